This design comes from an exercise in tuning for small area, a short achievable clock period and few clock cycles on the open sky130 flow, not from production work. The RTL was checked by simulation tests, not by an equivalence proof against the original design. The runs stand in the order in which they began. Some may have run side by side, so a run need not build on the results above it, and the first need not be the original design. Not every run is shown, and edits may drop behaviour that the tests do not exercise. Power is estimated from default activity; no workload was simulated.

### design.v
module priority_encoder #(parameter [31:0] W = 16)(
    input wire [W-1:0] input_vec,
    output reg output_valid,
    output reg [$clog2(W)-1:0] output_index
);
  integer i;
  always @(*) begin
    output_valid = 0;  
    output_index = 0;  
    for (i = W-1; i >= 0; i = i - 1) begin
      if (input_vec[i]) begin
        output_valid = 1;
        output_index = i[$clog2(W)-1:0];
      end
    end
  end
endmodule
module match_req_route_table (
    input wire [4*20-1:0] offset,
    output wire [4*(3 + 1)-1:0] route_map
);
    wire [20-1:0] channel_lower_bound [(3 + 1)-1:0];
    wire [20-1:0] channel_upper_bound [(3 + 1)-1:0];
    assign channel_lower_bound[0] = 0;
    assign channel_upper_bound[0] = 2 ** 12 - 768;
    assign channel_lower_bound[1] = 0;
    assign channel_upper_bound[1] = 2 ** 15 - 768;  
    assign channel_lower_bound[2] = 0;
    assign channel_upper_bound[2] = 2 ** 16 - 768;  
    assign channel_lower_bound[3] = 2 ** 16 - 768;
    assign channel_upper_bound[3] = 2 ** 20 - 1;  
    genvar i, j;
    generate
        for(i = 0; i < 4; i = i + 1) begin: ROUTE_MAP_GEN
            for(j = 0; j < (3 + 1); j = j + 1) begin: CHANNEL_GEN
                assign route_map[i*(3 + 1) + j] = 
                {offset[(i)*(20) +: (20)]} >= channel_lower_bound[j] && 
                {offset[(i)*(20) +: (20)]} < channel_upper_bound[j];
            end
        end
    endgenerate
endmodule
module lazy_summary_pipeline (
    input wire clk,
    input wire i_match_done,
    input wire [6-1:0] i_match_head_ptr,
    input wire [6-1:0] i_seq_head_ptr,
    input wire i_delim,
    input wire [4-1:0] i_match_valid,
    input wire [4*((5 + 6 - 1)+1)-1:0] i_match_len,
    input wire [4*20-1:0] i_offset,
    output wire o_summary_done,
    output wire [6-1:0] o_seq_head_ptr,
    output wire [17-1:0] o_summary_ll,
    output wire [(((5 + 6 - 1)+1))-1:0] o_summary_ml,
    output wire [20-1:0] o_summary_offset,
    output wire o_summary_delim,
    output wire o_summary_eoj,
    output wire [(((5 + 6 - 1)+1))-1:0] o_summary_overlap_len,
    output wire o_move_to_next_job,
    output wire [6-1:0] o_move_forward
);
    localparam GAIN_BITS = ((5 + 6 - 1)+1) + 2;
    reg s0_match_done_reg;
    reg [6-1:0] s0_seq_head_ptr_reg;
    reg s0_delim_reg;
    reg [4-1:0] s0_match_valid_reg;
    reg [4*(6+1)-1:0] s0_ll_reg;
    reg [4*((5 + 6 - 1)+1)-1:0] s0_match_len_reg;
    reg [4*20-1:0] s0_offset_reg;
    reg [4*$clog2(20)-1:0] s0_offset_bits_reg;
    reg [4*GAIN_BITS-1:0] s0_gain_reg;
    wire [4 * $clog2(20)-1:0] reversed_offset_bits;
    wire [4 * $clog2(20)-1:0] s0_offset_bits;
    function  automatic  [20-1:0] reverse_offset (
        input [20-1:0] offset
    );
        integer i;
        for(i = 0; i < 20; i = i + 1) begin
        reverse_offset[i] = offset[20-1-i];
        end
    endfunction
    genvar g_i;
    generate
        for(g_i = 0; g_i < 4; g_i = g_i + 1) begin: OFFSET_BITS_GEN
        /*verilator lint_off PINCONNECTEMPTY*/
        priority_encoder #(20) offset_bits_enc (
            .input_vec(reverse_offset({i_offset[(g_i)*(20) +: (20)]})),
            .output_valid(),
            .output_index({reversed_offset_bits[(g_i)*($clog2(20)) +: ($clog2(20))]})
        );
        assign {s0_offset_bits[(g_i)*($clog2(20)) +: ($clog2(20))]} = 20 - {reversed_offset_bits[(g_i)*($clog2(20)) +: ($clog2(20))]};
        end
    endgenerate
    always @(posedge clk) begin
        s0_match_done_reg <= i_match_done;
        s0_seq_head_ptr_reg <= i_seq_head_ptr;
        s0_delim_reg <= i_delim;
        s0_match_valid_reg <= i_match_valid;
        s0_match_len_reg <= i_match_len;
        s0_offset_bits_reg <= s0_offset_bits;
        s0_offset_reg <= i_offset;
        for(integer i = 0; i < 4; i = i + 1) begin
            {s0_ll_reg[(i)*(6+1) +: (6+1)]} <= {{(6+1)-$bits(i_match_head_ptr){1'b0}}, (i_match_head_ptr)} - {{(6+1)-$bits(i_seq_head_ptr){1'b0}}, (i_seq_head_ptr)} + i[6+1-1:0];
            {s0_gain_reg[(i)*(GAIN_BITS) +: (GAIN_BITS)]} <= {{(GAIN_BITS)-$bits({{i_match_len[(i)*(((5 + 6 - 1)+1)) +: (((5 + 6 - 1)+1))]}, 2'b0}){1'b0}}, ({{i_match_len[(i)*(((5 + 6 - 1)+1)) +: (((5 + 6 - 1)+1))]}, 2'b0})}
            + (GAIN_BITS)'(4 * (4 - i) + 20 + 1);  
        end
    end
    reg s1_match_done_reg;
    reg [6-1:0] s1_seq_head_ptr_reg;
    reg s1_delim_reg;
    reg [4-1:0] s1_match_valid_reg;
    reg [4*(6+1)-1:0] s1_ll_reg;
    reg [4*((5 + 6 - 1)+1)-1:0] s1_match_len_reg;
    reg [4*20-1:0] s1_offset_reg;
    reg [4*((5 + 6 - 1)+1)-1:0] s1_move_forward_reg; 
    reg [4*GAIN_BITS-1:0] s1_gain_reg;
    always @(posedge clk) begin
        s1_match_done_reg <= s0_match_done_reg;
        s1_seq_head_ptr_reg <= s0_seq_head_ptr_reg;
        s1_delim_reg <= s0_delim_reg;
        s1_match_valid_reg <= s0_match_valid_reg;
        s1_match_len_reg <= s0_match_len_reg;
        s1_offset_reg <= s0_offset_reg;
        s1_ll_reg <= s0_ll_reg;
        for(integer i = 0; i < 4; i = i + 1) begin
            {s1_gain_reg[(i)*(GAIN_BITS) +: (GAIN_BITS)]} <= s0_match_valid_reg[i] ? ({s0_gain_reg[(i)*(GAIN_BITS) +: (GAIN_BITS)]}
            - {{(GAIN_BITS)-$bits({s0_offset_bits_reg[(i)*($clog2(20)) +: ($clog2(20))]}){1'b0}}, ({s0_offset_bits_reg[(i)*($clog2(20)) +: ($clog2(20))]})}) : 0;
            {s1_move_forward_reg[(i)*(((5 + 6 - 1)+1)) +: (((5 + 6 - 1)+1))]} <= {s0_match_len_reg[(i)*(((5 + 6 - 1)+1)) +: (((5 + 6 - 1)+1))]} + 
            {{(((5 + 6 - 1)+1))-$bits({s0_ll_reg[(i)*(6+1) +: (6+1)]}){1'b0}}, ({s0_ll_reg[(i)*(6+1) +: (6+1)]})}; 
        end
    end
    localparam BEST_LAYER = $clog2(4);
    reg best_match_done_reg[BEST_LAYER-1:0];
    reg [6-1:0] best_seq_head_ptr_reg[BEST_LAYER-1:0];
    reg best_delim_reg[BEST_LAYER-1:0];
    wire [GAIN_BITS-1:0] cand_gain [4-1:0];
    genvar g_c;
    generate
        for(g_c = 0; g_c < 4; g_c = g_c + 1) begin: CAND_GEN
            assign cand_gain[g_c] = {s1_gain_reg[(g_c)*(GAIN_BITS) +: (GAIN_BITS)]};
        end
    endgenerate
    wire l0_sel_a = !(cand_gain[0] > cand_gain[1]);          
    wire l0_sel_b = !(cand_gain[2] > cand_gain[3]);          
    wire [1:0] l0_idx_a = {1'b0, l0_sel_a};
    wire [1:0] l0_idx_b = {1'b1, l0_sel_b};
    wire l1_sel = !(cand_gain[l0_idx_a] > cand_gain[l0_idx_b]);
    wire [1:0] best_idx = l1_sel ? l0_idx_b : l0_idx_a;
    reg [6+1-1:0] best_ll_q;
    reg [((5 + 6 - 1)+1)-1:0] best_match_len_q;
    reg [20-1:0] best_offset_q;
    reg [((5 + 6 - 1)+1)-1:0] best_move_forward_q;
    always @(posedge clk) begin
        best_match_done_reg[0] <= s1_match_done_reg;
        best_seq_head_ptr_reg[0] <= s1_seq_head_ptr_reg;
        best_delim_reg[0] <= s1_delim_reg;
        for(integer layer = 1; layer < BEST_LAYER; layer = layer + 1) begin
            best_match_done_reg[layer] <= best_match_done_reg[layer-1];
            best_seq_head_ptr_reg[layer] <= best_seq_head_ptr_reg[layer-1];
            best_delim_reg[layer] <= best_delim_reg[layer-1];
        end
        best_ll_q <= {s1_ll_reg[(best_idx)*(6+1) +: (6+1)]};
        best_match_len_q <= {s1_match_len_reg[(best_idx)*(((5 + 6 - 1)+1)) +: (((5 + 6 - 1)+1))]};
        best_offset_q <= {s1_offset_reg[(best_idx)*(20) +: (20)]};
        best_move_forward_q <= {s1_move_forward_reg[(best_idx)*(((5 + 6 - 1)+1)) +: (((5 + 6 - 1)+1))]};
    end
    reg s3_match_done_reg;
    reg [6-1:0] s3_seq_head_ptr_reg;
    reg [6+1-1:0] s3_ll_reg;
    reg [((5 + 6 - 1)+1)-1:0] s3_ml_reg;
    reg [20-1:0] s3_offset_reg;
    reg s3_eoj_reg;
    reg [(((5 + 6 - 1)+1))-1:0] s3_overlap_len_reg;
    reg s3_move_to_next_job_reg;
    reg [6-1:0] s3_move_forward_reg;
    reg s3_delim_reg;
    wire signed [((5 + 6 - 1)+1)+1-1:0] s3_overlap_len;
    assign s3_overlap_len = best_move_forward_q + {{(((5 + 6 - 1)+1))-$bits(best_seq_head_ptr_reg[BEST_LAYER-1]){1'b0}}, (best_seq_head_ptr_reg[BEST_LAYER-1])} - (2**6);
    always @(posedge clk) begin
        s3_match_done_reg <= best_match_done_reg[BEST_LAYER-1];
        s3_seq_head_ptr_reg <= best_seq_head_ptr_reg[BEST_LAYER-1];
        s3_delim_reg <= best_delim_reg[BEST_LAYER-1];
        if (s3_overlap_len >= 0) begin
            if(best_delim_reg[BEST_LAYER-1]) begin
                s3_ll_reg <= (2**6) - {{(6+1)-$bits(best_seq_head_ptr_reg[BEST_LAYER-1]){1'b0}}, (best_seq_head_ptr_reg[BEST_LAYER-1])};
                s3_ml_reg <= '0;
                s3_offset_reg <= '0;
                s3_eoj_reg <= 1'b1;
                s3_overlap_len_reg <= '0;
                s3_move_to_next_job_reg <= 1'b1;
                s3_move_forward_reg <= '0;
            end else begin
                s3_ll_reg <= best_ll_q;
                s3_ml_reg <= best_match_len_q;  
                s3_offset_reg <= best_offset_q;  
                s3_eoj_reg <= 1'b1;
                s3_overlap_len_reg <= s3_overlap_len[(((5 + 6 - 1)+1))-1:0];
                s3_move_to_next_job_reg <= 1'b1;
                s3_move_forward_reg <= '0;
            end
        end else begin
            s3_ll_reg <= best_ll_q;  
            s3_ml_reg <= best_match_len_q;  
            s3_offset_reg <= best_offset_q;  
            s3_eoj_reg <= 1'b0;
            s3_overlap_len_reg <= '0;
            s3_move_to_next_job_reg <= 1'b0;
            s3_move_forward_reg <= best_move_forward_q[6-1:0];  
        end
    end
    assign o_summary_done = s3_match_done_reg;
    assign o_seq_head_ptr = s3_seq_head_ptr_reg;
    assign o_summary_ll = {{(17)-$bits(s3_ll_reg){1'b0}}, (s3_ll_reg)};
    assign o_summary_ml = s3_ml_reg;
    assign o_summary_offset = s3_offset_reg;
    assign o_summary_delim = s3_delim_reg;
    assign o_summary_eoj = s3_eoj_reg;
    assign o_summary_overlap_len = s3_overlap_len_reg;
    assign o_move_to_next_job = s3_move_to_next_job_reg;
    assign o_move_forward = s3_move_forward_reg;
endmodule
module job_pe #(parameter JOB_PE_IDX = 0) (
    input wire clk,
    input wire rst_n,
    input wire hash_batch_valid,
    input wire [23-1:0] hash_batch_head_addr,
    input wire [(2**4)-1:0] hash_batch_history_valid,
    input wire [(2**4)*23-1:0] hash_batch_history_addr,
    input wire [(2**4)*($clog2(13)+1)-1:0] hash_batch_meta_match_len,
    input wire [(2**4)-1:0] hash_batch_meta_match_can_ext,
    input wire hash_batch_delim,
    output wire hash_batch_ready,
    output reg seq_valid,
    output reg [17-1:0] seq_ll,
    output reg [(((5 + 6 - 1)+1))-1:0] seq_ml,
    output reg [20-1:0] seq_offset,
    output reg seq_eoj,
    output reg [(((5 + 6 - 1)+1))-1:0] seq_overlap_len,
    output reg seq_delim,
    input wire seq_ready,
    output wire match_req_group_valid,
    output wire [4*23-1:0] match_req_group_head_addr,
    output reg [4*23-1:0] match_req_group_history_addr,
    output reg [4*(3 + 1)-1:0] match_req_group_router_map,
    output reg [4-1:0] match_req_group_strb,
    input wire match_req_group_ready,
    input wire match_resp_group_valid,
    output wire match_resp_group_ready,
    input wire [4*((5 + 6 - 1)+1)-1:0] match_resp_group_match_len
);
  localparam LAZY_GAIN_BITS = ((5 + 6 - 1)+1) + 3;
  reg [23-1:0] job_head_addr_reg;
  reg job_delim_reg;
  reg [(2**6)-1:0] job_tbl_history_valid_reg;
  reg [(2**6)*23-1:0] job_tbl_history_addr_reg;
  reg [(2**6)*($clog2(13)+1)-1:0] job_tbl_meta_match_len_reg;
  reg [(2**6)-1:0] job_tbl_meta_match_can_ext_reg;
  reg [(2**6)*20-1:0] job_tbl_offset_reg;  
  localparam S_LOAD = 3'b001;
  localparam S_SEEK_MATCH_HEAD = 3'b010;
  localparam S_LAZY_MATCH_REQ = 3'b011;
  localparam S_LAZY_MATCH_RESP = 3'b100;
  localparam S_LAZY_SUMMARY = 3'b101;
  localparam S_LIT_TAIL = 3'b110;
  reg [2:0] state_reg;
  localparam LOAD_COUNT_LOG2 = 6 - 4;
  localparam MAX_LOAD_COUNT = 2 ** LOAD_COUNT_LOG2;
  reg [LOAD_COUNT_LOG2+1-1:0] load_counter_reg;
  wire [(2**4)*20-1:0] hash_batch_offset;
  wire [(2**4)*23-1:0] hash_batch_history_addr_meta_bias;
  genvar g_i;
  generate
    for(g_i = 0; g_i < (2**4); g_i = g_i + 1) begin: HASH_BATCH_OFFSET_GEN
      assign {hash_batch_offset[(g_i)*(20) +: (20)]} = hash_batch_history_valid[g_i] ? 
      20'(hash_batch_head_addr + g_i[23-1:0] - {hash_batch_history_addr[(g_i)*(23) +: (23)]}) : '0;  
      assign {hash_batch_history_addr_meta_bias[(g_i)*(23) +: (23)]} = {hash_batch_history_addr[(g_i)*(23) +: (23)]} + 13;
    end
  endgenerate
  assign hash_batch_ready = (state_reg == S_LOAD);
  always @(posedge clk) begin
    if (!rst_n) begin
      load_counter_reg <= '0;
    end else begin
      if ((state_reg == S_LOAD)) begin
        if(hash_batch_valid) begin
          if (load_counter_reg == 0) begin
            job_head_addr_reg <= hash_batch_head_addr;
          end else if (load_counter_reg == (MAX_LOAD_COUNT[LOAD_COUNT_LOG2+1-1:0] - 1)) begin
            job_delim_reg <= hash_batch_delim;
          end
          for (integer i = 0; i < MAX_LOAD_COUNT; i = i + 1) begin
            if (i[LOAD_COUNT_LOG2+1-1:0] == load_counter_reg) begin
              job_tbl_history_valid_reg[i * (2**4) +: (2**4)] <= hash_batch_history_valid;
              job_tbl_history_addr_reg[i * 23 * (2**4) +: 23 * (2**4)] <= hash_batch_history_addr_meta_bias;
              job_tbl_meta_match_len_reg[i * ($clog2(13)+1) * (2**4) +: ($clog2(13)+1) * (2**4)] <= hash_batch_meta_match_len;
              job_tbl_meta_match_can_ext_reg[i * (2**4) +: (2**4)] <= hash_batch_meta_match_can_ext;
              job_tbl_offset_reg[i * 20 * (2**4) +: 20 * (2**4)] <= hash_batch_offset;
            end
          end
          load_counter_reg <= load_counter_reg + 1;
        end
      end else begin
        load_counter_reg <= '0;
      end
    end
  end
  reg [6-1:0] seq_head_ptr_reg;
  reg [6-1:0] match_head_ptr_reg;
  reg [6+1-1:0] match_head_ptr_plus_reg[4-1:0];
  wire [6-1:0] match_head_ptr_plus_idx[4-1:0];
  generate
    for(g_i = 0; g_i < 4; g_i = g_i + 1) begin: MATCH_HEAD_PTR_PLUS_IDX_GEN
      assign match_head_ptr_plus_idx[g_i] = (6)'(match_head_ptr_plus_reg[g_i]);
    end
  endgenerate
  wire lazy_summary_done, lazy_summary_seq_eoj, lazy_summary_overlap_len, lazy_summary_seq_delim, move_to_next_job;
  wire [6-1:0] move_forward;
  wire [17-1:0] lazy_summary_seq_ll;
  wire [(((5 + 6 - 1)+1))-1:0] lazy_summary_seq_ml;
  wire [20-1:0] lazy_summary_seq_offset;
  wire [(((5 + 6 - 1)+1))-1:0] lazy_summary_seq_overlap_len;
  wire [6-1:0] lazy_summary_seq_head_ptr;
  always @(posedge clk) begin
    if (state_reg == S_LOAD) begin
      seq_head_ptr_reg   <= 0;
      match_head_ptr_reg <= 0;
      for(integer i = 0; i < 4; i = i + 1) begin
        match_head_ptr_plus_reg[i] <= (6+1)'(i);
      end
    end else if (state_reg == S_SEEK_MATCH_HEAD) begin
      if((match_head_ptr_reg < (2**6) - 8) && (job_tbl_history_valid_reg[match_head_ptr_reg +: 8] == 8'h00)) begin
        match_head_ptr_reg <= match_head_ptr_reg + 8;
        for(integer i = 0; i < 4; i = i + 1) begin
          match_head_ptr_plus_reg[i] <= match_head_ptr_plus_reg[i] + 8;
        end
      end else if ((match_head_ptr_reg < (2**6) - 4) && (job_tbl_history_valid_reg[match_head_ptr_reg +: 4] == 4'h0)) begin
        match_head_ptr_reg <= match_head_ptr_reg + 4;
        for(integer i = 0; i < 4; i = i + 1) begin
          match_head_ptr_plus_reg[i] <= match_head_ptr_plus_reg[i] + 4;
        end
      end else if ((match_head_ptr_reg < (2**6) - 1) && (job_tbl_history_valid_reg[match_head_ptr_reg] == 1'b0)) begin
        match_head_ptr_reg <= match_head_ptr_reg + 1;
        for(integer i = 0; i < 4; i = i + 1) begin
          match_head_ptr_plus_reg[i] <= match_head_ptr_plus_reg[i] + 1;
        end
      end
    end else if (state_reg == S_LAZY_SUMMARY) begin
      if (seq_valid && seq_ready) begin
        seq_head_ptr_reg <= seq_head_ptr_reg + move_forward;
        match_head_ptr_reg <= seq_head_ptr_reg + move_forward;
        for(integer i = 0; i < 4; i = i + 1) begin
          match_head_ptr_plus_reg[i] <= seq_head_ptr_reg + (6+1)'(i) + move_forward;
        end
      end
    end
  end
  reg [17-1:0] lit_tail_seq_ll_reg;
  always @(posedge clk) begin
    lit_tail_seq_ll_reg <= {{(17)-$bits((match_head_ptr_reg - seq_head_ptr_reg)){1'b0}}, ((match_head_ptr_reg - seq_head_ptr_reg))} + 1;
  end
  reg [4-1:0] lazy_tbl_valid_reg;
  reg [4-1:0] lazy_tbl_pending_reg;
  reg [4*6-1:0] lazy_tbl_idx_reg;
  reg [4*23-1:0] lazy_tbl_head_addr_reg;
  reg [4*23-1:0] lazy_tbl_history_addr_reg;
  reg [4*((5 + 6 - 1)+1)-1:0] lazy_tbl_match_len_reg;
  reg [4*20-1:0] lazy_tbl_offset_reg;
  always @(posedge clk) begin
    if(state_reg == S_SEEK_MATCH_HEAD && job_tbl_history_valid_reg[match_head_ptr_reg]) begin
      for(integer i = 0; i < 4; i = i + 1) begin
        if(match_head_ptr_plus_reg[i] < (2**6)) begin
          lazy_tbl_valid_reg[i] <= job_tbl_history_valid_reg[match_head_ptr_plus_idx[i]];
          if(i == 0) begin
            lazy_tbl_pending_reg[i] <= job_tbl_history_valid_reg[match_head_ptr_plus_idx[i]] && job_tbl_meta_match_can_ext_reg[match_head_ptr_plus_idx[i]];
          end else begin
            lazy_tbl_pending_reg[i] <= job_tbl_history_valid_reg[match_head_ptr_plus_idx[i]] 
            && job_tbl_meta_match_can_ext_reg[match_head_ptr_plus_idx[i]]
            && ({job_tbl_offset_reg[(match_head_ptr_plus_idx[i])*(20) +: (20)]} != {job_tbl_offset_reg[(match_head_ptr_plus_idx[i-1])*(20) +: (20)]});
          end
          {lazy_tbl_idx_reg[(i)*(6) +: (6)]} <= match_head_ptr_plus_idx[i];
          {lazy_tbl_head_addr_reg[(i)*(23) +: (23)]} <= job_head_addr_reg + {{(23)-$bits(match_head_ptr_plus_idx[i]){1'b0}}, (match_head_ptr_plus_idx[i])} + 13;
          {lazy_tbl_history_addr_reg[(i)*(23) +: (23)]} <= {job_tbl_history_addr_reg[(match_head_ptr_plus_idx[i])*(23) +: (23)]};
          {lazy_tbl_offset_reg[(i)*(20) +: (20)]} <= {job_tbl_offset_reg[(match_head_ptr_plus_idx[i])*(20) +: (20)]};
          {lazy_tbl_match_len_reg[(i)*(((5 + 6 - 1)+1)) +: (((5 + 6 - 1)+1))]} <= {{(((5 + 6 - 1)+1))-$bits({job_tbl_meta_match_len_reg[(match_head_ptr_plus_idx[i])*(($clog2(13)+1)) +: (($clog2(13)+1))]}){1'b0}}, ({job_tbl_meta_match_len_reg[(match_head_ptr_plus_idx[i])*(($clog2(13)+1)) +: (($clog2(13)+1))]})};
        end else begin
          lazy_tbl_valid_reg[i] <= 1'b0;
          lazy_tbl_pending_reg[i] <= 1'b0;
          {lazy_tbl_match_len_reg[(i)*(((5 + 6 - 1)+1)) +: (((5 + 6 - 1)+1))]} <= '0;
        end
      end
    end else if (state_reg == S_LAZY_MATCH_RESP && match_resp_group_valid) begin
      for(integer i = 0; i < 4; i = i + 1) begin
        if(lazy_tbl_pending_reg[i]) begin
          {lazy_tbl_match_len_reg[(i)*(((5 + 6 - 1)+1)) +: (((5 + 6 - 1)+1))]} <= {lazy_tbl_match_len_reg[(i)*(((5 + 6 - 1)+1)) +: (((5 + 6 - 1)+1))]} + {match_resp_group_match_len[(i)*(((5 + 6 - 1)+1)) +: (((5 + 6 - 1)+1))]};
        end
      end
    end
  end
  assign match_req_group_valid = (state_reg == S_LAZY_MATCH_REQ) && (|lazy_tbl_pending_reg);
  assign match_req_group_head_addr = lazy_tbl_head_addr_reg;
  assign match_req_group_history_addr = lazy_tbl_history_addr_reg;
  assign match_req_group_strb = lazy_tbl_pending_reg;
  match_req_route_table mrrt(
    .offset(lazy_tbl_offset_reg),
    .route_map(match_req_group_router_map)
  );
  assign match_resp_group_ready = state_reg == S_LAZY_MATCH_RESP;
  lazy_summary_pipeline lsp_inst(
    .clk(clk),
    .i_match_done((state_reg == S_LAZY_MATCH_REQ & (&(~lazy_tbl_pending_reg))) | state_reg == S_LAZY_SUMMARY ),
    .i_match_head_ptr(match_head_ptr_reg),
    .i_seq_head_ptr(seq_head_ptr_reg),
    .i_delim(job_delim_reg),
    .i_match_valid(lazy_tbl_valid_reg),
    .i_match_len(lazy_tbl_match_len_reg),
    .i_offset(lazy_tbl_offset_reg),
    .o_summary_done(lazy_summary_done),
    .o_seq_head_ptr(lazy_summary_seq_head_ptr),
    .o_summary_ll(lazy_summary_seq_ll),
    .o_summary_ml(lazy_summary_seq_ml),
    .o_summary_offset(lazy_summary_seq_offset),
    .o_summary_eoj(lazy_summary_seq_eoj),
    .o_summary_overlap_len(lazy_summary_seq_overlap_len),
    .o_summary_delim(lazy_summary_seq_delim),
    .o_move_to_next_job(move_to_next_job),
    .o_move_forward(move_forward)
  );
  always @(*) begin
    case(state_reg)
      S_LAZY_SUMMARY: begin
        seq_valid = lazy_summary_done && (lazy_summary_seq_head_ptr == seq_head_ptr_reg);
        seq_ll = lazy_summary_seq_ll;
        seq_ml = lazy_summary_seq_ml;
        seq_offset = lazy_summary_seq_offset;
        seq_eoj = lazy_summary_seq_eoj;
        seq_overlap_len = lazy_summary_seq_overlap_len;
        seq_delim = lazy_summary_seq_delim;
      end
      S_LIT_TAIL: begin
        seq_valid = 1'b1;
        seq_ll = lit_tail_seq_ll_reg;
        seq_ml = '0;
        seq_offset = '0;
        seq_eoj = 1'b1;
        seq_overlap_len = '0;
        seq_delim = job_delim_reg;
      end
      default:begin
        seq_valid = 1'b0;
        seq_ll = '0;
        seq_ml = '0;
        seq_offset = '0;
        seq_eoj = 1'b0;
        seq_overlap_len = '0;
        seq_delim = 1'b0;
      end
    endcase
  end
  always @(posedge clk) begin
    if (!rst_n) begin
      state_reg <= S_LOAD;
    end else begin
      case (state_reg)
        S_LOAD: begin
          if(hash_batch_valid && (load_counter_reg == (MAX_LOAD_COUNT[LOAD_COUNT_LOG2+1-1:0]-1))) begin
            state_reg <= S_SEEK_MATCH_HEAD;
          end
        end
        S_SEEK_MATCH_HEAD: begin
          if (job_tbl_history_valid_reg[match_head_ptr_reg]) begin
            state_reg <= S_LAZY_MATCH_REQ;
          end else if (match_head_ptr_reg == (2**6) - 1) begin
            state_reg <= S_LIT_TAIL;
          end
        end
        S_LAZY_MATCH_REQ: begin
          if (((|lazy_tbl_pending_reg) && match_req_group_ready)) begin
            state_reg <= S_LAZY_MATCH_RESP;
          end else if (~(|lazy_tbl_pending_reg)) begin
            state_reg <= S_LAZY_SUMMARY;
          end
        end
        S_LAZY_MATCH_RESP: begin
          if (match_resp_group_valid) begin
            state_reg <= S_LAZY_SUMMARY;
          end
        end
        S_LAZY_SUMMARY: begin
          if (seq_valid && seq_ready) begin
            if(move_to_next_job) begin
              state_reg <= S_LOAD;
            end else begin
              state_reg <= S_SEEK_MATCH_HEAD;
            end
          end
        end
        S_LIT_TAIL: begin
          if (seq_valid && seq_ready) begin
            state_reg <= S_LOAD;
          end
        end
        default: begin
          state_reg <= S_LOAD;
        end
      endcase
    end
  end
endmodule
### run.sh
#!/bin/bash
# synth_recipe.tcl (not shown) runs the flow's synth.tcl, then flattens the netlist and writes it again
# the make line also repeats each setting of config.mk as NAME=value (left out here)
make -C /OpenROAD-flow-scripts/flow DESIGN_CONFIG=/design/flow/config.mk WORK_HOME=/design/flow/orfs CLKGATE_MAP_FILE= SYNTH_SCRIPT=/design/flow/synth_recipe.tcl finish
### config.mk
export PLATFORM = sky130hd
export DESIGN_NAME = job_pe
export DESIGN_NICKNAME = job_pe
export VERILOG_FILES = /design/flow/design.v
export SDC_FILE = /design/flow/constraint.sdc
export NUM_CORES = 4
export LEC_CHECK = 0
export CAP_MARGIN = 40
export CORE_MARGIN = 2
export CORE_UTILIZATION = 40
export PLACE_DENSITY = 0.6
export SLEW_MARGIN = 20
### constraint.sdc
create_clock -name core_clock -period 10.0 [get_ports {clk}]
set_input_delay 2.0000 -clock core_clock [delete_from_list [all_inputs] [get_ports {clk}]]
set_output_delay 2.0000 -clock core_clock [all_outputs]
set_load 0.01 [all_outputs]
==> results.cfg, run 1 <==
[setup_path]
worstSetupPathType = in2reg
end_kind = register
critical_path_required_ns = 10.82
timing.critical_path.fanout_max = 11
timing.critical_path.arrival_ns = 8.10
worst_setup_path_start_kind = input pin

[synthesis]
synth_warnings = 10
syn-cell-area_um2 = 263000
async_sr_flop_fraction = 0
post_synth_most_frequent_cells = mux4_2, edfxtp_1, ha_1
synthTopCellsByArea = edfxtp_1, mux4_2, dfxtp_1
synth_top_area_share = 0.404
most_frequent_cell_after_synthesis = mux4_2
ys_seq_elements = 4192
syn_area_per_cell_um2 = 15.8
post_synth_inst_count = 16600
synth.yosys.seq_area_share = 0.453
number_of_flops_mapped_to_enable_cells_by_yosys = 3540
synthDominantAreaCellType = edfxtp_1
yosys_most_used_dff = edfxtp_1
yosys.cell_types.count = 102

[sta]
final_max_slew_viols = 0
final_hold_viol_count = 0
skew_ns = 0.137
max-slew-margin-rel = 0.269
period_share = 0.727
max_clock_freq_mhz = 137
finalSetupViolCount = 0
timing.final.ws_setup_ns = 2.73
rsz_0062_raised_after_global_routing = no
fin_hold_ws_ns = 0.302
timing_worst_slew_pin_value_ns = 1.10
timing.final.crit_period_ns = 7.27

[clock_tree]
cts-hold-fix-buffers = 0
cts-buffers-inserted = 460
tritoncts_clock_tree = built
master_cell_of_the_clock_root_buffer = clkbuf_16
ctsResizeCount = 0
tritoncts_num_sinks = 4192
clk_transition_reported_paths_ns = 0.06
clock_latency_on_the_worst_skew_pair_ns = 1.16
post-cts-setup-buffers = 0
clock_tree.buffer_depth = 4
htree_levels = 5

[route]
routed_wl_mm = 1220
post_drt_wl_per_cell_um = 45.4
detail_route.drc_violations = 0
drt.antenna.violating_nets = 0
routed-via-count = 190000
drt_iter0_drc = 32900
drt-vias-per-instance = 7.07
drt_pass1_iterations = 6

[placed_design]
finalWeightedCongestion = 1.03
place.port_buffers = 812
hpwl_after_detailed_placement_mm = 916
postPlaceCellArea_um2 = 285000
dpl_worst_slack_ns = 1.85

[grt]
grt_antenna_before_repair = 246
grt_overflow = 0
grt_first_pass_wirelength_mm = 1610
global_route.usage.total = 0.357
vias_in_the_first_global_route = 176000
grt_start_max_net_pins = 129

[power_and_ir_drop]
power_dens_cells_nw_per_um2 = 174
peakVddDrop_mv = 0.170
leakage_uw = 0.102

[layout]
design_area_um2 = 302000
drive_gt1_frac = 0.315
largest_register_ffs = 1472
fill_cells = 56800
area_growth_pct = 14.9
nets = 19000

[worst_hold_path]
hold_class = reg2reg

[floorplan]
floorplan.die_area_um2 = 665000
start_util = 0.402
chipHeight_um = 815
io-pin-count = 823
standard_cell_rows = 297
die_x_um = 815
design.core.area_um2 = 655000

[outcome]
outcome = no timing/DRC/antenna violations

[job]
max_cap_violations = 0
layer usage:
layer | track usage | vias to the layer above | part of all wire
met1 | 0.457 | 98500 | 0.35
met2 | 0.480 | 16700 | 0.40
met5 | 0.000783 | - | 0.00060
met3 | 0.164 | 3070 | 0.16
li1 | - | 71500 | -
met4 | 0.244 | 108 | 0.083
final timing paths:
check / from / endpoint / slack [ns] / cells after the start
hold reg to reg: lsp_inst.s0_ll_reg[26] / lsp_inst.s1_ll_reg[26] / 0.30 / 0
setup reg to reg: match_head_ptr_plus_reg[3][0] / lazy_tbl_pending_reg[3] / 4.31 / 11
setup / recovery: hash_batch_head_addr[1] / job_tbl_offset_reg[439] / 2.73 / 18
hold / removal: lsp_inst.s0_ll_reg[26] / lsp_inst.s1_ll_reg[26] / 0.30 / 0
cell families after synthesis:
family                   Yosys count  share of synthesized area
AO/OA/AOI/OAI                   1881                     0.0483
XOR/XNOR                         858                     0.0286
other                              1                  0.0000142
buffers and inverters           1880                     0.0328
AND/OR/NAND/NOR                 2735                     0.0518
adder cells (fa/ha/maj)          857                     0.0419
flip-flops                      4192                      0.453
multiplexers                    4238                      0.343
metrics by stage:
stage,setup TNS [ns],util,power (µW),std cells
2_1_floorplan,-7586.73,-,28700,16700
3_3_place_gp,0,0.431,33800,25500
3_5_place_dp,0,0.435,34100,25700
4_1_cts,0,0.460,52200,26600
5_1_grt,0,0.461,53700,26700
6_report,0,0.462,52700,26900
placed cells by master (no fill, tap or decap), types with 546 or more instances in the layout:
cell,netlist,routed
dfxtp_1,652,626
clkdlybuf4s50_1,0,783
mux4_2,3764,3764
ha_1,816,816
buf_4,121,612
nor2_1,577,546
nand2_1,648,642
xnor2_1,647,601
edfxtp_1,3540,3540
inv_1,683,678
cell type report:
| type | instances | area (µm²) | share of cell area |
|---|---|---|---|
| Antenna cell | 188 | 470 | 0.00156 |
| Clock buffer | 544 | 12200 | 0.0405 |
| Multi-Input combinational cell | 10600 | 136000 | 0.450 |
| Clock inverter | 330 | 3860 | 0.0128 |
| Inverter | 693 | 2640 | 0.00872 |
| Tap cell | 8671 | 10800 | 0.0359 |
| Timing Repair Buffer | 1671 | 16800 | 0.0557 |
| Sequential cell | 4192 | 119000 | 0.395 |
worst max-delay path: stages:
cell             delay [ns]
clkdlybuf4s50_1        0.45
buf_4                  0.42
inv_1                  0.39
buf_8                  0.26
ha_1                   0.29
inv_1                  0.04
ha_1                   0.21
fa_1                   0.47
a21o_1                 0.19
a21o_1                 0.20
a21oi_1                0.22
o21ai_0                0.35
a41oi_1                0.84
o21ai_0                0.29
o41ai_1                0.73
o21ai_0                0.26
xnor2_1                0.21
and2_1                 0.22
where the power goes:
group / total (µW) / internal, µW / leakage (µW) / switching (µW)
registers: 21800 / 20700 / 0.0376 / 1110
logic: 12500 / 4950 / 0.0569 / 7600
clock network: 18300 / 10400 / 0.00779 / 7910
total: 52700 / 36100 / 0.102 / 16600
==> run 2, diff against run 1 <==
==> design.v (replaced) <==
module priority_encoder #(parameter [31:0] W = 16)(
    input wire [W-1:0] input_vec,
    output reg output_valid,
    output reg [$clog2(W)-1:0] output_index
);
  integer i;
  always @(*) begin
    output_valid = 0;  
    output_index = 0;  
    for (i = W-1; i >= 0; i = i - 1) begin
      if (input_vec[i]) begin
        output_valid = 1;
        output_index = i[$clog2(W)-1:0];
      end
    end
  end
endmodule
module match_req_route_table (
    input wire [4*20-1:0] offset,
    output wire [4*(3 + 1)-1:0] route_map
);
    wire [20-1:0] channel_lower_bound [(3 + 1)-1:0];
    wire [20-1:0] channel_upper_bound [(3 + 1)-1:0];
    assign channel_lower_bound[0] = 0;
    assign channel_upper_bound[0] = 2 ** 12 - 768;
    assign channel_lower_bound[1] = 0;
    assign channel_upper_bound[1] = 2 ** 15 - 768;  
    assign channel_lower_bound[2] = 0;
    assign channel_upper_bound[2] = 2 ** 16 - 768;  
    assign channel_lower_bound[3] = 2 ** 16 - 768;
    assign channel_upper_bound[3] = 2 ** 20 - 1;  
    genvar i, j;
    generate
        for(i = 0; i < 4; i = i + 1) begin: ROUTE_MAP_GEN
            for(j = 0; j < (3 + 1); j = j + 1) begin: CHANNEL_GEN
                assign route_map[i*(3 + 1) + j] = 
                {offset[(i)*(20) +: (20)]} >= channel_lower_bound[j] && 
                {offset[(i)*(20) +: (20)]} < channel_upper_bound[j];
            end
        end
    endgenerate
endmodule
module lazy_summary_pipeline (
    input wire clk,
    input wire i_match_done,
    input wire [6-1:0] i_match_head_ptr,
    input wire [6-1:0] i_seq_head_ptr,
    input wire i_delim,
    input wire [4-1:0] i_match_valid,
    input wire [4*((5 + 6 - 1)+1)-1:0] i_match_len,
    input wire [4*20-1:0] i_offset,
    output wire o_summary_done,
    output wire [6-1:0] o_seq_head_ptr,
    output wire [17-1:0] o_summary_ll,
    output wire [(((5 + 6 - 1)+1))-1:0] o_summary_ml,
    output wire [20-1:0] o_summary_offset,
    output wire o_summary_delim,
    output wire o_summary_eoj,
    output wire [(((5 + 6 - 1)+1))-1:0] o_summary_overlap_len,
    output wire o_move_to_next_job,
    output wire [6-1:0] o_move_forward
);
    localparam GAIN_BITS = ((5 + 6 - 1)+1) + 2;
    reg s0_match_done_reg;
    reg [6-1:0] s0_seq_head_ptr_reg;
    reg s0_delim_reg;
    reg [4-1:0] s0_match_valid_reg;
    reg [4*(6+1)-1:0] s0_ll_reg;
    reg [4*((5 + 6 - 1)+1)-1:0] s0_match_len_reg;
    reg [4*20-1:0] s0_offset_reg;
    reg [4*$clog2(20)-1:0] s0_offset_bits_reg;
    reg [4*GAIN_BITS-1:0] s0_gain_reg;
    wire [4 * $clog2(20)-1:0] reversed_offset_bits;
    wire [4 * $clog2(20)-1:0] s0_offset_bits;
    function  automatic  [20-1:0] reverse_offset (
        input [20-1:0] offset
    );
        integer i;
        for(i = 0; i < 20; i = i + 1) begin
        reverse_offset[i] = offset[20-1-i];
        end
    endfunction
    genvar g_i;
    generate
        for(g_i = 0; g_i < 4; g_i = g_i + 1) begin: OFFSET_BITS_GEN
        /*verilator lint_off PINCONNECTEMPTY*/
        priority_encoder #(20) offset_bits_enc (
            .input_vec(reverse_offset({i_offset[(g_i)*(20) +: (20)]})),
            .output_valid(),
            .output_index({reversed_offset_bits[(g_i)*($clog2(20)) +: ($clog2(20))]})
        );
        assign {s0_offset_bits[(g_i)*($clog2(20)) +: ($clog2(20))]} = 20 - {reversed_offset_bits[(g_i)*($clog2(20)) +: ($clog2(20))]};
        end
    endgenerate
    always @(posedge clk) begin
        s0_match_done_reg <= i_match_done;
        s0_seq_head_ptr_reg <= i_seq_head_ptr;
        s0_delim_reg <= i_delim;
        s0_match_valid_reg <= i_match_valid;
        s0_match_len_reg <= i_match_len;
        s0_offset_bits_reg <= s0_offset_bits;
        s0_offset_reg <= i_offset;
        for(integer i = 0; i < 4; i = i + 1) begin
            {s0_ll_reg[(i)*(6+1) +: (6+1)]} <= {{(6+1)-$bits(i_match_head_ptr){1'b0}}, (i_match_head_ptr)} - {{(6+1)-$bits(i_seq_head_ptr){1'b0}}, (i_seq_head_ptr)} + i[6+1-1:0];
            {s0_gain_reg[(i)*(GAIN_BITS) +: (GAIN_BITS)]} <= {{(GAIN_BITS)-$bits({{i_match_len[(i)*(((5 + 6 - 1)+1)) +: (((5 + 6 - 1)+1))]}, 2'b0}){1'b0}}, ({{i_match_len[(i)*(((5 + 6 - 1)+1)) +: (((5 + 6 - 1)+1))]}, 2'b0})}
            + (GAIN_BITS)'(4 * (4 - i) + 20 + 1);  
        end
    end
    reg s1_match_done_reg;
    reg [6-1:0] s1_seq_head_ptr_reg;
    reg s1_delim_reg;
    reg [4-1:0] s1_match_valid_reg;
    reg [4*(6+1)-1:0] s1_ll_reg;
    reg [4*((5 + 6 - 1)+1)-1:0] s1_match_len_reg;
    reg [4*20-1:0] s1_offset_reg;
    reg [4*((5 + 6 - 1)+1)-1:0] s1_move_forward_reg; 
    reg [4*GAIN_BITS-1:0] s1_gain_reg;
    always @(posedge clk) begin
        s1_match_done_reg <= s0_match_done_reg;
        s1_seq_head_ptr_reg <= s0_seq_head_ptr_reg;
        s1_delim_reg <= s0_delim_reg;
        s1_match_valid_reg <= s0_match_valid_reg;
        s1_match_len_reg <= s0_match_len_reg;
        s1_offset_reg <= s0_offset_reg;
        s1_ll_reg <= s0_ll_reg;
        for(integer i = 0; i < 4; i = i + 1) begin
            {s1_gain_reg[(i)*(GAIN_BITS) +: (GAIN_BITS)]} <= s0_match_valid_reg[i] ? ({s0_gain_reg[(i)*(GAIN_BITS) +: (GAIN_BITS)]}
            - {{(GAIN_BITS)-$bits({s0_offset_bits_reg[(i)*($clog2(20)) +: ($clog2(20))]}){1'b0}}, ({s0_offset_bits_reg[(i)*($clog2(20)) +: ($clog2(20))]})}) : 0;
            {s1_move_forward_reg[(i)*(((5 + 6 - 1)+1)) +: (((5 + 6 - 1)+1))]} <= {s0_match_len_reg[(i)*(((5 + 6 - 1)+1)) +: (((5 + 6 - 1)+1))]} + 
            {{(((5 + 6 - 1)+1))-$bits({s0_ll_reg[(i)*(6+1) +: (6+1)]}){1'b0}}, ({s0_ll_reg[(i)*(6+1) +: (6+1)]})}; 
        end
    end
    localparam BEST_LAYER = $clog2(4);
    reg best_match_done_reg[BEST_LAYER-1:0];
    reg [6-1:0] best_seq_head_ptr_reg[BEST_LAYER-1:0];
    reg best_delim_reg[BEST_LAYER-1:0];
    wire [GAIN_BITS-1:0] cand_gain [4-1:0];
    genvar g_c;
    generate
        for(g_c = 0; g_c < 4; g_c = g_c + 1) begin: CAND_GEN
            assign cand_gain[g_c] = {s1_gain_reg[(g_c)*(GAIN_BITS) +: (GAIN_BITS)]};
        end
    endgenerate
    wire l0_sel_a = !(cand_gain[0] > cand_gain[1]);          
    wire l0_sel_b = !(cand_gain[2] > cand_gain[3]);          
    wire [1:0] l0_idx_a = {1'b0, l0_sel_a};
    wire [1:0] l0_idx_b = {1'b1, l0_sel_b};
    wire l1_sel = !(cand_gain[l0_idx_a] > cand_gain[l0_idx_b]);
    wire [1:0] best_idx = l1_sel ? l0_idx_b : l0_idx_a;
    reg [6+1-1:0] best_ll_q;
    reg [((5 + 6 - 1)+1)-1:0] best_match_len_q;
    reg [20-1:0] best_offset_q;
    reg [((5 + 6 - 1)+1)-1:0] best_move_forward_q;
    always @(posedge clk) begin
        best_match_done_reg[0] <= s1_match_done_reg;
        best_seq_head_ptr_reg[0] <= s1_seq_head_ptr_reg;
        best_delim_reg[0] <= s1_delim_reg;
        for(integer layer = 1; layer < BEST_LAYER; layer = layer + 1) begin
            best_match_done_reg[layer] <= best_match_done_reg[layer-1];
            best_seq_head_ptr_reg[layer] <= best_seq_head_ptr_reg[layer-1];
            best_delim_reg[layer] <= best_delim_reg[layer-1];
        end
        best_ll_q <= {s1_ll_reg[(best_idx)*(6+1) +: (6+1)]};
        best_match_len_q <= {s1_match_len_reg[(best_idx)*(((5 + 6 - 1)+1)) +: (((5 + 6 - 1)+1))]};
        best_offset_q <= {s1_offset_reg[(best_idx)*(20) +: (20)]};
        best_move_forward_q <= {s1_move_forward_reg[(best_idx)*(((5 + 6 - 1)+1)) +: (((5 + 6 - 1)+1))]};
    end
    reg s3_match_done_reg;
    reg [6-1:0] s3_seq_head_ptr_reg;
    reg [6+1-1:0] s3_ll_reg;
    reg [((5 + 6 - 1)+1)-1:0] s3_ml_reg;
    reg [20-1:0] s3_offset_reg;
    reg s3_eoj_reg;
    reg [(((5 + 6 - 1)+1))-1:0] s3_overlap_len_reg;
    reg s3_move_to_next_job_reg;
    reg [6-1:0] s3_move_forward_reg;
    reg s3_delim_reg;
    wire signed [((5 + 6 - 1)+1)+1-1:0] s3_overlap_len;
    assign s3_overlap_len = best_move_forward_q + {{(((5 + 6 - 1)+1))-$bits(best_seq_head_ptr_reg[BEST_LAYER-1]){1'b0}}, (best_seq_head_ptr_reg[BEST_LAYER-1])} - (2**6);
    always @(posedge clk) begin
        s3_match_done_reg <= best_match_done_reg[BEST_LAYER-1];
        s3_seq_head_ptr_reg <= best_seq_head_ptr_reg[BEST_LAYER-1];
        s3_delim_reg <= best_delim_reg[BEST_LAYER-1];
        if (s3_overlap_len >= 0) begin
            if(best_delim_reg[BEST_LAYER-1]) begin
                s3_ll_reg <= (2**6) - {{(6+1)-$bits(best_seq_head_ptr_reg[BEST_LAYER-1]){1'b0}}, (best_seq_head_ptr_reg[BEST_LAYER-1])};
                s3_ml_reg <= '0;
                s3_offset_reg <= '0;
                s3_eoj_reg <= 1'b1;
                s3_overlap_len_reg <= '0;
                s3_move_to_next_job_reg <= 1'b1;
                s3_move_forward_reg <= '0;
            end else begin
                s3_ll_reg <= best_ll_q;
                s3_ml_reg <= best_match_len_q;  
                s3_offset_reg <= best_offset_q;  
                s3_eoj_reg <= 1'b1;
                s3_overlap_len_reg <= s3_overlap_len[(((5 + 6 - 1)+1))-1:0];
                s3_move_to_next_job_reg <= 1'b1;
                s3_move_forward_reg <= '0;
            end
        end else begin
            s3_ll_reg <= best_ll_q;  
            s3_ml_reg <= best_match_len_q;  
            s3_offset_reg <= best_offset_q;  
            s3_eoj_reg <= 1'b0;
            s3_overlap_len_reg <= '0;
            s3_move_to_next_job_reg <= 1'b0;
            s3_move_forward_reg <= best_move_forward_q[6-1:0];  
        end
    end
    assign o_summary_done = s3_match_done_reg;
    assign o_seq_head_ptr = s3_seq_head_ptr_reg;
    assign o_summary_ll = {{(17)-$bits(s3_ll_reg){1'b0}}, (s3_ll_reg)};
    assign o_summary_ml = s3_ml_reg;
    assign o_summary_offset = s3_offset_reg;
    assign o_summary_delim = s3_delim_reg;
    assign o_summary_eoj = s3_eoj_reg;
    assign o_summary_overlap_len = s3_overlap_len_reg;
    assign o_move_to_next_job = s3_move_to_next_job_reg;
    assign o_move_forward = s3_move_forward_reg;
endmodule
module job_pe #(parameter JOB_PE_IDX = 0) (
    input wire clk,
    input wire rst_n,
    input wire hash_batch_valid,
    input wire [23-1:0] hash_batch_head_addr,
    input wire [(2**4)-1:0] hash_batch_history_valid,
    input wire [(2**4)*23-1:0] hash_batch_history_addr,
    input wire [(2**4)*($clog2(13)+1)-1:0] hash_batch_meta_match_len,
    input wire [(2**4)-1:0] hash_batch_meta_match_can_ext,
    input wire hash_batch_delim,
    output wire hash_batch_ready,
    output reg seq_valid,
    output reg [17-1:0] seq_ll,
    output reg [(((5 + 6 - 1)+1))-1:0] seq_ml,
    output reg [20-1:0] seq_offset,
    output reg seq_eoj,
    output reg [(((5 + 6 - 1)+1))-1:0] seq_overlap_len,
    output reg seq_delim,
    input wire seq_ready,
    output wire match_req_group_valid,
    output wire [4*23-1:0] match_req_group_head_addr,
    output reg [4*23-1:0] match_req_group_history_addr,
    output reg [4*(3 + 1)-1:0] match_req_group_router_map,
    output reg [4-1:0] match_req_group_strb,
    input wire match_req_group_ready,
    input wire match_resp_group_valid,
    output wire match_resp_group_ready,
    input wire [4*((5 + 6 - 1)+1)-1:0] match_resp_group_match_len
);
  localparam AW = 23;
  localparam MW = ($clog2(13)+1);
  localparam LW = ((5 + 6 - 1)+1);
  localparam OW = 20;
  localparam NW = 16;             
  localparam EW = 3 + MW + OW + 3;  
  localparam F_V  = EW - 1;
  localparam F_VX = EW - 2;
  localparam F_PD = EW - 3;
  localparam F_M  = 3 + OW;       
  localparam F_D  = 3;            
  localparam F_AH = 0;            
  genvar g, h;
  reg [1:0] lc;         
  reg [1:0] njobs;      
  reg cur_id;           
  reg [AW-1:0] jhead [0:1];
  reg jdelim [0:1];
  reg [5:0] s;          
  localparam PH_A = 2'd0, PH_R = 2'd1, PH_B = 2'd2;
  reg [1:0] ph;
  wire cur_partial = (njobs == 2'd1) && (lc != 2'd0);
  wire have_cur = (njobs != 2'd0);
  wire cur_full = have_cur && !cur_partial;
  wire newest_is_cur = (njobs == 2'd0) || cur_partial;
  wire load_id = newest_is_cur ? cur_id : ~cur_id;
  wire nxt_loading = ((njobs == 2'd1) && (lc == 2'd0)) || ((njobs == 2'd2) && (lc != 2'd0));
  assign hash_batch_ready = newest_is_cur || (nxt_loading && (s[5:4] > lc));
  wire fire_b = hash_batch_valid && hash_batch_ready;
  wire [AW-1:0] cur_head = jhead[cur_id];
  wire cur_delim = jdelim[cur_id];
  reg [64*EW-1:0] tbl;
  wire [63:0] tv;
  generate
    for (g = 0; g < 64; g = g + 1) begin : TV_GEN
      assign tv[g] = tbl[g*EW + F_V];
    end
  endgenerate
  reg prev_v0;
  reg [OW-1:0] prev_d0;
  always @(*) begin
    case (lc)
      2'd1: begin prev_v0 = tbl[15*EW + F_V]; prev_d0 = tbl[15*EW + F_D +: OW]; end
      2'd2: begin prev_v0 = tbl[31*EW + F_V]; prev_d0 = tbl[31*EW + F_D +: OW]; end
      default: begin prev_v0 = tbl[47*EW + F_V]; prev_d0 = tbl[47*EW + F_D +: OW]; end
    endcase
  end
  wire [NW*EW-1:0] wdata;
  wire [NW*OW-1:0] wd;
  generate
    for (g = 0; g < NW; g = g + 1) begin : WR_GEN
      wire [AW-1:0] a = hash_batch_history_addr[g*AW +: AW];
      wire [AW-1:0] a13 = a + AW'(13);
      wire hv = hash_batch_history_valid[g];
      wire hx = hash_batch_meta_match_can_ext[g];
      wire [OW-1:0] d = hash_batch_head_addr[OW-1:0] + OW'(g) - a[OW-1:0];
      assign wd[g*OW +: OW] = d;
      wire pv;
      wire [OW-1:0] pdd;
      if (g == 0) begin : P0
        assign pv = prev_v0;
        assign pdd = prev_d0;
      end else begin : PN
        assign pv = hash_batch_history_valid[g-1];
        assign pdd = wd[(g-1)*OW +: OW];
      end
      wire same = pv ? (d == pdd) : (d == {OW{1'b0}});
      assign wdata[g*EW +: EW] = {hv, hv & hx, hv & hx & ~same,
                                  hash_batch_meta_match_len[g*MW +: MW], d, a13[AW-1:AW-3]};
    end
    for (g = 0; g < 4; g = g + 1) begin : SLOT_GEN
      always @(posedge clk) begin
        if (fire_b && (lc == g[1:0])) begin
          tbl[g*NW*EW +: NW*EW] <= wdata;
        end
      end
    end
  endgenerate
  wire [63:0] vm;
  generate
    for (g = 0; g < 64; g = g + 1) begin : VM_GEN
      assign vm[g] = tv[g] && (g[6:0] >= {1'b0, s});
    end
  endgenerate
  wire [63:0] pe_any [0:6];
  wire [383:0] pe_idx [0:6];
  assign pe_any[0] = vm;
  assign pe_idx[0] = 384'b0;
  generate
    for (g = 1; g <= 6; g = g + 1) begin : PE_LVL
      for (h = 0; h < (64 >> g); h = h + 1) begin : PE_NODE
        wire lo = pe_any[g-1][2*h];
        wire hi = pe_any[g-1][2*h+1];
        assign pe_any[g][h] = lo | hi;
        if (g == 1) begin : L1
          assign pe_idx[g][h*6 +: 6] = {5'b0, ~lo};
        end else begin : LN
          assign pe_idx[g][h*6 +: 6] = lo ? {{(7-g){1'b0}}, pe_idx[g-1][(2*h)*6 +: g-1]}
                                          : {{(7-g){1'b0}}, 1'b1, pe_idx[g-1][(2*h+1)*6 +: g-1]};
        end
      end
      for (h = (64 >> g); h < 64; h = h + 1) begin : PE_PAD
        assign pe_any[g][h] = 1'b0;
      end
      assign pe_idx[g][383:(64>>g)*6] = '0;
    end
  endgenerate
  wire found = pe_any[6][0];
  wire [5:0] pstar = pe_idx[6][5:0];
  reg pstar_ok;
  always @(*) begin
    case (lc)
      2'd1: pstar_ok = (pstar <= 6'd12);
      2'd2: pstar_ok = (pstar <= 6'd28);
      2'd3: pstar_ok = (pstar <= 6'd44);
      default: pstar_ok = 1'b0;
    endcase
  end
  wire [4*EW-1:0] bank_word;
  wire [3:0] bank_ovf;
  generate
    for (g = 0; g < 4; g = g + 1) begin : BANK_GEN
      wire [16*EW-1:0] rows;
      for (h = 0; h < 16; h = h + 1) begin : ROW_GEN
        assign rows[h*EW +: EW] = tbl[(4*h+g)*EW +: EW];
      end
      wire [4:0] rsel = {1'b0, pstar[5:2]} + ((g[1:0] < pstar[1:0]) ? 5'd1 : 5'd0);
      assign bank_word[g*EW +: EW] = rows[rsel[3:0]*EW +: EW];
      assign bank_ovf[g] = rsel[4];
    end
  endgenerate
  wire [4*EW-1:0] lane_word;
  wire [3:0] lane_in;
  generate
    for (g = 0; g < 4; g = g + 1) begin : LANE_GEN
      wire [1:0] bsel = pstar[1:0] + g[1:0];
      assign lane_word[g*EW +: EW] = bank_word[bsel*EW +: EW];
      assign lane_in[g] = ~bank_ovf[bsel];
    end
  endgenerate
  reg [3:0] l_v;
  reg [3:0] l_pend;
  reg l_anyp;
  reg [4*MW-1:0] l_m;
  reg [4*OW-1:0] l_off;
  reg [4*3-1:0] l_ah;
  reg [AW-1:0] l_head0;    
  reg [6:0] l_ll0;         
  wire [3:0] a_pend;
  generate
    for (g = 0; g < 4; g = g + 1) begin : APEND_GEN
      if (g == 0) begin : P0
        assign a_pend[g] = lane_word[g*EW + F_VX];
      end else begin : PN
        assign a_pend[g] = lane_in[g] & lane_word[g*EW + F_PD];
      end
    end
  endgenerate
  wire a_go = have_cur && (ph == PH_A) && (cur_full || (found && pstar_ok));
  wire a_step = a_go && found;
  wire out_busy = seq_valid;
  wire a_tail = a_go && !found && (!out_busy || seq_ready);
  always @(posedge clk) begin
    if (a_step) begin
      for (integer i = 0; i < 4; i = i + 1) begin
        l_v[i] <= lane_in[i] & lane_word[i*EW + F_V];
        l_m[i*MW +: MW] <= lane_in[i] ? lane_word[i*EW + F_M +: MW] : {MW{1'b0}};
        if (lane_in[i]) begin
          l_off[i*OW +: OW] <= lane_word[i*EW + F_V] ? lane_word[i*EW + F_D +: OW] : {OW{1'b0}};
          l_ah[i*3 +: 3] <= lane_word[i*EW + F_AH +: 3];
        end
      end
      l_pend <= a_pend;
      l_anyp <= |a_pend;
      l_head0 <= cur_head + {{(AW-6){1'b0}}, pstar} + AW'(13);
      l_ll0 <= {1'b0, pstar} - {1'b0, s};
    end
  end
  assign match_req_group_valid = (ph == PH_R);
  generate
    for (g = 0; g < 4; g = g + 1) begin : REQ_GEN
      wire [AW-1:0] hd = l_head0 + AW'(g);
      wire [OW-1:0] o = l_off[g*OW +: OW];
      wire [OW-1:0] hl = hd[OW-1:0] - o;
      assign match_req_group_head_addr[g*AW +: AW] = hd;
      always @(*) begin
        match_req_group_history_addr[g*AW +: AW] = {l_ah[g*3 +: 3], hl};
        match_req_group_router_map[g*4 + 0] = (o < OW'(3328));
        match_req_group_router_map[g*4 + 1] = (o < OW'(32000));
        match_req_group_router_map[g*4 + 2] = (o < OW'(64768));
        match_req_group_router_map[g*4 + 3] = (o >= OW'(64768)) && (o < OW'(20'hFFFFF));
      end
    end
  endgenerate
  always @(*) match_req_group_strb = l_pend;
  wire b_ok = (ph == PH_B) && !out_busy && cur_full;
  assign match_resp_group_ready = b_ok && l_anyp;
  wire b_commit = b_ok && (!l_anyp || match_resp_group_valid);
  wire [4*LW-1:0] len;
  wire [4*13-1:0] gain;
  wire [4*LW-1:0] mf;
  wire [4*7-1:0] ll;
  generate
    for (g = 0; g < 4; g = g + 1) begin : GAIN_GEN
      wire [LW-1:0] r = l_pend[g] ? match_resp_group_match_len[g*LW +: LW] : {LW{1'b0}};
      wire [OW-1:0] o = l_off[g*OW +: OW];
      reg [4:0] bits;
      always @(*) begin
        bits = 5'd20;
        for (integer k = 0; k < OW; k = k + 1) if (o[k]) bits = k[4:0] + 5'd1;
      end
      wire [12:0] gb = {6'b0, l_m[g*MW +: MW], 2'b00} + 13'(4 * (4 - g) + 21) - {8'b0, bits};
      wire [LW-1:0] gh = gb[12:2] + r;
      assign gain[g*13 +: 13] = l_v[g] ? {gh, gb[1:0]} : 13'd0;
      assign len[g*LW +: LW] = {{(LW-MW){1'b0}}, l_m[g*MW +: MW]} + r;
      assign ll[g*7 +: 7] = l_ll0 + 7'(g);
      assign mf[g*LW +: LW] = {{(LW-MW){1'b0}}, l_m[g*MW +: MW]} + r + {{(LW-7){1'b0}}, ll[g*7 +: 7]};
    end
  endgenerate
  wire [12:0] g0 = gain[0 +: 13], g1 = gain[13 +: 13], g2 = gain[26 +: 13], g3 = gain[39 +: 13];
  wire sel_a = !(g0 > g1);
  wire sel_b = !(g2 > g3);
  wire [12:0] ga = sel_a ? g1 : g0;
  wire [12:0] gbb = sel_b ? g3 : g2;
  wire sel_l1 = !(ga > gbb);
  wire [1:0] best = sel_l1 ? {1'b1, sel_b} : {1'b0, sel_a};
  wire [LW-1:0] mf_best = mf[best*LW +: LW];
  wire [LW-1:0] len_best = len[best*LW +: LW];
  wire [6:0] ll_best = ll[best*7 +: 7];
  wire [OW-1:0] off_best = l_off[best*OW +: OW];
  wire [11:0] t = {1'b0, mf_best} + {6'b0, s} - 12'd64;
  wire t_neg = t[11];
  wire job_end = a_tail || (b_commit && !t_neg);
  always @(posedge clk) begin
    if (!rst_n) begin
      seq_valid <= 1'b0;
    end else if (a_tail || b_commit) begin
      seq_valid <= 1'b1;
    end else if (seq_ready) begin
      seq_valid <= 1'b0;
    end
  end
  always @(posedge clk) begin
    if (a_tail || (b_commit && !t_neg && cur_delim)) begin
      seq_ll <= {{(17-7){1'b0}}, 7'd64 - {1'b0, s}};
      seq_ml <= '0;
      seq_offset <= '0;
      seq_eoj <= 1'b1;
      seq_overlap_len <= '0;
      seq_delim <= cur_delim;
    end else if (b_commit) begin
      seq_ll <= {{(17-7){1'b0}}, ll_best};
      seq_ml <= len_best;
      seq_offset <= off_best;
      seq_eoj <= !t_neg;
      seq_overlap_len <= t_neg ? {LW{1'b0}} : t[LW-1:0];
      seq_delim <= cur_delim;
    end
  end
  always @(posedge clk) begin
    if (fire_b) begin
      if (lc == 2'd0) jhead[load_id] <= hash_batch_head_addr;
      if (lc == 2'd3) jdelim[load_id] <= hash_batch_delim;
    end
  end
  always @(posedge clk) begin
    if (!rst_n) begin
      lc <= 2'd0;
      njobs <= 2'd0;
      cur_id <= 1'b0;
      s <= 6'd0;
      ph <= PH_A;
    end else begin
      if (fire_b) lc <= lc + 2'd1;
      njobs <= njobs + ((fire_b && lc == 2'd0) ? 2'd1 : 2'd0) - (job_end ? 2'd1 : 2'd0);
      if (job_end) begin
        cur_id <= ~cur_id;
        s <= 6'd0;
        ph <= PH_A;
      end else begin
        case (ph)
          PH_A: if (a_step) ph <= (|a_pend) ? PH_R : PH_B;
          PH_R: if (match_req_group_ready) ph <= PH_B;
          PH_B: if (b_commit) begin
                  ph <= PH_A;
                  s <= t[5:0];
                end
          default: ph <= PH_A;
        endcase
      end
    end
  end
endmodule
==> results.cfg, run 2 <==
[outcome]
outcome = no timing/DRC/antenna violations

[sta]
period_share = 0.966
skew_ns = 0.103
max_clock_freq_mhz = 104
timing.final.crit_period_ns = 9.66
final_max_slew_viols = 0
finalSetupViolCount = 0
rsz_0062_raised_after_global_routing = yes
final_hold_viol_count = 0
max-slew-margin-rel = 0.200
timing_worst_slew_pin_value_ns = 1.20

[layout]
drive_gt1_frac = 0.158
finalNonFillerCells = 16600
area_growth_pct = 21.8
most-common-layout-cells = edfxtp_1, nand2_1, ha_1
layout.cells.most_common = edfxtp_1
largest_register_ffs = 1984
nets = 13700
fill_cells = 28000

[setup_path]
critical_path.reg2reg.startpoint = l_off[3]
reg2reg_to = njobs[1]
reg2reg_depth = 50
worstSetupPathType = reg2reg
critical_path_required_ns = 10.72
setup.reg_to_reg.worst_slack_ns = 0.34
timing.critical_path.fanout_max = 7
timing.critical_path.arrival_ns = 10.38
worst_path_max_delay_cell = fa_1
end_kind = register
worst_setup_path_start_kind = register
timing.critical_path.slowest_cell_delay_ns = 0.51

[grt]
grt_start_max_net_pins = 152
vias_in_the_first_global_route = 94900
global_route.usage.total = 0.322
grt_first_pass_wirelength_mm = 734
grt_overflow = 0
grt_antenna_before_repair = 67

[clock_tree]
cts-hold-fix-buffers = 0
tritoncts_num_sinks = 2249
cts-buffers-inserted = 229
htree_levels = 4
master_cell_of_the_clock_root_buffer = clkbuf_16
clock_tree.buffer_depth = 4
clk_transition_reported_paths_ns = 0.07
tritoncts_clock_tree = built
clock_latency_on_the_worst_skew_pair_ns = 0.93

[route]
routed-via-count = 98700
post_drt_wl_per_cell_um = 32.2
drt_pass1_iterations = 9
routed_wl_mm = 536
drt_iter0_drc = 12100
drt.antenna.violating_nets = 0
drt-vias-per-instance = 5.94
detail_route.drc_violations = 0

[synthesis]
ys_seq_elements = 2249
post_synth_most_frequent_cells = edfxtp_1, nand2_1, ha_1
synthTopCellsByArea = edfxtp_1, ha_1, mux4_2
syn-cell-area_um2 = 128000
most_frequent_cell_after_synthesis = edfxtp_1
async_sr_flop_fraction = 0
post_synth_inst_count = 10700
synthDominantAreaCellType = edfxtp_1
yosys.cell_types.count = 116
number_of_flops_mapped_to_enable_cells_by_yosys = 2191
synth.yosys.seq_area_share = 0.522
syn_area_per_cell_um2 = 11.9
synth_top_area_share = 0.513
yosys_most_used_dff = edfxtp_1
synth_warnings = 1

[floorplan]
start_util = 0.403
die_x_um = 570
design.core.area_um2 = 319000
floorplan.die_area_um2 = 325000
chipHeight_um = 570
io-pin-count = 823
standard_cell_rows = 207

[placed_design]
finalWeightedCongestion = 0.981
placedCellCount = 16100
hpwl_after_detailed_placement_mm = 418
place.port_buffers = 812

[worst_hold_path]
timing.hold.worst.start = lc[1]
hold_path_depth = 2
hold_class = reg2reg
whs_endpoint = lc[1]

[job]
max_cap_violations = 0
==> run 2: cell types whose count changed in the layout (fill, tap and decap cells not counted), sizes merged, moves of 239 or more <==
| cell | previous run | this run |
|---|---|---|
| dfxtp | 652 | 58 |
| clkbuf | 563 | 267 |
| and2 | 339 | 100 |
| edfxtp | 3540 | 2191 |
| mux4 | 3810 | 381 |
| nand2 | 648 | 1262 |
==> run 2: cell type report <==
| class | count | area (µm²) | share of cell area |
|---|---|---|---|
| clock inverters | 153 | 1660 | 0.0106 |
| clock buffers | 265 | 5890 | 0.0377 |
| well taps | 4180 | 5230 | 0.0335 |
| diodes | 24 | 60.1 | 0.000385 |
| inverters | 682 | 2580 | 0.0165 |
| repair buffers | 1662 | 15200 | 0.0974 |
| flip-flops and latches | 2249 | 67000 | 0.429 |
| multi-input cells | 7412 | 58600 | 0.375 |
==> run 2: critical path: cells and delay by family (launching register included) <==
kind,cells,cell delay (ns)
and+or+nand+nor,20,3.16
muxes,1,0.30
AOI/OAI and AO/OA,12,1.95
DFF,1,0.46
adders and majority gates,8,2.40
xor gates and xnor gates,3,0.51
buffers and inverters,6,0.72
==> run 2: stage by stage <==
step           hold WS (ns)  worst slack, ns  instance area (µm²)   util  setup TNS [ns]
6_report              0.507            0.342               156000  0.490               0
5_1_grt               0.528           -0.203               156000  0.490          -0.525
4_1_cts               0.506           0.0372               155000  0.487               0
2_1_floorplan         0.469            -2.61               128000      -        -1320.21
3_3_place_gp          0.474           -0.665               146000  0.459          -25.95
3_5_place_dp          0.492           -0.562               148000  0.463          -21.08
==> run 2: cell families (layout without fill, tap and decap cells) <==
family | after synthesis | count (layout) | synth area share
AOI/OAI and AO/OA | 1699 | 1699 | 0.0872
xor gates and xnor gates | 924 | 924 | 0.0636
other | 1 | 34 | 0.0000292
buffers and inverters | 1092 | 2762 | 0.0339
DFF | 2249 | 2249 | 0.522
adders and majority gates | 892 | 892 | 0.0893
and+or+nand+nor | 3274 | 3276 | 0.119
muxes | 611 | 611 | 0.0851
==> run 2: what timing repair did <==
action,4_1_cts,5_1_grt
endpoints found under the setup margin,50,62
gates cloned,0,3
pin swaps,0,82
gates resized for setup,18,117
setup buffers,2,30
hold endpoints to repair,0,0
==> run 2: how the worst max path moves through the flow <==
stage	start	cells after the start	slack (ns)	to
2_1_floorplan	hash_batch_valid	4	-2.61	tbl[1488]
3_3_place_gp	match_resp_group_match_len[22]	44	-0.67	njobs[1]
3_5_place_dp	match_resp_group_match_len[22]	44	-0.56	njobs[1]
4_1_cts	l_off[44]	55	0.04	njobs[1]
5_1_grt	l_off[61]	54	-0.20	njobs[1]
6_report	l_off[3]	50	0.34	njobs[1]
==> run 2: per-layer routing <==
layer / part of all wire / GRT usage
met1: 0.38 / 0.414
met2: 0.44 / 0.498
met3: 0.11 / 0.0779
met4: 0.067 / 0.183
met5: 0.00032 / 0
Testbench counts for the RTL of run 2, summed over its fixed seeds: cycles 34,226.
Power of run 2 is not shown: the default activity estimate is doubtful for this run.
==> run 3, diff against run 2 <==
--- a/design.v
+++ b/design.v
@@ -222,2 +222,419 @@
 endmodule
+module jp_load (
+    input wire [20-1:0] hb,
+    input wire [(2**4)-1:0] hv_in,
+    input wire [(2**4)*23-1:0] ha_in,
+    input wire [(2**4)*($clog2(13)+1)-1:0] hm_in,
+    input wire [(2**4)-1:0] hx_in,
+    input wire prev_v0,
+    input wire [20-1:0] prev_d0,
+    output wire [(2**4)*(3 + ($clog2(13)+1) + 20 + 3)-1:0] wdata
+);
+  function automatic [24:0] padd(input [23:0] a, input [23:0] b, input ci); 
+    reg [23:0] p, gg, pp; 
+    integer i, d; 
+    begin 
+      p = a ^ b; 
+      gg = a & b; 
+      pp = p; 
+      gg[0] = gg[0] | (p[0] & ci); 
+      for (d = 1; d < 24; d = d * 2) begin 
+        for (i = 23; i >= d; i = i - 1) begin 
+          gg[i] = gg[i] | (pp[i] & gg[i-d]); 
+          pp[i] = pp[i] & pp[i-d]; 
+        end 
+      end 
+      padd = {gg[23], p ^ {gg[22:0], ci}}; 
+    end 
+  endfunction 
+  function automatic [47:0] csa(input [23:0] a, input [23:0] b, input [23:0] c); 
+    begin 
+      csa = {((a & b) | (a & c) | (b & c)) << 1, a ^ b ^ c}; 
+    end 
+  endfunction
+  localparam AW = 23;
+  localparam MW = ($clog2(13)+1);
+  localparam OW = 20;
+  localparam EW = (3 + ($clog2(13)+1) + 20 + 3);
+  genvar g;
+  wire [16*OW-1:0] dall;
+  generate
+    for (g = 0; g < 16; g = g + 1) begin : WR_GEN
+      wire [AW-1:0] a = ha_in[g*AW +: AW];
+      wire hv = hv_in[g];
+      wire hx = hx_in[g];
+      wire [47:0] dcs = csa({4'b0, hb}, {4'b0, ~a[OW-1:0]}, 24'(g + 1));
+      wire [24:0] ds = padd(dcs[23:0], dcs[47:24], 1'b0);
+      wire [OW-1:0] d = ds[OW-1:0];
+      assign dall[g*OW +: OW] = d;
+      wire c13 = (&a[OW-1:4]) & (a[3:0] >= 4'd3);
+      wire [2:0] ah = a[AW-1:OW] + {2'b0, c13};
+      wire pv;
+      wire [OW-1:0] pd;     
+      if (g == 0) begin : P0
+        assign pv = prev_v0;
+        assign pd = prev_d0;
+      end else begin : PN
+        assign pv = hv_in[g-1];
+        assign pd = dall[(g-1)*OW +: OW];
+      end
+      wire same = pv ? (d == pd) : (d == {OW{1'b0}});
+      assign wdata[g*EW +: EW] = {hv, hv & hx, hv & hx & ~same,
+                                  hm_in[g*MW +: MW], d, ah};
+    end
+  endgenerate
+endmodule
+module jp_seek (
+    input wire [64*(3 + ($clog2(13)+1) + 20 + 3)-1:0] tbl,
+    input wire [5:0] s,
+    input wire [1:0] lc,
+    input wire [23-1:0] cur_h13,
+    output wire [4*(3 + ($clog2(13)+1) + 20 + 3)-1:0] bank_word,
+    output wire [3:0] bank_ovf,
+    output reg [5:0] pstar,
+    output wire found,
+    output wire pstar_ok,
+    output wire lanyp_a,
+    output wire [23-1:0] hq_sum
+);
+  function automatic [24:0] padd(input [23:0] a, input [23:0] b, input ci); 
+    reg [23:0] p, gg, pp; 
+    integer i, d; 
+    begin 
+      p = a ^ b; 
+      gg = a & b; 
+      pp = p; 
+      gg[0] = gg[0] | (p[0] & ci); 
+      for (d = 1; d < 24; d = d * 2) begin 
+        for (i = 23; i >= d; i = i - 1) begin 
+          gg[i] = gg[i] | (pp[i] & gg[i-d]); 
+          pp[i] = pp[i] & pp[i-d]; 
+        end 
+      end 
+      padd = {gg[23], p ^ {gg[22:0], ci}}; 
+    end 
+  endfunction 
+  function automatic [47:0] csa(input [23:0] a, input [23:0] b, input [23:0] c); 
+    begin 
+      csa = {((a & b) | (a & c) | (b & c)) << 1, a ^ b ^ c}; 
+    end 
+  endfunction
+  localparam AW = 23;
+  localparam EW = (3 + ($clog2(13)+1) + 20 + 3);
+  localparam F_V  = EW - 1;
+  localparam F_VX = EW - 2;
+  localparam F_PD = EW - 3;
+  genvar g, h;
+  function automatic [7:0] thermo8(input [2:0] x);
+    integer k;
+    begin
+      for (k = 0; k < 8; k = k + 1) thermo8[k] = (k >= x);
+    end
+  endfunction
+  wire [7:0] th_h = thermo8(s[5:3]);
+  wire [7:0] th_l = thermo8(s[2:0]);
+  wire [7:0] eq_h = th_h & ~{th_h[6:0], 1'b0};
+  wire [63:0] vm;
+  generate
+    for (g = 0; g < 64; g = g + 1) begin : VM_GEN
+      assign vm[g] = tbl[g*EW + F_V] & ((th_h[g/8] & ~eq_h[g/8]) | (eq_h[g/8] & th_l[g%8]));
+    end
+  endgenerate
+  reg [63:0] po;
+  always @(*) begin
+    po = vm;
+    for (integer d = 1; d < 64; d = d * 2)
+      for (integer i = 63; i >= d; i = i - 1)
+        po[i] = po[i] | po[i-d];
+  end
+  wire [63:0] fh = vm & ~{po[62:0], 1'b0};
+  assign found = po[63];
+  always @(*) begin
+    for (integer b = 0; b < 6; b = b + 1) begin
+      pstar[b] = 1'b0;
+      for (integer k = 0; k < 64; k = k + 1)
+        if (k[b]) pstar[b] = pstar[b] | fh[k];
+    end
+  end
+  wire ok1 = |fh[12:0];
+  wire ok2 = |fh[28:0];
+  wire ok3 = |fh[44:0];
+  assign pstar_ok = (lc == 2'd1) ? ok1 : (lc == 2'd2) ? ok2 : (lc == 2'd3) ? ok3 : 1'b0;
+  generate
+    for (g = 0; g < 4; g = g + 1) begin : BANK_GEN
+      wire [15:0] rs;
+      for (h = 0; h < 16; h = h + 1) begin : RS_GEN
+        assign rs[h] = fh[4*h+g] | ((4*h+g-1 >= 0) ? fh[(4*h+g-1 >= 0) ? 4*h+g-1 : 0] : 1'b0)
+                     | ((4*h+g-2 >= 0) ? fh[(4*h+g-2 >= 0) ? 4*h+g-2 : 0] : 1'b0)
+                     | ((4*h+g-3 >= 0) ? fh[(4*h+g-3 >= 0) ? 4*h+g-3 : 0] : 1'b0);
+      end
+      reg [EW-1:0] wsel;
+      always @(*) begin
+        wsel = {EW{1'b0}};
+        for (integer r = 0; r < 16; r = r + 1)
+          wsel = wsel | ({EW{rs[r]}} & tbl[(4*r+g)*EW +: EW]);
+      end
+      assign bank_word[g*EW +: EW] = wsel;
+      assign bank_ovf[g] = (g < 1 ? fh[61] : 1'b0) | (g < 2 ? fh[62] : 1'b0) | (g < 3 ? fh[63] : 1'b0);
+    end
+  endgenerate
+  wire [3:0] apend;
+  generate
+    for (g = 0; g < 4; g = g + 1) begin : APEND_GEN
+      wire [1:0] bs = pstar[1:0] + g[1:0];
+      wire [EW-1:0] w = bank_word[bs*EW +: EW];
+      if (g == 0) begin : P0
+        assign apend[g] = w[F_VX];
+      end else begin : PN
+        assign apend[g] = ~bank_ovf[bs] & w[F_PD];
+      end
+    end
+  endgenerate
+  assign lanyp_a = |apend;
+  wire [24:0] hqs = padd({1'b0, cur_h13}, {18'b0, pstar}, 1'b0);
+  assign hq_sum = hqs[AW-1:0];
+endmodule
+module jp_lane (
+    input wire [4*(3 + ($clog2(13)+1) + 20 + 3)-1:0] bw,
+    input wire [3:0] bovf,
+    input wire [1:0] lp_lo,
+    input wire [4*20-1:0] lo_off,
+    output wire [3:0] lv,
+    output wire [3:0] lpend,
+    output wire [4*($clog2(13)+1)-1:0] lm,
+    output wire [4*20-1:0] loff,
+    output wire [4*20-1:0] ld,
+    output wire [4*3-1:0] lah
+);
+  localparam MW = ($clog2(13)+1);
+  localparam OW = 20;
+  localparam EW = (3 + ($clog2(13)+1) + 20 + 3);
+  localparam F_V  = EW - 1;
+  localparam F_VX = EW - 2;
+  localparam F_PD = EW - 3;
+  localparam F_M  = 3 + OW;
+  localparam F_D  = 3;
+  localparam F_AH = 0;
+  genvar g;
+  generate
+    for (g = 0; g < 4; g = g + 1) begin : LANE_GEN
+      wire [1:0] bs = lp_lo + g[1:0];
+      wire [EW-1:0] w = bw[bs*EW +: EW];
+      wire lin = ~bovf[bs];
+      assign lv[g] = lin & w[F_V];
+      if (g == 0) begin : P0
+        assign lpend[g] = w[F_VX];
+      end else begin : PN
+        assign lpend[g] = lin & w[F_PD];
+      end
+      assign lm[g*MW +: MW] = lin ? w[F_M +: MW] : {MW{1'b0}};
+      assign loff[g*OW +: OW] = lin ? (w[F_V] ? w[F_D +: OW] : {OW{1'b0}}) : lo_off[g*OW +: OW];
+      assign ld[g*OW +: OW] = w[F_D +: OW];
+      assign lah[g*3 +: 3] = w[F_AH +: 3];
+    end
+  endgenerate
+endmodule
+module jp_gain (
+    input wire [4*($clog2(13)+1)-1:0] lm,
+    input wire [4*20-1:0] loff,
+    output wire [4*9-1:0] gcomb
+);
+  function automatic [24:0] padd(input [23:0] a, input [23:0] b, input ci); 
+    reg [23:0] p, gg, pp; 
+    integer i, d; 
+    begin 
+      p = a ^ b; 
+      gg = a & b; 
+      pp = p; 
+      gg[0] = gg[0] | (p[0] & ci); 
+      for (d = 1; d < 24; d = d * 2) begin 
+        for (i = 23; i >= d; i = i - 1) begin 
+          gg[i] = gg[i] | (pp[i] & gg[i-d]); 
+          pp[i] = pp[i] & pp[i-d]; 
+        end 
+      end 
+      padd = {gg[23], p ^ {gg[22:0], ci}}; 
+    end 
+  endfunction 
+  function automatic [47:0] csa(input [23:0] a, input [23:0] b, input [23:0] c); 
+    begin 
+      csa = {((a & b) | (a & c) | (b & c)) << 1, a ^ b ^ c}; 
+    end 
+  endfunction
+  localparam MW = ($clog2(13)+1);
+  localparam OW = 20;
+  genvar g;
+  generate
+    for (g = 0; g < 4; g = g + 1) begin : G_GEN
+      wire [OW-1:0] o = loff[g*OW +: OW];
+      reg [4:0] bits;
+      always @(*) begin
+        bits = 5'd20;
+        for (integer k = 0; k < OW; k = k + 1) if (o[k]) bits = k[4:0] + 5'd1;
+      end
+      wire [24:0] gs = padd({17'b0, lm[g*MW +: MW], 2'b00}, {15'b0, 9'(4 * (4 - g) + 21)} + {15'b0, 4'hf, ~bits}, 1'b1);
+      assign gcomb[g*9 +: 9] = gs[8:0];
+    end
+  endgenerate
+endmodule
+module jp_req (
+    input wire [23-1:0] lhq,
+    input wire [4*20-1:0] loff,
+    input wire [4*20-1:0] ld,
+    input wire [4*3-1:0] lah,
+    output wire [4*23-1:0] head_addr,
+    output wire [4*23-1:0] hist_addr,
+    output wire [4*4-1:0] router_map
+);
+  function automatic [24:0] padd(input [23:0] a, input [23:0] b, input ci); 
+    reg [23:0] p, gg, pp; 
+    integer i, d; 
+    begin 
+      p = a ^ b; 
+      gg = a & b; 
+      pp = p; 
+      gg[0] = gg[0] | (p[0] & ci); 
+      for (d = 1; d < 24; d = d * 2) begin 
+        for (i = 23; i >= d; i = i - 1) begin 
+          gg[i] = gg[i] | (pp[i] & gg[i-d]); 
+          pp[i] = pp[i] & pp[i-d]; 
+        end 
+      end 
+      padd = {gg[23], p ^ {gg[22:0], ci}}; 
+    end 
+  endfunction 
+  function automatic [47:0] csa(input [23:0] a, input [23:0] b, input [23:0] c); 
+    begin 
+      csa = {((a & b) | (a & c) | (b & c)) << 1, a ^ b ^ c}; 
+    end 
+  endfunction
+  localparam AW = 23;
+  localparam OW = 20;
+  genvar g;
+  generate
+    for (g = 0; g < 4; g = g + 1) begin : REQ_GEN
+      wire [24:0] hd = padd({1'b0, lhq}, 24'(g), 1'b0);
+      wire [OW-1:0] o = loff[g*OW +: OW];
+      wire [47:0] hcs = csa({4'b0, lhq[OW-1:0]}, {4'b0, ~ld[g*OW +: OW]}, 24'(g + 1));
+      wire [24:0] hl = padd(hcs[23:0], hcs[47:24], 1'b0);
+      wire [24:0] c0 = padd({4'b0, o}, 24'd1045248, 1'b0);     
+      wire [24:0] c1 = padd({4'b0, o}, 24'd1016576, 1'b0);     
+      wire [24:0] c2 = padd({4'b0, o}, 24'd983808, 1'b0);      
+      assign head_addr[g*AW +: AW] = hd[AW-1:0];
+      assign hist_addr[g*AW +: AW] = {lah[g*3 +: 3], hl[OW-1:0]};
+      assign router_map[g*4 + 0] = !c0[OW];
+      assign router_map[g*4 + 1] = !c1[OW];
+      assign router_map[g*4 + 2] = !c2[OW];
+      assign router_map[g*4 + 3] = c2[OW] && (o != 20'hFFFFF);
+    end
+  endgenerate
+endmodule
+module jp_b (
+    input wire [4*((5 + 6 - 1)+1)-1:0] resp,
+    input wire [3:0] lv,
+    input wire [3:0] lpend,
+    input wire lanyp,
+    input wire [4*($clog2(13)+1)-1:0] lm,
+    input wire [4*20-1:0] loff,
+    input wire [4*9-1:0] gq,
+    input wire [4*9-1:0] gcomb,
+    input wire [5:0] lp,
+    input wire [5:0] s,
+    input wire force_fin,
+    input wire fin_if_end,
+    output wire [(7 + ((5 + 6 - 1)+1) + 20 + 1 + ((5 + 6 - 1)+1) + 6)-1:0] rec_best,
+    output wire tpos_best
+);
+  function automatic [24:0] padd(input [23:0] a, input [23:0] b, input ci); 
+    reg [23:0] p, gg, pp; 
+    integer i, d; 
+    begin 
+      p = a ^ b; 
+      gg = a & b; 
+      pp = p; 
+      gg[0] = gg[0] | (p[0] & ci); 
+      for (d = 1; d < 24; d = d * 2) begin 
+        for (i = 23; i >= d; i = i - 1) begin 
+          gg[i] = gg[i] | (pp[i] & gg[i-d]); 
+          pp[i] = pp[i] & pp[i-d]; 
+        end 
+      end 
+      padd = {gg[23], p ^ {gg[22:0], ci}}; 
+    end 
+  endfunction 
+  function automatic [47:0] csa(input [23:0] a, input [23:0] b, input [23:0] c); 
+    begin 
+      csa = {((a & b) | (a & c) | (b & c)) << 1, a ^ b ^ c}; 
+    end 
+  endfunction
+  localparam LW = ((5 + 6 - 1)+1);
+  localparam MW = ($clog2(13)+1);
+  localparam OW = 20;
+  localparam RW = (7 + ((5 + 6 - 1)+1) + 20 + 1 + ((5 + 6 - 1)+1) + 6);
+  genvar g;
+  wire [4*RW-1:0] rec;       
+  wire [3:0] tpos;
+  wire [3:0] gz;             
+  wire [4*12-1:0] rx;        
+  wire [24:0] lls = padd({18'b0, lp}, {18'h3ffff, ~s}, 1'b1);       
+  generate
+    for (g = 0; g < 4; g = g + 1) begin : LB_GEN
+      wire [LW-1:0] r = lpend[g] ? resp[g*LW +: LW] : {LW{1'b0}};
+      wire [OW-1:0] o = loff[g*OW +: OW];
+      wire [MW-1:0] m = lm[g*MW +: MW];
+      wire [8:0] G = gq[g*9 +: 9];
+      wire [24:0] gh = padd({17'b0, G[8:2]}, {13'b0, r}, 1'b0);
+      assign gz[g] = (G[1:0] == 2'b00) && gh[LW] && (gh[LW-1:0] == {LW{1'b0}});
+      assign rx[g*12 +: 12] = {gh[LW], r};
+      wire [6:0] ll = lls[6:0] + 7'(g);
+      wire [24:0] ks = padd({19'b0, m}, {17'b0, ll}, 1'b0);
+      wire [6:0] K = ks[6:0];                                        
+      wire [24:0] lens = padd({19'b0, m}, {13'b0, r}, 1'b0);
+      wire [24:0] mfs = padd({17'b0, K}, {13'b0, r}, 1'b0);
+      wire [LW-1:0] mf = mfs[LW-1:0];
+      wire [24:0] t6 = padd({18'b0, mf[5:0]}, {18'b0, s}, 1'b0);
+      assign tpos[g] = (|mf[LW-1:6]) | t6[6];
+      wire [LW-1:0] ovl = t6[LW-1:0] + {mf[LW-1:6], 6'b0} - LW'(64);
+      wire [5:0] sn = t6[5:0];
+      wire fin = force_fin || (tpos[g] && fin_if_end);
+      assign rec[g*RW +: RW] = fin ? {7'd64 - {1'b0, s}, {LW{1'b0}}, {OW{1'b0}}, 1'b1, {LW{1'b0}}, sn}
+                                   : {ll, lens[LW-1:0], o, tpos[g], tpos[g] ? ovl : {LW{1'b0}}, sn};
+    end
+  endgenerate
+  function automatic cmp_req(input vi, input vj, input zi, input [11:0] ri, input [11:0] rj,
+                             input [8:0] gi, input [8:0] gj);
+    reg [24:0] dg;
+    reg [47:0] c3;
+    reg [24:0] z;
+    begin
+      dg = padd({15'b0, gi}, {15'h7fff, ~gj}, 1'b1);    
+      c3 = csa({{10{ri[11]}}, ri, 2'b00}, ~{{10{rj[11]}}, rj, 2'b00}, dg[23:0]);
+      z = padd(c3[23:0], c3[47:24], 1'b0);
+      cmp_req = vi && (vj ? !z[15] : !zi);
+    end
+  endfunction
+  function automatic cmp_nr(input vi, input vj, input [8:0] gi, input [8:0] gj);
+    reg [24:0] z;
+    begin
+      z = padd({15'b0, gj}, {15'b0, ~gi}, 1'b1);       
+      cmp_nr = vi && (!vj || !z[9]);
+    end
+  endfunction
+  wire [11:0] r0 = rx[0 +: 12], r1 = rx[12 +: 12], r2 = rx[24 +: 12], r3 = rx[36 +: 12];
+  wire [8:0] q0 = gq[0 +: 9], q1 = gq[9 +: 9], q2 = gq[18 +: 9], q3 = gq[27 +: 9];
+  wire [8:0] n0 = gcomb[0 +: 9], n1 = gcomb[9 +: 9], n2 = gcomb[18 +: 9], n3 = gcomb[27 +: 9];
+  wire c01 = lanyp ? cmp_req(lv[0], lv[1], gz[0], r0, r1, q0, q1) : cmp_nr(lv[0], lv[1], n0, n1);
+  wire c23 = lanyp ? cmp_req(lv[2], lv[3], gz[2], r2, r3, q2, q3) : cmp_nr(lv[2], lv[3], n2, n3);
+  wire c02 = lanyp ? cmp_req(lv[0], lv[2], gz[0], r0, r2, q0, q2) : cmp_nr(lv[0], lv[2], n0, n2);
+  wire c03 = lanyp ? cmp_req(lv[0], lv[3], gz[0], r0, r3, q0, q3) : cmp_nr(lv[0], lv[3], n0, n3);
+  wire c12 = lanyp ? cmp_req(lv[1], lv[2], gz[1], r1, r2, q1, q2) : cmp_nr(lv[1], lv[2], n1, n2);
+  wire c13 = lanyp ? cmp_req(lv[1], lv[3], gz[1], r1, r3, q1, q3) : cmp_nr(lv[1], lv[3], n1, n3);
+  wire a_gt_b = c01 ? (c23 ? c02 : c03) : (c23 ? c12 : c13);
+  wire [RW-1:0] rec_a = c01 ? rec[0 +: RW] : rec[RW +: RW];
+  wire [RW-1:0] rec_b = c23 ? rec[2*RW +: RW] : rec[3*RW +: RW];
+  assign rec_best = a_gt_b ? rec_a : rec_b;
+  wire tpos_a = c01 ? tpos[0] : tpos[1];
+  wire tpos_b = c23 ? tpos[2] : tpos[3];
+  assign tpos_best = a_gt_b ? tpos_a : tpos_b;
+endmodule
 module job_pe #(parameter JOB_PE_IDX = 0) (
@@ -255,11 +672,8 @@
   localparam OW = 20;
-  localparam NW = 16;             
-  localparam EW = 3 + MW + OW + 3;  
+  localparam NW = 16;                
+  localparam EW = (3 + ($clog2(13)+1) + 20 + 3);            
+  localparam RW = (7 + ((5 + 6 - 1)+1) + 20 + 1 + ((5 + 6 - 1)+1) + 6);
   localparam F_V  = EW - 1;
-  localparam F_VX = EW - 2;
-  localparam F_PD = EW - 3;
-  localparam F_M  = 3 + OW;       
-  localparam F_D  = 3;            
-  localparam F_AH = 0;            
-  genvar g, h;
+  localparam F_D  = 3;
+  genvar g;
   reg [1:0] lc;         
@@ -267,6 +681,6 @@
   reg cur_id;           
-  reg [AW-1:0] jhead [0:1];
+  reg [AW-1:0] jh13 [0:1];   
   reg jdelim [0:1];
   reg [5:0] s;          
-  localparam PH_A = 2'd0, PH_R = 2'd1, PH_B = 2'd2;
+  localparam PH_A = 2'd0, PH_R = 2'd1, PH_B = 2'd2, PH_W = 2'd3;
   reg [1:0] ph;
@@ -280,11 +694,5 @@
   wire fire_b = hash_batch_valid && hash_batch_ready;
-  wire [AW-1:0] cur_head = jhead[cur_id];
+  wire [AW-1:0] cur_h13 = jh13[cur_id];
   wire cur_delim = jdelim[cur_id];
   reg [64*EW-1:0] tbl;
-  wire [63:0] tv;
-  generate
-    for (g = 0; g < 64; g = g + 1) begin : TV_GEN
-      assign tv[g] = tbl[g*EW + F_V];
-    end
-  endgenerate
   reg prev_v0;
@@ -299,27 +707,16 @@
   wire [NW*EW-1:0] wdata;
-  wire [NW*OW-1:0] wd;
+  jp_load u_load (
+    .hb(hash_batch_head_addr[OW-1:0]),
+    .hv_in(hash_batch_history_valid),
+    .ha_in(hash_batch_history_addr),
+    .hm_in(hash_batch_meta_match_len),
+    .hx_in(hash_batch_meta_match_can_ext),
+    .prev_v0(prev_v0),
+    .prev_d0(prev_d0),
+    .wdata(wdata)
+  );
   generate
-    for (g = 0; g < NW; g = g + 1) begin : WR_GEN
-      wire [AW-1:0] a = hash_batch_history_addr[g*AW +: AW];
-      wire [AW-1:0] a13 = a + AW'(13);
-      wire hv = hash_batch_history_valid[g];
-      wire hx = hash_batch_meta_match_can_ext[g];
-      wire [OW-1:0] d = hash_batch_head_addr[OW-1:0] + OW'(g) - a[OW-1:0];
-      assign wd[g*OW +: OW] = d;
-      wire pv;
-      wire [OW-1:0] pdd;
-      if (g == 0) begin : P0
-        assign pv = prev_v0;
-        assign pdd = prev_d0;
-      end else begin : PN
-        assign pv = hash_batch_history_valid[g-1];
-        assign pdd = wd[(g-1)*OW +: OW];
-      end
-      wire same = pv ? (d == pdd) : (d == {OW{1'b0}});
-      assign wdata[g*EW +: EW] = {hv, hv & hx, hv & hx & ~same,
-                                  hash_batch_meta_match_len[g*MW +: MW], d, a13[AW-1:AW-3]};
-    end
     for (g = 0; g < 4; g = g + 1) begin : SLOT_GEN
       always @(posedge clk) begin
-        if (fire_b && (lc == g[1:0])) begin
+        if (hash_batch_ready && (lc == g[1:0])) begin
           tbl[g*NW*EW +: NW*EW] <= wdata;
@@ -329,181 +726,115 @@
   endgenerate
-  wire [63:0] vm;
-  generate
-    for (g = 0; g < 64; g = g + 1) begin : VM_GEN
-      assign vm[g] = tv[g] && (g[6:0] >= {1'b0, s});
-    end
-  endgenerate
-  wire [63:0] pe_any [0:6];
-  wire [383:0] pe_idx [0:6];
-  assign pe_any[0] = vm;
-  assign pe_idx[0] = 384'b0;
-  generate
-    for (g = 1; g <= 6; g = g + 1) begin : PE_LVL
-      for (h = 0; h < (64 >> g); h = h + 1) begin : PE_NODE
-        wire lo = pe_any[g-1][2*h];
-        wire hi = pe_any[g-1][2*h+1];
-        assign pe_any[g][h] = lo | hi;
-        if (g == 1) begin : L1
-          assign pe_idx[g][h*6 +: 6] = {5'b0, ~lo};
-        end else begin : LN
-          assign pe_idx[g][h*6 +: 6] = lo ? {{(7-g){1'b0}}, pe_idx[g-1][(2*h)*6 +: g-1]}
-                                          : {{(7-g){1'b0}}, 1'b1, pe_idx[g-1][(2*h+1)*6 +: g-1]};
-        end
-      end
-      for (h = (64 >> g); h < 64; h = h + 1) begin : PE_PAD
-        assign pe_any[g][h] = 1'b0;
-      end
-      assign pe_idx[g][383:(64>>g)*6] = '0;
-    end
-  endgenerate
-  wire found = pe_any[6][0];
-  wire [5:0] pstar = pe_idx[6][5:0];
-  reg pstar_ok;
-  always @(*) begin
-    case (lc)
-      2'd1: pstar_ok = (pstar <= 6'd12);
-      2'd2: pstar_ok = (pstar <= 6'd28);
-      2'd3: pstar_ok = (pstar <= 6'd44);
-      default: pstar_ok = 1'b0;
-    endcase
-  end
   wire [4*EW-1:0] bank_word;
   wire [3:0] bank_ovf;
-  generate
-    for (g = 0; g < 4; g = g + 1) begin : BANK_GEN
-      wire [16*EW-1:0] rows;
-      for (h = 0; h < 16; h = h + 1) begin : ROW_GEN
-        assign rows[h*EW +: EW] = tbl[(4*h+g)*EW +: EW];
-      end
-      wire [4:0] rsel = {1'b0, pstar[5:2]} + ((g[1:0] < pstar[1:0]) ? 5'd1 : 5'd0);
-      assign bank_word[g*EW +: EW] = rows[rsel[3:0]*EW +: EW];
-      assign bank_ovf[g] = rsel[4];
-    end
-  endgenerate
-  wire [4*EW-1:0] lane_word;
-  wire [3:0] lane_in;
-  generate
-    for (g = 0; g < 4; g = g + 1) begin : LANE_GEN
-      wire [1:0] bsel = pstar[1:0] + g[1:0];
-      assign lane_word[g*EW +: EW] = bank_word[bsel*EW +: EW];
-      assign lane_in[g] = ~bank_ovf[bsel];
-    end
-  endgenerate
-  reg [3:0] l_v;
-  reg [3:0] l_pend;
-  reg l_anyp;
-  reg [4*MW-1:0] l_m;
-  reg [4*OW-1:0] l_off;
-  reg [4*3-1:0] l_ah;
-  reg [AW-1:0] l_head0;    
-  reg [6:0] l_ll0;         
-  wire [3:0] a_pend;
-  generate
-    for (g = 0; g < 4; g = g + 1) begin : APEND_GEN
-      if (g == 0) begin : P0
-        assign a_pend[g] = lane_word[g*EW + F_VX];
-      end else begin : PN
-        assign a_pend[g] = lane_in[g] & lane_word[g*EW + F_PD];
-      end
+  wire [5:0] pstar;
+  wire found, pstar_ok, lanyp_a;
+  wire [AW-1:0] hq_sum;
+  jp_seek u_seek (
+    .tbl(tbl), .s(s), .lc(lc), .cur_h13(cur_h13),
+    .bank_word(bank_word), .bank_ovf(bank_ovf), .pstar(pstar), .found(found),
+    .pstar_ok(pstar_ok), .lanyp_a(lanyp_a), .hq_sum(hq_sum)
+  );
+  reg [4*EW-1:0] bw;      
+  reg [3:0] bovf;         
+  reg [5:0] lp;           
+  reg [AW-1:0] lhq;       
+  always @(posedge clk) begin
+    if (ph == PH_A) begin
+      bw <= bank_word;
+      bovf <= bank_ovf;
+      lp <= pstar;
+      lhq <= hq_sum;
     end
-  endgenerate
+  end
   wire a_go = have_cur && (ph == PH_A) && (cur_full || (found && pstar_ok));
   wire a_step = a_go && found;
-  wire out_busy = seq_valid;
+  reg sv_q;        
+  reg rec_wait;    
+  reg [6:0] alt_ll;
+  always @(*) seq_valid = sv_q && !rec_wait;
+  wire out_busy = sv_q;
   wire a_tail = a_go && !found && (!out_busy || seq_ready);
+  reg [4*OW-1:0] lo_off;    
+  wire [3:0] lv, lpend;
+  wire [4*MW-1:0] lm;
+  wire [4*OW-1:0] loff, ld;
+  wire [4*3-1:0] lah;
+  jp_lane u_lane (
+    .bw(bw), .bovf(bovf), .lp_lo(lp[1:0]), .lo_off(lo_off),
+    .lv(lv), .lpend(lpend), .lm(lm), .loff(loff), .ld(ld), .lah(lah)
+  );
+  wire lanyp = |lpend;
+  wire [4*9-1:0] gcomb;
+  jp_gain u_gain (.lm(lm), .loff(loff), .gcomb(gcomb));
+  assign match_req_group_valid = (ph == PH_R);
+  wire [4*AW-1:0] req_hist;
+  wire [4*4-1:0] req_map;
+  jp_req u_req (
+    .lhq(lhq), .loff(loff), .ld(ld), .lah(lah),
+    .head_addr(match_req_group_head_addr), .hist_addr(req_hist), .router_map(req_map)
+  );
+  always @(*) begin
+    match_req_group_history_addr = req_hist;
+    match_req_group_router_map = req_map;
+    match_req_group_strb = lpend;
+  end
+  reg [4*9-1:0] gq;
   always @(posedge clk) begin
-    if (a_step) begin
-      for (integer i = 0; i < 4; i = i + 1) begin
-        l_v[i] <= lane_in[i] & lane_word[i*EW + F_V];
-        l_m[i*MW +: MW] <= lane_in[i] ? lane_word[i*EW + F_M +: MW] : {MW{1'b0}};
-        if (lane_in[i]) begin
-          l_off[i*OW +: OW] <= lane_word[i*EW + F_V] ? lane_word[i*EW + F_D +: OW] : {OW{1'b0}};
-          l_ah[i*3 +: 3] <= lane_word[i*EW + F_AH +: 3];
-        end
-      end
-      l_pend <= a_pend;
-      l_anyp <= |a_pend;
-      l_head0 <= cur_head + {{(AW-6){1'b0}}, pstar} + AW'(13);
-      l_ll0 <= {1'b0, pstar} - {1'b0, s};
-    end
+    if (ph == PH_R) gq <= gcomb;
   end
-  assign match_req_group_valid = (ph == PH_R);
-  generate
-    for (g = 0; g < 4; g = g + 1) begin : REQ_GEN
-      wire [AW-1:0] hd = l_head0 + AW'(g);
-      wire [OW-1:0] o = l_off[g*OW +: OW];
-      wire [OW-1:0] hl = hd[OW-1:0] - o;
-      assign match_req_group_head_addr[g*AW +: AW] = hd;
-      always @(*) begin
-        match_req_group_history_addr[g*AW +: AW] = {l_ah[g*3 +: 3], hl};
-        match_req_group_router_map[g*4 + 0] = (o < OW'(3328));
-        match_req_group_router_map[g*4 + 1] = (o < OW'(32000));
-        match_req_group_router_map[g*4 + 2] = (o < OW'(64768));
-        match_req_group_router_map[g*4 + 3] = (o >= OW'(64768)) && (o < OW'(20'hFFFFF));
+  wire b_ok = (ph == PH_B) && !out_busy;
+  assign match_resp_group_ready = b_ok && lanyp;
+  wire b_commit = b_ok && (!lanyp || match_resp_group_valid);
+  wire delim_arrive = fire_b && (lc == 2'd3) && cur_partial;
+  wire eff_full = cur_full || delim_arrive;
+  wire eff_delim = cur_full ? cur_delim : hash_batch_delim;
+  wire [RW-1:0] rec_best;
+  wire tpos_best;
+  jp_b u_b (
+    .resp(match_resp_group_match_len), .lv(lv), .lpend(lpend), .lanyp(lanyp),
+    .lm(lm), .loff(loff), .gq(gq), .gcomb(gcomb), .lp(lp), .s(s),
+    .force_fin(ph == PH_A), .fin_if_end(eff_full && eff_delim),
+    .rec_best(rec_best), .tpos_best(tpos_best)
+  );
+  wire [5:0] sn_best = rec_best[5:0];
+  wire w_end = (ph == PH_W) && delim_arrive;
+  wire job_end = a_tail || (b_commit && tpos_best && eff_full) || w_end;
+  wire emit = a_tail || b_commit;
+  always @(posedge clk) begin
+    if (!rst_n) begin
+      sv_q <= 1'b0;
+      rec_wait <= 1'b0;
+    end else begin
+      if (emit) begin
+        sv_q <= 1'b1;
+      end else if (seq_valid && seq_ready) begin
+        sv_q <= 1'b0;
       end
-    end
-  endgenerate
-  always @(*) match_req_group_strb = l_pend;
-  wire b_ok = (ph == PH_B) && !out_busy && cur_full;
-  assign match_resp_group_ready = b_ok && l_anyp;
-  wire b_commit = b_ok && (!l_anyp || match_resp_group_valid);
-  wire [4*LW-1:0] len;
-  wire [4*13-1:0] gain;
-  wire [4*LW-1:0] mf;
-  wire [4*7-1:0] ll;
-  generate
-    for (g = 0; g < 4; g = g + 1) begin : GAIN_GEN
-      wire [LW-1:0] r = l_pend[g] ? match_resp_group_match_len[g*LW +: LW] : {LW{1'b0}};
-      wire [OW-1:0] o = l_off[g*OW +: OW];
-      reg [4:0] bits;
-      always @(*) begin
-        bits = 5'd20;
-        for (integer k = 0; k < OW; k = k + 1) if (o[k]) bits = k[4:0] + 5'd1;
+      if (b_commit) begin
+        rec_wait <= !eff_full;
+      end else if (delim_arrive) begin
+        rec_wait <= 1'b0;
       end
-      wire [12:0] gb = {6'b0, l_m[g*MW +: MW], 2'b00} + 13'(4 * (4 - g) + 21) - {8'b0, bits};
-      wire [LW-1:0] gh = gb[12:2] + r;
-      assign gain[g*13 +: 13] = l_v[g] ? {gh, gb[1:0]} : 13'd0;
-      assign len[g*LW +: LW] = {{(LW-MW){1'b0}}, l_m[g*MW +: MW]} + r;
-      assign ll[g*7 +: 7] = l_ll0 + 7'(g);
-      assign mf[g*LW +: LW] = {{(LW-MW){1'b0}}, l_m[g*MW +: MW]} + r + {{(LW-7){1'b0}}, ll[g*7 +: 7]};
     end
-  endgenerate
-  wire [12:0] g0 = gain[0 +: 13], g1 = gain[13 +: 13], g2 = gain[26 +: 13], g3 = gain[39 +: 13];
-  wire sel_a = !(g0 > g1);
-  wire sel_b = !(g2 > g3);
-  wire [12:0] ga = sel_a ? g1 : g0;
-  wire [12:0] gbb = sel_b ? g3 : g2;
-  wire sel_l1 = !(ga > gbb);
-  wire [1:0] best = sel_l1 ? {1'b1, sel_b} : {1'b0, sel_a};
-  wire [LW-1:0] mf_best = mf[best*LW +: LW];
-  wire [LW-1:0] len_best = len[best*LW +: LW];
-  wire [6:0] ll_best = ll[best*7 +: 7];
-  wire [OW-1:0] off_best = l_off[best*OW +: OW];
-  wire [11:0] t = {1'b0, mf_best} + {6'b0, s} - 12'd64;
-  wire t_neg = t[11];
-  wire job_end = a_tail || (b_commit && !t_neg);
+  end
   always @(posedge clk) begin
-    if (!rst_n) begin
-      seq_valid <= 1'b0;
-    end else if (a_tail || b_commit) begin
-      seq_valid <= 1'b1;
-    end else if (seq_ready) begin
-      seq_valid <= 1'b0;
-    end
+    if (b_commit) alt_ll <= 7'd64 - {1'b0, s};
+    if (b_commit) lo_off <= loff;
   end
   always @(posedge clk) begin
-    if (a_tail || (b_commit && !t_neg && cur_delim)) begin
-      seq_ll <= {{(17-7){1'b0}}, 7'd64 - {1'b0, s}};
-      seq_ml <= '0;
-      seq_offset <= '0;
-      seq_eoj <= 1'b1;
-      seq_overlap_len <= '0;
-      seq_delim <= cur_delim;
-    end else if (b_commit) begin
-      seq_ll <= {{(17-7){1'b0}}, ll_best};
-      seq_ml <= len_best;
-      seq_offset <= off_best;
-      seq_eoj <= !t_neg;
-      seq_overlap_len <= t_neg ? {LW{1'b0}} : t[LW-1:0];
-      seq_delim <= cur_delim;
+    if (rec_wait && delim_arrive) begin
+      seq_delim <= hash_batch_delim;
+      if (hash_batch_delim && seq_eoj) begin
+        seq_ll <= {{(17-7){1'b0}}, alt_ll};
+        seq_ml <= '0;
+        seq_offset <= '0;
+        seq_overlap_len <= '0;
+      end
+    end else if (emit) begin
+      seq_ll <= {{(17-7){1'b0}}, rec_best[RW-1 -: 7]};
+      seq_ml <= rec_best[RW-8 -: LW];
+      seq_offset <= rec_best[RW-8-LW -: OW];
+      seq_eoj <= rec_best[RW-8-LW-OW];
+      seq_overlap_len <= rec_best[6 +: LW];
+      seq_delim <= eff_delim;
     end
@@ -512,3 +843,3 @@
     if (fire_b) begin
-      if (lc == 2'd0) jhead[load_id] <= hash_batch_head_addr;
+      if (lc == 2'd0) jh13[load_id] <= hash_batch_head_addr + AW'(13);
       if (lc == 2'd3) jdelim[load_id] <= hash_batch_delim;
@@ -532,9 +863,9 @@
         case (ph)
-          PH_A: if (a_step) ph <= (|a_pend) ? PH_R : PH_B;
+          PH_A: if (a_step) ph <= lanyp_a ? PH_R : PH_B;
           PH_R: if (match_req_group_ready) ph <= PH_B;
           PH_B: if (b_commit) begin
-                  ph <= PH_A;
-                  s <= t[5:0];
+                  ph <= tpos_best ? PH_W : PH_A;
+                  s <= sn_best;
                 end
-          default: ph <= PH_A;
+          default: ;
         endcase
--- a/config.mk
+++ b/config.mk
@@ -11,2 +11,4 @@
 export PLACE_DENSITY = 0.6
+export SETUP_SLACK_MARGIN = 3.5
 export SLEW_MARGIN = 20
+export SYNTH_HIERARCHICAL = 1
==> results.cfg, run 3 <==
[clock_tree]
master_cell_of_the_clock_root_buffer = clkbuf_16
clock_latency_on_the_worst_skew_pair_ns = 0.95
cts-buffers-inserted = 265
htree_levels = 5
tritoncts_clock_tree = built
tritoncts_num_sinks = 2379
clk_transition_reported_paths_ns = 0.06
clock_tree.buffer_depth = 4

[synthesis]
yosys.cell_types.count = 141
syn-cell-area_um2 = 143000
syn_area_per_cell_um2 = 11.8
async_sr_flop_fraction = 0
synth_top_area_share = 0.495
ys_seq_elements = 2379
mux_cell_area_share_after_synthesis = 0.0301
synth_adder_area_share = 0.119
synthTopCellsByArea = edfxtp_1, ha_1, xnor2_1
synth_top_family_by_area = compound AO/OA/AOI/OAI gates
synth.yosys.seq_area_share = 0.497
synthDominantAreaCellType = edfxtp_1
synth_warnings = 12
most_frequent_cell_after_synthesis = edfxtp_1
synth_compound_gate_area_share = 0.145
post_synth_most_frequent_cells = edfxtp_1, ha_1, inv_1
fraction_of_synthesized_cell_area_in_xor_and_xnor_cells = 0.0586
simple_logic_cell_fraction_of_the_synthesized_area = 0.103
yosys_most_used_dff = edfxtp_1
number_of_flops_mapped_to_enable_cells_by_yosys = 2363
post_synth_inst_count = 12200

[sta]
max_clock_freq_mhz = 129
final_max_slew_viols = 0
timing.final.crit_period_ns = 7.77
period_share = 0.777
timing_worst_slew_pin_value_ns = 1.10
fin_hold_ws_ns = 0.501
rsz_0062_raised_after_global_routing = yes
max-slew-margin-rel = 0.265
skew_ns = 0.0754
final_hold_viol_count = 0
finalSetupViolCount = 0
timing.final.ws_setup_ns = 2.23
timing.setup.tns_ns = 0

[setup_path]
timing.critical_path.fanout_max = 8
end_kind = register
cp_common_cell = ha_4
worstSetupPathType = reg2reg
worst_path_max_delay_cell = mux4_2
timing.critical_path.arrival_ns = 8.58
critical_path_required_ns = 10.82
worst_setup_path_start_kind = register
timing.critical_path.slowest_cell_delay_ns = 0.58

[route]
drt-vias-per-instance = 6.25
drt_iter0_drc = 18400
routed_wl_mm = 628
detail_route.drc_violations = 0
routed-via-count = 116000
post_drt_wl_per_cell_um = 33.8
drt.antenna.violating_nets = 0
drt_pass1_iterations = 10

[worst_hold_path]
hold_class = reg2reg

[floorplan]
io-pin-count = 823
standard_cell_rows = 219
start_util = 0.402
die_x_um = 603
chipHeight_um = 603
floorplan.die_area_um2 = 363000
design.core.area_um2 = 356000

[grt]
grt_start_max_net_pins = 158
grt_overflow = 0
grt_first_pass_wirelength_mm = 849
vias_in_the_first_global_route = 108000
grt_antenna_before_repair = 100
global_route.usage.total = 0.333

[placed_design]
dpl_worst_slack_ns = 0.498
place.port_buffers = 812
finalWeightedCongestion = 1.02
hpwl_after_detailed_placement_mm = 462

[job]
max_cap_violations = 0

[layout]
final_core_utilization = 0.494
drive_gt1_frac = 0.165
layout.cells.most_common = edfxtp_1
largest_register_ffs = 1984
fill_cells = 31500
area_growth_pct = 22.7
most-common-layout-cells = edfxtp_1, ha_1, inv_1
nets = 15400

[outcome]
outcome = no timing/DRC/antenna violations
-- run 3: worst max-delay path, delay by kind of cell (launching register included) --
family,cells,cell delay (ns)
fa+ha+maj,5,1.12
mux,3,1.12
buf+inv,7,0.72
xor+xnor,2,0.29
compound gates,13,2.79
simple gates,8,1.16
flops,1,0.42
-- run 3: cell type report --
class                           count  area, µm²  share of cell area
Clock buffer                      311       6940              0.0395
Inverter                          963       3660              0.0208
Multi-Input combinational cell   8280      70000               0.398
Tap cell                         4751       5940              0.0338
Sequential cell                  2379      71300               0.405
Timing Repair Buffer             1702      16300              0.0929
Antenna cell                       46        115            0.000655
Clock inverter                    159       1550             0.00882
Timing Repair inverter              1       5.00           0.0000285
-- run 3: routing by layer --
metal  routed length [µm]  up-vias  track usage
met5                  391        -            0
met4                46100       56        0.202
met3                79400     1653        0.101
met2               270000     7823        0.500
met1               232000    57000        0.420
li1                     -    49700            -
-- run 3: cells by family after synthesis --
family	Yosys count
compound gates	2851
buf+inv	1521
other cells	3
mux	334
flops	2379
simple gates	2841
fa+ha+maj	1291
xor+xnor	941
-- run 3: final timing paths --
check	start	endpoint	slack [ns]	cells after the start
worst max-delay path	lp[1]	njobs[1]	2.23	38
worst min-delay path	cur_id	register	0.50	2
worst max register to register	lp[1]	njobs[1]	2.23	38
worst min register to register	cur_id	register	0.50	2
-- run 3: timing repair --
item / CTS / global route
hold buffers: 0 / 0
pin swaps: 103 / 123
resized for setup: 579 / 512
gates cloned: 22 / 5
setup buffers: 145 / 119
endpoints found under the setup margin: 206 / 206
-- run 3: metrics by stage --
stage	cells	cell area (µm²)
final	18600	176000
after global routing	18600	176000
after CTS	18400	173000
after detailed placement	17800	160000
after global placement	17700	159000
after floorplan	12200	143000
-- run 3: Yosys stat by module (local to each module, per instance) --
module   copies in the design  flip-flops and latches
jp_seek                     1                       0
jp_b                        1                       0
jp_gain                     1                       0
jp_lane                     1                       0
job_pe                      1                    2379
jp_req                      1                       0
jp_load                     1                       0
Power of run 3 is left out: the tool's default activity adds up to more than one toggle a clock period on the data nets, which glitch-free logic cannot reach.
==> run 4, diff against run 3 <==
--- a/design.v
+++ b/design.v
@@ -532,8 +532,6 @@
 module jp_b (
-    input wire [4*((5 + 6 - 1)+1)-1:0] resp,
+    input wire [4*((5 + 6 - 1)+1)-1:0] rr,      
     input wire [3:0] lv,
-    input wire [3:0] lpend,
     input wire lanyp,
     input wire [4*($clog2(13)+1)-1:0] lm,
-    input wire [4*20-1:0] loff,
     input wire [4*9-1:0] gq,
@@ -542,6 +540,5 @@
     input wire [5:0] s,
-    input wire force_fin,
-    input wire fin_if_end,
-    output wire [(7 + ((5 + 6 - 1)+1) + 20 + 1 + ((5 + 6 - 1)+1) + 6)-1:0] rec_best,
-    output wire tpos_best
+    output wire [1:0] best,
+    output wire tpos_best,
+    output wire [5:0] sn_best
 );
@@ -571,7 +568,5 @@
   localparam MW = ($clog2(13)+1);
-  localparam OW = 20;
-  localparam RW = (7 + ((5 + 6 - 1)+1) + 20 + 1 + ((5 + 6 - 1)+1) + 6);
   genvar g;
-  wire [4*RW-1:0] rec;       
   wire [3:0] tpos;
+  wire [4*6-1:0] sn;
   wire [3:0] gz;             
@@ -581,22 +576,16 @@
     for (g = 0; g < 4; g = g + 1) begin : LB_GEN
-      wire [LW-1:0] r = lpend[g] ? resp[g*LW +: LW] : {LW{1'b0}};
-      wire [OW-1:0] o = loff[g*OW +: OW];
+      wire [LW-1:0] r = rr[g*LW +: LW];
       wire [MW-1:0] m = lm[g*MW +: MW];
       wire [8:0] G = gq[g*9 +: 9];
-      wire [24:0] gh = padd({17'b0, G[8:2]}, {13'b0, r}, 1'b0);
-      assign gz[g] = (G[1:0] == 2'b00) && gh[LW] && (gh[LW-1:0] == {LW{1'b0}});
-      assign rx[g*12 +: 12] = {gh[LW], r};
+      wire [24:0] c6 = padd({18'b0, r[5:0]}, {18'b0, G[7:2]}, 1'b0);
+      wire hi1 = &r[LW-1:6];
+      assign gz[g] = (G[1:0] == 2'b00) && hi1 && c6[6] && (c6[5:0] == 6'd0);
+      assign rx[g*12 +: 12] = {hi1 & c6[6], r};
       wire [6:0] ll = lls[6:0] + 7'(g);
       wire [24:0] ks = padd({19'b0, m}, {17'b0, ll}, 1'b0);
-      wire [6:0] K = ks[6:0];                                        
-      wire [24:0] lens = padd({19'b0, m}, {13'b0, r}, 1'b0);
-      wire [24:0] mfs = padd({17'b0, K}, {13'b0, r}, 1'b0);
+      wire [24:0] mfs = padd({17'b0, ks[6:0]}, {13'b0, r}, 1'b0);    
       wire [LW-1:0] mf = mfs[LW-1:0];
       wire [24:0] t6 = padd({18'b0, mf[5:0]}, {18'b0, s}, 1'b0);
-      assign tpos[g] = (|mf[LW-1:6]) | t6[6];
-      wire [LW-1:0] ovl = t6[LW-1:0] + {mf[LW-1:6], 6'b0} - LW'(64);
-      wire [5:0] sn = t6[5:0];
-      wire fin = force_fin || (tpos[g] && fin_if_end);
-      assign rec[g*RW +: RW] = fin ? {7'd64 - {1'b0, s}, {LW{1'b0}}, {OW{1'b0}}, 1'b1, {LW{1'b0}}, sn}
-                                   : {ll, lens[LW-1:0], o, tpos[g], tpos[g] ? ovl : {LW{1'b0}}, sn};
+      assign tpos[g] = (|mf[LW-1:6]) | t6[6];                         
+      assign sn[g*6 +: 6] = t6[5:0];
     end
@@ -608,7 +597,11 @@
     reg [24:0] z;
+    reg c;
     begin
       dg = padd({15'b0, gi}, {15'h7fff, ~gj}, 1'b1);    
-      c3 = csa({{10{ri[11]}}, ri, 2'b00}, ~{{10{rj[11]}}, rj, 2'b00}, dg[23:0]);
+      c3 = csa({11'b0, ri[10:0], 2'b00}, ~{11'b0, rj[10:0], 2'b00}, dg[23:0]);
       z = padd(c3[23:0], c3[47:24], 1'b0);
-      cmp_req = vi && (vj ? !z[15] : !zi);
+      if (ri[11] == rj[11]) c = !z[15];
+      else if (ri[11]) c = !z[15] && (z[14] || z[13]);
+      else c = !z[15] || (z[15:13] == 3'b111);
+      cmp_req = vi && (vj ? c : !zi);
     end
@@ -632,5 +625,3 @@
   wire a_gt_b = c01 ? (c23 ? c02 : c03) : (c23 ? c12 : c13);
-  wire [RW-1:0] rec_a = c01 ? rec[0 +: RW] : rec[RW +: RW];
-  wire [RW-1:0] rec_b = c23 ? rec[2*RW +: RW] : rec[3*RW +: RW];
-  assign rec_best = a_gt_b ? rec_a : rec_b;
+  assign best = a_gt_b ? {1'b0, !c01} : {1'b1, !c23};
   wire tpos_a = c01 ? tpos[0] : tpos[1];
@@ -638,2 +629,60 @@
   assign tpos_best = a_gt_b ? tpos_a : tpos_b;
+  wire [5:0] sn_a = c01 ? sn[0 +: 6] : sn[6 +: 6];
+  wire [5:0] sn_b = c23 ? sn[12 +: 6] : sn[18 +: 6];
+  assign sn_best = a_gt_b ? sn_a : sn_b;
+endmodule
+module jp_rec (
+    input wire [1:0] best,
+    input wire [4*((5 + 6 - 1)+1)-1:0] rr,
+    input wire [4*($clog2(13)+1)-1:0] lm,
+    input wire [4*20-1:0] loff,
+    input wire [5:0] lp,
+    input wire [5:0] s,
+    input wire tpos,
+    input wire fin,
+    output wire [6:0] o_ll,
+    output wire [((5 + 6 - 1)+1)-1:0] o_ml,
+    output wire [20-1:0] o_off,
+    output wire o_eoj,
+    output wire [((5 + 6 - 1)+1)-1:0] o_ovl
+);
+  function automatic [24:0] padd(input [23:0] a, input [23:0] b, input ci); 
+    reg [23:0] p, gg, pp; 
+    integer i, d; 
+    begin 
+      p = a ^ b; 
+      gg = a & b; 
+      pp = p; 
+      gg[0] = gg[0] | (p[0] & ci); 
+      for (d = 1; d < 24; d = d * 2) begin 
+        for (i = 23; i >= d; i = i - 1) begin 
+          gg[i] = gg[i] | (pp[i] & gg[i-d]); 
+          pp[i] = pp[i] & pp[i-d]; 
+        end 
+      end 
+      padd = {gg[23], p ^ {gg[22:0], ci}}; 
+    end 
+  endfunction 
+  function automatic [47:0] csa(input [23:0] a, input [23:0] b, input [23:0] c); 
+    begin 
+      csa = {((a & b) | (a & c) | (b & c)) << 1, a ^ b ^ c}; 
+    end 
+  endfunction
+  localparam LW = ((5 + 6 - 1)+1);
+  localparam MW = ($clog2(13)+1);
+  localparam OW = 20;
+  wire [LW-1:0] r = rr[best*LW +: LW];
+  wire [MW-1:0] m = lm[best*MW +: MW];
+  wire [OW-1:0] o = loff[best*OW +: OW];
+  wire [24:0] lls = padd({18'b0, lp}, {18'h3ffff, ~s}, 1'b1);
+  wire [6:0] ll = lls[6:0] + {5'b0, best};
+  wire [24:0] lens = padd({19'b0, m}, {13'b0, r}, 1'b0);
+  wire [24:0] ks = padd({19'b0, m}, {17'b0, ll}, 1'b0);
+  wire [24:0] mfs = padd({17'b0, ks[6:0]}, {13'b0, r}, 1'b0);
+  wire [24:0] ovs = padd({13'b0, mfs[LW-1:0]}, {13'b0, 5'b11111, s}, 1'b0);
+  assign o_ll = fin ? 7'd64 - {1'b0, s} : ll;
+  assign o_ml = fin ? {LW{1'b0}} : lens[LW-1:0];
+  assign o_off = fin ? {OW{1'b0}} : o;
+  assign o_eoj = fin | tpos;
+  assign o_ovl = (fin || !tpos) ? {LW{1'b0}} : ovs[LW-1:0];
 endmodule
@@ -741,3 +790,3 @@
   always @(posedge clk) begin
-    if (ph == PH_A) begin
+    if (ph == PH_A && !e_block) begin
       bw <= bank_word;
@@ -748,4 +797,2 @@
   end
-  wire a_go = have_cur && (ph == PH_A) && (cur_full || (found && pstar_ok));
-  wire a_step = a_go && found;
   reg sv_q;        
@@ -754,4 +801,9 @@
   always @(*) seq_valid = sv_q && !rec_wait;
-  wire out_busy = sv_q;
-  wire a_tail = a_go && !found && (!out_busy || seq_ready);
+  wire out_free = !sv_q || (seq_valid && seq_ready);
+  reg e_v;
+  wire e_write = e_v && out_free;
+  wire e_block = e_v && !out_free;    
+  wire a_go = have_cur && (ph == PH_A) && !e_block && (cur_full || (found && pstar_ok));
+  wire a_step = a_go && found;
+  wire a_tail = a_go && !found && !e_v && out_free;
   reg [4*OW-1:0] lo_off;    
@@ -782,5 +834,7 @@
   always @(posedge clk) begin
-    if (ph == PH_R) gq <= gcomb;
+    if (ph == PH_R) begin
+      gq <= gcomb;
+    end
   end
-  wire b_ok = (ph == PH_B) && !out_busy;
+  wire b_ok = (ph == PH_B) && !e_v;
   assign match_resp_group_ready = b_ok && lanyp;
@@ -790,14 +844,45 @@
   wire eff_delim = cur_full ? cur_delim : hash_batch_delim;
-  wire [RW-1:0] rec_best;
+  wire [4*LW-1:0] rr;
+  generate
+    for (g = 0; g < 4; g = g + 1) begin : RR_GEN
+      assign rr[g*LW +: LW] = lpend[g] ? match_resp_group_match_len[g*LW +: LW] : {LW{1'b0}};
+    end
+  endgenerate
+  wire [1:0] best;
   wire tpos_best;
+  wire [5:0] sn_best;
   jp_b u_b (
-    .resp(match_resp_group_match_len), .lv(lv), .lpend(lpend), .lanyp(lanyp),
-    .lm(lm), .loff(loff), .gq(gq), .gcomb(gcomb), .lp(lp), .s(s),
-    .force_fin(ph == PH_A), .fin_if_end(eff_full && eff_delim),
-    .rec_best(rec_best), .tpos_best(tpos_best)
+    .rr(rr), .lv(lv), .lanyp(lanyp), .lm(lm), .gq(gq), .gcomb(gcomb),
+    .lp(lp), .s(s), .best(best), .tpos_best(tpos_best), .sn_best(sn_best)
+  );
+  reg [1:0] e_best;
+  reg [4*LW-1:0] e_r;
+  reg [5:0] e_s;
+  reg e_tpos, e_known, e_delim;
+  always @(posedge clk) begin
+    if (b_commit) begin
+      e_best <= best;
+      e_r <= rr;
+      e_s <= s;
+      e_tpos <= tpos_best;
+      e_known <= eff_full;
+      e_delim <= eff_delim;
+    end else if (e_v && !e_known && delim_arrive) begin
+      e_known <= 1'b1;
+      e_delim <= hash_batch_delim;
+    end
+  end
+  wire d_known = e_known || delim_arrive;
+  wire d_val = e_known ? e_delim : hash_batch_delim;
+  wire [6:0] r_ll;
+  wire [LW-1:0] r_ml, r_ovl;
+  wire [OW-1:0] r_off;
+  wire r_eoj;
+  jp_rec u_rec (
+    .best(e_best), .rr(e_r), .lm(lm), .loff(loff), .lp(lp), .s(e_s),
+    .tpos(e_tpos), .fin(e_tpos && d_known && d_val),
+    .o_ll(r_ll), .o_ml(r_ml), .o_off(r_off), .o_eoj(r_eoj), .o_ovl(r_ovl)
   );
-  wire [5:0] sn_best = rec_best[5:0];
   wire w_end = (ph == PH_W) && delim_arrive;
   wire job_end = a_tail || (b_commit && tpos_best && eff_full) || w_end;
-  wire emit = a_tail || b_commit;
   always @(posedge clk) begin
@@ -806,4 +891,5 @@
       rec_wait <= 1'b0;
+      e_v <= 1'b0;
     end else begin
-      if (emit) begin
+      if (e_write || a_tail) begin
         sv_q <= 1'b1;
@@ -812,4 +898,4 @@
       end
-      if (b_commit) begin
-        rec_wait <= !eff_full;
+      if (e_write) begin
+        rec_wait <= !d_known;
       end else if (delim_arrive) begin
@@ -817,2 +903,7 @@
       end
+      if (b_commit) begin
+        e_v <= 1'b1;
+      end else if (e_write) begin
+        e_v <= 1'b0;
+      end
     end
@@ -820,3 +911,3 @@
   always @(posedge clk) begin
-    if (b_commit) alt_ll <= 7'd64 - {1'b0, s};
+    if (e_write) alt_ll <= 7'd64 - {1'b0, e_s};
     if (b_commit) lo_off <= loff;
@@ -832,9 +923,16 @@
       end
-    end else if (emit) begin
-      seq_ll <= {{(17-7){1'b0}}, rec_best[RW-1 -: 7]};
-      seq_ml <= rec_best[RW-8 -: LW];
-      seq_offset <= rec_best[RW-8-LW -: OW];
-      seq_eoj <= rec_best[RW-8-LW-OW];
-      seq_overlap_len <= rec_best[6 +: LW];
-      seq_delim <= eff_delim;
+    end else if (a_tail) begin
+      seq_ll <= {{(17-7){1'b0}}, 7'd64 - {1'b0, s}};
+      seq_ml <= '0;
+      seq_offset <= '0;
+      seq_eoj <= 1'b1;
+      seq_overlap_len <= '0;
+      seq_delim <= cur_delim;
+    end else if (e_write) begin
+      seq_ll <= {{(17-7){1'b0}}, r_ll};
+      seq_ml <= r_ml;
+      seq_offset <= r_off;
+      seq_eoj <= r_eoj;
+      seq_overlap_len <= r_ovl;
+      seq_delim <= d_val;
     end
@@ -847,2 +945,20 @@
   end
+  wire inc_j = fire_b && (lc == 2'd0);
+  wire [1:0] nj_keep = inc_j ? njobs + 2'd1 : njobs;
+  wire [1:0] nj_dec = inc_j ? njobs : njobs - 2'd1;
+  wire early_end = a_tail || w_end;                  
+  wire b_end_if = b_commit && eff_full;              
+  wire [1:0] nj_t0 = early_end ? nj_dec : nj_keep;
+  wire [1:0] nj_t1 = (early_end || b_end_if) ? nj_dec : nj_keep;
+  reg [1:0] ph_n0;                                   
+  always @(*) begin
+    ph_n0 = ph;
+    if (early_end) ph_n0 = PH_A;
+    else case (ph)
+      PH_A: if (a_step) ph_n0 = lanyp_a ? PH_R : PH_B;
+      PH_R: if (match_req_group_ready) ph_n0 = PH_B;
+      default: ;
+    endcase
+  end
+  wire [5:0] s_n0 = early_end ? 6'd0 : s;
   always @(posedge clk) begin
@@ -856,17 +972,10 @@
       if (fire_b) lc <= lc + 2'd1;
-      njobs <= njobs + ((fire_b && lc == 2'd0) ? 2'd1 : 2'd0) - (job_end ? 2'd1 : 2'd0);
-      if (job_end) begin
-        cur_id <= ~cur_id;
-        s <= 6'd0;
-        ph <= PH_A;
+      njobs <= tpos_best ? nj_t1 : nj_t0;
+      cur_id <= cur_id ^ (early_end || (b_end_if && tpos_best));
+      if (b_commit) begin
+        ph <= (tpos_best && !eff_full) ? PH_W : PH_A;
+        s <= sn_best & {6{!(tpos_best && eff_full)}};
       end else begin
-        case (ph)
-          PH_A: if (a_step) ph <= lanyp_a ? PH_R : PH_B;
-          PH_R: if (match_req_group_ready) ph <= PH_B;
-          PH_B: if (b_commit) begin
-                  ph <= tpos_best ? PH_W : PH_A;
-                  s <= sn_best;
-                end
-          default: ;
-        endcase
+        ph <= ph_n0;
+        s <= s_n0;
       end
--- a/config.mk
+++ b/config.mk
@@ -11,3 +11,3 @@
 export PLACE_DENSITY = 0.6
-export SETUP_SLACK_MARGIN = 3.5
+export SETUP_SLACK_MARGIN = 4
 export SLEW_MARGIN = 20
==> results.cfg, run 4 <==
[sta]
finalSetupViolCount = 0
skew_ns = 0.106
max_clock_freq_mhz = 132
timing.final.crit_period_ns = 7.56
rsz_0062_raised_after_global_routing = yes
period_share = 0.756
max-slew-margin-rel = 0.232
final_hold_viol_count = 0
timing_worst_slew_pin_value_ns = 1.15
final_max_slew_viols = 0
timing.final.ws_setup_ns = 2.44
timing.setup.tns_ns = 0

[setup_path]
critical_path_required_ns = 10.81
cp_common_cell = buf_6
timing.critical_path.arrival_ns = 8.37
timing.critical_path.slowest_cell_delay_ns = 0.44
timing.critical_path.fanout_max = 10
worstSetupPathType = reg2reg
worst_path_max_delay_cell = edfxtp_1
end_kind = register
worst_setup_path_start_kind = register

[floorplan]
chipHeight_um = 600
design.core.area_um2 = 353000
floorplan.die_area_um2 = 360000
start_util = 0.403
standard_cell_rows = 218
io-pin-count = 823
die_x_um = 600

[grt]
grt_first_pass_wirelength_mm = 851
grt_overflow = 0
grt_start_max_net_pins = 154
global_route.usage.total = 0.335
grt_antenna_before_repair = 112
vias_in_the_first_global_route = 107000

[outcome]
outcome = no timing/DRC/antenna violations

[placed_design]
dpl_worst_slack_ns = 1.16
hpwl_after_detailed_placement_mm = 459
finalWeightedCongestion = 1.02
postPlaceCellArea_um2 = 159000
place.port_buffers = 812

[layout]
layout.cells.most_common = edfxtp_1
fill_cells = 31100
area_growth_pct = 24.0
multi_input_gate_area_in_the_final_layout_um2 = 67800
design_area_um2 = 176000
drive_gt1_frac = 0.181
largest_register_ffs = 1984
nets = 15200
seq_area_um2 = 73000
most-common-layout-cells = edfxtp_1, ha_1, inv_1

[route]
drt-vias-per-instance = 6.23
post_drt_wl_per_cell_um = 34.2
met1_routed_wirelength_after_detailed_routing_mm = 231
drt_pass1_iterations = 10
met2RoutedLength_mm = 274
drt.antenna.violating_nets = 0
route.top_layer_used = met5
wl_met3_mm = 75.3
drt_iter0_drc = 16900
routed-via-count = 115000
detail_route.drc_violations = 0
routed_wl_mm = 630

[synthesis]
synthTopCellsByArea = edfxtp_1, ha_1, xnor2_1
yosys.cell_types.count = 140
synth_warnings = 13
synth.yosys.seq_area_share = 0.513
ys_seq_elements = 2435
syn-cell-area_um2 = 142000
syn_area_per_cell_um2 = 12.0
most_frequent_cell_after_synthesis = edfxtp_1
async_sr_flop_fraction = 0
number_of_flops_mapped_to_enable_cells_by_yosys = 2418
post_synth_most_frequent_cells = edfxtp_1, ha_1, inv_1
yosys_most_used_dff = edfxtp_1
synthDominantAreaCellType = edfxtp_1
synth_top_area_share = 0.510
post_synth_inst_count = 11900

[clock_tree]
tritoncts_clock_tree = built
clock_tree.buffer_depth = 4
tritoncts_num_sinks = 2435
clk_transition_reported_paths_ns = 0.06
clock_latency_on_the_worst_skew_pair_ns = 0.96
htree_levels = 5
cts-buffers-inserted = 273
master_cell_of_the_clock_root_buffer = clkbuf_16

[job]
max_cap_violations = 0

[worst_hold_path]
hold_class = reg2reg
[run 4: cell count changes in the layout (fill, tap and decap cells not counted), moves of 38 or more]
| cell | delta |
|---|---|
| buf_4 | +38 |
| buf_6 | +45 |
| nor3_1 | +47 |
| a22oi_1 | -52 |
| o21ai_0 | -52 |
| edfxtp_1 | +55 |
| mux2i_1 | -76 |
[run 4: cell families (layout without fill, tap and decap cells)]
logic type	count (synthesis)	in the layout	synth area share
adders and majority gates	1255	1255	0.116
xor gates and xnor gates	955	955	0.0592
muxes	270	272	0.0288
other	3	97	0.0000792
buffers and inverters	1452	3218	0.0445
AOI/OAI and AO/OA	2671	2671	0.136
DFF	2435	2435	0.513
and+or+nand+nor	2818	2820	0.102
[run 4: worst paths after layout]
check	from	to	slack, ns	cells after the start
worst max-delay path	lp[0]	njobs[1]	2.44	34
worst min-delay path	tbl[1738]	bw[2]	0.53	2
worst max register to register	lp[0]	njobs[1]	2.44	34
worst min register to register	tbl[1738]	bw[2]	0.53	2
[run 4: metal layers]
layer	up-vias	track usage
li1	48800	-
met1	56500	0.419
met2	7972	0.507
met3	1717	0.0906
met4	44	0.226
met5	-	0
[run 4: what timing repair did]
action / in CTS / in global routing
buffers inserted: 208 / 171
pin swaps: 126 / 155
cloned: 22 / 7
setup endpoints to repair: 386 / 190
gates resized for setup: 915 / 475
hold buffers: 0 / 0
[run 4: worst max-delay path: cells and delay by family, from the launching register on]
family	cells	cell delay (ns)
simple gates	7	1.51
flops	1	0.44
xor+xnor	2	0.38
buf+inv	8	1.14
compound gates	12	2.73
fa+ha+maj	2	0.54
mux	3	0.66
[run 4: Yosys stat by module, one instance, submodules excluded]
module,cell area (µm²),cells inside,copies in the design
job_pe,75800,2894,1
jp_load,25000,3339,1
jp_seek,13800,2122,1
jp_b,11500,1416,1
jp_req,6650,948,1
jp_lane,4530,509,1
jp_rec,2820,318,1
jp_gain,2060,313,1
[run 4: layout make-up]
class | count | area share
flip-flops and latches | 2435 | 0.414
well taps | 4730 | 0.0336
clock buffers | 330 | 0.0406
multi-input cells | 7991 | 0.384
diodes | 79 | 0.00112
inverters | 931 | 0.0202
repair buffers | 1796 | 0.0970
clock inverters | 161 | 0.00945
[run 4: stage by stage]
step / hold WS [ns] / cells / utilization
2_1_floorplan: 0.493 / 11900 / -
3_3_place_gp: 0.527 / 17400 / 0.447
3_5_place_dp: 0.534 / 17500 / 0.449
4_1_cts: 0.533 / 18200 / 0.488
6_report: 0.531 / 18500 / 0.499
5_1_grt: 0.575 / 18400 / 0.499
Power of run 4 is not shown: the default activity estimate is doubtful for this run.
==> run 5, diff against run 4 <==
--- a/design.v
+++ b/design.v
@@ -297,3 +297,4 @@
     output wire lanyp_a,
-    output wire [23-1:0] hq_sum
+    output wire [23-1:0] hq_sum,
+    output wire [4*5-1:0] bank_bits
 );
@@ -377,2 +378,9 @@
       assign bank_word[g*EW +: EW] = wsel;
+      wire [20-1:0] o = wsel[3 +: 20];
+      reg [4:0] bits;
+      always @(*) begin
+        bits = 5'd20;
+        for (integer k = 0; k < 20; k = k + 1) if (o[k]) bits = k[4:0] + 5'd1;
+      end
+      assign bank_bits[g*5 +: 5] = bits;
       assign bank_ovf[g] = (g < 1 ? fh[61] : 1'b0) | (g < 2 ? fh[62] : 1'b0) | (g < 3 ? fh[63] : 1'b0);
@@ -401,2 +409,4 @@
     input wire [4*20-1:0] lo_off,
+    input wire [4*5-1:0] bbits,
+    output wire [4*5-1:0] lbits,
     output wire [3:0] lv,
@@ -433,2 +443,3 @@
       assign lah[g*3 +: 3] = w[F_AH +: 3];
+      assign lbits[g*5 +: 5] = bbits[bs*5 +: 5];
     end
@@ -438,3 +449,3 @@
     input wire [4*($clog2(13)+1)-1:0] lm,
-    input wire [4*20-1:0] loff,
+    input wire [4*5-1:0] lbits,
     output wire [4*9-1:0] gcomb
@@ -468,8 +479,3 @@
     for (g = 0; g < 4; g = g + 1) begin : G_GEN
-      wire [OW-1:0] o = loff[g*OW +: OW];
-      reg [4:0] bits;
-      always @(*) begin
-        bits = 5'd20;
-        for (integer k = 0; k < OW; k = k + 1) if (o[k]) bits = k[4:0] + 5'd1;
-      end
+      wire [4:0] bits = lbits[g*5 +: 5];
       wire [24:0] gs = padd({17'b0, lm[g*MW +: MW], 2'b00}, {15'b0, 9'(4 * (4 - g) + 21)} + {15'b0, 4'hf, ~bits}, 1'b1);
@@ -531,14 +537,51 @@
 endmodule
-module jp_b (
-    input wire [4*((5 + 6 - 1)+1)-1:0] rr,      
+module jp_dg (
+    input wire [4*9-1:0] gq,
+    output wire [6*16-1:0] dg      
+);
+  function automatic [24:0] padd(input [23:0] a, input [23:0] b, input ci); 
+    reg [23:0] p, gg, pp; 
+    integer i, d; 
+    begin 
+      p = a ^ b; 
+      gg = a & b; 
+      pp = p; 
+      gg[0] = gg[0] | (p[0] & ci); 
+      for (d = 1; d < 24; d = d * 2) begin 
+        for (i = 23; i >= d; i = i - 1) begin 
+          gg[i] = gg[i] | (pp[i] & gg[i-d]); 
+          pp[i] = pp[i] & pp[i-d]; 
+        end 
+      end 
+      padd = {gg[23], p ^ {gg[22:0], ci}}; 
+    end 
+  endfunction 
+  function automatic [47:0] csa(input [23:0] a, input [23:0] b, input [23:0] c); 
+    begin 
+      csa = {((a & b) | (a & c) | (b & c)) << 1, a ^ b ^ c}; 
+    end 
+  endfunction
+  function automatic [15:0] dif(input [8:0] gi, input [8:0] gj);
+    reg [24:0] d;
+    begin
+      d = padd({15'b0, gi}, {15'h7fff, ~gj}, 1'b1);
+      dif = d[15:0];
+    end
+  endfunction
+  wire [8:0] q0 = gq[0 +: 9], q1 = gq[9 +: 9], q2 = gq[18 +: 9], q3 = gq[27 +: 9];
+  assign dg[0*16 +: 16] = dif(q0, q1);
+  assign dg[1*16 +: 16] = dif(q2, q3);
+  assign dg[2*16 +: 16] = dif(q0, q2);
+  assign dg[3*16 +: 16] = dif(q0, q3);
+  assign dg[4*16 +: 16] = dif(q1, q2);
+  assign dg[5*16 +: 16] = dif(q1, q3);
+endmodule
+module jp_cmp (
+    input wire [4*((5 + 6 - 1)+1)-1:0] rr,
     input wire [3:0] lv,
     input wire lanyp,
-    input wire [4*($clog2(13)+1)-1:0] lm,
     input wire [4*9-1:0] gq,
+    input wire [6*16-1:0] dg,
     input wire [4*9-1:0] gcomb,
-    input wire [5:0] lp,
-    input wire [5:0] s,
-    output wire [1:0] best,
-    output wire tpos_best,
-    output wire [5:0] sn_best
+    output wire [5:0] c
 );
@@ -567,13 +610,7 @@
   localparam LW = ((5 + 6 - 1)+1);
-  localparam MW = ($clog2(13)+1);
   genvar g;
-  wire [3:0] tpos;
-  wire [4*6-1:0] sn;
-  wire [3:0] gz;             
-  wire [4*12-1:0] rx;        
-  wire [24:0] lls = padd({18'b0, lp}, {18'h3ffff, ~s}, 1'b1);       
+  wire [3:0] wr, gz;
   generate
-    for (g = 0; g < 4; g = g + 1) begin : LB_GEN
+    for (g = 0; g < 4; g = g + 1) begin : W_GEN
       wire [LW-1:0] r = rr[g*LW +: LW];
-      wire [MW-1:0] m = lm[g*MW +: MW];
       wire [8:0] G = gq[g*9 +: 9];
@@ -581,27 +618,18 @@
       wire hi1 = &r[LW-1:6];
+      assign wr[g] = hi1 & c6[6];
       assign gz[g] = (G[1:0] == 2'b00) && hi1 && c6[6] && (c6[5:0] == 6'd0);
-      assign rx[g*12 +: 12] = {hi1 & c6[6], r};
-      wire [6:0] ll = lls[6:0] + 7'(g);
-      wire [24:0] ks = padd({19'b0, m}, {17'b0, ll}, 1'b0);
-      wire [24:0] mfs = padd({17'b0, ks[6:0]}, {13'b0, r}, 1'b0);    
-      wire [LW-1:0] mf = mfs[LW-1:0];
-      wire [24:0] t6 = padd({18'b0, mf[5:0]}, {18'b0, s}, 1'b0);
-      assign tpos[g] = (|mf[LW-1:6]) | t6[6];                         
-      assign sn[g*6 +: 6] = t6[5:0];
     end
   endgenerate
-  function automatic cmp_req(input vi, input vj, input zi, input [11:0] ri, input [11:0] rj,
-                             input [8:0] gi, input [8:0] gj);
-    reg [24:0] dg;
+  function automatic cmp_req(input vi, input vj, input zi, input wi, input wj,
+                             input [10:0] ri, input [10:0] rj, input [15:0] d);
     reg [47:0] c3;
     reg [24:0] z;
-    reg c;
+    reg cc;
     begin
-      dg = padd({15'b0, gi}, {15'h7fff, ~gj}, 1'b1);    
-      c3 = csa({11'b0, ri[10:0], 2'b00}, ~{11'b0, rj[10:0], 2'b00}, dg[23:0]);
+      c3 = csa({11'b0, ri, 2'b00}, ~{11'b0, rj, 2'b00}, {{8{d[15]}}, d});
       z = padd(c3[23:0], c3[47:24], 1'b0);
-      if (ri[11] == rj[11]) c = !z[15];
-      else if (ri[11]) c = !z[15] && (z[14] || z[13]);
-      else c = !z[15] || (z[15:13] == 3'b111);
-      cmp_req = vi && (vj ? c : !zi);
+      if (wi == wj) cc = !z[15];
+      else if (wi) cc = !z[15] && (z[14] || z[13]);
+      else cc = !z[15] || (z[15:13] == 3'b111);
+      cmp_req = vi && (vj ? cc : !zi);
     end
@@ -615,11 +643,80 @@
   endfunction
-  wire [11:0] r0 = rx[0 +: 12], r1 = rx[12 +: 12], r2 = rx[24 +: 12], r3 = rx[36 +: 12];
-  wire [8:0] q0 = gq[0 +: 9], q1 = gq[9 +: 9], q2 = gq[18 +: 9], q3 = gq[27 +: 9];
+  wire [10:0] r0 = rr[0 +: 11], r1 = rr[11 +: 11], r2 = rr[22 +: 11], r3 = rr[33 +: 11];
   wire [8:0] n0 = gcomb[0 +: 9], n1 = gcomb[9 +: 9], n2 = gcomb[18 +: 9], n3 = gcomb[27 +: 9];
-  wire c01 = lanyp ? cmp_req(lv[0], lv[1], gz[0], r0, r1, q0, q1) : cmp_nr(lv[0], lv[1], n0, n1);
-  wire c23 = lanyp ? cmp_req(lv[2], lv[3], gz[2], r2, r3, q2, q3) : cmp_nr(lv[2], lv[3], n2, n3);
-  wire c02 = lanyp ? cmp_req(lv[0], lv[2], gz[0], r0, r2, q0, q2) : cmp_nr(lv[0], lv[2], n0, n2);
-  wire c03 = lanyp ? cmp_req(lv[0], lv[3], gz[0], r0, r3, q0, q3) : cmp_nr(lv[0], lv[3], n0, n3);
-  wire c12 = lanyp ? cmp_req(lv[1], lv[2], gz[1], r1, r2, q1, q2) : cmp_nr(lv[1], lv[2], n1, n2);
-  wire c13 = lanyp ? cmp_req(lv[1], lv[3], gz[1], r1, r3, q1, q3) : cmp_nr(lv[1], lv[3], n1, n3);
+  assign c[0] = lanyp ? cmp_req(lv[0], lv[1], gz[0], wr[0], wr[1], r0, r1, dg[0*16 +: 16]) : cmp_nr(lv[0], lv[1], n0, n1);
+  assign c[1] = lanyp ? cmp_req(lv[2], lv[3], gz[2], wr[2], wr[3], r2, r3, dg[1*16 +: 16]) : cmp_nr(lv[2], lv[3], n2, n3);
+  assign c[2] = lanyp ? cmp_req(lv[0], lv[2], gz[0], wr[0], wr[2], r0, r2, dg[2*16 +: 16]) : cmp_nr(lv[0], lv[2], n0, n2);
+  assign c[3] = lanyp ? cmp_req(lv[0], lv[3], gz[0], wr[0], wr[3], r0, r3, dg[3*16 +: 16]) : cmp_nr(lv[0], lv[3], n0, n3);
+  assign c[4] = lanyp ? cmp_req(lv[1], lv[2], gz[1], wr[1], wr[2], r1, r2, dg[4*16 +: 16]) : cmp_nr(lv[1], lv[2], n1, n2);
+  assign c[5] = lanyp ? cmp_req(lv[1], lv[3], gz[1], wr[1], wr[3], r1, r3, dg[5*16 +: 16]) : cmp_nr(lv[1], lv[3], n1, n3);
+endmodule
+module jp_lend (
+    input wire [4*((5 + 6 - 1)+1)-1:0] rr,
+    input wire [4*($clog2(13)+1)-1:0] lm,
+    input wire [5:0] lp,
+    input wire [5:0] s,
+    output wire [3:0] tpos,
+    output wire [4*6-1:0] sn
+);
+  function automatic [24:0] padd(input [23:0] a, input [23:0] b, input ci); 
+    reg [23:0] p, gg, pp; 
+    integer i, d; 
+    begin 
+      p = a ^ b; 
+      gg = a & b; 
+      pp = p; 
+      gg[0] = gg[0] | (p[0] & ci); 
+      for (d = 1; d < 24; d = d * 2) begin 
+        for (i = 23; i >= d; i = i - 1) begin 
+          gg[i] = gg[i] | (pp[i] & gg[i-d]); 
+          pp[i] = pp[i] & pp[i-d]; 
+        end 
+      end 
+      padd = {gg[23], p ^ {gg[22:0], ci}}; 
+    end 
+  endfunction 
+  function automatic [47:0] csa(input [23:0] a, input [23:0] b, input [23:0] c); 
+    begin 
+      csa = {((a & b) | (a & c) | (b & c)) << 1, a ^ b ^ c}; 
+    end 
+  endfunction
+  localparam LW = ((5 + 6 - 1)+1);
+  localparam MW = ($clog2(13)+1);
+  genvar g;
+  wire [24:0] lls = padd({18'b0, lp}, {18'h3ffff, ~s}, 1'b1);       
+  generate
+    for (g = 0; g < 4; g = g + 1) begin : LB_GEN
+      wire [LW-1:0] r = rr[g*LW +: LW];
+      wire [MW-1:0] m = lm[g*MW +: MW];
+      wire [6:0] ll = lls[6:0] + 7'(g);
+      wire [24:0] ks = padd({19'b0, m}, {17'b0, ll}, 1'b0);
+      wire [24:0] mfs = padd({17'b0, ks[6:0]}, {13'b0, r}, 1'b0);    
+      wire [LW-1:0] mf = mfs[LW-1:0];
+      wire [24:0] t6 = padd({18'b0, mf[5:0]}, {18'b0, s}, 1'b0);
+      assign tpos[g] = (|mf[LW-1:6]) | t6[6];                         
+      assign sn[g*6 +: 6] = t6[5:0];
+    end
+  endgenerate
+endmodule
+module jp_b (
+    input wire [4*((5 + 6 - 1)+1)-1:0] rr,      
+    input wire [3:0] lv,
+    input wire lanyp,
+    input wire [4*($clog2(13)+1)-1:0] lm,
+    input wire [4*9-1:0] gq,
+    input wire [4*9-1:0] gcomb,
+    input wire [5:0] lp,
+    input wire [5:0] s,
+    output wire [1:0] best,
+    output wire tpos_best,
+    output wire [5:0] sn_best
+);
+  wire [6*16-1:0] dg;
+  wire [5:0] c;
+  wire [3:0] tpos;
+  wire [4*6-1:0] sn;
+  jp_dg u_dg (.gq(gq), .dg(dg));
+  jp_cmp u_cmp (.rr(rr), .lv(lv), .lanyp(lanyp), .gq(gq), .dg(dg), .gcomb(gcomb), .c(c));
+  jp_lend u_lend (.rr(rr), .lm(lm), .lp(lp), .s(s), .tpos(tpos), .sn(sn));
+  wire c01 = c[0], c23 = c[1], c02 = c[2], c03 = c[3], c12 = c[4], c13 = c[5];
   wire a_gt_b = c01 ? (c23 ? c02 : c03) : (c23 ? c12 : c13);
@@ -780,2 +877,3 @@
   wire [AW-1:0] hq_sum;
+  wire [4*5-1:0] bank_bits;
   jp_seek u_seek (
@@ -783,3 +881,3 @@
     .bank_word(bank_word), .bank_ovf(bank_ovf), .pstar(pstar), .found(found),
-    .pstar_ok(pstar_ok), .lanyp_a(lanyp_a), .hq_sum(hq_sum)
+    .pstar_ok(pstar_ok), .lanyp_a(lanyp_a), .hq_sum(hq_sum), .bank_bits(bank_bits)
   );
@@ -789,2 +887,3 @@
   reg [AW-1:0] lhq;       
+  reg [4*5-1:0] bbits;    
   always @(posedge clk) begin
@@ -795,2 +894,3 @@
       lhq <= hq_sum;
+      bbits <= bank_bits;
     end
@@ -809,2 +909,3 @@
   reg [4*OW-1:0] lo_off;    
+  wire [4*5-1:0] lbits;
   wire [3:0] lv, lpend;
@@ -814,3 +915,3 @@
   jp_lane u_lane (
-    .bw(bw), .bovf(bovf), .lp_lo(lp[1:0]), .lo_off(lo_off),
+    .bw(bw), .bovf(bovf), .lp_lo(lp[1:0]), .lo_off(lo_off), .bbits(bbits), .lbits(lbits),
     .lv(lv), .lpend(lpend), .lm(lm), .loff(loff), .ld(ld), .lah(lah)
@@ -819,3 +920,3 @@
   wire [4*9-1:0] gcomb;
-  jp_gain u_gain (.lm(lm), .loff(loff), .gcomb(gcomb));
+  jp_gain u_gain (.lm(lm), .lbits(lbits), .gcomb(gcomb));
   assign match_req_group_valid = (ph == PH_R);
==> results.cfg, run 5 <==
[floorplan]
standard_cell_rows = 222
io-pin-count = 823
chipHeight_um = 609
design.core.area_um2 = 365000
die_x_um = 609
start_util = 0.401
floorplan.die_area_um2 = 371000

[synthesis]
post_synth_most_frequent_cells = edfxtp_1, ha_1, inv_1
fraction_of_synthesized_cell_area_in_xor_and_xnor_cells = 0.0578
synth_adder_area_share = 0.113
synth_top_family_by_area = compound AO/OA/AOI/OAI gates
post_synth_inst_count = 12300
synth_warnings = 15
syn-cell-area_um2 = 146000
simple_logic_cell_fraction_of_the_synthesized_area = 0.109
mux_cell_area_share_after_synthesis = 0.0301
yosys.cell_types.count = 154
syn_area_per_cell_um2 = 11.9
synth.yosys.seq_area_share = 0.502
synthDominantAreaCellType = edfxtp_1
synth_compound_gate_area_share = 0.139
ys_seq_elements = 2455
synthTopCellsByArea = edfxtp_1, ha_1, xnor2_1
synth_top_area_share = 0.500
async_sr_flop_fraction = 0
most_frequent_cell_after_synthesis = edfxtp_1
number_of_flops_mapped_to_enable_cells_by_yosys = 2438
yosys_most_used_dff = edfxtp_1

[outcome]
outcome = no timing/DRC/antenna violations

[grt]
grt_first_pass_wirelength_mm = 858
grt_start_max_net_pins = 161
grt_overflow = 0
grt_antenna_before_repair = 82
global_route.usage.total = 0.329
vias_in_the_first_global_route = 110000

[route]
post_drt_wl_per_cell_um = 33.6
drt.antenna.violating_nets = 0
drt_iter0_drc = 17700
drt_pass1_iterations = 11
drt-vias-per-instance = 6.24
routed-via-count = 118000
routed_wl_mm = 634
detail_route.drc_violations = 0

[clock_tree]
clock_tree.buffer_depth = 4
htree_levels = 5
clk_transition_reported_paths_ns = 0.06
master_cell_of_the_clock_root_buffer = clkbuf_16
tritoncts_num_sinks = 2455
cts-buffers-inserted = 264
clock_latency_on_the_worst_skew_pair_ns = 0.97
tritoncts_clock_tree = built

[sta]
timing.setup.tns_ns = 0
timing_worst_slew_pin_value_ns = 1.25
max_clock_freq_mhz = 150
final_max_slew_viols = 0
final_hold_viol_count = 0
rsz_0062_raised_after_global_routing = yes
timing.final.crit_period_ns = 6.69
finalSetupViolCount = 0
skew_ns = 0.0834
period_share = 0.669
max-slew-margin-rel = 0.164

[layout]
most-common-layout-cells = edfxtp_1, ha_1, inv_1
finalNonFillerCells = 18900
final_core_utilization = 0.493
nets = 15600
area_growth_pct = 22.7
fill_cells = 32400
layout.cells.most_common = edfxtp_1
largest_register_ffs = 1984
drive_gt1_frac = 0.179

[setup_path]
setup.reg_to_reg.worst_slack_ns = 3.52
critical_path.reg2reg.startpoint = lp[1]
end_kind = output pin
timing.critical_path.arrival_ns = 4.69
crit_path_start = lp[1]
timing.critical_path.slowest_cell_delay_ns = 0.44
timing.critical_path.fanout_max = 8
crit_path_end = match_req_group_history_addr[88]
reg2reg_depth = 26
worstSetupPathType = reg2out
worst_path_max_delay_cell = edfxtp_1
critical_path_required_ns = 8.00
critical_path.cell_chain = buf_12 -> buf_16 -> buf_6 -> buf_12 -> clkbuf_16 -> mux4_2 -> ha_4 -> buf_6 -> fa_2 -> nor2b_2 -> o31a_1 -> o211ai_1 -> buf_4 -> a21oi_4 -> mux2i_1 -> a311oi_2 -> buf_2
worst_setup_path_start_kind = register
reg2reg_to = s[5]

[placed_design]
hpwl_after_detailed_placement_mm = 463
place.port_buffers = 812
placedCellCount = 18000
finalWeightedCongestion = 0.990

[worst_hold_path]
hold_class = reg2reg
timing.hold.worst.start = tbl[1366]

[job]
max_cap_violations = 0
==> run 5: cell types whose count changed after synthesis, moves of 64 or more <==
cell      before   now
inv_1        926  1076
a222oi_1     299   162
nand2_1      607   761
nand3_1      364   262
clkbuf_1     247   183
a221oi_1     136   209
and3_1       107   200
a21oi_1      600   534
==> run 5: worst min-delay path by stage <==
stage	to	slack (ns)	cells after the start
3_5_place_dp	bw[2]	0.51	2
6_report	bw[2]	0.52	2
2_1_floorplan	bw[0]	0.49	2
5_1_grt	bw[2]	0.54	2
3_3_place_gp	bw[2]	0.51	2
4_1_cts	bw[2]	0.52	2
==> run 5: layout make-up <==
type / instances / area [µm²] / area share
Antenna cell: 50 / 125 / 0.000696
Tap cell: 4816 / 6030 / 0.0335
Clock inverter: 162 / 1740 / 0.00967
Multi-Input combinational cell: 8268 / 70800 / 0.394
Timing Repair Buffer: 1710 / 16500 / 0.0917
Sequential cell: 2455 / 73600 / 0.409
Inverter: 1080 / 4090 / 0.0227
Clock buffer: 316 / 6930 / 0.0385
==> run 5: logic make-up after synthesis <==
logic type,Yosys count
fa+ha+maj,1257
mux,238
xor+xnor,955
flops,2455
compound gates,2765
other cells,3
buf+inv,1625
simple gates,3038
==> run 5: timing repair <==
item / in CTS / in global routing
gates cloned: 19 / 3
resized for setup: 938 / 368
setup buffers: 208 / 114
pin swaps: 159 / 183
hold buffers: 0 / 0
endpoints found under the setup margin: 395 / 194
==> run 5: per-module statistics from Yosys, one instance, submodules excluded <==
| module | area (µm²) | cells | flops+latches |
|---|---|---|---|
| jp_lend | 3500 | 441 | 0 |
| jp_b | 278 | 28 | 0 |
| jp_lane | 5050 | 523 | 0 |
| jp_seek | 16500 | 2506 | 0 |
| job_pe | 76500 | 2910 | 2455 |
| jp_rec | 2820 | 318 | 0 |
| jp_dg | 2510 | 350 | 0 |
| jp_req | 6790 | 971 | 0 |
| jp_gain | 1250 | 168 | 0 |
| jp_cmp | 6470 | 846 | 0 |
| jp_load | 24800 | 3275 | 0 |
==> run 5: routing by layer <==
metal  global-route usage  up-vias  wire length (µm)
met5             0.000904        -               397
met4                0.185       26             42700
met3               0.0956     1591             78900
met2                0.504     7945            278000
met1                0.415    58100            234000
li1                     -    50000                 -
==> run 5: critical path: cells and delay by family, from the launching register on <==
kind / cells / cell delay [ns]
buf+inv: 8 / 1.20
compound gates: 4 / 0.77
fa+ha+maj: 2 / 0.66
mux: 2 / 0.52
flops: 1 / 0.44
simple gates: 1 / 0.17
==> run 5: through the flow <==
| stage | hold slack (ns) | worst slack (ns) | cell area [µm²] |
|---|---|---|---|
| detailed placement | 0.508 | 1.84 | 163000 |
| floorplan | 0.495 | 2.01 | 147000 |
| global placement | 0.514 | 1.82 | 162000 |
| finish | 0.521 | 3.31 | 180000 |
| CTS | 0.523 | 3.32 | 177000 |
| global route | 0.544 | 3.22 | 180000 |
Power of run 5 is not shown: the default activity estimate is doubtful for this run.

## static timing again, ports no longer ideal
The results above use ideal ports. As a check the final layouts listed here were re-extracted and re-timed, cells and wires unchanged.
Step 1 (the two cells are an assumption about what drives the block):
set clk [get_ports {clk}]
set_driving_cell -lib_cell sky130_fd_sc_hd__clkbuf_16 $clk
set_driving_cell -lib_cell sky130_fd_sc_hd__buf_2 [delete_from_list [all_inputs] $clk]
Step 2 times the ports against the registers' clock, not the clock port: input delays grow and output delays shrink by t, the midpoint of the rising clock arrivals with the driver on.
Slacks: no drivers / after step 1 / after step 2; pairs: no drivers / after step 1.
run	t (ns)	setup slack, ns	clock arrival spread, ns	slew at the worst register clock pin (ns)
run 1	1.252	2.725 / 2.858 / 1.607	0.137 / 0.137	0.08 / 0.08
run 2	1.002	0.342 / 0.342 / -0.165	0.103 / 0.103	0.07 / 0.07
run 3	1.027	2.234 / 2.234 / 1.456	0.080 / 0.080	0.07 / 0.07
run 4	1.023	2.445 / 2.445 / 2.301	0.109 / 0.108	0.07 / 0.07
run 5	1.044	3.311 / 3.196 / 2.638	0.083 / 0.083	0.07 / 0.07
Met with ideal ports but missed after step 2: setup timing in run 2. The setup slack of run 1, which loses most, moves by +0.133 ns with the drivers and by -1.118 ns with both steps.
